This design comes from an exercise in tuning for small area on the open sky130 flow, not from production work.
At most, simulation tests tie the RTL to the original design; equivalence was not proved.
The runs stand in the order in which they began. Some may have run side by side, so a run need not build on the results above it, and the first need not be the original design.
The series may have gaps, and a smaller design here may also do less where the tests do not look.
Function not checked in runs 5, 6, 11 to 16, 18 and 20: the RTL went through the layout flow alone.
In runs 11 to 30 the design's own scripts or RTL, not TritonCTS, make the clock network.
The clock input has no modelled driver; a real chip could not lean on it and would need a root buffer or a full tree.
Power figures rest on the tool's default switching activity, not on a simulated workload.

==> design.v <==
module uart_tx(
    input clk,
    input rst,
    input [7:0] data_in,
    input valid,
    output reg tx
);
    parameter CLK_FREQ = 12000000;
    parameter BAUD_RATE = 9600;
    parameter CLKS_PER_BIT = CLK_FREQ / BAUD_RATE;
    reg [3:0] bit_index;
    reg [13:0] clk_count;
    reg [9:0] tx_shift_reg;
    reg tx_active;
    reg [1:0] state;
    reg [7:0] digits[0:3];
    reg [1:0] digit_index;
    always @(posedge clk or posedge rst) begin
        if (rst) begin
            bit_index <= 0;
            clk_count <= 0;
            tx_shift_reg <= 10'b1111111111;
            tx <= 1;
            tx_active <= 0;
            state <= 0;
            digit_index <= 0;
        end else begin
            case (state)
                0: begin  
                    if (valid && !tx_active) begin
                        digits[0] <= (data_in / 100) + 8'd48;  
                        digits[1] <= ((data_in % 100) / 10) + 8'd48;  
                        digits[2] <= (data_in % 10) + 8'd48;  
                        digits[3] <= 8'd10;  
                        digit_index <= 0;
                        state <= 1;
                    end
                end
                1: begin  
                    if (!tx_active) begin
                        tx_shift_reg <= {1'b1, digits[digit_index], 1'b0};  
                        tx_active <= 1;
                        bit_index <= 0;
                        clk_count <= 0;
                        state <= 2;
                    end
                end
                2: begin  
                    if (tx_active) begin
                        if (clk_count == CLKS_PER_BIT - 1) begin
                            clk_count <= 0;
                            tx <= tx_shift_reg[bit_index];
                            bit_index <= bit_index + 1;
                            if (bit_index == 9) begin
                                tx_active <= 0;
                                tx <= 1;
                                if (digit_index == 3)
                                    state <= 0;
                                else begin
                                    digit_index <= digit_index + 1;
                                    state <= 1;
                                end
                            end
                        end else begin
                            clk_count <= clk_count + 1;
                        end
                    end
                end
            endcase
        end
    end
endmodule
module dht11_reader(
    input clk,
    input rst,
    input dht_data,
    output reg [7:0] temperature,
    output reg data_valid
);
    reg [16:0] counter;
    reg [5:0] bit_index;
    reg [39:0] data_bits;
    reg [3:0] state;
    parameter IDLE = 0, START = 1, WAIT_RESP = 2, READ_BITS = 3, DONE = 4;
    always @(posedge clk or posedge rst) begin
        if (rst) begin
            counter <= 0;
            bit_index <= 0;
            data_bits <= 0;
            state <= IDLE;
            temperature <= 0;
            data_valid <= 0;
        end else begin
            case (state)
                IDLE: begin
                    counter <= counter + 1;
                    if (counter == 100000) begin
                        counter <= 0;
                        state <= START;
                    end
                end
                START: begin
                    counter <= counter + 1;
                    if (counter < 18000) begin
                    end else begin
                        counter <= 0;
                        state <= WAIT_RESP;
                    end
                end
                WAIT_RESP: begin
                    state <= READ_BITS;
                    bit_index <= 0;
                    data_bits <= 0;
                end
                READ_BITS: begin
                    counter <= counter + 1;
                    if (counter == 500) begin
                        data_bits <= {data_bits[38:0], dht_data};
                        bit_index <= bit_index + 1;
                        counter <= 0;
                        if (bit_index == 39) begin
                            state <= DONE;
                        end
                    end
                end
                DONE: begin
                    temperature <= data_bits[31:24];
                    data_valid <= 1;
                    state <= IDLE;
                end
            endcase
        end
    end
endmodule
module top(
    input clk,
    input rst,
    input dht_data,
    output tx,
    output led_red,
    output led_green,
    output led_blue
);
    wire [7:0] temperature;
    wire data_valid;
    dht11_reader reader(
        .clk(clk),
        .rst(rst),
        .dht_data(dht_data),
        .temperature(temperature),
        .data_valid(data_valid)
    );
    uart_tx uart(
        .clk(clk),
        .rst(rst),
        .data_in(temperature),
        .valid(data_valid),
        .tx(tx)
    );
    assign led_red   = (temperature > 30);
    assign led_green = (temperature >= 20 && temperature <= 30);
    assign led_blue  = (temperature < 20);
endmodule
==> run.sh <==
#!/bin/bash
# synth_recipe.tcl (not shown) runs the flow's synth.tcl, then flattens the netlist and writes it again
# the make line also repeats each setting of config.mk as NAME=value (left out here)
make -C /OpenROAD-flow-scripts/flow DESIGN_CONFIG=/design/flow/config.mk WORK_HOME=/design/flow/orfs CLKGATE_MAP_FILE= SYNTH_SCRIPT=/design/flow/synth_recipe.tcl finish
==> config.mk <==
export PLATFORM = sky130hd
export DESIGN_NAME = top
export DESIGN_NICKNAME = top
export VERILOG_FILES = /design/flow/design.v
export SDC_FILE = /design/flow/constraint.sdc
export NUM_CORES = 4
export LEC_CHECK = 0
export CAP_MARGIN = 20
export CORE_MARGIN = 2
export CORE_UTILIZATION = 40
export SLEW_MARGIN = 20
==> constraint.sdc <==
create_clock -name core_clock -period 20.0 [get_ports {clk}]
set_input_delay 4.0000 -clock core_clock [delete_from_list [all_inputs] [get_ports {clk}]]
set_output_delay 4.0000 -clock core_clock [all_outputs]
set_load 0.01 [all_outputs]
==> metrics.md, run 1 <==
| Metric | Value |
|---|---|
| Area fraction in compound gates after synthesis | `0.2244` |
| Via count | `6065` |
| Nets | `882` |
| Die Footprint | `19930 um^2` |
| Remaining Overflow, GRT | `0` |
| Syn Inst Count | `866` |
| Final wirelength | `16.04 mm` |
| Max cap viols | `0` |
| Final Max Slew Viols | `0` |
| Sequential area share after synthesis | `0.4059` |
| Ys Warns | `3` |
| Worst Min Path Start | `reader.data_bits[21]` |
| Setup Buffers After CTS | `0` |
| Row Count | `50` |
| Core Footprint | `18580 um^2` |
| CTS tree | `done` |
| Final hold violation count | `0` |
| Max reg flops | `32` |
| Number of flops mapped to enable cells by yosys | `18` |
| Req. time, crit path | `16000 ps` |
| Syn nets | `893` |
| Reg with most FFs | `reader.data_bits` |
| FF-to-FF path depth | `18` |
| Synth Area in Adders | `0.04289` |
| Clock Pin Slew Worst Setup and Hold Paths | `60 ps` |
| Startpoint Class | `flop` |
| Min-delay worst type | `flop to flop` |
| Average wire per standard cell | `14.55 um` |
| Fraction of registers with async set/reset | `0.8475` |
| Layout cells sized above 1 | `0.1048` |
| Dpl ws | `13820 ps` |
| Post-cts hold buffer count | `0` |
| R2r setup slk | `14620 ps` |
| Post-DP HPWL | `10.99 mm` |
| H-tree depth | `4` |
| Total track usage | `0.1711` |
| Synth Cell Area | `7527 um^2` |
| Worst Path Max Fanout | `20` |
| Min Tclk post-route | `6629 ps` |
| Max Freq | `150.9 MHz` |
| Unrepaired setup endpoints after global routing | `false` |
| Initial antenna violation count | `0` |
| Top-count cell post-synth | `nand2_1` |
| Root Driver | `clkbuf_16` |
| Largest registers | `reader.data_bits: 32 flops, uart.digits: 18 flops, reader.counter: 17 flops` |
| RR Endpoint | `uart.digits[2][6]` |
| Status | `no timing/DRC/antenna violations` |
| Worst r2r src | `reader.temperature[6]` |
| Clk_skew | `10.06 ps` |
| Critical path class | `flop to primary output` |
| Io pins | `7` |
| Antenna Cells | `0` |
| Main combinational cell family by area after synthesis | `simple AND/OR/NAND/NOR gates` |
| Clock net sink count | `118` |
| Detailed Routing Iterations Pass 1 | `4` |
| Synth top area share | `0.2992` |
| CP Data Arrival Time | `2630 ps` |
| Drc violations | `0` |
| Worst setup EP type | `primary output` |
| Starting Density | `0.4051` |
| Initial drt markers | `386` |
| CTS Buffer Depth | `2` |
| XOR/XNOR share of the synthesized area | `0.04388` |
| Top cells by area, synth | `dfrtp_1 (30%), nand2_1 (7.4%), edfxtp_1 (7.2%), o21ai_0 (6.0%), ha_1 (4.0%)` |
| Slew HR | `0.3299` |
| Die height | `141.2 um` |
| CP endpoint | `led_blue` |
| Final setup fails | `0` |
| Fillers | `1789` |
| Post-synth top area cell | `dfrtp_1` |
| Synth Area per Inst | `8.692 um^2` |
| Multiplexer share of the synthesized area | `0.01745` |
| Hold depth | `2` |
| First-pass GRT wire length | `27.98 mm` |
| Vias in the first global route | `5561` |
| Via density | `5.504` |
| CP startpoint | `reader.temperature[3]` |
| Port bufs | `6` |
| Worst-Margin Slew | `1001 ps` |
| Area grow syn2layout | `10.94%` |
| Die width | `141.2 um` |
| Worst skew pair latency | `420 ps` |
| PostCTS Resize Cnt | `0` |
| Maximum number of pins on one net before global-route repair | `57` |
| Setup TNS | `0 ps` |
| Simple-Gate Fraction of Synth Area | `0.2246` |
| Top cells by count, synth | `nand2_1 (148), dfrtp_1 (90), o21ai_0 (90)` |
| RD Place Congestion | `0.8503` |
| Setup WS post-layout | `13370 ps` |
| Synthesis-stage register bit count | `118` |
| Post-DRT Antenna Nets | `0` |
| Number of distinct library cells after synthesis | `90` |
| Top FF cell, synth | `dfrtp_1` |
| Period Utilization, post-route | `0.3314` |
| CTS buffer count | `17` |
## cell usage in the layout, fill, tap and decap left out, types with 5 or more instances in the layout
cell type,count
a211oi_1,7
a21o_1,8
a21oi_1,38
a221oi_1,5
a22o_1,5
a22oi_1,6
a31oi_1,6
and2_1,10
and3_1,9
buf_4,6
clkbuf_16,17
clkdlybuf4s50_1,6
dfrtp_1,90
dfstp_2,10
edfxtp_1,18
ha_1,24
inv_1,33
mux2_2,5
nand2_1,148
nand2b_1,10
nand3_1,18
nand4_1,16
nor2_1,70
nor2b_1,7
nor3_1,15
o211ai_1,5
o21a_1,5
o21ai_0,90
o21ai_1,8
o22ai_1,10
or3_1,8
xnor2_1,17
xor2_1,17
## metrics by stage
stage,util,instance area [um^2],cells,hold WS [ps]
floorplan,-,7527,866,440.7
global placement,0.4178,7764,1070,459.0
detailed placement,0.4178,7764,1070,468.8
CTS,0.4494,8351,1102,477.8
global route,0.4494,8351,1102,488.1
finish,0.4494,8351,1102,474.1
## worst max-delay path: stages, from the launching register on
cell and delay, ps:
dfrtp_1 580, inv_1 280, nand2_1 130, a2111oi_0 560
clkdlybuf4s50_1 650
## logic make-up after synthesis
| family | Yosys count |
|---|---|
| and+or+nand+nor | 349 |
| AOI/OAI and AO/OA | 250 |
| DFF | 118 |
| buffers and inverters | 77 |
| xor gates and xnor gates | 36 |
| adders and majority gates | 26 |
| muxes | 10 |
## worst min path at each step
stage	end
floorplan	reader.data_valid
global placement	reader.data_bits[22]
detailed placement	reader.data_bits[24]
CTS	uart.tx_shift_reg[7]
global route	uart.tx_shift_reg[2]
finish	reader.data_bits[21]
## per-layer routing
| layer | track usage | routed length (um) | up-vias |
|---|---|---|---|
| li1 | - | - | 3098 |
| met5 | 0 | 0 | - |
| met3 | 0.03635 | 580 | 20 |
| met4 | 0.05474 | 222 | 0 |
| met2 | 0.2440 | 6981 | 122 |
| met1 | 0.2576 | 8253 | 2825 |
## layout make-up
class	instances	area, um^2	area share
multi-input cells	671	4177	0.5002
flip-flops and latches	118	3055	0.3659
clock buffers	22	454.2	0.05439
well taps	234	292.8	0.03506
inverters	35	133.9	0.01603
clock inverters	10	132.6	0.01588
repair buffers	12	105.1	0.01259
Power of run 1 is not shown: the default activity estimate is doubtful for this run.
==> run 2: changes to the inputs <==
==> design.v (replaced) <==
module top(
    input clk,
    input rst,
    input dht_data,
    output tx,
    output led_red,
    output led_green,
    output led_blue
);
    reg [8:0] q;
    reg [8:0] b;
    reg [9:0] temp;      
    reg [9:0] cap;       
    reg       valid;
    wire tick  = (q == 9'd500);
    wire sp    = (b == 9'd288);
    wire last  = (b == 9'd287);
    wire done  = sp & (q == 9'd232);
    wire shift = tick & (b[8:3] == 6'b100000);    
    wire clear = ~b[8] & b[7];                    
    wire [3:0] o  = cap[3:0];
    wire [3:0] t  = cap[7:4];
    wire [3:0] oa = (o >= 4'd5) ? o + 4'd3 : o;
    wire [3:0] ta = (t >= 4'd5) ? t + 4'd3 : t;
    wire [9:0] dd = {cap[8], ta, oa, dht_data};
    always @(posedge clk or posedge rst) begin
        if (rst) begin
            q <= 9'd233;
            b <= 9'd288;
            temp <= 10'd0;
            valid <= 1'b0;
        end else begin
            if (tick) begin
                q <= last ? 9'd232 : 9'd0;
                b <= sp ? 9'd13 : b + 9'd1;
            end else begin
                q <= q + 9'd1;
            end
            if (done) begin
                temp <= cap;
                valid <= 1'b1;
            end
        end
    end
    always @(posedge clk) begin
        if (done)
            cap <= temp;
        else if (shift)
            cap <= dd;
        else if (clear)
            cap <= 10'd0;
    end
    assign led_red   = (temp[9:8] != 2'd0) | (temp[7:4] > 4'd3) |
                       ((temp[7:4] == 4'd3) & (temp[3:0] != 4'd0));
    assign led_blue  = (temp[9:8] == 2'd0) & (temp[7:4] < 4'd2);
    assign led_green = ~led_red & ~led_blue;
    reg [10:0] p;
    reg [3:0]  s;
    reg [1:0]  c;
    reg        old;     
    wire pt  = (p == 11'd1251);
    wire s9  = (s == 4'd9);
    wire c3  = (c == 2'd3);
    wire eom = pt & s9 & c3;
    always @(posedge clk or posedge rst) begin
        if (rst) begin
            p <= 11'd0;
            s <= 4'd0;
            c <= 2'd0;
        end else if (valid) begin
            if (pt) begin
                p <= {9'd0, ~s9, s9 & ~c3};
                s <= s9 ? 4'd0 : s + 4'd1;
                if (s9)
                    c <= c + 2'd1;
            end else begin
                p <= p + 11'd1;
            end
        end
    end
    always @(posedge clk) begin
        if (~valid | eom)
            old <= 1'b0;
        else if (done)
            old <= 1'b1;
    end
    wire [9:0] v = old ? cap : temp;
    wire [1:0] k = s[1:0] - 2'd2;    
    reg dbit;
    always @(*) begin
        case (c)
            2'd0: dbit = ~k[1] & v[{3'b100, k[0]}];
            2'd1: dbit = v[{2'b01, k}];
            2'd2: dbit = v[{2'b00, k}];
            default: dbit = k[0];
        endcase
    end
    assign tx = (s == 4'd0) |
                ((s >= 4'd2) & (s <= 4'd5) & dbit) |
                ((s == 4'd6 | s == 4'd7) & ~c3);
endmodule
==> metrics.md, run 2 <==
| Metric | Value |
|---|---|
| Status | `no timing/DRC/antenna violations` |
| Top cells by count, synth | `dfrtp_1 (39), nor2_1 (22), inv_1 (18)` |
| Top cells by area, synth | `dfrtp_1 (31%), edfxtp_1 (9.5%), dfstp_2 (5.8%), ha_1 (4.7%), xnor2_1 (4.4%)` |
| Worst Path Max Fanout | `14` |
| Synthesis-stage register bit count | `57` |
| Initial antenna violation count | `0` |
| PostCTS Resize Cnt | `0` |
| Top-count cell post-synth | `dfrtp_1` |
| Vias in the first global route | `2089` |
| Number of flops mapped to enable cells by yosys | `10` |
| Root Driver | `clkbuf_8` |
| Min-delay worst type | `flop to flop` |
| Number of distinct library cells after synthesis | `55` |
| Req. time, crit path | `16000 ps` |
| Antenna Cells | `0` |
| Worst-Margin Slew | `947.3 ps` |
| Final setup fails | `0` |
| Port bufs | `6` |
| Non-Filler Instances | `409` |
| Post-cts hold buffer count | `0` |
| Maximum number of pins on one net before global-route repair | `47` |
| Starting Density | `0.4121` |
| CP Data Arrival Time | `2640 ps` |
| First-pass GRT wire length | `10.21 mm` |
| Io pins | `7` |
| CTS Buffer Depth | `2` |
| Synth top area share | `0.3081` |
| Reg with most FFs | `p` |
| Average wire per standard cell | `14.43 um` |
| Layout cells sized above 1 | `0.1531` |
| Core Footprint | `7687 um^2` |
| Synth Area per Inst | `10.74 um^2` |
| Most frequent cells in the layout | `dfrtp_1 (39), nor2_1 (22), inv_1 (17)` |
| Area of the multi-input gates | `1568 um^2` |
| Setup TNS | `0 ps` |
| Synth Cell Area | `3168 um^2` |
| Min Tclk post-route | `6640 ps` |
| CTS buffer count | `9` |
| Unrepaired setup endpoints after global routing | `false` |
| Sequential area share after synthesis | `0.4672` |
| Via density | `5.381` |
| Top FF cell, synth | `dfrtp_1` |
| Slew HR | `0.3661` |
| Initial drt markers | `143` |
| Setup Buffers After CTS | `0` |
| Nets | `317` |
| # placed instances | `393` |
| Max Freq | `150.6 MHz` |
| Largest registers | `p: 11 flops, cap: 10 flops, temp: 10 flops` |
| Remaining Overflow, GRT | `0` |
| Startpoint Class | `flop` |
| Post-synth top area cell | `dfrtp_1` |
| Row Count | `32` |
| Clk_skew | `4.443 ps` |
| Final Max Slew Viols | `0` |
| H-tree depth | `3` |
| RD Place Congestion | `0.7987` |
| Via count | `2201` |
| Syn Inst Count | `295` |
| Clock net sink count | `57` |
| Max cap viols | `0` |
| Drc violations | `0` |
| Final hold violation count | `0` |
| Area grow syn2layout | `9.676%` |
| Syn nets | `310` |
| Worst setup EP type | `primary output` |
| Fillers | `735` |
| Period Utilization, post-route | `0.3320` |
| Max reg flops | `11` |
| Critical path class | `flop to primary output` |
| Clock Pin Slew Worst Setup and Hold Paths | `60 ps` |
| Register area | `1480 um^2` |
| Post-DP HPWL | `3.961 mm` |
| Post-DRT Antenna Nets | `0` |
| Final wirelength | `5.900 mm` |
| Die width | `93.00 um` |
| Fin util | `0.4520` |
| Total track usage | `0.1497` |
| Die Footprint | `8648 um^2` |
| Detailed Routing Iterations Pass 1 | `4` |
| Die height | `93.00 um` |
| Most common cell after layout, fill and taps aside | `dfrtp_1` |
| Worst skew pair latency | `340 ps` |
| Fraction of registers with async set/reset | `0.8070` |
| CTS tree | `done` |
| Ys Warns | `1` |
[run 2: cell types whose count changed in the layout (fill, tap and decap cells not counted), moves of 12 or more]
| cell | previous run | this run |
|---|---|---|
| dfrtp_1 | 90 | 39 |
| ha_1 | 24 | 12 |
| clkbuf_16 | 17 | 0 |
| nand2_1 | 148 | 14 |
| inv_1 | 33 | 17 |
| nor2_1 | 70 | 22 |
| o21ai_0 | 90 | 11 |
| a21oi_1 | 38 | 9 |
[run 2: per-stage QoR]
step                setup slack (ps)  instance area, um^2  hold slack [ps]
detailed placement             13710                 3311            504.5
CTS                            13340                 3473            515.9
global placement               13760                 3311            485.0
finish                         13360                 3475            509.2
floorplan                      14460                 3168            460.2
global route                   13220                 3475            544.1
[run 2: routing by layer]
metal  up-vias  track usage  part of all wire
met5         -            0                 0
met4         0      0.04412             0.012
met3         8      0.05479             0.038
met2        36       0.2144              0.45
met1      1074       0.2124              0.50
li1       1083            -                 -
[run 2: path summary, 6_finish.rpt]
check | to | depth (start not counted) | start | slack (ps)
max | tx | 5 | s[0] | 13360
min | b[6] | 1 | b[6] | 510
max reg2reg | cap[3] | 5 | b[8] | 17130
min reg2reg | b[6] | 1 | b[6] | 510
max in group asynchronous | temp[2] | 2 | rst | 15410
min in group asynchronous | p[3] | 2 | rst | 4110
[run 2: cells by family (layout without fill, tap and decap cells)]
logic type | Yosys count | after routing | synth area share
AO/OA/AOI/OAI | 51 | 51 | 0.1153
XOR/XNOR | 24 | 24 | 0.06635
adder cells (fa/ha/maj) | 12 | 12 | 0.04739
buffers and inverters | 29 | 41 | 0.03791
flip-flops | 57 | 57 | 0.4672
multiplexers | 22 | 22 | 0.09005
AND/OR/NAND/NOR | 100 | 100 | 0.1758
[run 2: critical path, cell delays in order (launching register included)]
cell	delay [ps]
dfrtp_1	720
mux4_2	580
a2bb2oi_1	150
a22oi_1	220
o221ai_1	150
clkdlybuf4s50_1	500
[run 2: area by class of cell]
| cell class | count | area share |
|---|---|---|
| Clock buffer | 11 | 0.04069 |
| Sequential cell | 57 | 0.4260 |
| Tap cell | 102 | 0.03673 |
| Clock inverter | 5 | 0.006122 |
| Inverter | 18 | 0.01981 |
| Timing Repair Buffer | 7 | 0.01945 |
| Multi-Input combinational cell | 209 | 0.4512 |
Power of run 2 is not shown: the default activity estimate is doubtful for this run.
==> run 3: changes to the inputs <==
==> design.v (replaced) <==
module top(
    input clk,
    input rst,
    input dht_data,
    output tx,
    output led_red,
    output led_green,
    output led_blue
);
    reg [8:0] q;
    reg [8:0] b;
    reg [9:0] cap;       
    reg       red, blue;
    reg       valid;
    wire q_fb  = q[3] ^ q[8];
    wire tick  = (q == 9'b011110001);
    wire samp  = (q == 9'b001111000);
    wire last  = b[8] & (&b[4:0]);                
    wire done  = tick & last;                     
    wire shift = samp & (b[8:3] == 6'b100000);    
    wire clear = ~b[8] & b[7];                    
    wire [1:0] ch = cap[9:8];
    wire [3:0] ct = cap[7:4];
    wire [3:0] co = cap[3:0];
    wire [3:0] oa = (co >= 4'd5) ? co + 4'd3 : co;
    wire [3:0] ta = (ct >= 4'd5) ? ct + 4'd3 : ct;
    wire [8:0] q_nx;
    assign q_nx[0] = tick ? (last ? 1'b1 : 1'b0) : q_fb;
    assign q_nx[1] = q[0];
    assign q_nx[2] = q[1];
    assign q_nx[3] = q[2];
    assign q_nx[4] = tick ? (last ? 1'b0 : 1'b1) : q[3];
    assign q_nx[5] = q[4];
    assign q_nx[6] = q[5];
    assign q_nx[7] = tick ? (last ? 1'b1 : 1'b0) : q[6];
    assign q_nx[8] = q[7];
    always @(posedge clk or posedge rst) begin
        if (rst) begin
            q <= 9'b111100011;
            b <= 9'd12;
            red <= 1'b0;
            blue <= 1'b1;
            valid <= 1'b0;
        end else begin
            q <= q_nx;
            if (tick)
                b <= last ? 9'd12 : b + 9'd1;
            if (done) begin
                red <= (ch != 2'd0) | (ct > 4'd3) | ((ct == 4'd3) & (co != 4'd0));
                blue <= (ch == 2'd0) & (ct < 4'd2);
                valid <= 1'b1;
            end
        end
    end
    always @(posedge clk) begin
        if (shift)
            cap <= {cap[8], ta, oa, dht_data};
        else if (clear)
            cap <= 10'd0;
    end
    assign led_red   = red;
    assign led_blue  = blue;
    assign led_green = ~red & ~blue;
    reg [10:0] p;
    reg [3:0]  s;
    reg [1:0]  c;
    reg [9:0]  v;       
    reg        pend;    
    wire p_fb = p[8] ^ p[10];
    wire pt  = (p == 11'b10000001001);
    wire s9  = &s;
    wire c3  = &c;
    wire eom = pt & s9 & c3;
    wire [10:0] p_nx;
    assign p_nx[0] = p_fb;
    assign p_nx[1] = p[0];
    assign p_nx[2] = pt ? (s9 ? (c3 ? 1'b0 : 1'b1) : 1'b1) : p[1];
    assign p_nx[3] = pt ? (s9 ? (c3 ? 1'b0 : 1'b0) : 1'b1) : p[2];
    assign p_nx[4] = pt ? (s9 ? (c3 ? 1'b0 : 1'b0) : 1'b0) : p[3];
    assign p_nx[5] = p[4];
    assign p_nx[6] = p[5];
    assign p_nx[7] = p[6];
    assign p_nx[8] = p[7];
    assign p_nx[9] = pt ? (s9 ? (c3 ? 1'b1 : 1'b0) : 1'b0) : p[8];
    assign p_nx[10] = pt ? (s9 ? (c3 ? 1'b1 : 1'b1) : 1'b0) : p[9];
    always @(posedge clk or posedge rst) begin
        if (rst) begin
            p <= 11'b01111111010;
            s <= 4'd15;
            c <= 2'd0;
        end else begin
            p <= p_nx;
            if (pt) begin
                s <= s9 ? 4'd6 : s + 4'd1;
                if (s9)
                    c <= c + 2'd1;
            end
        end
    end
    always @(posedge clk) begin
        if (eom & (pend | done))
            v <= cap;
        pend <= ~eom & (pend | done);
    end
    wire [1:0] k = s[1:0];    
    reg dbit;
    always @(*) begin
        case (c)
            2'd0: dbit = ~k[1] & v[{3'b100, k[0]}];
            2'd1: dbit = v[{2'b01, k}];
            2'd2: dbit = v[{2'b00, k}];
            default: dbit = k[0];
        endcase
    end
    assign tx = ~valid | (s == 4'd6) |
                ((s[3:2] == 2'b10) & dbit) |
                ((s[3:1] == 3'b110) & ~c3);
endmodule
==> metrics.md, run 3 <==
| Metric | Value |
|---|---|
| Register area | `1598 um^2` |
| Clock net sink count | `59` |
| Critical path class | `flop to primary output` |
| First-pass GRT wire length | `7.976 mm` |
| H-tree depth | `3` |
| WL met2 | `2.059 mm` |
| Non-Filler Instances | `320` |
| PostCTS Resize Cnt | `0` |
| Post-DP HPWL | `3.045 mm` |
| Setup TNS | `0 ps` |
| Max reg flops | `11` |
| Clock Pin Slew Worst Setup and Hold Paths | `80 ps` |
| Number of distinct library cells after synthesis | `49` |
| Crit path max-delay family | `flip-flops` |
| Final setup fails | `0` |
| Post-synth top area cell | `edfxtp_1` |
| CTS Buffer Depth | `2` |
| Top cells by count, synth | `dfstp_2 (21), edfxtp_1 (20), nand2_1 (18)` |
| Syn Inst Count | `226` |
| Starting Density | `0.4175` |
| Maximum number of pins on one net before global-route repair | `39` |
| Final hold violation count | `0` |
| Min Tclk post-route | `6380 ps` |
| Final wirelength | `4.540 mm` |
| Critical Path Max Stage Delay | `630 ps` |
| Core Footprint | `6386 um^2` |
| Synth top area share | `0.2252` |
| Met1 Wirelength | `2.255 mm` |
| Layout cells sized above 1 | `0.2016` |
| Io pins | `7` |
| Met3 Wirelength | `114 um` |
| Detailed Routing Iterations Pass 1 | `4` |
| Synthesis-stage register bit count | `59` |
| Die height | `85.65 um` |
| Number of flops mapped to enable cells by yosys | `20` |
| Row Count | `29` |
| Total track usage | `0.1429` |
| Slowest cell on crit path | `dfstp_2` |
| Max Freq | `156.7 MHz` |
| Fraction of registers with async set/reset | `0.6441` |
| Final Hold Slack | `368.6 ps` |
| Req. time, crit path | `16000 ps` |
| Setup Buffers After CTS | `0` |
| Post-cts hold buffer count | `0` |
| Final Max Slew Viols | `0` |
| Syn nets | `241` |
| Largest registers | `p: 11 flops, cap: 10 flops, v: 10 flops` |
| Synth Area per Inst | `11.80 um^2` |
| Reg with most FFs | `p` |
| # placed instances | `304` |
| Period Utilization, post-route | `0.3190` |
| Area of the multi-input gates | `977.2 um^2` |
| Initial drt markers | `43` |
| Unrepaired setup endpoints after global routing | `false` |
| Via density | `5.181` |
| Most frequent cells in the layout | `dfstp_2 (21), edfxtp_1 (20), nand2_1 (18)` |
| Area grow syn2layout | `13.14%` |
| Sequential area share after synthesis | `0.5992` |
| RD Place Congestion | `0.7849` |
| CP Data Arrival Time | `2380 ps` |
| Top Layer Used | `met4` |
| Nets | `253` |
| Post-DRT Antenna Nets | `0` |
| Remaining Overflow, GRT | `0` |
| Worst setup EP type | `primary output` |
| Die width | `85.65 um` |
| Min-delay worst type | `flop to flop` |
| Max cap viols | `0` |
| Drc violations | `0` |
| Fillers | `567` |
| Dpl ws | `13960 ps` |
| Buf+Inv Stages, Crit Path | `1` |
| Via count | `1658` |
| Clk_skew | `10.07 ps` |
| Setup WS post-layout | `13620 ps` |
| Ys Warns | `1` |
| Worst Path Max Fanout | `8` |
| Antenna Cells | `0` |
| Port bufs | `6` |
| Worst skew pair latency | `340 ps` |
| Top cells by area, synth | `edfxtp_1 (23%), dfstp_2 (21%), dfrtp_1 (16%), ha_1 (5.6%), nand2_1 (2.5%)` |
| Slew HR | `0.3844` |
| Top-count cell post-synth | `dfstp_2` |
| CTS tree | `done` |
| CTS buffer count | `9` |
| Top FF cell, synth | `dfstp_2` |
| Most common cell after layout, fill and taps aside | `dfstp_2` |
| Synth Cell Area | `2666 um^2` |
| Worst-Margin Slew | `917.3 ps` |
| Die Footprint | `7335 um^2` |
| Initial antenna violation count | `0` |
| Status | `no timing/DRC/antenna violations` |
| Startpoint Class | `flop` |
| CP cell instances | `mux4_2 -> a2bb2oi_1 -> a31oi_1 -> o211ai_1 -> clkdlybuf4s50_1` |
| Root Driver | `clkbuf_8` |
| Average wire per standard cell | `14.19 um` |
| Vias in the first global route | `1705` |
-- run 3: final timing paths --
kind / endpoint / from / slack, ps / cells past startpoint
setup / recovery: tx / s[0] / 13620 / 5
hold / removal: p[6] / p[5] / 370 / 0
setup reg to reg: v[8] / q[5] / 17470 / 4
hold reg to reg: p[6] / p[5] / 370 / 0
max in group asynchronous: blue / rst / 15580 / 3
min in group asynchronous: p[10] / rst / 4060 / 3
-- run 3: cells by family after synthesis --
family,share of synthesized area
compound gates,0.08869
xor+xnor,0.02957
fa+ha+maj,0.05631
buf+inv,0.03425
flops,0.5993
mux,0.03707
simple gates,0.1549
-- run 3: routing by layer --
layer / track usage / up-vias
li1: - / 821
met4: 0.09235 / 0
met2: 0.2152 / 25
met3: 0.02599 / 9
met5: 0 / -
met1: 0.1896 / 803
-- run 3: metrics by stage --
step | area, um^2 | utilization
4_1_cts | 3017 | 0.4724
5_1_grt | 3017 | 0.4724
3_3_place_gp | 2799 | 0.4383
2_1_floorplan | 2666 | -
6_report | 3017 | 0.4724
3_5_place_dp | 2799 | 0.4383
-- run 3: layout make-up --
| class | instances | share of cell area |
|---|---|---|
| multi-input cells | 145 | 0.3239 |
| clock inverters | 6 | 0.02281 |
| well taps | 77 | 0.03194 |
| inverters | 16 | 0.01991 |
| clock buffers | 10 | 0.04936 |
| flip-flops and latches | 59 | 0.5297 |
| repair buffers | 7 | 0.02240 |
-- run 3: worst register-to-register path: stages (launching register included) --
cell and delay (ps):
dfstp_2 540, nand4b_1 170, or3_1 570, or2_1 400
a21oi_2 480
Power of run 3 is not shown: the default activity estimate is doubtful for this run.
==> run 4: changes to the inputs <==
--- a/config.mk
+++ b/config.mk
@@ -8,4 +8,7 @@
 export CAP_MARGIN = 20
 export CORE_MARGIN = 2
 export CORE_UTILIZATION = 40
+export CTS_BUF_LIST = sky130_fd_sc_hd__clkbuf_4
+export CTS_CLUSTER_DIAMETER = 100
+export CTS_CLUSTER_SIZE = 30
 export SLEW_MARGIN = 20
==> metrics.md, run 4 <==
| Metric | Value |
|---|---|
| Post-synth top area cell | `edfxtp_1` |
| Setup WS post-layout | `13560 ps` |
| First-pass GRT wire length | `8.010 mm` |
| Worst Path Max Fanout | `8` |
| Max cap viols | `0` |
| PostCTS Resize Cnt | `0` |
| Clock net sink count | `59` |
| Die height | `85.65 um` |
| Initial antenna violation count | `0` |
| Remaining Overflow, GRT | `0` |
| Slew HR | `0.3854` |
| Final setup fails | `0` |
| Min Tclk post-route | `6444 ps` |
| Startpoint Class | `flop` |
| Die width | `85.65 um` |
| Period Utilization, post-route | `0.3222` |
| Min-delay worst type | `flop to flop` |
| Post-cts hold buffer count | `0` |
| H-tree depth | `3` |
| CTS Buffer Depth | `2` |
| FF-to-FF path depth | `4` |
| Maximum number of pins on one net before global-route repair | `39` |
| RR Endpoint | `v[0]` |
| R2r setup slk | `17470 ps` |
| Clock Pin Slew Worst Setup and Hold Paths | `110 ps` |
| Status | `no timing/DRC/antenna violations` |
| Unrepaired setup endpoints after global routing | `false` |
| Area grow syn2layout | `11.22%` |
| Syn nets | `241` |
| Total track usage | `0.1422` |
| Final wirelength | `4.496 mm` |
| Nets | `253` |
| Worst r2r src | `q[5]` |
| Req. time, crit path | `16000 ps` |
| Via count | `1658` |
| Setup TNS | `0 ps` |
| Number of flops mapped to enable cells by yosys | `20` |
| Die Footprint | `7335 um^2` |
| Detailed Routing Iterations Pass 1 | `4` |
| Clk_skew | `11.96 ps` |
| Via density | `5.181` |
| CTS tree | `done` |
| Initial drt markers | `62` |
| Antenna Cells | `0` |
| Reg with most FFs | `p` |
| Top cells by count, synth | `dfstp_2 (21), edfxtp_1 (20), nand2_1 (18)` |
| Most frequent cells in the layout | `dfstp_2 (21), edfxtp_1 (20), nand2_1 (18)` |
| Dpl ws | `13960 ps` |
| Top cells by area, synth | `edfxtp_1 (23%), dfstp_2 (21%), dfrtp_1 (16%), ha_1 (5.6%), nand2_1 (2.5%)` |
| Synth top area share | `0.2252` |
| Synth Area per Inst | `11.80 um^2` |
| Setup Buffers After CTS | `0` |
| Fraction of registers with async set/reset | `0.6441` |
| Ys Warns | `1` |
| Worst setup EP type | `primary output` |
| RD Place Congestion | `0.7849` |
| Top FF cell, synth | `dfstp_2` |
| Syn Inst Count | `226` |
| Post-DRT Antenna Nets | `0` |
| Sequential area share after synthesis | `0.5992` |
| Fin util | `0.4643` |
| Drc violations | `0` |
| CTS buffer count | `9` |
| Hold Path Sink | `p[5]` |
| Worst Min Path Start | `p[4]` |
| Number of distinct library cells after synthesis | `49` |
| Row Count | `29` |
| Starting Density | `0.4175` |
| Most common cell after layout, fill and taps aside | `dfstp_2` |
| Top-count cell post-synth | `dfstp_2` |
| Io pins | `7` |
| Root Driver | `clkbuf_4` |
| Max Freq | `155.2 MHz` |
| Final Max Slew Viols | `0` |
| Vias in the first global route | `1722` |
| Hold depth | `0` |
| Final Hold Slack | `374.1 ps` |
| Synthesis-stage register bit count | `59` |
| Worst-Margin Slew | `915.8 ps` |
| Synth Cell Area | `2666 um^2` |
| Layout cells sized above 1 | `0.2016` |
| Port bufs | `6` |
| Critical path class | `flop to primary output` |
| Largest registers | `p: 11 flops, cap: 10 flops, v: 10 flops` |
| CP Data Arrival Time | `2440 ps` |
| Final hold violation count | `0` |
| Worst skew pair latency | `400 ps` |
| Core Footprint | `6386 um^2` |
| Post-DP HPWL | `3.045 mm` |
| Max reg flops | `11` |
| Average wire per standard cell | `14.05 um` |
run 4: how the worst max path moves through the flow:
stage	start	slack [ps]	end	depth (start not counted)
final	s[0]	13560	tx	5
after global routing	s[0]	13420	tx	5
after CTS	s[0]	13510	tx	5
after detailed placement	s[0]	13960	tx	5
after global placement	s[0]	13970	tx	5
after floorplan	s[0]	14400	tx	5
run 4: worst max-delay path, stage by stage (launching register included):
cell	delay, ps
dfstp_2	640
mux4_2	520
a2bb2oi_1	140
a31oi_1	170
o211ai_1	100
clkdlybuf4s50_1	480
run 4: routing by layer:
metal	up-vias	routed length, um	global-route usage
met2	22	2065	0.2166
met1	805	2214	0.1903
met3	10	111	0.02887
met5	-	0	0
li1	821	-	-
met4	0	105	0.07937
run 4: metrics by stage:
stage	area (um^2)	cells
finish	2965	320
global route	2965	320
CTS	2965	320
detailed placement	2799	304
global placement	2799	304
floorplan	2666	226
run 4: kinds of logic (layout without fill, tap and decap cells):
family,Yosys count,after routing,synth area share
and+or+nand+nor,78,78,0.1549
DFF,59,59,0.5993
AOI/OAI and AO/OA,38,38,0.08869
buffers and inverters,22,39,0.03425
adders and majority gates,12,12,0.05631
xor gates and xnor gates,9,9,0.02957
muxes,8,8,0.03707
run 4: area by class of cell:
class	instances	area, um^2
inverter	16	60.06
tap	77	96.34
clock inverter	7	98.84
multi-input combinational	145	977.2
timing repair buffer	7	67.56
clock buffer	9	67.56
sequential	59	1598
fill	574	3421
Power of run 4 is not shown: the default activity estimate is doubtful for this run.
==> run 5: changes to the inputs <==
--- a/design.v
+++ b/design.v
@@ -22,8 +22,18 @@
     wire [1:0] ch = cap[9:8];
     wire [3:0] ct = cap[7:4];
     wire [3:0] co = cap[3:0];
-    wire [3:0] oa = (co >= 4'd5) ? co + 4'd3 : co;
-    wire [3:0] ta = (ct >= 4'd5) ? ct + 4'd3 : ct;
+    function [3:0] adj(input [3:0] d);
+        reg a3;
+        begin
+            a3 = d[3] | (d[2] & (d[1] | d[0]));
+            adj = {a3,
+                   (d[3] & d[0]) | (d[2] & ~d[1] & ~d[0]),
+                   (d[1] & (~d[2] | d[0])) | (d[3] & ~d[0]),
+                   d[0] ^ a3};
+        end
+    endfunction
+    wire [3:0] oa = adj(co);
+    wire [3:0] ta = adj(ct);
     wire [8:0] q_nx;
     assign q_nx[0] = tick ? (last ? 1'b1 : 1'b0) : q_fb;
     assign q_nx[1] = q[0];
@@ -46,8 +56,8 @@
             if (tick)
                 b <= last ? 9'd12 : b + 9'd1;
             if (done) begin
-                red <= (ch != 2'd0) | (ct > 4'd3) | ((ct == 4'd3) & (co != 4'd0));
-                blue <= (ch == 2'd0) & (ct < 4'd2);
+                red <= (|ch) | ct[3] | ct[2] | (ct[1] & ct[0] & (|co));
+                blue <= ~((|ch) | ct[3] | ct[2] | ct[1]);
                 valid <= 1'b1;
             end
         end
--- a/config.mk
+++ b/config.mk
@@ -8,7 +8,7 @@
 export CAP_MARGIN = 20
 export CORE_MARGIN = 2
 export CORE_UTILIZATION = 40
-export CTS_BUF_LIST = sky130_fd_sc_hd__clkbuf_4
-export CTS_CLUSTER_DIAMETER = 100
-export CTS_CLUSTER_SIZE = 30
+export CTS_BUF_LIST = sky130_fd_sc_hd__clkbuf_16
+export CTS_CLUSTER_DIAMETER = 500
+export CTS_CLUSTER_SIZE = 60
 export SLEW_MARGIN = 20
==> metrics.md, run 5 <==
| Metric | Value |
|---|---|
| Status | `no timing/DRC/antenna violations` |
| Fraction of registers with async set/reset | `0.6441` |
| Met3 Wirelength | `158 um` |
| Clk_skew | `6.583 ps` |
| Setup TNS | `0 ps` |
| Post-DP HPWL | `2.868 mm` |
| Sequential area share after synthesis | `0.6184` |
| CTS Buffer Depth | `2` |
| First-pass GRT wire length | `7.659 mm` |
| CTS tree | `done` |
| Syn Inst Count | `208` |
| Worst skew pair latency | `330 ps` |
| Simple-Gate Fraction of Synth Area | `0.1443` |
| Top cells by count, synth | `dfstp_2 (21), edfxtp_1 (20), dfrtp_1 (17), o21ai_0 (17), inv_1 (12)` |
| Initial drt markers | `81` |
| Area fraction in compound gates after synthesis | `0.1404` |
| Unrepaired setup endpoints after global routing | `false` |
| Maximum number of pins on one net before global-route repair | `39` |
| Top cells by area, synth | `edfxtp_1 (23%), dfstp_2 (21%), dfrtp_1 (16%), ha_1 (3.4%), o21ai_0 (3.3%)` |
| Top-count cell post-synth | `dfstp_2` |
| Most frequent cells in the layout | `dfstp_2 (21), edfxtp_1 (20), o21ai_0 (17), dfrtp_1 (17), inv_1 (13)` |
| Startpoint Class | `flop` |
| Initial antenna violation count | `0` |
| Nets | `232` |
| XOR/XNOR share of the synthesized area | `0.01017` |
| Largest registers | `p: 11 flops, cap: 10 flops, v: 10 flops` |
| Total track usage | `0.1409` |
| Starting Density | `0.4092` |
| Io pins | `7` |
| Syn nets | `218` |
| Number of distinct library cells after synthesis | `50` |
| H-tree depth | `3` |
| Root Driver | `clkbuf_16` |
| Post-DRT Antenna Nets | `0` |
| Synth top area share | `0.2324` |
| Clock Pin Slew Worst Setup and Hold Paths | `50 ps` |
| Final wirelength | `4.491 mm` |
| Average wire per standard cell | `14.77 um` |
| Fillers | `580` |
| Max Freq | `153.2 MHz` |
| Worst Path Max Fanout | `8` |
| Dpl ws | `13800 ps` |
| Post-synth top area cell | `edfxtp_1` |
| Core Footprint | `6314 um^2` |
| Reg with most FFs | `p` |
| Main combinational cell family by area after synthesis | `simple AND/OR/NAND/NOR gates` |
| Min-delay worst type | `flop to flop` |
| Final Max Slew Viols | `0` |
| Area grow syn2layout | `16.66%` |
| Worst-Margin Slew | `497.9 ps` |
| Slew HR | `0.6670` |
| Setup Buffers After CTS | `0` |
| Final setup fails | `0` |
| Synth Area per Inst | `12.42 um^2` |
| Die width | `84.37 um` |
| Synthesis-stage register bit count | `59` |
| Top Layer Used | `met4` |
| Worst setup EP type | `primary output` |
| Met1 Wirelength | `2.241 mm` |
| Synth Area in Adders | `0.03390` |
| Max cap viols | `0` |
| CP Data Arrival Time | `2530 ps` |
| Layout cells sized above 1 | `0.1982` |
| Setup WS post-layout | `13470 ps` |
| Ys Warns | `1` |
| RD Place Congestion | `0.8158` |
| CTS buffer count | `9` |
| Detailed Routing Iterations Pass 1 | `4` |
| Via count | `1645` |
| Vias in the first global route | `1622` |
| Post-cts hold buffer count | `0` |
| Req. time, crit path | `16000 ps` |
| Die Footprint | `7118 um^2` |
| Critical path class | `flop to primary output` |
| Most common cell after layout, fill and taps aside | `dfstp_2` |
| Antenna Cells | `0` |
| Min Tclk post-route | `6527 ps` |
| Die height | `84.37 um` |
| Via density | `5.411` |
| Synth Cell Area | `2584 um^2` |
| WL met2 | `2.009 mm` |
| Clock net sink count | `59` |
| Period Utilization, post-route | `0.3263` |
| Remaining Overflow, GRT | `0` |
| Drc violations | `0` |
| Max reg flops | `11` |
| Port bufs | `6` |
| Final hold violation count | `0` |
| PostCTS Resize Cnt | `0` |
| Top FF cell, synth | `dfstp_2` |
| Row Count | `29` |
| Number of flops mapped to enable cells by yosys | `20` |
| Multiplexer share of the synthesized area | `0.02518` |
[run 5: cell types whose count changed in the layout (fill, tap and decap cells not counted), moves of 4 or more]
cell and change:
o21a_1 +5, o21ai_0 +7, clkbuf_4 -9, xnor2_1 -4, ha_1 -5, nand2_1 -10, clkbuf_16 +9, nor2_1 -5
[run 5: path summary, 6_finish.rpt]
| check | end | slack [ps] | depth (start not counted) | start |
|---|---|---|---|---|
| max in group asynchronous | blue | 15560 | 3 | rst |
| worst min-delay path | p[7] | 360 | 0 | p[6] |
| worst max-delay path | tx | 13470 | 5 | s[0] |
| worst min register to register | p[7] | 360 | 0 | p[6] |
| worst max register to register | v[1] | 17690 | 4 | q[6] |
| min in group asynchronous | b[5] | 4100 | 3 | rst |
[run 5: final cells by class]
class,count,area [um^2],area share
repair buffers,8,75.07,0.02491
well taps,77,96.34,0.03196
multi-input cells,132,914.6,0.3034
inverters,12,45.04,0.01494
clock buffers,9,225.2,0.07472
flip-flops and latches,59,1598,0.5301
clock inverters,7,60.06,0.01993
[run 5: cells by family after synthesis]
kind of cell	count (synthesis)
xor gates and xnor gates	3
muxes	5
DFF	59
and+or+nand+nor	63
adders and majority gates	7
buffers and inverters	17
AOI/OAI and AO/OA	54
[run 5: critical path, cell delays in order, from the launching register on]
cell	delay, ps
dfstp_2	630
mux4_2	520
nand2b_1	150
a311oi_1	300
o211ai_1	120
clkdlybuf4s50_1	480
[run 5: through the flow]
stage | cell area, um^2 | cells | hold WS (ps) | utilization
2_1_floorplan | 2584 | 208 | 347.2 | -
4_1_cts | 3014 | 304 | 364.1 | 0.4774
3_5_place_dp | 2729 | 288 | 360.2 | 0.4322
6_report | 3014 | 304 | 361.0 | 0.4774
5_1_grt | 3014 | 304 | 368.6 | 0.4774
3_3_place_gp | 2729 | 288 | 351.0 | 0.4322
[run 5: per-layer routing]
metal  GRT usage  vias up
met5           0        -
met4     0.06205        0
met3     0.06490        8
met2      0.2035       19
met1      0.1829      809
li1            -      809
Power of run 5 is not shown: the default activity estimate is doubtful for this run.
==> run 6: changes to the inputs <==
--- a/config.mk
+++ b/config.mk
@@ -8,7 +8,7 @@
 export CAP_MARGIN = 20
 export CORE_MARGIN = 2
 export CORE_UTILIZATION = 40
-export CTS_BUF_LIST = sky130_fd_sc_hd__clkbuf_16
+export CTS_BUF_LIST = sky130_fd_sc_hd__clkbuf_8
 export CTS_CLUSTER_DIAMETER = 500
 export CTS_CLUSTER_SIZE = 60
 export SLEW_MARGIN = 20
==> metrics.md, run 6 <==
| Metric | Value |
|---|---|
| Largest registers | `p: 11 flops, cap: 10 flops, v: 10 flops` |
| Fraction of registers with async set/reset | `0.6441` |
| Via count | `1635` |
| Row Count | `29` |
| Port bufs | `6` |
| Via density | `5.378` |
| Min Tclk post-route | `6537 ps` |
| Final setup fails | `0` |
| Total track usage | `0.1372` |
| Maximum number of pins on one net before global-route repair | `39` |
| Syn Inst Count | `208` |
| Sequential area share after synthesis | `0.6184` |
| Synthesis-stage register bit count | `59` |
| Final Hold Slack | `359.7 ps` |
| Top cells by count, synth | `dfstp_2 (21), edfxtp_1 (20), dfrtp_1 (17), o21ai_0 (17), inv_1 (12)` |
| Syn nets | `218` |
| Post-DRT Antenna Nets | `0` |
| Post-synth top area cell | `edfxtp_1` |
| Reg with most FFs | `p` |
| Max reg flops | `11` |
| Initial antenna violation count | `0` |
| Worst Path Max Fanout | `8` |
| Die height | `84.37 um` |
| Initial drt markers | `85` |
| Nets | `232` |
| Clock Pin Slew Worst Setup and Hold Paths | `70 ps` |
| Antenna Cells | `0` |
| Min-delay worst type | `flop to flop` |
| Worst setup EP type | `primary output` |
| Worst-Margin Slew | `492.3 ps` |
| Worst skew pair latency | `330 ps` |
| Req. time, crit path | `16000 ps` |
| Setup TNS | `0 ps` |
| CTS Buffer Depth | `2` |
| Starting Density | `0.4092` |
| Clk_skew | `11.24 ps` |
| Slew HR | `0.6708` |
| Fillers | `588` |
| Unrepaired setup endpoints after global routing | `false` |
| Synth top area share | `0.2324` |
| Die Footprint | `7118 um^2` |
| Layout cells sized above 1 | `0.2026` |
| H-tree depth | `3` |
| Top-count cell post-synth | `dfstp_2` |
| Final wirelength | `4.405 mm` |
| Setup Buffers After CTS | `0` |
| Post-cts hold buffer count | `0` |
| Critical path class | `flop to primary output` |
| Most common cell after layout, fill and taps aside | `dfstp_2` |
| RD Place Congestion | `0.8158` |
| CP Data Arrival Time | `2540 ps` |
| Most frequent cells in the layout | `dfstp_2 (21), edfxtp_1 (20), o21ai_0 (17), dfrtp_1 (17), inv_1 (13)` |
| Final hold violation count | `0` |
| Top cells by area, synth | `edfxtp_1 (23%), dfstp_2 (21%), dfrtp_1 (16%), ha_1 (3.4%), o21ai_0 (3.3%)` |
| Max Freq | `153.0 MHz` |
| Number of distinct library cells after synthesis | `50` |
| Post-DP HPWL | `2.868 mm` |
| PostCTS Resize Cnt | `0` |
| CTS tree | `done` |
| Top FF cell, synth | `dfstp_2` |
| Die width | `84.37 um` |
| Io pins | `7` |
| Number of flops mapped to enable cells by yosys | `20` |
| Synth Area per Inst | `12.42 um^2` |
| Max cap viols | `0` |
| Startpoint Class | `flop` |
| Detailed Routing Iterations Pass 1 | `5` |
| Period Utilization, post-route | `0.3269` |
| Core Footprint | `6314 um^2` |
| Status | `no timing/DRC/antenna violations` |
| Root Driver | `clkbuf_8` |
| Drc violations | `0` |
| CTS buffer count | `9` |
| Area grow syn2layout | `13.51%` |
| Remaining Overflow, GRT | `0` |
| Average wire per standard cell | `14.49 um` |
| First-pass GRT wire length | `7.583 mm` |
| Final Max Slew Viols | `0` |
| Clock net sink count | `59` |
| Synth Cell Area | `2584 um^2` |
| Ys Warns | `1` |
| Vias in the first global route | `1602` |
[run 6: cell counts after synthesis]
No cell type changed its count.
[run 6: layer usage]
metal | global-route usage | share of wire | wire length [um] | vias to the layer above
met1 | 0.1830 | 0.51 | 2246 | 796
li1 | - | - | - | 808
met5 | 0 | 0 | 0 | -
met3 | 0.05605 | 0.035 | 156 | 6
met2 | 0.2013 | 0.44 | 1947 | 25
met4 | 0.05339 | 0.012 | 55 | 0
[run 6: final timing paths]
path	startpoint	end	depth (start not counted)	slack, ps
max reg2reg	p[3]	v[1]	4	17740
max	s[0]	tx	5	13460
min	p[6]	p[7]	0	360
min in group asynchronous	rst	b[1]	3	4090
min reg2reg	p[6]	p[7]	0	360
max in group asynchronous	rst	p[6]	3	15560
[run 6: cell type report]
cell class / count / area, um^2 / share of cell area
Sequential cell: 59 / 1598 / 0.5448
Tap cell: 77 / 96.34 / 0.03285
Timing Repair Buffer: 8 / 75.07 / 0.02560
Multi-Input combinational cell: 132 / 914.6 / 0.3119
Clock buffer: 11 / 151.4 / 0.05162
Clock inverter: 5 / 52.55 / 0.01792
Inverter: 12 / 45.04 / 0.01536
[run 6: critical path, cell delays in order, from the launching register on]
cell and delay, ps:
dfstp_2 640, mux4_2 520, nand2b_1 150, a311oi_1 300, o211ai_1 120, clkdlybuf4s50_1 480
[run 6: cells by family (layout without fill, tap and decap cells)]
| logic type | count (synthesis) | in the layout | share of synthesized area |
|---|---|---|---|
| DFF | 59 | 59 | 0.6184 |
| AOI/OAI and AO/OA | 54 | 54 | 0.1404 |
| muxes | 5 | 5 | 0.02518 |
| adders and majority gates | 7 | 7 | 0.03390 |
| buffers and inverters | 17 | 36 | 0.02760 |
| xor gates and xnor gates | 3 | 3 | 0.01017 |
| and+or+nand+nor | 63 | 63 | 0.1443 |
[run 6: metrics by stage]
step,utilization,worst slack [ps],area [um^2],instances
2_1_floorplan,-,14160,2584,208
3_3_place_gp,0.4322,13830,2729,288
3_5_place_dp,0.4322,13800,2729,288
4_1_cts,0.4645,13440,2933,304
5_1_grt,0.4645,13330,2933,304
6_report,0.4645,13460,2933,304
Power of run 6 is not shown: the default activity estimate is doubtful for this run.
==> run 7: changes to the inputs <==
--- a/design.v
+++ b/design.v
@@ -75,7 +75,6 @@
     reg [3:0]  s;
     reg [1:0]  c;
     reg [9:0]  v;       
-    reg        pend;    
     wire p_fb = p[8] ^ p[10];
     wire pt  = (p == 11'b10000001001);
     wire s9  = &s;
@@ -107,10 +106,10 @@
             end
         end
     end
+    wire fresh = done | (~b[8] & ~b[7]);    
     always @(posedge clk) begin
-        if (eom & (pend | done))
+        if (eom & fresh)
             v <= cap;
-        pend <= ~eom & (pend | done);
     end
     wire [1:0] k = s[1:0];    
     reg dbit;
--- a/config.mk
+++ b/config.mk
@@ -8,7 +8,7 @@
 export CAP_MARGIN = 20
 export CORE_MARGIN = 2
 export CORE_UTILIZATION = 40
-export CTS_BUF_LIST = sky130_fd_sc_hd__clkbuf_8
-export CTS_CLUSTER_DIAMETER = 500
-export CTS_CLUSTER_SIZE = 60
+export CTS_BUF_LIST = sky130_fd_sc_hd__clkbuf_4
+export CTS_CLUSTER_DIAMETER = 100
+export CTS_CLUSTER_SIZE = 30
 export SLEW_MARGIN = 20
==> metrics.md, run 7 <==
| Metric | Value |
|---|---|
| Post-DRT Antenna Nets | `0` |
| Detailed Routing Iterations Pass 1 | `5` |
| Port bufs | `6` |
| Vias in the first global route | `1557` |
| Hold Path Sink | `q[6]` |
| Root Driver | `clkbuf_4` |
| Post-synth top area cell | `edfxtp_1` |
| Register area | `1578 um^2` |
| Via density | `5.294` |
| Clock Pin Slew Worst Setup and Hold Paths | `100 ps` |
| Layout cells sized above 1 | `0.2052` |
| R2r setup slk | `17330 ps` |
| Worst r2r src | `b[0]` |
| Setup Buffers After CTS | `0` |
| Buf+Inv Stages, Crit Path | `1` |
| Initial antenna violation count | `0` |
| Final Max Slew Viols | `0` |
| Area grow syn2layout | `11.15%` |
| Worst setup EP type | `primary output` |
| Slowest cell on crit path | `dfstp_2` |
| Final wirelength | `4.383 mm` |
| Area of the multi-input gates | `885.9 um^2` |
| Clk_skew | `5.711 ps` |
| Setup WS post-layout | `13550 ps` |
| Top cells by area, synth | `edfxtp_1 (24%), dfstp_2 (22%), dfrtp_1 (17%), ha_1 (3.4%), o21ai_0 (2.8%)` |
| Die width | `83.81 um` |
| Largest registers | `p: 11 flops, cap: 10 flops, v: 10 flops` |
| Reg with most FFs | `p` |
| Post-DP HPWL | `2.880 mm` |
| Crit path max-delay family | `flip-flops` |
| Clock net sink count | `58` |
| Slew HR | `0.3916` |
| Met1 Track Usage GR | `0.1992` |
| Req. time, crit path | `16000 ps` |
| Synthesis-stage register bit count | `58` |
| Total track usage | `0.1394` |
| RR Endpoint | `v[3]` |
| Worst skew pair latency | `410 ps` |
| Period Utilization, post-route | `0.3227` |
| Max reg flops | `11` |
| Crit. path cell count | `5` |
| Remaining Overflow, GRT | `0` |
| Maximum number of pins on one net before global-route repair | `39` |
| Synth top area share | `0.2358` |
| Die Footprint | `7023 um^2` |
| Top FF cell, synth | `dfstp_2` |
| Antenna Cells | `0` |
| Number of distinct library cells after synthesis | `49` |
| Synth Cell Area | `2547 um^2` |
| PostCTS Resize Cnt | `0` |
| FF-to-FF path depth | `6` |
| Syn nets | `220` |
| Most common cell after layout, fill and taps aside | `dfstp_2` |
| Hold depth | `0` |
| Row Count | `29` |
| Core Footprint | `6241 um^2` |
| Grt met3 use | `0.03561` |
| Top cells by count, synth | `dfstp_2 (21), edfxtp_1 (20), dfrtp_1 (17)` |
| CTS tree | `done` |
| Fraction of registers with async set/reset | `0.6552` |
| Initial drt markers | `64` |
| CP Data Arrival Time | `2450 ps` |
| Dpl ws | `13980 ps` |
| Die height | `83.81 um` |
| Max cap viols | `0` |
| Synth Area per Inst | `12.13 um^2` |
| Min Tclk post-route | `6455 ps` |
| First-pass GRT wire length | `7.562 mm` |
| Ys Warns | `1` |
| CTS Buffer Depth | `2` |
| Io pins | `7` |
| Final hold violation count | `0` |
| Unrepaired setup endpoints after global routing | `false` |
| Min-delay worst type | `flop to flop` |
| Grt met2 use | `0.1898` |
| Max Freq | `154.9 MHz` |
| Top-count cell post-synth | `dfstp_2` |
| CP cell instances | `mux4_2 -> a2bb2oi_1 -> a31oi_1 -> o211ai_1 -> clkdlybuf4s50_1` |
| Worst Path Max Fanout | `6` |
| Starting Density | `0.4082` |
| Drc violations | `0` |
| Startpoint Class | `flop` |
| Design area | `2831 um^2` |
| Critical Path Max Stage Delay | `630 ps` |
| Gr busiest metal | `met1` |
| CTS buffer count | `9` |
| Setup TNS | `0 ps` |
| Sequential area share after synthesis | `0.6194` |
| Number of flops mapped to enable cells by yosys | `20` |
| Syn Inst Count | `210` |
| Average wire per standard cell | `14.32 um` |
| Worst-Margin Slew | `912.6 ps` |
| Nets | `234` |
| Final Hold Slack | `372.5 ps` |
| RD Place Congestion | `0.7739` |
| Post-cts hold buffer count | `0` |
| Worst Min Path Start | `q[5]` |
| Fillers | `590` |
| Status | `no timing/DRC/antenna violations` |
| H-tree depth | `3` |
| Critical path class | `flop to primary output` |
| Via count | `1620` |
| Placement Cell Area | `2688 um^2` |
| Final setup fails | `0` |
| Most frequent cells in the layout | `dfstp_2 (21), edfxtp_1 (20), dfrtp_1 (17)` |
-- run 7: cell types whose count changed after synthesis, moves of 3 or more --
cell     delta
o21a_1      -3
o21ai_0     -3
nor2_1      +3
and3_1      +3
-- run 7: kinds of logic after synthesis --
logic type                 after synthesis  share of synthesized area
AOI/OAI and AO/OA                       46                     0.1154
buffers and inverters                   19                    0.03291
muxes                                    7                    0.03438
adders and majority gates                7                    0.03438
DFF                                     58                     0.6194
xor gates and xnor gates                 4                    0.01375
and+or+nand+nor                         69                     0.1498
-- run 7: how the worst max path moves through the flow --
stage,start,end,slack [ps]
4_1_cts,s[0],tx,13500
5_1_grt,s[0],tx,13440
3_5_place_dp,s[0],tx,13980
6_report,s[0],tx,13550
3_3_place_gp,s[0],tx,14010
2_1_floorplan,s[0],tx,14470
-- run 7: layout make-up --
class / instances / area share
Clock buffer: 9 / 0.02386
Tap cell: 77 / 0.03403
Clock inverter: 7 / 0.02696
Inverter: 14 / 0.01856
Multi-Input combinational cell: 133 / 0.3129
Timing Repair Buffer: 8 / 0.02651
Sequential cell: 58 / 0.5572
-- run 7: per-layer routing --
metal,part of all wire,wire length (um),vias to the layer above
met2,0.43,1905,23
met1,0.51,2225,782
li1,-,-,804
met4,0.024,107,0
met3,0.033,145,11
met5,0,0,-
-- run 7: stage by stage --
stage / std cells / util
2_1_floorplan: 210 / -
3_3_place_gp: 290 / 0.4306
3_5_place_dp: 290 / 0.4306
4_1_cts: 306 / 0.4537
5_1_grt: 306 / 0.4537
6_report: 306 / 0.4537
Power of run 7 is not shown: the default activity estimate is doubtful for this run.
==> run 8: changes to the inputs <==
==> flow/run.sh (new file) <==
#!/bin/bash
# Own layout flow: the standard flow (standard.sh) with two changes:
#  - synthesis maps with an area-oriented ABC script (flow/area.abc) instead
#    of ORFS's speed script; everything else in synthesis is the standard flow's;
#  - ports are buffered with the smallest buffer (buf_1).
# Each tool's output stays in orfs/logs/; make's output goes to flow.log.
set -euo pipefail
W=$(pwd)
sed 's|^  log_cmd abc {\*}\$abc_args$|  log_cmd abc -script '"$W"'/flow/area.abc {*}[lrange $abc_args 2 end]|' \
    "$FLOW_HOME/scripts/synth.tcl" > "$W/synth_area.tcl"
grep -q "flow/area.abc" "$W/synth_area.tcl"
sed 's|^source \$::env(SCRIPTS_DIR)/synth.tcl$|source '"$W"'/synth_area.tcl|' synth_recipe.tcl > "$W/synth_top.tcl"
grep -q "synth_area.tcl" "$W/synth_top.tcl"
sed -e 's|SYNTH_SCRIPT=[^ ]*|SYNTH_SCRIPT='"$W"'/synth_top.tcl "BUFFER_PORTS_ARGS=-buffer_cell sky130_fd_sc_hd__buf_1"|' \
    standard.sh > "$W/my_standard.sh"
grep -q "synth_top.tcl" "$W/my_standard.sh"
bash "$W/my_standard.sh" > "$W/flow.log" 2>&1
==> flow/area.abc (new file) <==
strash
ifraig
scorr
dc2
strash
&get -n
&dch -f
&nf -a
&put
==> standard.sh (new file) <==
#!/bin/bash
# synth_recipe.tcl (not shown) runs the flow's synth.tcl, then flattens the netlist and writes it again
# the make line also repeats each setting of config.mk as NAME=value (left out here)
make -C /OpenROAD-flow-scripts/flow DESIGN_CONFIG=/design/flow/config.mk WORK_HOME=/design/flow/orfs CLKGATE_MAP_FILE= SYNTH_SCRIPT=/design/flow/synth_recipe.tcl "${@:-finish}"
removed: run.sh
==> metrics.md, run 8 <==
| Metric | Value |
|---|---|
| Worst skew pair latency | `390 ps` |
| Drc violations | `0` |
| Die Footprint | `6783 um^2` |
| H-tree depth | `3` |
| CTS tree | `done` |
| Largest registers | `p: 11 flops, cap: 10 flops, v: 10 flops` |
| Req. time, crit path | `16000 ps` |
| Clock net sink count | `58` |
| Worst Path Max Fanout | `9` |
| Post-DRT Antenna Nets | `0` |
| Top-count cell post-synth | `dfstp_2` |
| Setup TNS | `0 ps` |
| Die height | `82.36 um` |
| Port bufs | `6` |
| Setup Buffers After CTS | `0` |
| Clock Pin Slew Worst Setup and Hold Paths | `100 ps` |
| Most frequent cells in the layout | `dfstp_2 (21), edfxtp_1 (20), nand2_1 (17), dfrtp_1 (17), clkinv_1 (16)` |
| Via density | `5.113` |
| Maximum number of pins on one net before global-route repair | `39` |
| Synth Cell Area | `2456 um^2` |
| Fraction of registers with async set/reset | `0.6552` |
| Final Hold Slack | `354.4 ps` |
| Via count | `1544` |
| Die width | `82.36 um` |
| Antenna Cells | `0` |
| Max reg flops | `11` |
| Synth Area per Inst | `12.10 um^2` |
| Average wire per standard cell | `13.57 um` |
| Clk_skew | `12.05 ps` |
| Post-synth top area cell | `edfxtp_1` |
| Reg with most FFs | `p` |
| Min Tclk post-route | `6357 ps` |
| Period Utilization, post-route | `0.3179` |
| Sequential area share after synthesis | `0.6424` |
| Max Freq | `157.3 MHz` |
| Syn Inst Count | `203` |
| First-pass GRT wire length | `6.962 mm` |
| Ys Warns | `1` |
| Final setup fails | `0` |
| Max cap viols | `0` |
| Simple-Gate Fraction of Synth Area | `0.1691` |
| Layout cells sized above 1 | `0.1674` |
| Number of flops mapped to enable cells by yosys | `20` |
| Area fraction in compound gates after synthesis | `0.09679` |
| Post-DP HPWL | `2.825 mm` |
| Core Footprint | `5921 um^2` |
| Top cells by count, synth | `dfstp_2 (21), edfxtp_1 (20), dfrtp_1 (17), nand2_1 (17), o21ai_0 (15)` |
| Starting Density | `0.4148` |
| Syn nets | `213` |
| Multiplexer share of the synthesized area | `0.01834` |
| Synth Area in Adders | `0.03566` |
| Nets | `232` |
| Area grow syn2layout | `9.577%` |
| Synth top area share | `0.2445` |
| Synthesis-stage register bit count | `58` |
| CP Data Arrival Time | `2360 ps` |
| Status | `no timing/DRC/antenna violations` |
| Initial drt markers | `66` |
| Most common cell after layout, fill and taps aside | `dfstp_2` |
| Root Driver | `clkbuf_4` |
| Final Max Slew Viols | `0` |
| Io pins | `7` |
| Post-cts hold buffer count | `0` |
| Top cells by area, synth | `edfxtp_1 (24%), dfstp_2 (22%), dfrtp_1 (17%), ha_1 (3.6%), o21ai_0 (3.1%)` |
| Detailed Routing Iterations Pass 1 | `4` |
| RD Place Congestion | `0.8228` |
| Unrepaired setup endpoints after global routing | `false` |
| Row Count | `28` |
| CTS buffer count | `9` |
| Remaining Overflow, GRT | `0` |
| Slew HR | `0.6799` |
| PostCTS Resize Cnt | `0` |
| Main combinational cell family by area after synthesis | `simple AND/OR/NAND/NOR gates` |
| Total track usage | `0.1427` |
| Number of distinct library cells after synthesis | `37` |
| Final wirelength | `4.097 mm` |
| Final hold violation count | `0` |
| Top FF cell, synth | `dfstp_2` |
| Placement Cell Area | `2587 um^2` |
| Design area | `2691 um^2` |
| Initial antenna violation count | `0` |
| CTS Buffer Depth | `2` |
| Worst-Margin Slew | `475.7 ps` |
| Min-delay worst type | `flop to flop` |
| Startpoint Class | `flop` |
| XOR/XNOR share of the synthesized area | `0.01783` |
| Worst setup EP type | `primary output` |
| Critical path class | `flop to primary output` |
| Vias in the first global route | `1455` |
[run 8: cell count changes in the layout (fill, tap and decap cells not counted), moves of 4 or more]
| cell | previous run | this run |
|---|---|---|
| or2_0 | 0 | 4 |
| nand2_1 | 9 | 17 |
| inv_1 | 14 | 0 |
| buf_1 | 0 | 6 |
| mux2_2 | 4 | 0 |
| a21oi_1 | 8 | 13 |
| clkinv_1 | 0 | 16 |
| a31oi_1 | 5 | 1 |
| clkdlybuf4s50_1 | 6 | 0 |
| nor2b_1 | 3 | 7 |
[run 8: worst max-delay path, cell delays in order, from the launching register on]
cell,delay (ps)
dfstp_2,640
mux4_2,510
o21ai_0,150
a21oi_1,50
o311ai_0,360
nand3_1,120
buf_1,140
[run 8: layout make-up]
class / count / area (um^2)
fillers: 555 / 3229
flip-flops and latches: 58 / 1578
multi-input cells: 132 / 829.5
well taps: 75 / 93.84
clock buffers: 11 / 82.58
inverters: 13 / 48.80
repair buffers: 8 / 37.54
clock inverters: 5 / 21.27
[run 8: final timing paths]
kind,to,slack (ps),startpoint,cells past startpoint
worst max-delay path,tx,13640,s[0],6
worst min-delay path,p[7],350,p[6],0
worst max register to register,v[0],17520,q[7],5
worst min register to register,p[7],350,p[6],0
max in group asynchronous,b[3],15960,rst,3
min in group asynchronous,p[2],3680,rst,3
[run 8: logic make-up (layout without fill, tap and decap cells)]
family	Yosys count	after routing
xor+xnor	5	5
simple gates	78	78
flops	58	58
mux	2	2
fa+ha+maj	7	7
compound gates	40	40
buf+inv	13	37
[run 8: per-layer routing]
layer | GRT usage | up-vias | part of all wire
li1 | - | 783 | -
met1 | 0.1752 | 740 | 0.50
met2 | 0.2169 | 15 | 0.45
met3 | 0.06522 | 6 | 0.031
met4 | 0.06000 | 0 | 0.017
met5 | 0 | - | 0
[run 8: through the flow]
step	util	setup WS (ps)	instances
6_report	0.4546	13640	302
5_1_grt	0.4546	13460	302
4_1_cts	0.4546	13610	302
3_5_place_dp	0.4370	14050	286
3_3_place_gp	0.4370	14060	286
2_1_floorplan	-	14250	203
Power of run 8 is not shown: the default activity estimate is doubtful for this run.
==> run 9: changes to the inputs <==
--- a/config.mk
+++ b/config.mk
@@ -7,8 +7,9 @@
 export LEC_CHECK = 0
 export CAP_MARGIN = 20
 export CORE_MARGIN = 2
-export CORE_UTILIZATION = 40
+export CORE_UTILIZATION = 80
 export CTS_BUF_LIST = sky130_fd_sc_hd__clkbuf_4
 export CTS_CLUSTER_DIAMETER = 100
 export CTS_CLUSTER_SIZE = 30
+export PLACE_DENSITY = 0.88
 export SLEW_MARGIN = 20
==> metrics.md, run 9 <==
| Metric | Value |
|---|---|
| Status | `no timing/DRC/antenna violations` |
| CP Data Arrival Time | `2310 ps` |
| Top FF cell, synth | `dfstp_2` |
| Final wirelength | `4.504 mm` |
| Vias in the first global route | `1559` |
| Post-DRT Antenna Nets | `0` |
| Post-cts hold buffer count | `0` |
| Post-synth top area cell | `edfxtp_1` |
| Area of the multi-input gates | `829.5 um^2` |
| Clock net sink count | `58` |
| Synthesis-stage register bit count | `58` |
| Setup TNS | `0 ps` |
| Most common cell after layout, fill and taps aside | `dfstp_2` |
| Top-count cell post-synth | `dfstp_2` |
| Row Count | `20` |
| Maximum number of pins on one net before global-route repair | `39` |
| Die width | `59.41 um` |
| Period Utilization, post-route | `0.3156` |
| Area grow syn2layout | `8.558%` |
| Dpl ws | `14090 ps` |
| Max reg flops | `11` |
| Register area | `1578 um^2` |
| Average wire per standard cell | `17.32 um` |
| PostCTS Resize Cnt | `0` |
| R2r setup slk | `17460 ps` |
| Worst r2r src | `q[7]` |
| Worst skew pair latency | `380 ps` |
| Syn Inst Count | `203` |
| FF-to-FF path depth | `5` |
| Unrepaired setup endpoints after global routing | `false` |
| Min-delay worst type | `flop to flop` |
| Root Driver | `clkbuf_4` |
| Layout cells sized above 1 | `0.1806` |
| Core Footprint | `2978 um^2` |
| RR Endpoint | `v[2]` |
| Min Tclk post-route | `6312 ps` |
| Clock Pin Slew Worst Setup and Hold Paths | `100 ps` |
| RD Place Congestion | `0.8317` |
| Detailed Routing Iterations Pass 1 | `5` |
| Via density | `6.258` |
| Startpoint Class | `flop` |
| Max cap viols | `0` |
| Req. time, crit path | `16000 ps` |
| Die height | `59.41 um` |
| Largest registers | `p: 11 flops, cap: 10 flops, v: 10 flops` |
| Initial drt markers | `191` |
| Number of distinct library cells after synthesis | `37` |
| Via count | `1627` |
| CTS tree | `done` |
| Starting Density | `0.8248` |
| Final setup fails | `0` |
| Post-DP HPWL | `3.035 mm` |
| Fillers | `138` |
| Port bufs | `6` |
| H-tree depth | `3` |
| Nets | `232` |
| Die Footprint | `3530 um^2` |
| Initial antenna violation count | `0` |
| Synth Area per Inst | `12.10 um^2` |
| Final hold violation count | `0` |
| Top cells by area, synth | `edfxtp_1 (24%), dfstp_2 (22%), dfrtp_1 (17%), ha_1 (3.6%), o21ai_0 (3.1%)` |
| Synth top area share | `0.2445` |
| Most frequent cells in the layout | `dfstp_2 (21), edfxtp_1 (20), nand2_1 (17), dfrtp_1 (17), o21ai_0 (15)` |
| CP startpoint | `s[0]` |
| Ys Warns | `1` |
| Syn nets | `213` |
| Fraction of registers with async set/reset | `0.6552` |
| Reg with most FFs | `p` |
| Io pins | `7` |
| Critical path class | `flop to primary output` |
| Total track usage | `0.3087` |
| Setup WS post-layout | `13690 ps` |
| Clk_skew | `20.64 ps` |
| Antenna Cells | `0` |
| Synth Cell Area | `2456 um^2` |
| Drc violations | `0` |
| Worst Path Max Fanout | `9` |
| Sequential area share after synthesis | `0.6424` |
| CTS Buffer Depth | `2` |
| Remaining Overflow, GRT | `0` |
| Max Freq | `158.4 MHz` |
| Top cells by count, synth | `dfstp_2 (21), edfxtp_1 (20), dfrtp_1 (17), nand2_1 (17), o21ai_0 (15)` |
| Slew HR | `0.6690` |
| Worst setup EP type | `primary output` |
| Final Max Slew Viols | `0` |
| CP endpoint | `tx` |
| CTS buffer count | `9` |
| Number of flops mapped to enable cells by yosys | `20` |
| First-pass GRT wire length | `7.562 mm` |
| Setup Buffers After CTS | `0` |
| Worst-Margin Slew | `491.9 ps` |
==> run 9: cell type report <==
cell class,instances,share of cell area
Timing Repair Buffer,8,0.01408
Tap cell,33,0.01549
Multi-Input combinational cell,132,0.3111
Sequential cell,58,0.5917
Clock inverter,6,0.02112
Inverter,13,0.01830
Clock buffer,10,0.02816
==> run 9: logic make-up after synthesis <==
logic type | synth area share
AO/OA/AOI/OAI | 0.09679
AND/OR/NAND/NOR | 0.1691
XOR/XNOR | 0.01783
adder cells (fa/ha/maj) | 0.03566
multiplexers | 0.01834
buffers and inverters | 0.01987
flip-flops | 0.6424
==> run 9: how the worst min path moves through the flow <==
stage / start / endpoint / slack [ps] / cells after the start
floorplan: p[0] / p[1] / 350 / 0
global placement: q[4] / q[5] / 350 / 0
detailed placement: q[5] / q[6] / 360 / 0
CTS: p[5] / p[6] / 370 / 0
global route: p[5] / p[6] / 380 / 0
finish: p[5] / p[6] / 370 / 0
==> run 9: stage by stage <==
step / hold WS, ps / cell area, um^2 / util / cells
4_1_cts: 372.3 / 2666 / 0.8954 / 260
2_1_floorplan: 346.6 / 2456 / - / 203
5_1_grt: 378.4 / 2666 / 0.8954 / 260
3_3_place_gp: 350.3 / 2535 / 0.8513 / 244
3_5_place_dp: 359.2 / 2535 / 0.8513 / 244
6_report: 372.5 / 2666 / 0.8954 / 260
==> run 9: worst max-delay path, stage by stage (launching register included) <==
cell	delay, ps
dfstp_2	650
mux4_2	510
o21ai_0	150
a21oi_1	60
o311ai_0	330
nand3_1	110
buf_1	140
==> run 9: metal layers <==
| metal | vias to the layer above | GRT usage | part of all wire |
|---|---|---|---|
| met2 | 56 | 0.4851 | 0.51 |
| met4 | 0 | 0.1364 | 0.025 |
| met1 | 785 | 0.3978 | 0.42 |
| met5 | - | 0 | 0 |
| met3 | 12 | 0.09607 | 0.042 |
| li1 | 774 | - | - |
Power of run 9 is not shown: the default activity estimate is doubtful for this run.
==> run 10: changes to the inputs <==
--- a/config.mk
+++ b/config.mk
@@ -7,9 +7,9 @@
 export LEC_CHECK = 0
 export CAP_MARGIN = 20
 export CORE_MARGIN = 2
-export CORE_UTILIZATION = 80
+export CORE_UTILIZATION = 65
 export CTS_BUF_LIST = sky130_fd_sc_hd__clkbuf_4
 export CTS_CLUSTER_DIAMETER = 100
 export CTS_CLUSTER_SIZE = 30
-export PLACE_DENSITY = 0.88
+export PLACE_DENSITY = 0.75
 export SLEW_MARGIN = 20
==> metrics.md, run 10 <==
| Metric | Value |
|---|---|
| Status | `no timing/DRC/antenna violations` |
| Crit path max-delay family | `flip-flops` |
| Worst skew pair latency | `380 ps` |
| Synth Cell Area | `2456 um^2` |
| Most frequent cells in the layout | `dfstp_2 (21), edfxtp_1 (20), nand2_1 (17), dfrtp_1 (17)` |
| Req. time, crit path | `16000 ps` |
| CP Data Arrival Time | `2390 ps` |
| Area of the multi-input gates | `829.5 um^2` |
| Row Count | `22` |
| Via density | `5.811` |
| Via count | `1598` |
| Final hold violation count | `0` |
| Top-count cell post-synth | `dfstp_2` |
| Setup Buffers After CTS | `0` |
| Fin util | `0.7393` |
| Synthesis-stage register bit count | `58` |
| RD Place Congestion | `0.7839` |
| Synth top area share | `0.2445` |
| Vias in the first global route | `1565` |
| Hold depth | `0` |
| Layout cells sized above 1 | `0.1718` |
| Post-synth top area cell | `edfxtp_1` |
| FF-to-FF path depth | `5` |
| Slew HR | `0.6876` |
| Clock net sink count | `58` |
| Worst Path Max Fanout | `9` |
| Post-DP HPWL | `2.888 mm` |
| Non-Filler Instances | `275` |
| Syn nets | `213` |
| Starting Density | `0.6760` |
| Number of distinct library cells after synthesis | `37` |
| Worst-Margin Slew | `467.2 ps` |
| Post-cts hold buffer count | `0` |
| Startpoint Class | `flop` |
| Die height | `65.47 um` |
| Top cells by count, synth | `dfstp_2 (21), edfxtp_1 (20), dfrtp_1 (17), nand2_1 (17), o21ai_0 (15)` |
| H-tree depth | `3` |
| Port bufs | `6` |
| Fraction of registers with async set/reset | `0.6552` |
| CTS buffer count | `9` |
| First-pass GRT wire length | `7.251 mm` |
| Final Max Slew Viols | `0` |
| CTS Buffer Depth | `2` |
| Register area | `1578 um^2` |
| Core Footprint | `3633 um^2` |
| Period Utilization, post-route | `0.3194` |
| Reg with most FFs | `p` |
| Setup TNS | `0 ps` |
| Grt met3 use | `0.06678` |
| RR Endpoint | `v[2]` |
| Unrepaired setup endpoints after global routing | `false` |
| Die Footprint | `4286 um^2` |
| Clk_skew | `10.83 ps` |
| Clock Pin Slew Worst Setup and Hold Paths | `80 ps` |
| Detailed Routing Iterations Pass 1 | `4` |
| Maximum number of pins on one net before global-route repair | `39` |
| Antenna Cells | `0` |
| Drc violations | `0` |
| CTS tree | `done` |
| Initial antenna violation count | `0` |
| Min Tclk post-route | `6388 ps` |
| R2r setup slk | `17560 ps` |
| Buf+Inv Stages, Crit Path | `1` |
| Root Driver | `clkbuf_4` |
| Design area | `2686 um^2` |
| Met1 Track Usage GR | `0.3068` |
| Die width | `65.47 um` |
| Slowest cell on crit path | `dfstp_2` |
| Worst setup EP type | `primary output` |
| # placed instances | `259` |
| Sequential area share after synthesis | `0.6424` |
| Synth Area per Inst | `12.10 um^2` |
| Top FF cell, synth | `dfstp_2` |
| CP cell instances | `mux4_2 -> o21ai_0 -> a21oi_1 -> o311ai_0 -> nand3_1 -> buf_1` |
| Ys Warns | `1` |
| Largest registers | `p: 11 flops, cap: 10 flops, v: 10 flops` |
| Nets | `232` |
| Final wirelength | `4.151 mm` |
| Worst r2r src | `q[7]` |
| Max cap viols | `0` |
| Top cells by area, synth | `edfxtp_1 (24%), dfstp_2 (22%), dfrtp_1 (17%), ha_1 (3.6%), o21ai_0 (3.1%)` |
| Max Freq | `156.5 MHz` |
| Grt met2 use | `0.3712` |
| Hold Path Sink | `p[7]` |
| Number of flops mapped to enable cells by yosys | `20` |
| Remaining Overflow, GRT | `0` |
| Most common cell after layout, fill and taps aside | `dfstp_2` |
| Io pins | `7` |
| Post-DRT Antenna Nets | `0` |
| Worst Min Path Start | `p[6]` |
| PostCTS Resize Cnt | `0` |
| Max reg flops | `11` |
| Final setup fails | `0` |
| Fillers | `261` |
| Average wire per standard cell | `15.09 um` |
| Critical path class | `flop to primary output` |
| Gr busiest metal | `met2` |
| Critical Path Max Stage Delay | `640 ps` |
| Syn Inst Count | `203` |
| Total track usage | `0.2338` |
| Area grow syn2layout | `9.374%` |
| Placement Cell Area | `2554 um^2` |
| Initial drt markers | `80` |
| Min-delay worst type | `flop to flop` |
-- run 10: changes by cell type in the layout (fill, tap and decap cells not counted) --
| cell | change |
|---|---|
| clkbuf_4 | +2 |
| clkinv_1 | +2 |
| clkinv_2 | -3 |
| inv_4 | -1 |
-- run 10: final cells by class --
cell class	instances	area share
timing repair buffer	8	0.01397
tap	48	0.02236
clock inverter	4	0.01584
clock buffer	12	0.03354
multi-input combinational	132	0.3088
inverter	13	0.01816
sequential	58	0.5873
-- run 10: layer usage --
metal / vias up / part of all wire
met3: 8 / 0.037
met1: 779 / 0.45
met2: 39 / 0.49
met4: 0 / 0.018
met5: - / 0
li1: 772 / -
-- run 10: logic make-up after synthesis --
kind of cell	after synthesis	synth area share
multiplexers	2	0.01834
AND/OR/NAND/NOR	78	0.1691
AO/OA/AOI/OAI	40	0.09679
XOR/XNOR	5	0.01783
adder cells (fa/ha/maj)	7	0.03566
buffers and inverters	13	0.01987
flip-flops	58	0.6424
-- run 10: worst max-delay path by stage --
stage	start	slack [ps]	endpoint	cells past startpoint
after floorplan	s[0]	14250	tx	5
after global placement	s[0]	14110	tx	6
after detailed placement	s[0]	14000	tx	6
after CTS	s[0]	13570	tx	6
after global routing	s[0]	13420	tx	6
final	s[0]	13610	tx	6
-- run 10: metrics by stage --
| stage | hold slack [ps] | setup WS [ps] |
|---|---|---|
| floorplan | 346.6 | 14250 |
| global placement | 352.2 | 14110 |
| detailed placement | 357.1 | 14000 |
| CTS | 372.6 | 13570 |
| global route | 380.4 | 13420 |
| finish | 374.0 | 13610 |
Power of run 10 is not shown: the default activity estimate is doubtful for this run.
==> run 11: changes to the inputs <==
--- a/design.v
+++ b/design.v
@@ -7,11 +7,12 @@
     output led_green,
     output led_blue
 );
-    reg [8:0] q;
+    reg [8:0] q_r;
+    wire [8:0] q = q_r;
     reg [8:0] b;
     reg [9:0] cap;       
     reg       red, blue;
-    reg       valid;
+    wire      valid = ~(red & blue);
     wire q_fb  = q[3] ^ q[8];
     wire tick  = (q == 9'b011110001);
     wire samp  = (q == 9'b001111000);
@@ -46,19 +47,17 @@
     assign q_nx[8] = q[7];
     always @(posedge clk or posedge rst) begin
         if (rst) begin
-            q <= 9'b111100011;
+            q_r <= 9'b111100011;
             b <= 9'd12;
-            red <= 1'b0;
+            red <= 1'b1;
             blue <= 1'b1;
-            valid <= 1'b0;
         end else begin
-            q <= q_nx;
+            q_r <= q_nx;
             if (tick)
                 b <= last ? 9'd12 : b + 9'd1;
             if (done) begin
                 red <= (|ch) | ct[3] | ct[2] | (ct[1] & ct[0] & (|co));
                 blue <= ~((|ch) | ct[3] | ct[2] | ct[1]);
-                valid <= 1'b1;
             end
         end
     end
@@ -68,11 +67,13 @@
         else if (clear)
             cap <= 10'd0;
     end
-    assign led_red   = red;
+    assign led_red   = red & ~blue;
     assign led_blue  = blue;
     assign led_green = ~red & ~blue;
-    reg [10:0] p;
-    reg [3:0]  s;
+    reg [10:0] p_r;
+    wire [10:0] p = p_r;
+    reg [3:0]  s_r;
+    wire [3:0] s = s_r;
     reg [1:0]  c;
     reg [9:0]  v;       
     wire p_fb = p[8] ^ p[10];
@@ -92,15 +93,16 @@
     assign p_nx[8] = p[7];
     assign p_nx[9] = pt ? (s9 ? (c3 ? 1'b1 : 1'b0) : 1'b0) : p[8];
     assign p_nx[10] = pt ? (s9 ? (c3 ? 1'b1 : 1'b1) : 1'b0) : p[9];
+    wire [3:0] s_nx = s9 ? 4'd6 : s + 4'd1;
     always @(posedge clk or posedge rst) begin
         if (rst) begin
-            p <= 11'b01111111010;
-            s <= 4'd15;
+            p_r <= 11'b01111111010;
+            s_r <= 4'd15;
             c <= 2'd0;
         end else begin
-            p <= p_nx;
+            p_r <= p_nx;
             if (pt) begin
-                s <= s9 ? 4'd6 : s + 4'd1;
+                s_r <= s_nx;
                 if (s9)
                     c <= c + 2'd1;
             end
==> flow/run.sh (replaced) <==
#!/bin/bash
# Own layout flow: the standard flow (standard.sh) with three changes:
#  - synthesis maps with an area-oriented ABC script (flow/area.abc) instead
#    of ORFS's speed script; everything else in synthesis is the standard flow's;
#  - ports are buffered with the smallest buffer (buf_1);
#  - CTS builds a one-level clock tree (flow/clock_tree.tcl) in place of
#    TritonCTS's H-tree; the rest of ORFS's cts.tcl (hold repair etc.) runs.
# Each tool's output stays in orfs/logs/; make's output goes to flow.log.
set -euo pipefail
W=$(pwd)
# ORFS scripts, with cts.tcl calling flow/clock_tree.tcl
rm -rf "$W/scripts"; cp -r "$FLOW_HOME/scripts" "$W/scripts"
sed -i 's|^log_cmd clock_tree_synthesis {\*}\$cts_args$|source '"$W"'/flow/clock_tree.tcl|' "$W/scripts/cts.tcl"
grep -q "flow/clock_tree.tcl" "$W/scripts/cts.tcl"
sed -i 's|^  log_cmd abc {\*}\$abc_args$|  log_cmd abc -script '"$W"'/flow/area.abc {*}[lrange $abc_args 2 end]|' "$W/scripts/synth.tcl"
grep -q "flow/area.abc" "$W/scripts/synth.tcl"
sed -e 's|SYNTH_SCRIPT=[^ ]*|SYNTH_SCRIPT='"$W"'/synth_recipe.tcl SCRIPTS_DIR='"$W"'/scripts CLOCK_BUF=sky130_fd_sc_hd__clkbuf_8 CLOCK_GROUPS=4 "BUFFER_PORTS_ARGS=-buffer_cell sky130_fd_sc_hd__buf_1"|' \
    standard.sh > "$W/my_standard.sh"
grep -q "SCRIPTS_DIR=" "$W/my_standard.sh"
bash "$W/my_standard.sh" > "$W/flow.log" 2>&1
==> flow/clock_tree.tcl (new file) <==
# Replaces clock_tree_synthesis in ORFS's cts.tcl: the clock sinks are split
# into CLOCK_GROUPS groups by position (each split halves the largest group
# across its wider side) and each group is driven by one CLOCK_BUF buffer at
# the group's centroid. The clock port drives only these buffers, so every
# register sees one buffer between the port and its clock pin.
proc my_clock_buffers { buf ng } {
  set block [ord::get_db_block]
  set net [$block findNet clk]
  set sinks {}
  foreach it [$net getITerms] {
    set inst [$it getInst]
    set loc [$inst getLocation]
    lappend sinks [list [lindex $loc 0] [lindex $loc 1] [$inst getName]/[[$it getMTerm] getName]]
  }
  set groups [list $sinks]
  while {[llength $groups] < $ng} {
    set gi 0; set best -1
    for {set i 0} {$i < [llength $groups]} {incr i} {
      if {[llength [lindex $groups $i]] > $best} { set best [llength [lindex $groups $i]]; set gi $i }
    }
    set g [lindex $groups $gi]
    set xs [lmap s $g {lindex $s 0}]; set ys [lmap s $g {lindex $s 1}]
    set wx [expr [tcl::mathfunc::max {*}$xs] - [tcl::mathfunc::min {*}$xs]]
    set wy [expr [tcl::mathfunc::max {*}$ys] - [tcl::mathfunc::min {*}$ys]]
    set k [expr {$wx >= $wy ? 0 : 1}]
    set g [lsort -integer -index $k $g]
    set h [expr [llength $g] / 2]
    set groups [lreplace $groups $gi $gi [lrange $g 0 [expr $h - 1]] [lrange $g $h end]]
  }
  set i 0
  foreach g $groups {
    set sx 0; set sy 0; set pins {}
    foreach s $g { set sx [expr $sx + [lindex $s 0]]; set sy [expr $sy + [lindex $s 1]]; lappend pins [get_pins [lindex $s 2]] }
    set x [expr $sx / [llength $g] / 1000.0]; set y [expr $sy / [llength $g] / 1000.0]
    insert_buffer -buffer_cell $buf -net clk -load_pins $pins -location [list $x $y] -buffer_name clkbuf_g$i -net_name clk_g$i
    puts "clock group $i: [llength $g] sinks, $buf at $x $y"
    incr i
  }
}
my_clock_buffers $::env(CLOCK_BUF) $::env(CLOCK_GROUPS)
set_propagated_clock [all_clocks]
==> config.mk (replaced) <==
export PLATFORM = sky130hd
export DESIGN_NAME = top
export DESIGN_NICKNAME = top
export VERILOG_FILES = /design/flow/design.v
export SDC_FILE = /design/flow/constraint.sdc
export NUM_CORES = 4
export LEC_CHECK = 0
export CAP_MARGIN = 20
export CORE_MARGIN = 2
export CORE_UTILIZATION = 40
export SLEW_MARGIN = 20
==> metrics.md, run 11 <==
| Metric | Value |
|---|---|
| Initial drt markers | `109` |
| Final wirelength | `4.015 mm` |
| Startpoint Class | `flop` |
| Via count | `1499` |
| Layout cells sized above 1 | `0.1495` |
| Final Max Slew Viols | `0` |
| Maximum number of pins on one net before global-route repair | `38` |
| Most common cell after layout, fill and taps aside | `dfstp_2` |
| Synth top area share | `0.2438` |
| Port bufs | `6` |
| Grt met2 use | `0.2129` |
| Req. time, crit path | `16000 ps` |
| Number of distinct library cells after synthesis | `39` |
| Worst-Margin Slew | `450.3 ps` |
| Worst Path Max Fanout | `8` |
| Io pins | `7` |
| Setup Buffers After CTS | `0` |
| PostCTS Resize Cnt | `0` |
| Unrepaired setup endpoints after global routing | `false` |
| Setup TNS | `0 ps` |
| Clock Pin Slew Worst Setup and Hold Paths | `90 ps` |
| Critical path class | `flop to primary output` |
| Die Footprint | `6803 um^2` |
| Clk_skew | `5.808 ps` |
| Antenna Cells | `0` |
| Starting Density | `0.4161` |
| Hold depth | `0` |
| Post-DRT Antenna Nets | `0` |
| Die height | `82.48 um` |
| Core Footprint | `5921 um^2` |
| Register area | `1554 um^2` |
| Vias in the first global route | `1466` |
| FF-to-FF path depth | `5` |
| Worst skew pair latency | `150 ps` |
| Hold Path Sink | `p_r[8]` |
| Top cells by area, synth | `edfxtp_1 (24%), dfstp_2 (23%), dfrtp_1 (15%), ha_1 (3.6%), a21oi_1 (2.8%)` |
| Largest registers | `p_r: 11 flops, cap: 10 flops, v: 10 flops` |
| Worst Min Path Start | `p_r[7]` |
| Nets | `226` |
| RD Place Congestion | `0.7474` |
| Min Tclk post-route | `6049 ps` |
| Post-cts hold buffer count | `0` |
| Remaining Overflow, GRT | `0` |
| Synth Area per Inst | `12.32 um^2` |
| CP Data Arrival Time | `2050 ps` |
| Slew HR | `0.6989` |
| Average wire per standard cell | `13.89 um` |
| Final hold violation count | `0` |
| Top-count cell post-synth | `dfstp_2` |
| RR Endpoint | `v[5]` |
| Most frequent cells in the layout | `dfstp_2 (22), edfxtp_1 (20), nor2_1 (16)` |
| Synth Cell Area | `2464 um^2` |
| Gr busiest metal | `met2` |
| Max Freq | `165.3 MHz` |
| Grt met3 use | `0.01196` |
| Top FF cell, synth | `dfstp_2` |
| Fraction of registers with async set/reset | `0.6491` |
| Worst r2r src | `q_r[6]` |
| Post-synth top area cell | `edfxtp_1` |
| Via density | `5.187` |
| Met1 Track Usage GR | `0.1872` |
| First-pass GRT wire length | `6.920 mm` |
| Top cells by count, synth | `dfstp_2 (22), edfxtp_1 (20), nor2_1 (16)` |
| Syn Inst Count | `200` |
| Area grow syn2layout | `8.177%` |
| Period Utilization, post-route | `0.3024` |
| R2r setup slk | `17410 ps` |
| Total track usage | `0.1274` |
| Max reg flops | `11` |
| Fillers | `551` |
| Min-delay worst type | `flop to flop` |
| Sequential area share after synthesis | `0.6308` |
| Final setup fails | `0` |
| Die width | `82.48 um` |
| Initial antenna violation count | `0` |
| Number of flops mapped to enable cells by yosys | `20` |
| Status | `no timing/DRC/antenna violations` |
| Synthesis-stage register bit count | `57` |
| Reg with most FFs | `p_r` |
| Ys Warns | `1` |
| CP startpoint | `s_r[0]` |
| Worst setup EP type | `primary output` |
| Max cap viols | `0` |
| Drc violations | `0` |
| Post-DP HPWL | `2.866 mm` |
| Area of the multi-input gates | `864.6 um^2` |
| Detailed Routing Iterations Pass 1 | `4` |
| Row Count | `28` |
| Syn nets | `210` |
-- run 11: cell count changes after synthesis, sizes merged, moves of 3 or more --
cell / change
nor2b: -3
mux2: +4
nand2: -6
o21ai: -4
-- run 11: worst max path at each step --
| stage | end | slack, ps | cells past startpoint |
|---|---|---|---|
| 5_1_grt | tx | 13750 | 6 |
| 4_1_cts | tx | 13920 | 6 |
| 3_3_place_gp | tx | 14120 | 6 |
| 3_5_place_dp | tx | 14100 | 6 |
| 2_1_floorplan | tx | 14230 | 5 |
| 6_report | tx | 13950 | 6 |
-- run 11: routing by layer --
| metal | wire length, um | part of all wire |
|---|---|---|
| met4 | 44 | 0.011 |
| met2 | 1864 | 0.46 |
| met1 | 1989 | 0.50 |
| met5 | 0 | 0 |
| met3 | 117 | 0.029 |
-- run 11: area by class of cell, without the clock buffers --
class	count	area share
flip-flops and latches	57	0.5831
multi-input cells	131	0.3244
inverters	12	0.01690
repair buffers	10	0.01972
well taps	75	0.03521
-- run 11: stage by stage --
stage	std cells	hold WS (ps)	instance area [um^2]	util	setup WS (ps)
2_1_floorplan	200	358.4	2464	-	14230
3_3_place_gp	285	364.2	2610	0.4408	14120
3_5_place_dp	285	366.4	2610	0.4408	14100
4_1_cts	289	380.5	2665	0.4501	13920
5_1_grt	289	386.4	2665	0.4501	13750
6_report	289	377.7	2665	0.4501	13950
-- run 11: logic make-up after synthesis --
| group | synth area share |
|---|---|
| adders and majority gates | 0.03555 |
| AOI/OAI and AO/OA | 0.09345 |
| xor gates and xnor gates | 0.01422 |
| DFF | 0.6308 |
| buffers and inverters | 0.01828 |
| and+or+nand+nor | 0.1712 |
| muxes | 0.03656 |
-- run 11: critical path, cell delays in order (launching register included) --
cell      delay (ps)
dfstp_2          620
mux4_2           500
o21ai_0          150
a21oi_1           50
o311ai_0         260
o311ai_0         170
buf_1            150
Power of run 11 is not shown: the default activity estimate is doubtful for this run.
==> run 12: changes to the inputs <==
--- a/config.mk
+++ b/config.mk
@@ -5,7 +5,7 @@
 export SDC_FILE = /design/flow/constraint.sdc
 export NUM_CORES = 4
 export LEC_CHECK = 0
-export CAP_MARGIN = 20
+export CAP_MARGIN = 0
 export CORE_MARGIN = 2
 export CORE_UTILIZATION = 40
-export SLEW_MARGIN = 20
+export SLEW_MARGIN = 0
==> metrics.md, run 12 <==
| Metric | Value |
|---|---|
| Status | `no timing/DRC/antenna violations` |
| Design area | `2665 um^2` |
| First-pass GRT wire length | `6.920 mm` |
| Number of flops mapped to enable cells by yosys | `20` |
| Antenna Cells | `0` |
| Core Footprint | `5921 um^2` |
| Starting Density | `0.4161` |
| Max reg flops | `11` |
| Initial antenna violation count | `0` |
| Worst Min Path Start | `p_r[7]` |
| Req. time, crit path | `16000 ps` |
| CP Data Arrival Time | `2050 ps` |
| Largest registers | `p_r: 11 flops, cap: 10 flops, v: 10 flops` |
| Area grow syn2layout | `8.177%` |
| Setup Buffers After CTS | `0` |
| Number of distinct library cells after synthesis | `39` |
| Max Freq | `165.3 MHz` |
| Worst Path Max Fanout | `8` |
| Via count | `1499` |
| Dpl ws | `14100 ps` |
| Critical path class | `flop to primary output` |
| Initial drt markers | `109` |
| Synth Cell Area | `2464 um^2` |
| Top FF cell, synth | `dfstp_2` |
| Worst-Margin Slew | `450.3 ps` |
| Syn nets | `210` |
| Fillers | `551` |
| Setup TNS | `0 ps` |
| Drc violations | `0` |
| Post-synth top area cell | `edfxtp_1` |
| Synth top area share | `0.2438` |
| Sequential area share after synthesis | `0.6308` |
| Ys Warns | `1` |
| Die Footprint | `6803 um^2` |
| Area fraction in compound gates after synthesis | `0.09345` |
| Unrepaired setup endpoints after global routing | `false` |
| Worst path most repeated cell | `o311ai_0` |
| Multiplexer share of the synthesized area | `0.03657` |
| Syn Inst Count | `200` |
| Remaining Overflow, GRT | `0` |
| Startpoint Class | `flop` |
| Final Hold Slack | `377.7 ps` |
| Slowest cell on crit path | `dfstp_2` |
| Final hold violation count | `0` |
| Min Tclk post-route | `6049 ps` |
| Clk_skew | `5.808 ps` |
| Clock Pin Slew Worst Setup and Hold Paths | `90 ps` |
| Period Utilization, post-route | `0.3024` |
| Top-count cell post-synth | `dfstp_2` |
| Reg with most FFs | `p_r` |
| Layout cells sized above 1 | `0.1495` |
| Average wire per standard cell | `13.89 um` |
| Io pins | `7` |
| Maximum number of pins on one net before global-route repair | `38` |
| Final wirelength | `4.015 mm` |
| XOR/XNOR share of the synthesized area | `0.01422` |
| Hold depth | `0` |
| Row Count | `28` |
| RD Place Congestion | `0.7474` |
| Critical Path Max Stage Delay | `620 ps` |
| Hold Path Sink | `p_r[8]` |
| Vias in the first global route | `1466` |
| R2r setup slk | `17410 ps` |
| Final setup fails | `0` |
| Detailed Routing Iterations Pass 1 | `4` |
| Setup WS post-layout | `13950 ps` |
| Worst r2r src | `q_r[6]` |
| PostCTS Resize Cnt | `0` |
| Post-DRT Antenna Nets | `0` |
| Post-DP HPWL | `2.866 mm` |
| Synth Area per Inst | `12.32 um^2` |
| RR Endpoint | `v[5]` |
| Port bufs | `6` |
| Fraction of registers with async set/reset | `0.6491` |
| Via density | `5.187` |
| Top cells by count, synth | `dfstp_2 (22), edfxtp_1 (20), nor2_1 (16)` |
| Post-cts hold buffer count | `0` |
| Synthesis-stage register bit count | `57` |
| Worst setup EP type | `primary output` |
| Min-delay worst type | `flop to flop` |
| Die height | `82.48 um` |
| Nets | `226` |
| Most frequent cells in the layout | `dfstp_2 (22), edfxtp_1 (20), nor2_1 (16)` |
| Final Max Slew Viols | `0` |
| Most common cell after layout, fill and taps aside | `dfstp_2` |
| Top cells by area, synth | `edfxtp_1 (24%), dfstp_2 (23%), dfrtp_1 (15%), ha_1 (3.6%), a21oi_1 (2.8%)` |
| Placement Cell Area | `2610 um^2` |
| CP cell instances | `mux4_2 -> o21ai_0 -> a21oi_1 -> o311ai_0 -> o311ai_0 -> buf_1` |
| FF-to-FF path depth | `5` |
| Max cap viols | `0` |
| Slew HR | `0.6989` |
| Synth Area in Adders | `0.03555` |
| Simple-Gate Fraction of Synth Area | `0.1712` |
| Worst skew pair latency | `150 ps` |
| Die width | `82.48 um` |
| Main combinational cell family by area after synthesis | `simple AND/OR/NAND/NOR gates` |
| Total track usage | `0.1274` |
[run 12: worst max-delay path: cells and delay by family, from the launching register on]
| family | cells | cell delay (ps) |
|---|---|---|
| compound gates | 4 | 630 |
| flops | 1 | 620 |
| buf+inv | 1 | 150 |
| mux | 1 | 500 |
[run 12: metal layers]
metal  global-route usage  wire [um]  vias up
met5                    0          0        -
met4              0.01333         44        0
met3              0.01196        117        4
met2               0.2129       1864       15
met1               0.1872       1989      710
li1                     -          -      770
[run 12: cell families (layout without fill, tap and decap cells)]
logic type	count (synthesis)	after routing
muxes	6	6
and+or+nand+nor	76	76
AOI/OAI and AO/OA	38	38
DFF	57	57
xor gates and xnor gates	4	4
buffers and inverters	12	26
adders and majority gates	7	7
[run 12: worst max-delay path by stage]
stage | startpoint | endpoint | slack, ps | cells after the start
2_1_floorplan | s_r[0] | tx | 14230 | 5
3_3_place_gp | s_r[0] | tx | 14120 | 6
5_1_grt | s_r[0] | tx | 13750 | 6
4_1_cts | s_r[0] | tx | 13920 | 6
3_5_place_dp | s_r[0] | tx | 14100 | 6
6_report | s_r[0] | tx | 13950 | 6
[run 12: stage by stage]
| step | utilization | instances |
|---|---|---|
| 6_report | 0.4501 | 289 |
| 5_1_grt | 0.4501 | 289 |
| 4_1_cts | 0.4501 | 289 |
| 3_5_place_dp | 0.4408 | 285 |
| 3_3_place_gp | 0.4408 | 285 |
| 2_1_floorplan | - | 200 |
[run 12: layout make-up, without the clock buffers]
class                   count  area, um^2  share of cell area
well taps                  75       93.84             0.03521
multi-input cells         131       864.6              0.3244
inverters                  12       45.04             0.01690
repair buffers             10       52.55             0.01972
flip-flops and latches     57        1554              0.5831
Power of run 12 is not shown: the default activity estimate is doubtful for this run.
==> run 13: changes to the inputs <==
--- a/config.mk
+++ b/config.mk
@@ -7,5 +7,6 @@
 export LEC_CHECK = 0
 export CAP_MARGIN = 0
 export CORE_MARGIN = 2
-export CORE_UTILIZATION = 40
+export CORE_UTILIZATION = 60
+export PLACE_DENSITY = 0.7
 export SLEW_MARGIN = 0
==> metrics.md, run 13 <==
| Metric | Value |
|---|---|
| Status | `no timing/DRC/antenna violations` |
| Io pins | `7` |
| Worst path most repeated cell | `o311ai_0` |
| Drc violations | `0` |
| Die width | `68.08 um` |
| Number of distinct library cells after synthesis | `39` |
| Syn Inst Count | `200` |
| Unrepaired setup endpoints after global routing | `false` |
| Synth Area per Inst | `12.32 um^2` |
| Final Hold Slack | `378.6 ps` |
| Worst Path Max Fanout | `8` |
| Nets | `226` |
| RR Endpoint | `v[6]` |
| FF-to-FF path depth | `5` |
| Largest registers | `p_r: 11 flops, cap: 10 flops, v: 10 flops` |
| Initial drt markers | `68` |
| Port bufs | `6` |
| Max cap viols | `0` |
| Dpl ws | `14050 ps` |
| Detailed Routing Iterations Pass 1 | `4` |
| Fillers | `310` |
| Most frequent cells in the layout | `dfstp_2 (22), edfxtp_1 (20), nor2_1 (16)` |
| Setup WS post-layout | `13910 ps` |
| Slew HR | `0.6968` |
| Clock Pin Slew Worst Setup and Hold Paths | `80 ps` |
| Worst-Margin Slew | `454.9 ps` |
| Req. time, crit path | `16000 ps` |
| Period Utilization, post-route | `0.3044` |
| Total track usage | `0.1796` |
| Startpoint Class | `flop` |
| Max Freq | `164.3 MHz` |
| Ys Warns | `1` |
| Synth Cell Area | `2464 um^2` |
| Post-DRT Antenna Nets | `0` |
| Worst setup EP type | `primary output` |
| Hold Path Sink | `p_r[6]` |
| Synth top area share | `0.2438` |
| Hold depth | `0` |
| Worst Min Path Start | `p_r[5]` |
| Top FF cell, synth | `dfstp_2` |
| Via count | `1531` |
| Post-synth top area cell | `edfxtp_1` |
| Die height | `68.08 um` |
| Post-cts hold buffer count | `0` |
| CP startpoint | `s_r[0]` |
| Number of flops mapped to enable cells by yosys | `20` |
| R2r setup slk | `17450 ps` |
| Critical Path Max Stage Delay | `620 ps` |
| Area grow syn2layout | `6.907%` |
| Worst skew pair latency | `140 ps` |
| Post-DP HPWL | `2.895 mm` |
| Final setup fails | `0` |
| Maximum number of pins on one net before global-route repair | `38` |
| Die Footprint | `4635 um^2` |
| Setup TNS | `0 ps` |
| Slowest cell on crit path | `dfstp_2` |
| Worst r2r src | `q_r[6]` |
| Design area | `2634 um^2` |
| Vias in the first global route | `1394` |
| Initial antenna violation count | `0` |
| Min Tclk post-route | `6088 ps` |
| Max reg flops | `11` |
| Final Max Slew Viols | `0` |
| Row Count | `23` |
| Layout cells sized above 1 | `0.1495` |
| First-pass GRT wire length | `6.506 mm` |
| Min-delay worst type | `flop to flop` |
| Syn nets | `210` |
| Remaining Overflow, GRT | `0` |
| Final wirelength | `3.884 mm` |
| Top cells by count, synth | `dfstp_2 (22), edfxtp_1 (20), nor2_1 (16)` |
| Final hold violation count | `0` |
| CP Data Arrival Time | `2090 ps` |
| Clk_skew | `4.244 ps` |
| Core Footprint | `3971 um^2` |
| Critical path class | `flop to primary output` |
| RD Place Congestion | `0.8357` |
| Antenna Cells | `0` |
| Setup Buffers After CTS | `0` |
| Fraction of registers with async set/reset | `0.6491` |
| Synthesis-stage register bit count | `57` |
| Placement Cell Area | `2579 um^2` |
| Top cells by area, synth | `edfxtp_1 (24%), dfstp_2 (23%), dfrtp_1 (15%), ha_1 (3.6%), a21oi_1 (2.8%)` |
| Average wire per standard cell | `14.71 um` |
| Sequential area share after synthesis | `0.6308` |
| Reg with most FFs | `p_r` |
| PostCTS Resize Cnt | `0` |
| Starting Density | `0.6204` |
| Most common cell after layout, fill and taps aside | `dfstp_2` |
| Top-count cell post-synth | `dfstp_2` |
| CP cell instances | `mux4_2 -> o21ai_0 -> a21oi_1 -> o311ai_0 -> o311ai_0 -> buf_1` |
| Via density | `5.799` |
run 13: cell counts after synthesis:
Identical to the previous run, type by type.
run 13: logic make-up (layout without fill, tap and decap cells):
family                   count (synthesis)  in the layout  synth area share
AO/OA/AOI/OAI                           38             38           0.09345
XOR/XNOR                                 4              4           0.01422
adder cells (fa/ha/maj)                  7              7           0.03555
buffers and inverters                   12             26           0.01828
flip-flops                              57             57            0.6308
multiplexers                             6              6           0.03656
AND/OR/NAND/NOR                         76             76            0.1712
run 13: layer usage:
metal / routed length (um) / global-route usage / part of all wire / vias to the layer above
li1: - / - / - / 762
met1: 1881 / 0.2632 / 0.48 / 750
met2: 1878 / 0.3083 / 0.48 / 17
met3: 102 / 0.008224 / 0.026 / 2
met4: 22 / 0.02500 / 0.0057 / 0
met5: 0 / 0 / 0 / -
run 13: layout make-up, without the clock buffers:
class                      instances  area, um^2  share of cell area
sequential                        57        1554              0.5900
multi-input combinational        131       864.6              0.3283
tap                               50       62.56             0.02375
timing repair buffer              10       52.55             0.01995
inverter                          12       45.04             0.01710
run 13: worst max path at each step:
stage               cells after the start  to  slack, ps
finish                                  6  tx      13910
detailed placement                      6  tx      14050
CTS                                     6  tx      13880
global placement                        6  tx      14120
global route                            6  tx      13760
floorplan                               5  tx      14230
run 13: worst max-delay path, delay by kind of cell (launching register included):
kind | cells | cell delay [ps]
flops | 1 | 620
mux | 1 | 510
buf+inv | 1 | 150
compound gates | 4 | 660
run 13: per-stage QoR:
stage | utilization | instances
floorplan | - | 200
detailed placement | 0.6493 | 260
global placement | 0.6493 | 260
finish | 0.6632 | 264
global route | 0.6632 | 264
CTS | 0.6632 | 264
Power of run 13 is not shown: the default activity estimate is doubtful for this run.
==> run 14: changes to the inputs <==
--- a/config.mk
+++ b/config.mk
@@ -7,6 +7,7 @@
 export LEC_CHECK = 0
 export CAP_MARGIN = 0
 export CORE_MARGIN = 2
-export CORE_UTILIZATION = 60
-export PLACE_DENSITY = 0.7
+export CORE_UTILIZATION = 40
+export GPL_ROUTABILITY_DRIVEN = 0
+export GPL_TIMING_DRIVEN = 0
 export SLEW_MARGIN = 0
==> metrics.md, run 14 <==
| Metric | Value |
|---|---|
| Via count | `1485` |
| CP endpoint | `tx` |
| Post-synth top area cell | `edfxtp_1` |
| Number of distinct library cells after synthesis | `39` |
| Max Freq | `164.0 MHz` |
| Worst path most repeated cell | `o311ai_0` |
| Top-count cell post-synth | `dfstp_2` |
| Largest registers | `p_r: 11 flops, cap: 10 flops, v: 10 flops` |
| Critical Path Max Stage Delay | `630 ps` |
| Post-DP HPWL | `2.812 mm` |
| Setup Buffers After CTS | `0` |
| Max reg flops | `11` |
| Die height | `82.48 um` |
| Post-DRT Antenna Nets | `0` |
| Number of flops mapped to enable cells by yosys | `20` |
| Sequential area share after synthesis | `0.6308` |
| Detailed Routing Iterations Pass 1 | `4` |
| Hold depth | `0` |
| Top cells by count, synth | `dfstp_2 (22), edfxtp_1 (20), nor2_1 (16)` |
| Row Count | `28` |
| Max cap viols | `0` |
| Synth top area share | `0.2438` |
| R2r setup slk | `17410 ps` |
| Worst-Margin Slew | `869.0 ps` |
| Port bufs | `6` |
| Remaining Overflow, GRT | `0` |
| Synth Cell Area | `2464 um^2` |
| Via density | `5.211` |
| Die width | `82.48 um` |
| Worst Path Max Fanout | `8` |
| Antenna Cells | `0` |
| First-pass GRT wire length | `6.934 mm` |
| Min Tclk post-route | `6096 ps` |
| FF-to-FF path depth | `5` |
| Req. time, crit path | `16000 ps` |
| Most frequent cells in the layout | `dfstp_2 (22), edfxtp_1 (20), nor2_1 (16)` |
| Top cells by area, synth | `edfxtp_1 (24%), dfstp_2 (23%), dfrtp_1 (15%), ha_1 (3.6%), a21oi_1 (2.8%)` |
| Total track usage | `0.1260` |
| Maximum number of pins on one net before global-route repair | `38` |
| Layout cells sized above 1 | `0.1429` |
| Final hold violation count | `0` |
| Crit. path cell count | `6` |
| Syn Inst Count | `200` |
| Initial drt markers | `87` |
| Drc violations | `0` |
| Slowest cell on crit path | `dfstp_2` |
| Final wirelength | `3.980 mm` |
| Critical path class | `flop to primary output` |
| Final Hold Slack | `369.5 ps` |
| Top FF cell, synth | `dfstp_2` |
| Syn nets | `210` |
| Setup TNS | `0 ps` |
| Average wire per standard cell | `13.96 um` |
| Min-delay worst type | `flop to flop` |
| Nets | `222` |
| CP cell instances | `mux4_2 -> o21ai_0 -> a21oi_1 -> o311ai_0 -> o311ai_0 -> buf_1` |
| Synth Area per Inst | `12.32 um^2` |
| PostCTS Resize Cnt | `0` |
| Startpoint Class | `flop` |
| Clk_skew | `5.866 ps` |
| CP Data Arrival Time | `2100 ps` |
| Synthesis-stage register bit count | `57` |
| Worst skew pair latency | `150 ps` |
| Unrepaired setup endpoints after global routing | `false` |
| Initial antenna violation count | `0` |
| Area grow syn2layout | `7.212%` |
| Core Footprint | `5921 um^2` |
| Buf+Inv Stages, Crit Path | `1` |
| Reg with most FFs | `p_r` |
| Status | `no timing/DRC/antenna violations` |
| Io pins | `7` |
| Worst setup EP type | `primary output` |
| Worst r2r src | `q_r[6]` |
| Ys Warns | `1` |
| Crit path max-delay family | `compound AO/OA/AOI/OAI gates` |
| CP startpoint | `s_r[0]` |
| Clock Pin Slew Worst Setup and Hold Paths | `90 ps` |
| Period Utilization, post-route | `0.3048` |
| Post-cts hold buffer count | `0` |
| Most common cell after layout, fill and taps aside | `dfstp_2` |
| Fraction of registers with async set/reset | `0.6491` |
| Starting Density | `0.4161` |
| Vias in the first global route | `1488` |
| Final Max Slew Viols | `0` |
| Slew HR | `0.4153` |
| RR Endpoint | `v[0]` |
| Die Footprint | `6803 um^2` |
| Final setup fails | `0` |
==> run 14: cell counts after synthesis <==
No cell type changed its count.
==> run 14: per-layer routing <==
| layer | up-vias | track usage | wire length (um) |
|---|---|---|---|
| li1 | 751 | - | - |
| met1 | 718 | 0.1875 | 2054 |
| met2 | 8 | 0.2105 | 1808 |
| met3 | 8 | 0.007609 | 62 |
| met4 | 0 | 0.01333 | 55 |
| met5 | - | 0 | 0 |
==> run 14: area by class of cell, without the clock buffers <==
class / count / area [um^2]
flip-flops and latches: 57 / 1554
repair buffers: 6 / 22.52
fillers: 563 / 3279
well taps: 75 / 93.84
inverters: 12 / 45.04
multi-input cells: 131 / 870.8
==> run 14: cell families after synthesis <==
kind of cell | Yosys count | synth area share
DFF | 57 | 0.6308
and+or+nand+nor | 76 | 0.1712
muxes | 6 | 0.03656
buffers and inverters | 12 | 0.01828
adders and majority gates | 7 | 0.03555
xor gates and xnor gates | 4 | 0.01422
AOI/OAI and AO/OA | 38 | 0.09345
==> run 14: worst min-delay path by stage <==
| stage | from | to |
|---|---|---|
| 2_1_floorplan | p_r[7] | p_r[8] |
| 3_3_place_gp | p_r[7] | p_r[8] |
| 3_5_place_dp | p_r[7] | p_r[8] |
| 4_1_cts | p_r[7] | p_r[8] |
| 5_1_grt | p_r[7] | p_r[8] |
| 6_report | p_r[7] | p_r[8] |
==> run 14: worst register-to-register path: cells and delay by family, from the launching register on <==
kind / cells / cell delay (ps)
simple gates: 4 / 1510
flops: 1 / 550
compound gates: 1 / 190
==> run 14: metrics by stage <==
stage	cells	utilization	setup WS (ps)	instance area [um^2]
after CTS	285	0.4451	13860	2635
after detailed placement	281	0.4358	14040	2580
final	285	0.4461	13900	2641
after global routing	285	0.4461	13770	2641
after global placement	281	0.4358	14060	2580
after floorplan	200	-	14230	2464
Power of run 14 is not shown: the default activity estimate is doubtful for this run.
==> run 15: changes to the inputs <==
==> config.mk (replaced) <==
export PLATFORM = sky130hd
export DESIGN_NAME = top
export DESIGN_NICKNAME = top
export VERILOG_FILES = /design/flow/design.v
export SDC_FILE = /design/flow/constraint.sdc
export NUM_CORES = 4
export LEC_CHECK = 0
export CAP_MARGIN = 20
export CORE_MARGIN = 2
export CORE_UTILIZATION = 40
export GPL_TIMING_DRIVEN = 0
export SLEW_MARGIN = 20
==> metrics.md, run 15 <==
| Metric | Value |
|---|---|
| Status | `no timing/DRC/antenna violations` |
| Via count | `1493` |
| Die Footprint | `6803 um^2` |
| Post-synth top area cell | `edfxtp_1` |
| Top FF cell, synth | `dfstp_2` |
| Synth top area share | `0.2438` |
| Syn nets | `210` |
| Setup TNS | `0 ps` |
| Remaining Overflow, GRT | `0` |
| RR Endpoint | `cap[3]` |
| Core Footprint | `5921 um^2` |
| Worst setup EP type | `primary output` |
| Most common cell after layout, fill and taps aside | `dfstp_2` |
| Detailed Routing Iterations Pass 1 | `4` |
| Number of flops mapped to enable cells by yosys | `20` |
| Top cells by count, synth | `dfstp_2 (22), edfxtp_1 (20), nor2_1 (16)` |
| Die width | `82.48 um` |
| Post-DRT Antenna Nets | `0` |
| Maximum number of pins on one net before global-route repair | `38` |
| Clk_skew | `7.708 ps` |
| Final Max Slew Viols | `0` |
| R2r setup slk | `17430 ps` |
| Clock Pin Slew Worst Setup and Hold Paths | `90 ps` |
| Largest registers | `p_r: 11 flops, cap: 10 flops, v: 10 flops` |
| Setup Buffers After CTS | `0` |
| Most frequent cells in the layout | `dfstp_2 (22), edfxtp_1 (20), nor2_1 (16)` |
| Ys Warns | `1` |
| PostCTS Resize Cnt | `0` |
| Area grow syn2layout | `7.262%` |
| Reg with most FFs | `p_r` |
| Worst Path Max Fanout | `8` |
| Max cap viols | `0` |
| Antenna Cells | `0` |
| Synthesis-stage register bit count | `57` |
| Starting Density | `0.4161` |
| Average wire per standard cell | `13.89 um` |
| Critical path class | `flop to primary output` |
| Top-count cell post-synth | `dfstp_2` |
| Synth Cell Area | `2464 um^2` |
| Hold Path Sink | `p_r[8]` |
| First-pass GRT wire length | `6.886 mm` |
| Slew HR | `0.4208` |
| Worst Min Path Start | `p_r[7]` |
| Max Freq | `164.4 MHz` |
| Min Tclk post-route | `6082 ps` |
| Total track usage | `0.1255` |
| Initial antenna violation count | `0` |
| Period Utilization, post-route | `0.3041` |
| Io pins | `7` |
| RD Place Congestion | `0.7127` |
| Vias in the first global route | `1506` |
| Min-delay worst type | `flop to flop` |
| Via density | `5.239` |
| Die height | `82.48 um` |
| Startpoint Class | `flop` |
| Req. time, crit path | `16000 ps` |
| Final hold violation count | `0` |
| Max reg flops | `11` |
| Top cells by area, synth | `edfxtp_1 (24%), dfstp_2 (23%), dfrtp_1 (15%), ha_1 (3.6%), a21oi_1 (2.8%)` |
| Nets | `222` |
| Worst r2r src | `q_r[6]` |
| Post-cts hold buffer count | `0` |
| Fraction of registers with async set/reset | `0.6491` |
| Sequential area share after synthesis | `0.6308` |
| Worst-Margin Slew | `863.1 ps` |
| Initial drt markers | `86` |
| Hold depth | `0` |
| Port bufs | `6` |
| Post-DP HPWL | `2.804 mm` |
| Syn Inst Count | `200` |
| Row Count | `28` |
| Number of distinct library cells after synthesis | `39` |
| Synth Area per Inst | `12.32 um^2` |
| Worst skew pair latency | `150 ps` |
| Unrepaired setup endpoints after global routing | `false` |
| Final wirelength | `3.958 mm` |
| CP Data Arrival Time | `2080 ps` |
| FF-to-FF path depth | `4` |
| Final setup fails | `0` |
| Layout cells sized above 1 | `0.1429` |
| Drc violations | `0` |
run 15: cell counts after synthesis:
No cell type changed its count.
run 15: worst max path at each step:
stage	from	end	slack (ps)	cells after the start
floorplan	s_r[0]	tx	14230	5
global placement	s_r[0]	tx	14060	6
detailed placement	s_r[0]	tx	14060	6
CTS	s_r[0]	tx	13880	6
global route	s_r[0]	tx	13790	6
finish	s_r[0]	tx	13920	6
run 15: layout make-up, without the clock buffers:
cell class              count  area (um^2)
fillers                   555         3278
inverters                  12        46.29
multi-input cells         131        870.8
flip-flops and latches     57         1554
well taps                  75        93.84
repair buffers              6        22.52
run 15: logic make-up after synthesis:
family	Yosys count	synth area share
adder cells (fa/ha/maj)	7	0.03555
AND/OR/NAND/NOR	76	0.1712
AO/OA/AOI/OAI	38	0.09345
multiplexers	6	0.03656
buffers and inverters	12	0.01828
flip-flops	57	0.6308
XOR/XNOR	4	0.01422
run 15: through the flow:
stage	hold slack (ps)	setup slack, ps	cell area (um^2)	util	instances
6_report	368.9	13920	2643	0.4463	285
5_1_grt	385.5	13790	2643	0.4463	285
4_1_cts	372.3	13880	2643	0.4463	285
3_5_place_dp	363.5	14060	2587	0.4370	281
3_3_place_gp	362.8	14060	2580	0.4358	281
2_1_floorplan	358.4	14230	2464	-	200
run 15: critical path, cell delays in order (launching register included):
cell and delay [ps]:
dfstp_2 640, mux4_2 500, o21ai_0 150, a21oi_1 60
o311ai_0 260, o311ai_0 170, buf_1 160
run 15: routing by layer:
metal | routed length (um) | up-vias | global-route usage
li1 | - | 753 | -
met1 | 2016 | 726 | 0.1854
met2 | 1807 | 8 | 0.2097
met3 | 69 | 6 | 0.007609
met4 | 65 | 0 | 0.01667
met5 | 0 | - | 0
Power of run 15 is not shown: the default activity estimate is doubtful for this run.
==> run 16: changes to the inputs <==
==> flow/area.abc (replaced) <==
strash
ifraig
scorr
dc2
strash
&get -n
&deepsyn -T 20
&dch -f
&nf -a
&put
==> metrics.md, run 16 <==
| Metric | Value |
|---|---|
| Ys Warns | `1` |
| Min Tclk post-route | `6246 ps` |
| Setup Buffers After CTS | `0` |
| Synth Cell Area | `2412 um^2` |
| Post-synth top area cell | `edfxtp_1` |
| Total track usage | `0.1218` |
| Final wirelength | `3.765 mm` |
| Final setup fails | `0` |
| Worst setup EP type | `primary output` |
| Die height | `81.66 um` |
| Worst skew pair latency | `150 ps` |
| Die Footprint | `6668 um^2` |
| RD Place Congestion | `0.7885` |
| Clk_skew | `3.543 ps` |
| Core Footprint | `5886 um^2` |
| Area grow syn2layout | `7.158%` |
| Drc violations | `0` |
| Post-DRT Antenna Nets | `0` |
| Starting Density | `0.4099` |
| Row Count | `28` |
| Detailed Routing Iterations Pass 1 | `5` |
| Synth top area share | `0.2490` |
| Io pins | `7` |
| Syn nets | `206` |
| Synth Area per Inst | `12.31 um^2` |
| Most frequent cells in the layout | `dfstp_2 (22), edfxtp_1 (20), nor2_1 (18)` |
| Unrepaired setup endpoints after global routing | `false` |
| Number of flops mapped to enable cells by yosys | `20` |
| PostCTS Resize Cnt | `0` |
| Clock Pin Slew Worst Setup and Hold Paths | `90 ps` |
| Sequential area share after synthesis | `0.6442` |
| Post-cts hold buffer count | `0` |
| Status | `no timing/DRC/antenna violations` |
| Setup TNS | `0 ps` |
| Startpoint Class | `flop` |
| Initial drt markers | `51` |
| Initial antenna violation count | `0` |
| Min-delay worst type | `flop to flop` |
| Remaining Overflow, GRT | `0` |
| Die width | `81.66 um` |
| Max cap viols | `0` |
| CP Data Arrival Time | `2250 ps` |
| Number of distinct library cells after synthesis | `40` |
| Final Max Slew Viols | `0` |
| Antenna Cells | `0` |
| Worst-Margin Slew | `910.9 ps` |
| Fraction of registers with async set/reset | `0.6491` |
| Critical path class | `flop to primary output` |
| Top cells by area, synth | `edfxtp_1 (25%), dfstp_2 (24%), dfrtp_1 (16%), ha_1 (3.6%), a21oi_1 (3.5%)` |
| Top FF cell, synth | `dfstp_2` |
| Vias in the first global route | `1450` |
| Synthesis-stage register bit count | `57` |
| Slew HR | `0.3887` |
| Post-DP HPWL | `2.621 mm` |
| Grt met3 use | `0.01319` |
| Layout cells sized above 1 | `0.1408` |
| First-pass GRT wire length | `6.589 mm` |
| Max reg flops | `11` |
| Syn Inst Count | `196` |
| Reg with most FFs | `p_r` |
| Met1 Track Usage GR | `0.1707` |
| Top-count cell post-synth | `dfstp_2` |
| Area of the multi-input gates | `805.8 um^2` |
| Average wire per standard cell | `13.40 um` |
| Via count | `1429` |
| Top cells by count, synth | `dfstp_2 (22), edfxtp_1 (20), nor2_1 (18)` |
| Worst Path Max Fanout | `9` |
| Req. time, crit path | `16000 ps` |
| Via density | `5.085` |
| Grt met2 use | `0.2131` |
| Gr busiest metal | `met2` |
| Period Utilization, post-route | `0.3123` |
| Largest registers | `p_r: 11 flops, cap: 10 flops, v: 10 flops` |
| Final hold violation count | `0` |
| Register area | `1554 um^2` |
| R2r setup slk | `16990 ps` |
| Max Freq | `160.1 MHz` |
| Maximum number of pins on one net before global-route repair | `38` |
| Nets | `218` |
| Port bufs | `6` |
| Fin util | `0.4392` |
| Fillers | `557` |
| Most common cell after layout, fill and taps aside | `dfstp_2` |
-- run 16: cell types whose count changed after synthesis, sizes merged, moves of 3 or more --
cell / delta
mux2: -3
nand3: -3
a21oi: +3
mux2i: +4
nor4: -4
-- run 16: critical path, stage by stage, from the launching register on --
cell	delay, ps
dfstp_2	660
mux4_2	530
mux2_1	290
a211o_1	290
o2111ai_1	100
nand3_1	90
buf_1	130
-- run 16: routing by layer --
layer | wire length [um] | share of wire
met5 | 0 | 0
met4 | 45 | 0.012
met3 | 110 | 0.029
met2 | 1736 | 0.46
met1 | 1873 | 0.50
-- run 16: final timing paths --
kind	start	to	cells after the start
max in group asynchronous	rst	b[7]	2
setup / recovery	s_r[0]	tx	6
hold reg to reg	q_r[5]	q_r[6]	0
hold / removal	q_r[5]	q_r[6]	0
setup reg to reg	p_r[3]	v[5]	5
min in group asynchronous	rst	p_r[2]	2
-- run 16: cell families after synthesis --
kind of cell | share of synthesized area
and+or+nand+nor | 0.1483
adders and majority gates | 0.03631
buffers and inverters | 0.02178
DFF | 0.6442
xor gates and xnor gates | 0.01453
AOI/OAI and AO/OA | 0.09492
muxes | 0.03994
-- run 16: layout make-up, without the clock buffers --
type / count / area share
tap: 75 / 0.03630
inverter: 14 / 0.02081
multi-input combinational: 125 / 0.3117
sequential: 57 / 0.6012
timing repair buffer: 6 / 0.008712
-- run 16: per-stage QoR --
step	area [um^2]	setup WS, ps	hold WS (ps)	cells
after floorplan	2412	14100	346.6	196
after global placement	2529	13910	355.8	277
after detailed placement	2530	13910	357.2	277
after CTS	2585	13720	371.0	281
after global routing	2585	13660	374.9	281
final	2585	13750	369.4	281
Power of run 16 is not shown: the default activity estimate is doubtful for this run.
==> run 17: changes to the inputs <==
--- a/design.v
+++ b/design.v
@@ -113,14 +113,25 @@
         if (eom & fresh)
             v <= cap;
     end
-    wire [1:0] k = s[1:0];    
     reg dbit;
     always @(*) begin
-        case (c)
-            2'd0: dbit = ~k[1] & v[{3'b100, k[0]}];
-            2'd1: dbit = v[{2'b01, k}];
-            2'd2: dbit = v[{2'b00, k}];
-            default: dbit = k[0];
+        case ({c, s[1:0]})
+            4'b0000: dbit = v[8];      
+            4'b0001: dbit = v[9];
+            4'b0010: dbit = 1'b0;
+            4'b0011: dbit = 1'b0;
+            4'b0100: dbit = v[4];      
+            4'b0101: dbit = v[5];
+            4'b0110: dbit = v[6];
+            4'b0111: dbit = v[7];
+            4'b1000: dbit = v[0];      
+            4'b1001: dbit = v[1];
+            4'b1010: dbit = v[2];
+            4'b1011: dbit = v[3];
+            4'b1100: dbit = 1'b0;      
+            4'b1101: dbit = 1'b1;
+            4'b1110: dbit = 1'b0;
+            default: dbit = 1'b1;
         endcase
     end
     assign tx = ~valid | (s == 4'd6) |
==> metrics.md, run 17 <==
| Metric | Value |
|---|---|
| Top-count cell post-synth | `dfstp_2` |
| Top FF cell, synth | `dfstp_2` |
| Max cap viols | `0` |
| Worst Path Max Fanout | `6` |
| Crit path max-delay family | `compound AO/OA/AOI/OAI gates` |
| Clock Pin Slew Worst Setup and Hold Paths | `80 ps` |
| Die width | `82.34 um` |
| Io pins | `7` |
| PostCTS Resize Cnt | `0` |
| Row Count | `28` |
| Port bufs | `6` |
| Critical path class | `flop to primary output` |
| Clk_skew | `11.20 ps` |
| Initial antenna violation count | `0` |
| Gr busiest metal | `met2` |
| Starting Density | `0.4146` |
| Via density | `5.190` |
| Detailed Routing Iterations Pass 1 | `4` |
| Most frequent cells in the layout | `dfstp_2 (22), edfxtp_1 (20), nand2_1 (17), a21oi_1 (17), nor2_1 (16)` |
| Area grow syn2layout | `7.034%` |
| Final Max Slew Viols | `0` |
| Req. time, crit path | `16000 ps` |
| Layout cells sized above 1 | `0.1256` |
| Initial drt markers | `95` |
| Post-synth top area cell | `edfxtp_1` |
| Synth top area share | `0.2446` |
| Grt met2 use | `0.2145` |
| Met1 Track Usage GR | `0.1815` |
| Worst setup EP type | `primary output` |
| Slowest cell on crit path | `dfstp_2` |
| Status | `no timing/DRC/antenna violations` |
| Via count | `1505` |
| CP cell instances | `clkinv_1 -> ha_1 -> a222oi_1 -> clkinv_1 -> a222oi_1 -> and3_1 -> o21ai_0 -> buf_1` |
| Unrepaired setup endpoints after global routing | `false` |
| Number of distinct library cells after synthesis | `39` |
| Core Footprint | `5921 um^2` |
| Most common cell after layout, fill and taps aside | `dfstp_2` |
| Syn Inst Count | `205` |
| Sequential area share after synthesis | `0.6330` |
| Final setup fails | `0` |
| Grt met3 use | `0.01304` |
| Startpoint Class | `flop` |
| Syn nets | `219` |
| Antenna Cells | `0` |
| Top cells by count, synth | `dfstp_2 (22), edfxtp_1 (20), a21oi_1 (17), nand2_1 (17), nor2_1 (16)` |
| Final hold violation count | `0` |
| Post-DP HPWL | `2.955 mm` |
| RD Place Congestion | `0.7781` |
| Synthesis-stage register bit count | `57` |
| Final wirelength | `4.113 mm` |
| Post-cts hold buffer count | `0` |
| Drc violations | `0` |
| Total track usage | `0.1268` |
| Setup TNS | `0 ps` |
| Setup Buffers After CTS | `0` |
| Top cells by area, synth | `edfxtp_1 (24%), dfstp_2 (24%), dfrtp_1 (15%), ha_1 (5.6%), a21oi_1 (3.5%)` |
| Synth Cell Area | `2455 um^2` |
| Worst skew pair latency | `150 ps` |
| Synth Area per Inst | `11.97 um^2` |
| Period Utilization, post-route | `0.3140` |
| Nets | `231` |
| Max Freq | `159.2 MHz` |
| Die height | `82.34 um` |
| Remaining Overflow, GRT | `0` |
| Slew HR | `0.3952` |
| Die Footprint | `6780 um^2` |
| Average wire per standard cell | `14.18 um` |
| Ys Warns | `1` |
| Worst-Margin Slew | `901.1 ps` |
| Critical Path Max Stage Delay | `590 ps` |
| Reg with most FFs | `p_r` |
| Max reg flops | `11` |
| CP Data Arrival Time | `2280 ps` |
| First-pass GRT wire length | `6.803 mm` |
| Number of flops mapped to enable cells by yosys | `20` |
| Min-delay worst type | `flop to flop` |
| Fraction of registers with async set/reset | `0.6491` |
| Vias in the first global route | `1423` |
| Buf+Inv Stages, Crit Path | `3` |
| Maximum number of pins on one net before global-route repair | `38` |
| Post-DRT Antenna Nets | `0` |
| Largest registers | `p_r: 11 flops, cap: 10 flops, v: 10 flops` |
| Min Tclk post-route | `6281 ps` |
-- run 17: cell type report, without the clock buffers --
| cell class | count | area (um^2) |
|---|---|---|
| tap | 75 | 93.84 |
| sequential | 57 | 1554 |
| fill | 547 | 3293 |
| multi-input combinational | 134 | 848.3 |
| timing repair buffer | 6 | 22.52 |
| inverter | 14 | 53.80 |
-- run 17: kinds of logic after synthesis --
group / after synthesis / share of synthesized area
buffers and inverters: 14 / 0.02141
xor gates and xnor gates: 3 / 0.01071
DFF: 57 / 0.6330
muxes: 2 / 0.008664
adders and majority gates: 11 / 0.05606
and+or+nand+nor: 76 / 0.1616
AOI/OAI and AO/OA: 42 / 0.1086
-- run 17: worst reg2reg max path, stage by stage (launching register included) --
cell	delay, ps
dfstp_2	530
nor4b_1	240
and3_1	400
and4_1	320
o2111a_1	490
-- run 17: through the flow --
| step | util | hold WS (ps) | area, um^2 | setup slack [ps] | instances |
|---|---|---|---|---|---|
| after floorplan | - | 346.6 | 2455 | 14100 | 205 |
| after global placement | 0.4343 | 354.4 | 2571 | 13900 | 286 |
| after detailed placement | 0.4345 | 356.5 | 2572 | 13910 | 286 |
| after CTS | 0.4438 | 367.8 | 2628 | 13710 | 290 |
| after global routing | 0.4438 | 376.0 | 2628 | 13570 | 290 |
| final | 0.4438 | 367.7 | 2628 | 13720 | 290 |
-- run 17: metal layers --
layer / vias up / wire length [um]
met2: 9 / 1896
met1: 734 / 2092
met5: - / 0
met4: 0 / 37
li1: 760 / -
met3: 2 / 86
-- run 17: final timing paths --
kind / from / end / slack (ps) / cells after the start
min: p_r[7] / p_r[8] / 370 / 0
max reg2reg: p_r[3] / v[6] / 17680 / 4
min in group asynchronous: rst / c[1] / 3880 / 2
max: s_r[0] / tx / 13720 / 8
min reg2reg: p_r[7] / p_r[8] / 370 / 0
max in group asynchronous: rst / q_r[6] / 15730 / 2
Power of run 17 is not shown: the default activity estimate is doubtful for this run.
==> run 18: changes to the inputs <==
--- a/design.v
+++ b/design.v
@@ -113,25 +113,14 @@
         if (eom & fresh)
             v <= cap;
     end
+    wire [1:0] k = s[1:0];    
     reg dbit;
     always @(*) begin
-        case ({c, s[1:0]})
-            4'b0000: dbit = v[8];      
-            4'b0001: dbit = v[9];
-            4'b0010: dbit = 1'b0;
-            4'b0011: dbit = 1'b0;
-            4'b0100: dbit = v[4];      
-            4'b0101: dbit = v[5];
-            4'b0110: dbit = v[6];
-            4'b0111: dbit = v[7];
-            4'b1000: dbit = v[0];      
-            4'b1001: dbit = v[1];
-            4'b1010: dbit = v[2];
-            4'b1011: dbit = v[3];
-            4'b1100: dbit = 1'b0;      
-            4'b1101: dbit = 1'b1;
-            4'b1110: dbit = 1'b0;
-            default: dbit = 1'b1;
+        case (c)
+            2'd0: dbit = ~k[1] & v[{3'b100, k[0]}];
+            2'd1: dbit = v[{2'b01, k}];
+            2'd2: dbit = v[{2'b00, k}];
+            default: dbit = k[0];
         endcase
     end
     assign tx = ~valid | (s == 4'd6) |
==> flow/run.sh (replaced) <==
#!/bin/bash
# Own layout flow: the standard flow (standard.sh) with three changes:
#  - synthesis maps with an area-oriented ABC script (flow/area.abc) instead
#    of ORFS's speed script, and leaves adders to ABC (no ADDER_MAP_FILE)
#    instead of mapping them to half/full adder cells first; everything else
#    in synthesis is the standard flow's;
#  - ports are buffered with the smallest buffer (buf_1);
#  - CTS builds a one-level clock tree (flow/clock_tree.tcl) in place of
#    TritonCTS's H-tree; the rest of ORFS's cts.tcl (hold repair etc.) runs.
# Each tool's output stays in orfs/logs/; make's output goes to flow.log.
set -euo pipefail
W=$(pwd)
# ORFS scripts, with cts.tcl calling flow/clock_tree.tcl
rm -rf "$W/scripts"; cp -r "$FLOW_HOME/scripts" "$W/scripts"
sed -i 's|^log_cmd clock_tree_synthesis {\*}\$cts_args$|source '"$W"'/flow/clock_tree.tcl|' "$W/scripts/cts.tcl"
grep -q "flow/clock_tree.tcl" "$W/scripts/cts.tcl"
sed -i 's|^  log_cmd abc {\*}\$abc_args$|  log_cmd abc -script '"$W"'/flow/area.abc {*}[lrange $abc_args 2 end]|' "$W/scripts/synth.tcl"
grep -q "flow/area.abc" "$W/scripts/synth.tcl"
sed -e 's|SYNTH_SCRIPT=[^ ]*|SYNTH_SCRIPT='"$W"'/synth_recipe.tcl SCRIPTS_DIR='"$W"'/scripts CLOCK_BUF=sky130_fd_sc_hd__clkbuf_8 CLOCK_GROUPS=4 ADDER_MAP_FILE= "BUFFER_PORTS_ARGS=-buffer_cell sky130_fd_sc_hd__buf_1"|' \
    standard.sh > "$W/my_standard.sh"
grep -q "SCRIPTS_DIR=" "$W/my_standard.sh"
bash "$W/my_standard.sh" > "$W/flow.log" 2>&1
==> flow/area.abc (replaced) <==
strash
ifraig
scorr
dc2
strash
&get -n
&deepsyn -T 10
&dch -f
&nf -a
&put
==> metrics.md, run 18 <==
| Metric | Value |
|---|---|
| Main combinational cell family by area after synthesis | `simple AND/OR/NAND/NOR gates` |
| Detailed Routing Iterations Pass 1 | `4` |
| Max cap viols | `0` |
| Worst-Margin Slew | `617.2 ps` |
| Via density | `5.109` |
| Post-synth top area cell | `edfxtp_1` |
| Sequential area share after synthesis | `0.6805` |
| Number of flops mapped to enable cells by yosys | `20` |
| Post-cts hold buffer count | `0` |
| Syn Inst Count | `184` |
| Synth Area per Inst | `12.41 um^2` |
| Top FF cell, synth | `dfstp_2` |
| Post-DRT Antenna Nets | `0` |
| Post-DP HPWL | `2.453 mm` |
| Worst IR drop on VDD | `0.00004874 V` |
| FF-to-FF path depth | `6` |
| Setup Buffers After CTS | `0` |
| Via count | `1359` |
| Fraction of registers with async set/reset | `0.6491` |
| Die height | `79.56 um` |
| Final wirelength | `3.556 mm` |
| Area grow syn2layout | `7.397%` |
| Maximum number of pins on one net before global-route repair | `38` |
| Worst skew pair latency | `150 ps` |
| Row Count | `27` |
| Final hold violation count | `0` |
| Setup TNS | `0 ps` |
| Final Hold Slack | `369.7 ps` |
| Most frequent cells in the layout | `nor2_1 (25), dfstp_2 (22), edfxtp_1 (20)` |
| Die width | `79.56 um` |
| Period Utilization, post-route | `0.3047` |
| Synth Area in Adders | `0` |
| Layout cells sized above 1 | `0.1443` |
| Clk_skew | `7.423 ps` |
| Top cells by area, synth | `edfxtp_1 (26%), dfstp_2 (25%), dfrtp_1 (16%), nor2_1 (4.1%), a21oi_1 (3.1%)` |
| Critical path class | `flop to primary output` |
| Top cells by count, synth | `nor2_1 (25), dfstp_2 (22), edfxtp_1 (20)` |
| Io pins | `7` |
| Drc violations | `0` |
| Synthesis-stage register bit count | `57` |
| CP Data Arrival Time | `2090 ps` |
| Most common cell after layout, fill and taps aside | `nor2_1` |
| Total track usage | `0.1178` |
| Initial drt markers | `26` |
| Min Tclk post-route | `6094 ps` |
| Hold depth | `0` |
| PostCTS Resize Cnt | `0` |
| Final setup fails | `0` |
| Port bufs | `6` |
| Unrepaired setup endpoints after global routing | `false` |
| Synth Cell Area | `2283 um^2` |
| Max Freq | `164.1 MHz` |
| Pleak | `0.0009165 uW` |
| Average wire per standard cell | `13.37 um` |
| Max reg flops | `11` |
| Vias in the first global route | `1288` |
| Remaining Overflow, GRT | `0` |
| Number of distinct library cells after synthesis | `39` |
| RD Place Congestion | `0.7073` |
| Clock Pin Slew Worst Setup and Hold Paths | `90 ps` |
| Ys Warns | `1` |
| Startpoint Class | `flop` |
| Initial antenna violation count | `0` |
| Top-count cell post-synth | `nor2_1` |
| Starting Density | `0.4147` |
| Slew HR | `0.5881` |
| Worst setup EP type | `primary output` |
| Multiplexer share of the synthesized area | `0.01425` |
| Worst Path Max Fanout | `9` |
| XOR/XNOR share of the synthesized area | `0.02685` |
| Largest registers | `p_r: 11 flops, cap: 10 flops, v: 10 flops` |
| Status | `no timing/DRC/antenna violations` |
| First-pass GRT wire length | `6.216 mm` |
| Antenna Cells | `0` |
| Req. time, crit path | `16000 ps` |
| Final Max Slew Viols | `0` |
| Simple-Gate Fraction of Synth Area | `0.1693` |
| Reg with most FFs | `p_r` |
| Nets | `199` |
| Core Footprint | `5507 um^2` |
| P per Cell Area | `68.45 nW/um^2` |
| Min-delay worst type | `flop to flop` |
| Area fraction in compound gates after synthesis | `0.09260` |
| Synth top area share | `0.2630` |
| Die Footprint | `6329 um^2` |
| Syn nets | `187` |
## run 18: cell types whose count changed in the layout (fill, tap and decap cells not counted), moves of 3 or more
cell and change:
a21oi_1 -3, a222oi_1 -3, a22o_1 -3, and2_0 +3, clkinv_1 -4, ha_1 -11, nand2_1 -8, nor2_1 +9
nor3_1 -7, xnor2_1 +3
## run 18: per-layer routing
layer	global-route usage	routed length [um]
met5	0	0
met3	0.007919	73
met4	0.01897	71
met1	0.1790	1811
met2	0.1891	1600
## run 18: logic make-up (layout without fill, tap and decap cells)
group	after synthesis	after routing
AO/OA/AOI/OAI	35	35
XOR/XNOR	7	7
buffers and inverters	10	20
flip-flops	57	57
multiplexers	2	2
AND/OR/NAND/NOR	73	73
## run 18: per-stage QoR
stage / util / area (um^2) / cells / total power [uW] / worst slack [ps]
final: 0.4454 / 2452 / 266 / 167.9 / 13910
after global routing: 0.4454 / 2452 / 266 / 175.0 / 13750
after CTS: 0.4454 / 2452 / 266 / 169.4 / 13890
after detailed placement: 0.4354 / 2397 / 262 / 124.3 / 14060
after global placement: 0.4351 / 2396 / 262 / 124.2 / 14060
after floorplan: - / 2283 / 184 / 123.7 / 14250
## run 18: layout make-up, without the clock buffers
class,instances,area (um^2)
fillers,491,3054
repair buffers,6,22.52
flip-flops and latches,57,1554
inverters,10,38.79
multi-input cells,117,691.9
well taps,72,90.09
## run 18: final timing paths
check	from	slack (ps)	endpoint
max	s_r[0]	13910	tx
min	q_r[5]	370	q_r[6]
max reg2reg	q_r[5]	17320	v[1]
min reg2reg	q_r[5]	370	q_r[6]
max in group asynchronous	rst	15740	red
min in group asynchronous	rst	3880	q_r[2]
## run 18: worst max-delay path, cell delays in order, from the launching register on
cell and delay, ps:
dfstp_2 620, mux4_2 500, nor2b_1 140, o21ai_0 130, o21ai_0 110, a221o_1 320, buf_1 130
## run 18: where the power goes
part	internal (uW)	switching (uW)	leakage, uW	total [uW]
clock	18.4	27.5	0.0000288	46.0
combinational	0.130	1.46	0.000321	1.59
sequential	120	0	0.000567	120
total	139	29.0	0.000917	168
==> run 19: changes to the inputs <==
--- a/design.v
+++ b/design.v
@@ -113,14 +113,25 @@
         if (eom & fresh)
             v <= cap;
     end
-    wire [1:0] k = s[1:0];    
     reg dbit;
     always @(*) begin
-        case (c)
-            2'd0: dbit = ~k[1] & v[{3'b100, k[0]}];
-            2'd1: dbit = v[{2'b01, k}];
-            2'd2: dbit = v[{2'b00, k}];
-            default: dbit = k[0];
+        case ({c, s[1:0]})
+            4'b0000: dbit = v[8];      
+            4'b0001: dbit = v[9];
+            4'b0010: dbit = 1'b0;
+            4'b0011: dbit = 1'b0;
+            4'b0100: dbit = v[4];      
+            4'b0101: dbit = v[5];
+            4'b0110: dbit = v[6];
+            4'b0111: dbit = v[7];
+            4'b1000: dbit = v[0];      
+            4'b1001: dbit = v[1];
+            4'b1010: dbit = v[2];
+            4'b1011: dbit = v[3];
+            4'b1100: dbit = 1'b0;      
+            4'b1101: dbit = 1'b1;
+            4'b1110: dbit = 1'b0;
+            default: dbit = 1'b1;
         endcase
     end
     assign tx = ~valid | (s == 4'd6) |
==> metrics.md, run 19 <==
| Metric | Value |
|---|---|
| Status | `no timing/DRC/antenna violations` |
| Area of the multi-input gates | `680.7 um^2` |
| Critical Path Max Stage Delay | `670 ps` |
| Register area | `1554 um^2` |
| Number of distinct library cells after synthesis | `36` |
| Post-synth top area cell | `edfxtp_1` |
| Min Tclk post-route | `5866 ps` |
| Remaining Overflow, GRT | `0` |
| Post-DP HPWL | `2.422 mm` |
| Startpoint Class | `flop` |
| XOR/XNOR share of the synthesized area | `0.02309` |
| Nets | `204` |
| Clock Pin Slew Worst Setup and Hold Paths | `90 ps` |
| Total track usage | `0.1174` |
| Synthesis-stage register bit count | `57` |
| Die width | `79.43 um` |
| Slew HR | `0.4029` |
| Post-DRT Antenna Nets | `0` |
| Synth Area per Inst | `12.04 um^2` |
| Multiplexer share of the synthesized area | `0.01319` |
| Worst IR drop on VDD | `0.00003432 V` |
| Min-delay worst type | `flop to flop` |
| Die height | `79.43 um` |
| Initial antenna violation count | `0` |
| Simple-Gate Fraction of Synth Area | `0.1688` |
| Non-Filler Instances | `271` |
| Max reg flops | `11` |
| Initial drt markers | `57` |
| Core Footprint | `5507 um^2` |
| Ys Warns | `1` |
| Final hold violation count | `0` |
| First-pass GRT wire length | `6.244 mm` |
| Most frequent cells in the layout | `nor2_1 (22), dfstp_2 (22), edfxtp_1 (20)` |
| Antenna Cells | `0` |
| RD Place Congestion | `0.8001` |
| Maximum number of pins on one net before global-route repair | `38` |
| Row Count | `27` |
| Io pins | `7` |
| Die Footprint | `6309 um^2` |
| Drc violations | `0` |
| Max Freq | `170.5 MHz` |
| Via density | `5.015` |
| Max cap viols | `0` |
| Area fraction in compound gates after synthesis | `0.09401` |
| Unrepaired setup endpoints after global routing | `false` |
| Syn Inst Count | `189` |
| Period Utilization, post-route | `0.2933` |
| Psw | `29.19 uW` |
| Final Max Slew Viols | `0` |
| Slowest cell on crit path | `dfstp_2` |
| Worst skew pair latency | `150 ps` |
| Detailed Routing Iterations Pass 1 | `4` |
| Top cells by count, synth | `dfstp_2 (22), nor2_1 (22), edfxtp_1 (20)` |
| Internal power | `138.9 uW` |
| Average wire per standard cell | `12.92 um` |
| PostCTS Resize Cnt | `0` |
| Req. time, crit path | `16000 ps` |
| Main combinational cell family by area after synthesis | `simple AND/OR/NAND/NOR gates` |
| Critical path class | `flop to primary output` |
| Logic pwr share | `0.009` |
| R2r setup slk | `16940 ps` |
| Layout cells sized above 1 | `0.1357` |
| Crit path max-delay family | `flip-flops` |
| Synth top area share | `0.2639` |
| Largest registers | `p_r: 11 flops, cap: 10 flops, v: 10 flops` |
| Top cells by area, synth | `edfxtp_1 (26%), dfstp_2 (25%), dfrtp_1 (16%), nor2_1 (3.6%), a21oi_1 (2.6%)` |
| Port bufs | `6` |
| Setup Buffers After CTS | `0` |
| Post-cts hold buffer count | `0` |
| # placed instances | `267` |
| Fraction of registers with async set/reset | `0.6491` |
| Via count | `1359` |
| Final wirelength | `3.501 mm` |
| Vias in the first global route | `1356` |
| Synth Cell Area | `2276 um^2` |
| Worst setup EP type | `primary output` |
| Buf+Inv Stages, Crit Path | `1` |
| Starting Density | `0.4133` |
| Pleak | `0.0009175 uW` |
| Syn nets | `192` |
| CP Data Arrival Time | `1870 ps` |
| Setup TNS | `0 ps` |
| Final setup fails | `0` |
| Clock share of power | `0.275` |
| Sw Share | `0.1737` |
| Top FF cell, synth | `dfstp_2` |
| CP cell instances | `mux2i_1 -> a22oi_1 -> a211oi_1 -> o22ai_1 -> a22oi_1 -> o31ai_1 -> buf_1` |
| Synth Area in Adders | `0` |
| Area grow syn2layout | `7.421%` |
| Sequential area share after synthesis | `0.6828` |
| Worst-Margin Slew | `895.6 ps` |
| Sequential share of power | `0.716` |
| Number of flops mapped to enable cells by yosys | `20` |
| Clk_skew | `5.199 ps` |
| P per Cell Area | `68.74 nW/um^2` |
| Worst Path Max Fanout | `12` |
| Fillers | `529` |
| Reg with most FFs | `p_r` |
| Worst path most repeated cell | `a22oi_1` |
## run 19: layout make-up, without the clock buffers
cell class / instances / share of cell area
inverter: 11 / 0.01740
timing repair buffer: 6 / 0.009212
sequential: 57 / 0.6356
multi-input combinational: 121 / 0.2784
tap: 72 / 0.03685
## run 19: per-stage QoR
step / total power, uW / area, um^2 / setup slack, ps / hold WS [ps] / util
floorplan: 123.7 / 2276 / 14530 / 346.6 / -
global placement: 124.2 / 2389 / 14290 / 349.1 / 0.4338
detailed placement: 124.3 / 2390 / 14270 / 355.7 / 0.4340
CTS: 170.0 / 2445 / 14080 / 370.0 / 0.4440
global route: 175.3 / 2445 / 13960 / 379.3 / 0.4440
finish: 168.1 / 2445 / 14130 / 370.6 / 0.4440
## run 19: final timing paths
check	startpoint	to	depth (start not counted)
min in group asynchronous	rst	c[0]	2
max	s_r[0]	tx	7
min reg2reg	q_r[5]	q_r[6]	0
max in group asynchronous	rst	q_r[6]	2
max reg2reg	q_r[5]	v[0]	5
min	q_r[5]	q_r[6]	0
## run 19: metal layers
metal	wire length, um	GRT usage	up-vias
met1	1765	0.1739	647
li1	-	-	696
met4	48	0.01379	0
met5	0	0	-
met3	77	0.01018	4
met2	1609	0.1950	12
## run 19: logic make-up after synthesis
kind of cell,after synthesis
and+or+nand+nor,76
DFF,57
AOI/OAI and AO/OA,36
buffers and inverters,11
xor gates and xnor gates,6
muxes,3
## run 19: power groups by stage
stage               combinational (uW)  clock [uW]  sequential [uW]
floorplan                         1.11           0              123
global placement                  1.67           0              123
detailed placement                1.70           0              123
CTS                               1.72        48.0              120
global route                      1.96        53.0              120
finish                            1.59        46.2              120
## run 19: worst register-to-register path, stage by stage (launching register included)
cell and delay [ps]:
dfstp_2 540, nand4b_1 150, nor4_1 480, and4_1 350, nand3_1 350, a21oi_1 820
==> run 20: changes to the inputs <==
--- a/design.v
+++ b/design.v
@@ -18,23 +18,18 @@
     wire samp  = (q == 9'b001111000);
     wire last  = b[8] & (&b[4:0]);                
     wire done  = tick & last;                     
-    wire shift = samp & (b[8:3] == 6'b100000);    
-    wire clear = ~b[8] & b[7];                    
+    wire conv  = b[8];
+    wire step  = samp & (conv ? ~(b[5] | b[4] | b[3]) : b[7]);
     wire [1:0] ch = cap[9:8];
     wire [3:0] ct = cap[7:4];
     wire [3:0] co = cap[3:0];
-    function [3:0] adj(input [3:0] d);
-        reg a3;
+    function [3:0] adj(input [3:0] d, input en);
         begin
-            a3 = d[3] | (d[2] & (d[1] | d[0]));
-            adj = {a3,
-                   (d[3] & d[0]) | (d[2] & ~d[1] & ~d[0]),
-                   (d[1] & (~d[2] | d[0])) | (d[3] & ~d[0]),
-                   d[0] ^ a3};
+            adj = (en & (d >= 4'd5)) ? d + 4'd3 : d;
         end
     endfunction
-    wire [3:0] oa = adj(co);
-    wire [3:0] ta = adj(ct);
+    wire [3:0] oa = adj(co, conv);
+    wire [3:0] ta = adj(ct, conv);
     wire [8:0] q_nx;
     assign q_nx[0] = tick ? (last ? 1'b1 : 1'b0) : q_fb;
     assign q_nx[1] = q[0];
@@ -62,10 +57,8 @@
         end
     end
     always @(posedge clk) begin
-        if (shift)
-            cap <= {cap[8], ta, oa, dht_data};
-        else if (clear)
-            cap <= 10'd0;
+        if (step)
+            cap <= {cap[8], ta, oa, dht_data & conv};
     end
     assign led_red   = red & ~blue;
     assign led_blue  = blue;
==> metrics.md, run 20 <==
| Metric | Value |
|---|---|
| Ys Warns | `1` |
| Top FF cell, synth | `dfstp_2` |
| CP Data Arrival Time | `2100 ps` |
| Startpoint Class | `flop` |
| Post-DP HPWL | `2.665 mm` |
| Core Footprint | `5473 um^2` |
| Post-cts hold buffer count | `0` |
| Die height | `79.20 um` |
| Maximum number of pins on one net before global-route repair | `38` |
| Row Count | `27` |
| Critical path class | `flop to primary output` |
| Syn Inst Count | `168` |
| R2r setup slk | `16530 ps` |
| Via count | `1319` |
| Antenna Cells | `0` |
| Top cells by count, synth | `dfstp_2 (22), edfxtp_1 (20), nor2_1 (17)` |
| Synthesis-stage register bit count | `57` |
| Fraction of registers with async set/reset | `0.6491` |
| Detailed Routing Iterations Pass 1 | `4` |
| Slowest cell on crit path | `dfstp_2` |
| RD Place Congestion | `0.7788` |
| Hold depth | `0` |
| CP endpoint | `tx` |
| Number of flops mapped to enable cells by yosys | `20` |
| Port bufs | `6` |
| Clock Pin Slew Worst Setup and Hold Paths | `80 ps` |
| CP cell instances | `mux4_2 -> nor2b_1 -> o21ai_0 -> o22ai_1 -> a221o_1 -> buf_1` |
| Final setup fails | `0` |
| Worst-Margin Slew | `870.6 ps` |
| PostCTS Resize Cnt | `0` |
| Top cells by area, synth | `edfxtp_1 (27%), dfstp_2 (26%), dfrtp_1 (17%), nor2_1 (2.8%), a21o_1 (1.7%)` |
| Reg with most FFs | `p_r` |
| Syn nets | `171` |
| Initial antenna violation count | `0` |
| Max Freq | `163.9 MHz` |
| Unrepaired setup endpoints after global routing | `false` |
| Max cap viols | `0` |
| Period Utilization, post-route | `0.3051` |
| Area grow syn2layout | `8.075%` |
| Clk_skew | `8.209 ps` |
| Min-delay worst type | `flop to flop` |
| Sequential area share after synthesis | `0.6869` |
| Area of the multi-input gates | `699.4 um^2` |
| Synth Cell Area | `2262 um^2` |
| Synth Area per Inst | `13.47 um^2` |
| Setup TNS | `0 ps` |
| Average wire per standard cell | `14.39 um` |
| Most common cell after layout, fill and taps aside | `dfstp_2` |
| Post-synth top area cell | `edfxtp_1` |
| Vias in the first global route | `1355` |
| Register area | `1554 um^2` |
| Io pins | `7` |
| Max reg flops | `11` |
| Remaining Overflow, GRT | `0` |
| Drc violations | `0` |
| Nets | `184` |
| Most frequent cells in the layout | `dfstp_2 (22), edfxtp_1 (20), nor2_1 (17)` |
| Final wirelength | `3.611 mm` |
| Die width | `79.20 um` |
| Top-count cell post-synth | `dfstp_2` |
| Worst r2r src | `q_r[5]` |
| Starting Density | `0.4134` |
| Slew HR | `0.4196` |
| Min Tclk post-route | `6102 ps` |
| Worst Path Max Fanout | `9` |
| Setup Buffers After CTS | `0` |
| Critical Path Max Stage Delay | `640 ps` |
| CP startpoint | `s_r[0]` |
| Fillers | `514` |
| First-pass GRT wire length | `6.361 mm` |
| RR Endpoint | `v[3]` |
| FF-to-FF path depth | `6` |
| Final Max Slew Viols | `0` |
| Total track usage | `0.1227` |
| Synth top area share | `0.2655` |
| Largest registers | `p_r: 11 flops, cap: 10 flops, v: 10 flops` |
| Status | `no timing/DRC/antenna violations` |
| Worst skew pair latency | `150 ps` |
| Via density | `5.255` |
| Die Footprint | `6273 um^2` |
| Number of distinct library cells after synthesis | `43` |
| Req. time, crit path | `16000 ps` |
| Worst setup EP type | `primary output` |
| Initial drt markers | `106` |
| Final hold violation count | `0` |
| Post-DRT Antenna Nets | `0` |
| Layout cells sized above 1 | `0.1676` |
## run 20: how the worst min path moves through the flow
stage | startpoint | slack, ps | endpoint
2_1_floorplan | p_r[0] | 350 | p_r[1]
3_3_place_gp | q_r[5] | 360 | q_r[6]
3_5_place_dp | q_r[2] | 350 | q_r[3]
4_1_cts | p_r[5] | 370 | p_r[6]
5_1_grt | p_r[5] | 370 | p_r[6]
6_report | p_r[5] | 370 | p_r[6]
## run 20: kinds of logic after synthesis
group | count (synthesis) | share of synthesized area
compound gates | 34 | 0.1095
xor+xnor | 8 | 0.03097
buf+inv | 4 | 0.006635
flops | 57 | 0.6869
mux | 2 | 0.01438
simple gates | 63 | 0.1515
## run 20: worst max-delay path: cells and delay by family, from the launching register on
kind	cells	cell delay (ps)
AO/OA/AOI/OAI	3	530
buffers and inverters	1	120
flip-flops	1	640
multiplexers	1	510
AND/OR/NAND/NOR	1	150
## run 20: area by class of cell, without the clock buffers
type,count,area share
inverters,4,0.006653
multi-input cells,107,0.2861
flip-flops and latches,57,0.6356
well taps,72,0.03685
repair buffers,7,0.01228
## run 20: per-layer routing
layer,routed length (um),vias to the layer above,GRT usage
met1,1688,654,0.1724
met3,121,2,0.01250
li1,-,648,-
met5,0,-,0
met2,1791,15,0.2161
met4,10,0,0.008621
## run 20: through the flow
step                hold WS (ps)  utilization  setup WS [ps]  area (um^2)  std cells
floorplan                  346.6            -          14260         2262        168
detailed placement         353.2       0.4367          14060         2390        247
finish                     368.5       0.4467          13900         2445        251
CTS                        370.2       0.4467          13890         2445        251
global route               374.8       0.4467          13830         2445        251
global placement           356.6       0.4339          14090         2375        246
Power of run 20 is not shown: the default activity estimate is doubtful for this run.
==> run 21: changes to the inputs <==
--- a/design.v
+++ b/design.v
@@ -8,7 +8,7 @@
     output led_blue
 );
     reg [8:0] q_r;
-    wire [8:0] q = q_r;
+    wire [8:0] q = ~q_r;
     reg [8:0] b;
     reg [9:0] cap;       
     reg       red, blue;
@@ -42,12 +42,12 @@
     assign q_nx[8] = q[7];
     always @(posedge clk or posedge rst) begin
         if (rst) begin
-            q_r <= 9'b111100011;
+            q_r <= 9'b000011100;
             b <= 9'd12;
             red <= 1'b1;
             blue <= 1'b1;
         end else begin
-            q_r <= q_nx;
+            q_r <= ~q_nx;
             if (tick)
                 b <= last ? 9'd12 : b + 9'd1;
             if (done) begin
@@ -64,38 +64,38 @@
     assign led_blue  = blue;
     assign led_green = ~red & ~blue;
     reg [10:0] p_r;
-    wire [10:0] p = p_r;
+    wire [10:0] p = ~p_r;
     reg [3:0]  s_r;
-    wire [3:0] s = s_r;
+    wire [3:0] s = ~s_r;
     reg [1:0]  c;
     reg [9:0]  v;       
     wire p_fb = p[8] ^ p[10];
-    wire pt  = (p == 11'b10000001001);
+    wire pt  = (p == 11'b00010011000);
     wire s9  = &s;
     wire c3  = &c;
     wire eom = pt & s9 & c3;
     wire [10:0] p_nx;
     assign p_nx[0] = p_fb;
     assign p_nx[1] = p[0];
-    assign p_nx[2] = pt ? (s9 ? (c3 ? 1'b0 : 1'b1) : 1'b1) : p[1];
-    assign p_nx[3] = pt ? (s9 ? (c3 ? 1'b0 : 1'b0) : 1'b1) : p[2];
-    assign p_nx[4] = pt ? (s9 ? (c3 ? 1'b0 : 1'b0) : 1'b0) : p[3];
+    assign p_nx[2] = pt ? (s9 ? (c3 ? 1'b1 : 1'b0) : 1'b0) : p[1];
+    assign p_nx[3] = pt ? (s9 ? (c3 ? 1'b1 : 1'b1) : 1'b0) : p[2];
+    assign p_nx[4] = p[3];
     assign p_nx[5] = p[4];
-    assign p_nx[6] = p[5];
-    assign p_nx[7] = p[6];
-    assign p_nx[8] = p[7];
-    assign p_nx[9] = pt ? (s9 ? (c3 ? 1'b1 : 1'b0) : 1'b0) : p[8];
-    assign p_nx[10] = pt ? (s9 ? (c3 ? 1'b1 : 1'b1) : 1'b0) : p[9];
+    assign p_nx[6] = pt ? (s9 ? (c3 ? 1'b0 : 1'b1) : 1'b1) : p[5];
+    assign p_nx[7] = pt ? (s9 ? (c3 ? 1'b0 : 1'b0) : 1'b1) : p[6];
+    assign p_nx[8] = pt ? (s9 ? (c3 ? 1'b0 : 1'b0) : 1'b0) : p[7];
+    assign p_nx[9] = p[8];
+    assign p_nx[10] = p[9];
     wire [3:0] s_nx = s9 ? 4'd6 : s + 4'd1;
     always @(posedge clk or posedge rst) begin
         if (rst) begin
-            p_r <= 11'b01111111010;
-            s_r <= 4'd15;
+            p_r <= 11'b00001010111;
+            s_r <= 4'd0;
             c <= 2'd0;
         end else begin
-            p_r <= p_nx;
+            p_r <= ~p_nx;
             if (pt) begin
-                s_r <= s_nx;
+                s_r <= ~s_nx;
                 if (s9)
                     c <= c + 2'd1;
             end
==> metrics.md, run 21 <==
| Metric | Value |
|---|---|
| Top cells by area, synth | `dfrtp_1 (28%), edfxtp_1 (27%), dfstp_2 (14%), nor2_1 (2.0%), xnor2_1 (2.0%)` |
| Row Count | `27` |
| Vias in the first global route | `1394` |
| Initial antenna violation count | `0` |
| Fillers | `521` |
| Sequential area share after synthesis | `0.6871` |
| Worst Path Max Fanout | `10` |
| Setup TNS | `0 ps` |
| Average wire per standard cell | `14.23 um` |
| Core Footprint | `5473 um^2` |
| Min Tclk post-route | `5699 ps` |
| Min-delay worst type | `flop to flop` |
| Top cells by count, synth | `dfrtp_1 (25), edfxtp_1 (20), dfstp_2 (12), nor2_1 (12), nand2_1 (10)` |
| Post-DRT Antenna Nets | `0` |
| First-pass GRT wire length | `6.423 mm` |
| Main combinational cell family by area after synthesis | `simple AND/OR/NAND/NOR gates` |
| Synth Cell Area | `2243 um^2` |
| PostCTS Resize Cnt | `0` |
| Hold Path Sink | `p_r[1]` |
| Die Footprint | `6224 um^2` |
| Period Utilization, post-route | `0.2849` |
| Clock Pin Slew Worst Setup and Hold Paths | `80 ps` |
| Final Max Slew Viols | `0` |
| Worst-Margin Slew | `882.2 ps` |
| CP cell instances | `nor3b_1 -> a221oi_1 -> o21ai_0 -> o2bb2ai_1 -> a32oi_1 -> o21ai_0 -> buf_1` |
| Final wirelength | `3.644 mm` |
| Synth Area per Inst | `12.97 um^2` |
| Top FF cell, synth | `dfrtp_1` |
| Synthesis-stage register bit count | `57` |
| Synth top area share | `0.2789` |
| CP Data Arrival Time | `1700 ps` |
| Clk_skew | `9.474 ps` |
| Drc violations | `0` |
| Setup Buffers After CTS | `0` |
| Slowest cell on crit path | `dfrtp_1` |
| Reg with most FFs | `p_r` |
| Worst path most repeated cell | `o21ai_0` |
| Area fraction in compound gates after synthesis | `0.1071` |
| FF-to-FF path depth | `6` |
| Worst skew pair latency | `150 ps` |
| Via count | `1332` |
| Startpoint Class | `flop` |
| XOR/XNOR share of the synthesized area | `0.03904` |
| Status | `no timing/DRC/antenna violations` |
| Worst r2r src | `q_r[5]` |
| Syn Inst Count | `173` |
| Io pins | `7` |
| Total track usage | `0.1243` |
| Remaining Overflow, GRT | `0` |
| Top-count cell post-synth | `dfrtp_1` |
| Detailed Routing Iterations Pass 1 | `4` |
| Multiplexer share of the synthesized area | `0.01004` |
| Max reg flops | `11` |
| Critical path class | `flop to primary output` |
| Unrepaired setup endpoints after global routing | `false` |
| Worst setup EP type | `primary output` |
| Most common cell after layout, fill and taps aside | `dfrtp_1` |
| Layout cells sized above 1 | `0.1033` |
| Ys Warns | `1` |
| RD Place Congestion | `0.7090` |
| Max cap viols | `0` |
| Max Freq | `175.5 MHz` |
| Area grow syn2layout | `8.143%` |
| Initial drt markers | `126` |
| Nets | `189` |
| Fraction of registers with async set/reset | `0.6491` |
| R2r setup slk | `16250 ps` |
| Antenna Cells | `0` |
| Worst Min Path Start | `p_r[0]` |
| Die width | `78.89 um` |
| Final setup fails | `0` |
| Hold depth | `0` |
| Simple-Gate Fraction of Synth Area | `0.1417` |
| Number of distinct library cells after synthesis | `39` |
| RR Endpoint | `v[4]` |
| Post-synth top area cell | `dfrtp_1` |
| Final hold violation count | `0` |
| Slew HR | `0.4119` |
| Maximum number of pins on one net before global-route repair | `38` |
| Synth Area in Adders | `0` |
| Req. time, crit path | `16000 ps` |
| Largest registers | `p_r: 11 flops, cap: 10 flops, v: 10 flops` |
| Port bufs | `6` |
| Post-DP HPWL | `2.632 mm` |
| Dpl ws | `14470 ps` |
| Most frequent cells in the layout | `dfrtp_1 (25), edfxtp_1 (20), nor2_1 (12), dfstp_2 (12), nand2_1 (10)` |
| Critical Path Max Stage Delay | `500 ps` |
| Setup WS post-layout | `14300 ps` |
| Via density | `5.203` |
| Syn nets | `176` |
| Number of flops mapped to enable cells by yosys | `20` |
| Starting Density | `0.4099` |
| Die height | `78.89 um` |
| Post-cts hold buffer count | `0` |
-- run 21: cell count changes in the layout (fill, tap and decap cells not counted), moves of 3 or more --
| cell | change |
|---|---|
| dfrtp_1 | +10 |
| dfstp_2 | -10 |
| clkinv_1 | +5 |
| nor2_1 | -5 |
| o21ai_0 | +5 |
| a21o_1 | -3 |
| a21oi_1 | +3 |
-- run 21: area by class of cell, without the clock buffers --
| cell class | count | area, um^2 | area share |
|---|---|---|---|
| Timing Repair Buffer | 7 | 30.03 | 0.01238 |
| Tap cell | 72 | 90.09 | 0.03713 |
| Multi-Input combinational cell | 107 | 674.4 | 0.2780 |
| Sequential cell | 57 | 1541 | 0.6354 |
| Inverter | 9 | 35.03 | 0.01444 |
-- run 21: worst max path at each step --
stage               start  to  slack, ps
CTS                  c[0]  tx      14290
global route         c[0]  tx      14140
floorplan            c[0]  tx      14680
global placement     c[0]  tx      14560
finish               c[0]  tx      14300
detailed placement   c[0]  tx      14470
-- run 21: metrics by stage --
stage | hold slack, ps | cells | util | instance area, um^2
floorplan | 346.4 | 173 | - | 2243
global placement | 354.8 | 251 | 0.4305 | 2356
detailed placement | 357.7 | 252 | 0.4332 | 2371
CTS | 370.1 | 256 | 0.4433 | 2426
global route | 379.7 | 256 | 0.4433 | 2426
finish | 367.3 | 256 | 0.4433 | 2426
-- run 21: critical path: cells and delay by family (launching register included) --
kind / cells / cell delay (ps)
AOI/OAI and AO/OA: 5 / 650
DFF: 1 / 500
and+or+nand+nor: 1 / 240
buffers and inverters: 1 / 160
-- run 21: per-layer routing --
metal / wire length, um / up-vias / share of wire / global-route usage
met4: 74 / 0 / 0.020 / 0.02241
met5: 0 / - / 0 / 0
met1: 1682 / 656 / 0.46 / 0.1695
met3: 99 / 8 / 0.027 / 0.007955
met2: 1786 / 15 / 0.49 / 0.2231
li1: - / 653 / - / -
-- run 21: cell families after synthesis --
kind of cell    count (synthesis)
compound gates                 36
buf+inv                         9
mux                             2
simple gates                   59
flops                          57
xor+xnor                       10
Power of run 21 is not shown: the default activity estimate is doubtful for this run.
==> run 22: changes to the inputs <==
--- a/flow/run.sh
+++ b/flow/run.sh
@@ -16,7 +16,7 @@
 grep -q "flow/clock_tree.tcl" "$W/scripts/cts.tcl"
 sed -i 's|^  log_cmd abc {\*}\$abc_args$|  log_cmd abc -script '"$W"'/flow/area.abc {*}[lrange $abc_args 2 end]|' "$W/scripts/synth.tcl"
 grep -q "flow/area.abc" "$W/scripts/synth.tcl"
-sed -e 's|SYNTH_SCRIPT=[^ ]*|SYNTH_SCRIPT='"$W"'/synth_recipe.tcl SCRIPTS_DIR='"$W"'/scripts CLOCK_BUF=sky130_fd_sc_hd__clkbuf_8 CLOCK_GROUPS=4 ADDER_MAP_FILE= "BUFFER_PORTS_ARGS=-buffer_cell sky130_fd_sc_hd__buf_1"|' \
+sed -e 's|SYNTH_SCRIPT=[^ ]*|SYNTH_SCRIPT='"$W"'/synth_recipe.tcl SCRIPTS_DIR='"$W"'/scripts CLOCK_BUF=sky130_fd_sc_hd__buf_12 CLOCK_GROUPS=2 ADDER_MAP_FILE= "BUFFER_PORTS_ARGS=-buffer_cell sky130_fd_sc_hd__buf_1"|' \
     standard.sh > "$W/my_standard.sh"
 grep -q "SCRIPTS_DIR=" "$W/my_standard.sh"
 bash "$W/my_standard.sh" > "$W/flow.log" 2>&1
==> metrics.md, run 22 <==
| Metric | Value |
|---|---|
| Status | `no timing/DRC/antenna violations` |
| Drc violations | `0` |
| Startpoint Class | `flop` |
| Average wire per standard cell | `14.28 um` |
| Post-synth top area cell | `dfrtp_1` |
| Final setup fails | `0` |
| Port bufs | `6` |
| Most frequent cells in the layout | `dfrtp_1 (25), edfxtp_1 (20), nor2_1 (12), dfstp_2 (12), nand2_1 (10)` |
| Worst-Margin Slew | `885.5 ps` |
| Syn Inst Count | `173` |
| Max reg flops | `11` |
| Req. time, crit path | `16000 ps` |
| Starting Density | `0.4099` |
| Setup TNS | `0 ps` |
| Placement Cell Area | `2371 um^2` |
| Remaining Overflow, GRT | `0` |
| CP Data Arrival Time | `1710 ps` |
| Via count | `1323` |
| PostCTS Resize Cnt | `0` |
| Slew HR | `0.4097` |
| Die height | `78.89 um` |
| Worst path most repeated cell | `o21ai_0` |
| Syn nets | `176` |
| Total track usage | `0.1235` |
| Synth Area per Inst | `12.97 um^2` |
| Final hold violation count | `0` |
| Final wirelength | `3.627 mm` |
| Number of flops mapped to enable cells by yosys | `20` |
| Die width | `78.89 um` |
| Initial antenna violation count | `0` |
| Core Footprint | `5473 um^2` |
| Via density | `5.209` |
| Io pins | `7` |
| Fraction of registers with async set/reset | `0.6491` |
| Fillers | `521` |
| Critical path class | `flop to primary output` |
| Number of distinct library cells after synthesis | `39` |
| RD Place Congestion | `0.7090` |
| Min Tclk post-route | `5712 ps` |
| Register area | `1541 um^2` |
| Nets | `187` |
| Min-delay worst type | `flop to flop` |
| Setup Buffers After CTS | `0` |
| Reg with most FFs | `p_r` |
| Synth Cell Area | `2243 um^2` |
| Worst skew pair latency | `140 ps` |
| Most common cell after layout, fill and taps aside | `dfrtp_1` |
| Final Max Slew Viols | `0` |
| Synth top area share | `0.2789` |
| Row Count | `27` |
| Post-cts hold buffer count | `0` |
| Post-DP HPWL | `2.632 mm` |
| Initial drt markers | `65` |
| Synthesis-stage register bit count | `57` |
| Ys Warns | `1` |
| Clock Pin Slew Worst Setup and Hold Paths | `100 ps` |
| Unrepaired setup endpoints after global routing | `false` |
| Max Freq | `175.1 MHz` |
| Layout cells sized above 1 | `0.09341` |
| Design area | `2411 um^2` |
| Maximum number of pins on one net before global-route repair | `38` |
| Post-DRT Antenna Nets | `0` |
| Largest registers | `p_r: 11 flops, cap: 10 flops, v: 10 flops` |
| Critical Path Max Stage Delay | `510 ps` |
| CP cell instances | `nor3b_1 -> a221oi_1 -> o21ai_0 -> o2bb2ai_1 -> a32oi_1 -> o21ai_0 -> buf_1` |
| Area of the multi-input gates | `674.4 um^2` |
| Dpl ws | `14470 ps` |
| Slowest cell on crit path | `dfrtp_1` |
| Antenna Cells | `0` |
| Buf+Inv Stages, Crit Path | `1` |
| Sequential area share after synthesis | `0.6871` |
| Setup WS post-layout | `14290 ps` |
| Crit path max-delay family | `compound AO/OA/AOI/OAI gates` |
| Worst setup EP type | `primary output` |
| R2r setup slk | `16220 ps` |
| Area grow syn2layout | `7.473%` |
| Detailed Routing Iterations Pass 1 | `4` |
| Final Hold Slack | `370.3 ps` |
| Worst Path Max Fanout | `10` |
| Top FF cell, synth | `dfrtp_1` |
| Clk_skew | `7.405 ps` |
| Period Utilization, post-route | `0.2856` |
| Max cap viols | `0` |
| First-pass GRT wire length | `6.375 mm` |
| Die Footprint | `6224 um^2` |
| Top cells by area, synth | `dfrtp_1 (28%), edfxtp_1 (27%), dfstp_2 (14%), nor2_1 (2.0%), xnor2_1 (2.0%)` |
| Top cells by count, synth | `dfrtp_1 (25), edfxtp_1 (20), dfstp_2 (12), nor2_1 (12), nand2_1 (10)` |
| Top-count cell post-synth | `dfrtp_1` |
| Vias in the first global route | `1391` |
==> run 22: path summary, 6_finish.rpt <==
check                               to  startpoint  depth (start not counted)
worst max register to register    v[7]      q_r[5]                          6
worst min register to register  p_r[1]      p_r[0]                          0
max in group asynchronous       p_r[4]         rst                          2
worst min-delay path            p_r[1]      p_r[0]                          0
worst max-delay path                tx        c[0]                          7
min in group asynchronous         b[1]         rst                          2
==> run 22: worst register-to-register path, delay by kind of cell (launching register included) <==
kind	cells	cell delay, ps
flip-flops	1	390
AND/OR/NAND/NOR	5	2270
AO/OA/AOI/OAI	1	770
==> run 22: through the flow <==
stage / std cells / utilization
final: 254 / 0.4406
after global routing: 254 / 0.4406
after CTS: 254 / 0.4406
after detailed placement: 252 / 0.4332
after global placement: 251 / 0.4305
after floorplan: 173 / -
==> run 22: per-layer routing <==
metal / GRT usage / vias up / wire length, um
met5: 0 / - / 0
met4: 0.01897 / 0 / 56
met3: 0.007955 / 5 / 93
met2: 0.2248 / 15 / 1768
met1: 0.1672 / 655 / 1709
li1: - / 648 / -
==> run 22: logic make-up after synthesis <==
group | Yosys count | synth area share
AND/OR/NAND/NOR | 59 | 0.1417
flip-flops | 57 | 0.6871
AO/OA/AOI/OAI | 36 | 0.1071
XOR/XNOR | 10 | 0.03904
buffers and inverters | 9 | 0.01506
multiplexers | 2 | 0.01004
==> run 22: final cells by class, without the clock buffers <==
class                   instances  share of cell area
flip-flops and latches         57              0.6393
multi-input cells             107              0.2797
well taps                      72             0.03736
inverters                       9             0.01453
repair buffers                  7             0.01245
Power of run 22 is not shown: the default activity estimate is doubtful for this run.
==> run 23: changes to the inputs <==
--- a/flow/run.sh
+++ b/flow/run.sh
@@ -5,7 +5,8 @@
 #    instead of mapping them to half/full adder cells first; everything else
 #    in synthesis is the standard flow's;
 #  - ports are buffered with the smallest buffer (buf_1);
-#  - CTS builds a one-level clock tree (flow/clock_tree.tcl) in place of
+#  - CTS builds a one-level clock tree (flow/clock_tree.tcl: two buf_12,
+#    each driving the registers of one half of the core) in place of
 #    TritonCTS's H-tree; the rest of ORFS's cts.tcl (hold repair etc.) runs.
 # Each tool's output stays in orfs/logs/; make's output goes to flow.log.
 set -euo pipefail
==> metrics.md, run 23 <==
| Metric | Value |
|---|---|
| Met1 Track Usage GR | `0.1672` |
| Layout cells sized above 1 | `0.09341` |
| Row Count | `27` |
| Top cells by area, synth | `dfrtp_1 (28%), edfxtp_1 (27%), dfstp_2 (14%), nor2_1 (2.0%), xnor2_1 (2.0%)` |
| Syn nets | `176` |
| Via count | `1323` |
| Sequential area share after synthesis | `0.6871` |
| Ys Warns | `1` |
| Core Footprint | `5473 um^2` |
| Placement Cell Area | `2371 um^2` |
| Average wire per standard cell | `14.28 um` |
| Area grow syn2layout | `7.473%` |
| Period Utilization, post-route | `0.2856` |
| Drc violations | `0` |
| Grt met2 use | `0.2248` |
| Initial drt markers | `65` |
| Port bufs | `6` |
| Final setup fails | `0` |
| Fraction of registers with async set/reset | `0.6491` |
| Min Tclk post-route | `5712 ps` |
| Main combinational cell family by area after synthesis | `simple AND/OR/NAND/NOR gates` |
| Post-cts hold buffer count | `0` |
| Number of flops mapped to enable cells by yosys | `20` |
| Most frequent cells in the layout | `dfrtp_1 (25), edfxtp_1 (20), nor2_1 (12), dfstp_2 (12), nand2_1 (10)` |
| Die height | `78.89 um` |
| Simple-Gate Fraction of Synth Area | `0.1417` |
| Synth top area share | `0.2789` |
| Non-Filler Instances | `254` |
| Top FF cell, synth | `dfrtp_1` |
| Fillers | `521` |
| Vias in the first global route | `1391` |
| Synth Cell Area | `2243 um^2` |
| Synth Area per Inst | `12.97 um^2` |
| Worst-Margin Slew | `885.5 ps` |
| Largest registers | `p_r: 11 flops, cap: 10 flops, v: 10 flops` |
| Io pins | `7` |
| Gr busiest metal | `met2` |
| Nets | `187` |
| Detailed Routing Iterations Pass 1 | `4` |
| Clock Pin Slew Worst Setup and Hold Paths | `100 ps` |
| Worst skew pair latency | `140 ps` |
| Syn Inst Count | `173` |
| Unrepaired setup endpoints after global routing | `false` |
| Worst setup EP type | `primary output` |
| Antenna Cells | `0` |
| Post-synth top area cell | `dfrtp_1` |
| Max cap viols | `0` |
| Post-DRT Antenna Nets | `0` |
| Setup TNS | `0 ps` |
| Design area | `2411 um^2` |
| Post-DP HPWL | `2.632 mm` |
| Reg with most FFs | `p_r` |
| CP Data Arrival Time | `1710 ps` |
| Req. time, crit path | `16000 ps` |
| PostCTS Resize Cnt | `0` |
| Total track usage | `0.1235` |
| Min-delay worst type | `flop to flop` |
| Synth Area in Adders | `0` |
| Slew HR | `0.4097` |
| Die width | `78.89 um` |
| Status | `no timing/DRC/antenna violations` |
| Top cells by count, synth | `dfrtp_1 (25), edfxtp_1 (20), dfstp_2 (12), nor2_1 (12), nand2_1 (10)` |
| Register area | `1541 um^2` |
| Clk_skew | `7.405 ps` |
| Setup Buffers After CTS | `0` |
| Max reg flops | `11` |
| Startpoint Class | `flop` |
| Maximum number of pins on one net before global-route repair | `38` |
| Max Freq | `175.1 MHz` |
| Via density | `5.209` |
| Final hold violation count | `0` |
| Die Footprint | `6224 um^2` |
| RD Place Congestion | `0.7090` |
| Top-count cell post-synth | `dfrtp_1` |
| Final Hold Slack | `370.3 ps` |
| Remaining Overflow, GRT | `0` |
| First-pass GRT wire length | `6.375 mm` |
| Area of the multi-input gates | `674.4 um^2` |
| Grt met3 use | `0.007955` |
| Final wirelength | `3.627 mm` |
| Critical path class | `flop to primary output` |
| Multiplexer share of the synthesized area | `0.01004` |
| Initial antenna violation count | `0` |
| XOR/XNOR share of the synthesized area | `0.03904` |
| Most common cell after layout, fill and taps aside | `dfrtp_1` |
| Synthesis-stage register bit count | `57` |
| Starting Density | `0.4099` |
| Number of distinct library cells after synthesis | `39` |
| # placed instances | `252` |
| Final Max Slew Viols | `0` |
| Area fraction in compound gates after synthesis | `0.1071` |
| Worst Path Max Fanout | `10` |
[run 23: cell families after synthesis]
| family | count (synthesis) |
|---|---|
| XOR/XNOR | 10 |
| AND/OR/NAND/NOR | 59 |
| multiplexers | 2 |
| AO/OA/AOI/OAI | 36 |
| flip-flops | 57 |
| buffers and inverters | 9 |
[run 23: final cells by class, without the clock buffers]
cell class                 instances  share of cell area
sequential                        57              0.6393
multi-input combinational        107              0.2797
tap                               72             0.03736
inverter                           9             0.01453
timing repair buffer               7             0.01245
[run 23: critical path, stage by stage (launching register included)]
cell       delay [ps]
dfrtp_1           510
nor3b_1           240
a221oi_1           70
o21ai_0           190
o2bb2ai_1         150
a32oi_1            90
o21ai_0           170
buf_1             170
[run 23: per-stage QoR]
step | util | worst slack [ps]
after global placement | 0.4305 | 14560
after global routing | 0.4406 | 14130
final | 0.4406 | 14290
after floorplan | - | 14680
after CTS | 0.4406 | 14290
after detailed placement | 0.4332 | 14470
[run 23: routing by layer]
metal,share of wire,up-vias
met5,0,-
met4,0.015,0
met3,0.026,5
met2,0.49,15
met1,0.47,655
li1,-,648
[run 23: final timing paths]
check                           cells after the start  slack (ps)  endpoint    from
min in group asynchronous                           2        3880      b[1]     rst
worst max-delay path                                7       14290        tx    c[0]
worst max register to register                      6       16220      v[7]  q_r[5]
worst min-delay path                                0         370    p_r[1]  p_r[0]
worst min register to register                      0         370    p_r[1]  p_r[0]
max in group asynchronous                           2       15730    p_r[4]     rst
Power of run 23 is not shown: the default activity estimate is doubtful for this run.
==> run 24: changes to the inputs <==
==> flow/area.abc (replaced) <==
strash
ifraig
scorr
dc2
strash
&get -n
&deepsyn -T 10
&put
strash
dch -f
amap
topo
==> metrics.md, run 24 <==
| Metric | Value |
|---|---|
| Post-cts hold buffer count | `0` |
| Max cap viols | `0` |
| Total track usage | `0.1238` |
| PostCTS Resize Cnt | `0` |
| Worst skew pair latency | `140 ps` |
| CP Data Arrival Time | `1720 ps` |
| Detailed Routing Iterations Pass 1 | `4` |
| Clk_skew | `5.285 ps` |
| Initial antenna violation count | `0` |
| Average wire per standard cell | `12.67 um` |
| Top cells by count, synth | `nor2_1 (34), clkinv_1 (26), dfrtp_1 (25)` |
| Io pins | `7` |
| Final wirelength | `3.497 mm` |
| Synth Area per Inst | `11.38 um^2` |
| Synthesis-stage register bit count | `57` |
| Top cells by area, synth | `dfrtp_1 (28%), edfxtp_1 (27%), dfstp_2 (14%), nor2_1 (5.8%), clkinv_1 (4.4%)` |
| RD Place Congestion | `0.8956` |
| Die width | `78.47 um` |
| Nets | `209` |
| Min Tclk post-route | `5717 ps` |
| Synth Cell Area | `2218 um^2` |
| R2r setup slk | `16310 ps` |
| First-pass GRT wire length | `6.375 mm` |
| Top FF cell, synth | `dfrtp_1` |
| CP endpoint | `tx` |
| Number of flops mapped to enable cells by yosys | `20` |
| Slew HR | `0.4003` |
| Max Freq | `174.9 MHz` |
| Startpoint Class | `flop` |
| Die Footprint | `6158 um^2` |
| Reg with most FFs | `p_r` |
| Final hold violation count | `0` |
| Number of distinct library cells after synthesis | `30` |
| Area grow syn2layout | `7.558%` |
| Drc violations | `0` |
| Syn Inst Count | `195` |
| Final Max Slew Viols | `0` |
| Most common cell after layout, fill and taps aside | `nor2_1` |
| Via count | `1370` |
| Vias in the first global route | `1381` |
| Min-delay worst type | `flop to flop` |
| Initial drt markers | `58` |
| Port bufs | `6` |
| Layout cells sized above 1 | `0.08333` |
| Synth top area share | `0.2820` |
| Worst-Margin Slew | `899.5 ps` |
| Row Count | `27` |
| Worst Path Max Fanout | `6` |
| Remaining Overflow, GRT | `0` |
| Setup Buffers After CTS | `0` |
| Most frequent cells in the layout | `nor2_1 (34), clkinv_1 (25), dfrtp_1 (25)` |
| Worst r2r src | `q_r[5]` |
| Status | `no timing/DRC/antenna violations` |
| Starting Density | `0.4079` |
| Post-synth top area cell | `dfrtp_1` |
| Unrepaired setup endpoints after global routing | `false` |
| Critical path class | `flop to primary output` |
| Maximum number of pins on one net before global-route repair | `38` |
| Req. time, crit path | `16000 ps` |
| Top-count cell post-synth | `nor2_1` |
| Clock Pin Slew Worst Setup and Hold Paths | `110 ps` |
| Via density | `4.964` |
| Post-DP HPWL | `2.551 mm` |
| Sequential area share after synthesis | `0.6949` |
| Period Utilization, post-route | `0.2859` |
| Max reg flops | `11` |
| Final setup fails | `0` |
| FF-to-FF path depth | `12` |
| Setup TNS | `0 ps` |
| Largest registers | `p_r: 11 flops, cap: 10 flops, v: 10 flops` |
| RR Endpoint | `v[0]` |
| CP startpoint | `c[0]` |
| Antenna Cells | `0` |
| Syn nets | `198` |
| Worst setup EP type | `primary output` |
| Post-DRT Antenna Nets | `0` |
| Core Footprint | `5439 um^2` |
| Fraction of registers with async set/reset | `0.6491` |
| Ys Warns | `1` |
| Die height | `78.47 um` |
==> run 24: cell families (layout without fill, tap and decap cells) <==
family | Yosys count | after routing | synth area share
compound gates | 41 | 41 | 0.1156
simple gates | 71 | 71 | 0.1455
buf+inv | 26 | 35 | 0.04399
flops | 57 | 57 | 0.6949
==> run 24: worst min-delay path by stage <==
stage / start / end / slack, ps / cells after the start
finish: p_r[0] / p_r[1] / 370 / 0
detailed placement: p_r[0] / p_r[1] / 360 / 0
CTS: p_r[0] / p_r[1] / 370 / 0
floorplan: p_r[3] / p_r[4] / 350 / 0
global route: q_r[2] / q_r[3] / 380 / 0
global placement: q_r[1] / q_r[2] / 360 / 0
==> run 24: layout make-up, without the clock buffers <==
class                           count  area [um^2]
Timing Repair Buffer                7        30.03
Fill cell                         513         3053
Tap cell                           72        90.09
Sequential cell                    57         1541
Multi-Input combinational cell    112        585.6
Inverter                           26        98.84
==> run 24: per-stage QoR <==
| stage | worst slack, ps | utilization | area (um^2) | instances | hold slack [ps] |
|---|---|---|---|---|---|
| after floorplan | 14600 | - | 2218 | 195 | 347.3 |
| after global placement | 14440 | 0.4286 | 2331 | 273 | 357.1 |
| after detailed placement | 14480 | 0.4313 | 2346 | 274 | 355.8 |
| after CTS | 14280 | 0.4387 | 2386 | 276 | 374.9 |
| after global routing | 14100 | 0.4387 | 2386 | 276 | 380.9 |
| final | 14280 | 0.4387 | 2386 | 276 | 372.9 |
==> run 24: worst max-delay path, stage by stage (launching register included) <==
cell	delay [ps]
dfrtp_1	460
clkinv_1	120
o221a_1	190
a31oi_1	40
o32a_1	290
o32a_1	150
o21ai_0	160
buf_1	180
==> run 24: layer usage <==
| layer | routed length (um) | vias to the layer above | global-route usage |
|---|---|---|---|
| met5 | 0 | - | 0 |
| met4 | 38 | 0 | 0.01228 |
| met3 | 66 | 2 | 0.008046 |
| met2 | 1706 | 7 | 0.2284 |
| met1 | 1685 | 654 | 0.1664 |
| li1 | - | 707 | - |
Power of run 24 is not shown: the default activity estimate is doubtful for this run.
==> run 25: changes to the inputs <==
==> flow/area.abc (replaced) <==
strash
ifraig
scorr
dc2
strash
&get -n
&deepsyn -T 10
&dch -f
&nf -a -R 1000
&put
==> metrics.md, run 25 <==
| Metric | Value |
|---|---|
| Worst setup EP type | `primary output` |
| Total power | `165.4 uW` |
| Max reg flops | `11` |
| Final setup fails | `0` |
| Final wirelength | `3.547 mm` |
| First-pass GRT wire length | `6.078 mm` |
| Layout cells sized above 1 | `0.09239` |
| Max Freq | `176.9 MHz` |
| Starting Density | `0.4095` |
| Startpoint Class | `flop` |
| Dpl ws | `14520 ps` |
| Post-cts hold buffer count | `0` |
| FF-to-FF path depth | `8` |
| Post-synth top area cell | `dfrtp_1` |
| Area grow syn2layout | `7.359%` |
| Post-DP HPWL | `2.530 mm` |
| Synth Area per Inst | `12.65 um^2` |
| Synth Cell Area | `2227 um^2` |
| Period Utilization, post-route | `0.2826` |
| PostCTS Resize Cnt | `0` |
| Ys Warns | `1` |
| Placement Cell Area | `2351 um^2` |
| Initial antenna violation count | `0` |
| Post-DRT Antenna Nets | `0` |
| Status | `no timing/DRC/antenna violations` |
| Syn Inst Count | `176` |
| R2r setup slk | `16250 ps` |
| Via count | `1294` |
| Synth top area share | `0.2809` |
| Via density | `5.055` |
| Remaining Overflow, GRT | `0` |
| Pleak | `0.0008572 uW` |
| CP endpoint | `tx` |
| Core Footprint | `5439 um^2` |
| Vias in the first global route | `1321` |
| Setup Buffers After CTS | `0` |
| Non-Filler Instances | `256` |
| Worst r2r src | `q_r[5]` |
| Drc violations | `0` |
| Req. time, crit path | `16000 ps` |
| Port bufs | `6` |
| Row Count | `27` |
| Die height | `78.62 um` |
| Maximum number of pins on one net before global-route repair | `38` |
| Setup TNS | `0 ps` |
| Min-delay worst type | `flop to flop` |
| Final Max Slew Viols | `0` |
| Top cells by count, synth | `dfrtp_1 (25), edfxtp_1 (20), nand2_1 (15)` |
| Worst skew pair latency | `140 ps` |
| # placed instances | `254` |
| Sequential area share after synthesis | `0.6921` |
| Number of flops mapped to enable cells by yosys | `20` |
| Total track usage | `0.1187` |
| Most frequent cells in the layout | `dfrtp_1 (25), edfxtp_1 (20), nand2_1 (15)` |
| P per Cell Area | `69.18 nW/um^2` |
| Worst IR drop on VDD | `0.00003493 V` |
| Unrepaired setup endpoints after global routing | `false` |
| Antenna Cells | `0` |
| Clk_skew | `9.687 ps` |
| Clock Pin Slew Worst Setup and Hold Paths | `100 ps` |
| RR Endpoint | `v[0]` |
| Initial drt markers | `89` |
| Top cells by area, synth | `dfrtp_1 (28%), edfxtp_1 (27%), dfstp_2 (14%), nand2_1 (2.5%), o21ai_0 (2.5%)` |
| Final hold violation count | `0` |
| Syn nets | `179` |
| Die Footprint | `6180 um^2` |
| Most common cell after layout, fill and taps aside | `dfrtp_1` |
| Top-count cell post-synth | `dfrtp_1` |
| Top FF cell, synth | `dfrtp_1` |
| RD Place Congestion | `0.7283` |
| Setup WS post-layout | `14350 ps` |
| Fraction of registers with async set/reset | `0.6491` |
| CP Data Arrival Time | `1650 ps` |
| Slew HR | `0.4778` |
| Worst-Margin Slew | `779.1 ps` |
| Min Tclk post-route | `5653 ps` |
| CP startpoint | `c[0]` |
| Max cap viols | `0` |
| Reg with most FFs | `p_r` |
| Average wire per standard cell | `13.86 um` |
| Io pins | `7` |
| Synthesis-stage register bit count | `57` |
| Nets | `189` |
| Largest registers | `p_r: 11 flops, cap: 10 flops, v: 10 flops` |
| Design area | `2391 um^2` |
| Worst Path Max Fanout | `10` |
| Number of distinct library cells after synthesis | `34` |
| Critical path class | `flop to primary output` |
| Detailed Routing Iterations Pass 1 | `4` |
| Die width | `78.62 um` |
[run 25: cell count changes in the layout (fill, tap and decap cells not counted), sizes merged, moves of 3 or more]
cell and change:
nand2b +8, nor4 -5, clkinv -20, nor3b +3, nand3 +4, xor2 +4, nor2 -22, nor3 +3
xnor2 +6, a21oi -5, nand2 +4
[run 25: worst max-delay path, cell delays in order, from the launching register on]
cell	delay (ps)
dfrtp_1	500
nor3b_1	230
a221oi_1	70
o21ai_0	170
nand2_1	70
o21ai_0	80
a32oi_1	70
o21ai_0	150
buf_1	190
[run 25: cell type report, without the clock buffers]
| class | instances | area [um^2] |
|---|---|---|
| Timing Repair Buffer | 6 | 22.52 |
| Sequential cell | 57 | 1541 |
| Fill cell | 489 | 3048 |
| Inverter | 6 | 23.77 |
| Tap cell | 72 | 90.09 |
| Multi-Input combinational cell | 113 | 673.1 |
[run 25: through the flow]
stage          utilization  hold slack (ps)
3_3_place_gp        0.4302            355.7
2_1_floorplan            -            351.3
4_1_cts             0.4396            379.1
6_report            0.4396            376.0
3_5_place_dp        0.4323            363.3
5_1_grt             0.4396            383.8
[run 25: how the worst min path moves through the flow]
stage / startpoint / to / depth (start not counted) / slack (ps)
2_1_floorplan: p_r[0] / p_r[1] / 0 / 350
3_3_place_gp: p_r[0] / p_r[1] / 0 / 360
3_5_place_dp: q_r[2] / q_r[3] / 0 / 360
4_1_cts: p_r[0] / p_r[1] / 0 / 380
5_1_grt: p_r[0] / p_r[1] / 0 / 380
6_report: p_r[0] / p_r[1] / 0 / 380
[run 25: logic make-up (layout without fill, tap and decap cells)]
group / count (synthesis) / count (layout) / synth area share
compound gates: 34 / 34 / 0.09607
xor+xnor: 10 / 10 / 0.03932
buf+inv: 6 / 14 / 0.01011
flops: 57 / 57 / 0.6921
mux: 1 / 1 / 0.005056
simple gates: 68 / 68 / 0.1573
[run 25: power by group]
group / total [uW] / switching, uW / internal, uW
Clock: 43.7 / 27.3 / 16.3
Combinational: 1.55 / 1.43 / 0.114
Sequential: 120 / 0 / 120
[run 25: per-layer routing]
layer / global-route usage / share of wire / vias to the layer above / wire length [um]
met5: 0 / 0 / - / 0
met4: 0.01053 / 0.011 / 0 / 39
met3: 0.005747 / 0.016 / 4 / 58
met2: 0.2077 / 0.48 / 11 / 1719
met1: 0.1711 / 0.49 / 637 / 1729
li1: - / - / 642 / -
==> run 26: changes to the inputs <==
==> flow/area.abc (replaced) <==
strash
ifraig
scorr
dc2
strash
&get -n
&deepsyn -T 10
&put
strash
dch -f
amap
topo
--- a/config.mk
+++ b/config.mk
@@ -7,6 +7,7 @@
 export LEC_CHECK = 0
 export CAP_MARGIN = 20
 export CORE_MARGIN = 2
-export CORE_UTILIZATION = 40
+export CORE_UTILIZATION = 55
 export GPL_TIMING_DRIVEN = 0
+export PLACE_DENSITY = 0.7
 export SLEW_MARGIN = 20
==> metrics.md, run 26 <==
| Metric | Value |
|---|---|
| Worst-Margin Slew | `892.5 ps` |
| Worst skew pair latency | `140 ps` |
| Setup Buffers After CTS | `0` |
| Placement Cell Area | `2318 um^2` |
| Req. time, crit path | `16000 ps` |
| Initial drt markers | `87` |
| Fillers | `311` |
| Synth top area share | `0.2820` |
| Synth Area per Inst | `11.38 um^2` |
| Final wirelength | `3.513 mm` |
| Ys Warns | `1` |
| Clock Pin Slew Worst Setup and Hold Paths | `110 ps` |
| Remaining Overflow, GRT | `0` |
| Initial antenna violation count | `0` |
| Critical path class | `flop to primary output` |
| Top FF cell, synth | `dfrtp_1` |
| Startpoint Class | `flop` |
| Synthesis-stage register bit count | `57` |
| Top cells by area, synth | `dfrtp_1 (28%), edfxtp_1 (27%), dfstp_2 (14%), nor2_1 (5.8%), clkinv_1 (4.4%)` |
| Most common cell after layout, fill and taps aside | `nor2_1` |
| Design area | `2359 um^2` |
| Die width | `67.51 um` |
| Final Max Slew Viols | `0` |
| PostCTS Resize Cnt | `0` |
| Worst setup EP type | `primary output` |
| Maximum number of pins on one net before global-route repair | `38` |
| Max Freq | `176.1 MHz` |
| Post-cts hold buffer count | `0` |
| Drc violations | `0` |
| Area grow syn2layout | `6.317%` |
| Total track usage | `0.1704` |
| Syn nets | `198` |
| Fraction of registers with async set/reset | `0.6491` |
| First-pass GRT wire length | `6.154 mm` |
| RD Place Congestion | `0.7912` |
| Post-DP HPWL | `2.615 mm` |
| Via count | `1407` |
| Nets | `209` |
| Post-DRT Antenna Nets | `0` |
| Die height | `67.51 um` |
| Sequential area share after synthesis | `0.6949` |
| Min-delay worst type | `flop to flop` |
| Post-synth top area cell | `dfrtp_1` |
| Status | `no timing/DRC/antenna violations` |
| Vias in the first global route | `1353` |
| Period Utilization, post-route | `0.2840` |
| Layout cells sized above 1 | `0.08333` |
| Via density | `5.539` |
| Number of distinct library cells after synthesis | `30` |
| Worst Path Max Fanout | `6` |
| Slew HR | `0.4050` |
| Port bufs | `6` |
| Top cells by count, synth | `nor2_1 (34), clkinv_1 (26), dfrtp_1 (25)` |
| Antenna Cells | `0` |
| Top-count cell post-synth | `nor2_1` |
| Largest registers | `p_r: 11 flops, cap: 10 flops, v: 10 flops` |
| CP Data Arrival Time | `1680 ps` |
| Die Footprint | `4558 um^2` |
| Synth Cell Area | `2218 um^2` |
| Average wire per standard cell | `13.83 um` |
| Unrepaired setup endpoints after global routing | `false` |
| Syn Inst Count | `195` |
| Most frequent cells in the layout | `nor2_1 (34), clkinv_1 (25), dfrtp_1 (25)` |
| Reg with most FFs | `p_r` |
| Max cap viols | `0` |
| Number of flops mapped to enable cells by yosys | `20` |
| Final setup fails | `0` |
| Clk_skew | `10.60 ps` |
| Max reg flops | `11` |
| Setup TNS | `0 ps` |
| Fin util | `0.5982` |
| Row Count | `23` |
| Io pins | `7` |
| Detailed Routing Iterations Pass 1 | `4` |
| Min Tclk post-route | `5680 ps` |
| Core Footprint | `3943 um^2` |
| Starting Density | `0.5627` |
| Final hold violation count | `0` |
==> run 26: cell count changes after synthesis, moves of 4 or more <==
| cell | before | now |
|---|---|---|
| a21oi_1 | 7 | 12 |
| nand2_1 | 15 | 11 |
| nand2b_1 | 8 | 0 |
| clkinv_1 | 6 | 26 |
| xnor2_1 | 6 | 0 |
| nand3_1 | 8 | 4 |
| nor4_1 | 1 | 6 |
| nor2_1 | 12 | 34 |
| xor2_1 | 4 | 0 |
==> run 26: cell type report, without the clock buffers <==
class / instances / area, um^2 / share of cell area
tap: 50 / 62.56 / 0.02653
sequential: 57 / 1541 / 0.6536
timing repair buffer: 7 / 30.03 / 0.01273
multi-input combinational: 112 / 585.6 / 0.2483
inverter: 26 / 98.84 / 0.04191
==> run 26: metal layers <==
metal | up-vias | global-route usage | wire length (um)
met5 | - | 0 | 0
met4 | 0 | 0.01531 | 38
met3 | 3 | 0.006667 | 80
met2 | 20 | 0.2904 | 1720
met1 | 688 | 0.2539 | 1673
li1 | 696 | - | -
==> run 26: final timing paths <==
| kind | slack (ps) | depth (start not counted) | end | startpoint |
|---|---|---|---|---|
| hold reg to reg | 380 | 0 | q_r[3] | q_r[2] |
| setup reg to reg | 16190 | 12 | v[3] | q_r[5] |
| setup / recovery | 14320 | 7 | tx | c[0] |
| hold / removal | 380 | 0 | q_r[3] | q_r[2] |
| max in group asynchronous | 15730 | 2 | q_r[3] | rst |
| min in group asynchronous | 3890 | 2 | b[5] | rst |
==> run 26: critical path, stage by stage, from the launching register on <==
cell,delay (ps)
dfrtp_1,450
clkinv_1,110
o221a_1,190
a31oi_1,40
o32a_1,290
o32a_1,150
o21ai_0,140
buf_1,170
==> run 26: per-stage QoR <==
stage	hold WS (ps)	setup slack [ps]	instances
2_1_floorplan	347.3	14600	195
3_3_place_gp	357.9	14510	251
3_5_place_dp	363.9	14500	252
4_1_cts	379.3	14310	254
5_1_grt	384.6	14190	254
6_report	376.6	14320	254
==> run 26: logic make-up (layout without fill, tap and decap cells) <==
logic type | count (synthesis) | count (layout) | synth area share
AND/OR/NAND/NOR | 71 | 71 | 0.1455
buffers and inverters | 26 | 35 | 0.04399
AO/OA/AOI/OAI | 41 | 41 | 0.1156
flip-flops | 57 | 57 | 0.6949
Power of run 26 is not shown: the default activity estimate is doubtful for this run.
==> run 27: changes to the inputs <==
--- a/config.mk
+++ b/config.mk
@@ -7,7 +7,7 @@
 export LEC_CHECK = 0
 export CAP_MARGIN = 20
 export CORE_MARGIN = 2
-export CORE_UTILIZATION = 55
+export CORE_UTILIZATION = 70
 export GPL_TIMING_DRIVEN = 0
-export PLACE_DENSITY = 0.7
+export PLACE_DENSITY = 0.85
 export SLEW_MARGIN = 20
==> metrics.md, run 27 <==
| Metric | Value |
|---|---|
| Ys Warns | `1` |
| Fraction of registers with async set/reset | `0.6491` |
| CP startpoint | `c[0]` |
| PostCTS Resize Cnt | `0` |
| Slowest cell on crit path | `dfrtp_1` |
| Die width | `60.30 um` |
| Most common cell after layout, fill and taps aside | `nor2_1` |
| Initial antenna violation count | `0` |
| CP Data Arrival Time | `1700 ps` |
| Worst Path Max Fanout | `6` |
| Initial drt markers | `172` |
| Req. time, crit path | `16000 ps` |
| Top-count cell post-synth | `nor2_1` |
| Syn nets | `198` |
| Antenna Cells | `0` |
| Number of distinct library cells after synthesis | `30` |
| Min-delay worst type | `flop to flop` |
| Port bufs | `6` |
| Clk_skew | `6.837 ps` |
| Critical Path Max Stage Delay | `460 ps` |
| Worst r2r src | `q_r[5]` |
| Core Footprint | `3028 um^2` |
| Top cells by area, synth | `dfrtp_1 (28%), edfxtp_1 (27%), dfstp_2 (14%), nor2_1 (5.8%), clkinv_1 (4.4%)` |
| Critical path class | `flop to primary output` |
| Total track usage | `0.2233` |
| Starting Density | `0.7326` |
| Area grow syn2layout | `5.978%` |
| Slew HR | `0.4184` |
| Crit. path cell count | `7` |
| Clock Pin Slew Worst Setup and Hold Paths | `100 ps` |
| Max reg flops | `11` |
| Setup Buffers After CTS | `0` |
| Max Freq | `175.4 MHz` |
| Synth Cell Area | `2218 um^2` |
| Largest registers | `p_r: 11 flops, cap: 10 flops, v: 10 flops` |
| Period Utilization, post-route | `0.2851` |
| Nets | `209` |
| First-pass GRT wire length | `6.210 mm` |
| FF-to-FF path depth | `12` |
| Post-cts hold buffer count | `0` |
| Worst-Margin Slew | `872.4 ps` |
| Reg with most FFs | `p_r` |
| Worst path most repeated cell | `o32a_1` |
| Top FF cell, synth | `dfrtp_1` |
| Synth Area per Inst | `11.38 um^2` |
| Via count | `1491` |
| Die Footprint | `3635 um^2` |
| Final setup fails | `0` |
| Top cells by count, synth | `nor2_1 (34), clkinv_1 (26), dfrtp_1 (25)` |
| Vias in the first global route | `1419` |
| Maximum number of pins on one net before global-route repair | `38` |
| Post-DRT Antenna Nets | `0` |
| Unrepaired setup endpoints after global routing | `false` |
| Crit path max-delay family | `compound AO/OA/AOI/OAI gates` |
| Synthesis-stage register bit count | `57` |
| Final hold violation count | `0` |
| Sequential area share after synthesis | `0.6949` |
| Startpoint Class | `flop` |
| Most frequent cells in the layout | `nor2_1 (34), clkinv_1 (25), dfrtp_1 (25)` |
| Worst Min Path Start | `q_r[2]` |
| Final wirelength | `3.786 mm` |
| Max cap viols | `0` |
| Hold depth | `0` |
| Buf+Inv Stages, Crit Path | `2` |
| Worst skew pair latency | `140 ps` |
| Row Count | `20` |
| Final Max Slew Viols | `0` |
| Detailed Routing Iterations Pass 1 | `4` |
| CP cell instances | `clkinv_1 -> o221a_1 -> a31oi_1 -> o32a_1 -> o32a_1 -> o21ai_0 -> buf_1` |
| Setup TNS | `0 ps` |
| Syn Inst Count | `195` |
| Die height | `60.30 um` |
| Layout cells sized above 1 | `0.08333` |
| Min Tclk post-route | `5702 ps` |
| Status | `no timing/DRC/antenna violations` |
| Remaining Overflow, GRT | `0` |
| Via density | `6.012` |
| Average wire per standard cell | `15.27 um` |
| Synth top area share | `0.2820` |
| RD Place Congestion | `0.9307` |
| Worst setup EP type | `primary output` |
| Number of flops mapped to enable cells by yosys | `20` |
| Post-DP HPWL | `2.754 mm` |
| Drc violations | `0` |
| Io pins | `7` |
| Post-synth top area cell | `dfrtp_1` |
[run 27: worst reg2reg max path, delay by kind of cell (launching register included)]
family / cells / cell delay [ps]
buf+inv: 3 / 480
compound gates: 1 / 730
flops: 1 / 390
simple gates: 8 / 1860
[run 27: path summary, 6_finish.rpt]
path	slack, ps	endpoint
worst max-delay path	14300	tx
worst min-delay path	370	q_r[3]
worst max register to register	16170	v[3]
worst min register to register	370	q_r[3]
max in group asynchronous	15720	q_r[4]
min in group asynchronous	3890	b[5]
[run 27: layout make-up, without the clock buffers]
class,instances,area (um^2)
flip-flops and latches,57,1541
repair buffers,7,30.03
inverters,26,98.84
fillers,197,676.9
well taps,44,55.05
multi-input cells,112,585.6
[run 27: stage by stage]
stage	cells	hold WS, ps	utilization	instance area (um^2)	setup WS (ps)
after global placement	245	358.5	0.7583	2296	14510
after global routing	248	384.5	0.7764	2351	14210
after CTS	248	374.9	0.7764	2351	14310
after detailed placement	246	359.7	0.7632	2311	14490
after floorplan	195	347.3	-	2218	14600
final	248	373.5	0.7764	2351	14300
[run 27: metal layers]
| layer | share of wire | up-vias | wire length [um] | track usage |
|---|---|---|---|---|
| met1 | 0.43 | 722 | 1621 | 0.3090 |
| met3 | 0.048 | 7 | 182 | 0.01082 |
| li1 | - | 697 | - | - |
| met2 | 0.51 | 65 | 1927 | 0.4022 |
| met4 | 0.015 | 0 | 55 | 0.03175 |
| met5 | 0 | - | 0 | 0 |
[run 27: cells by family (layout without fill, tap and decap cells)]
family,after synthesis,after routing,share of synthesized area
buf+inv,26,35,0.04399
compound gates,41,41,0.1156
flops,57,57,0.6949
simple gates,71,71,0.1455
Power of run 27 is not shown: the default activity estimate is doubtful for this run.
==> run 28: changes to the inputs <==
--- a/design.v
+++ b/design.v
@@ -70,26 +70,26 @@
     reg [1:0]  c;
     reg [9:0]  v;       
     wire p_fb = p[8] ^ p[10];
-    wire pt  = (p == 11'b00010011000);
+    wire pt  = (p == 11'b10000001001);
     wire s9  = &s;
     wire c3  = &c;
     wire eom = pt & s9 & c3;
     wire [10:0] p_nx;
     assign p_nx[0] = p_fb;
     assign p_nx[1] = p[0];
-    assign p_nx[2] = pt ? (s9 ? (c3 ? 1'b1 : 1'b0) : 1'b0) : p[1];
-    assign p_nx[3] = pt ? (s9 ? (c3 ? 1'b1 : 1'b1) : 1'b0) : p[2];
-    assign p_nx[4] = p[3];
+    assign p_nx[2] = pt ? (s9 ? (c3 ? 1'b0 : 1'b1) : 1'b1) : p[1];
+    assign p_nx[3] = pt ? (s9 ? (c3 ? 1'b0 : 1'b0) : 1'b1) : p[2];
+    assign p_nx[4] = pt ? (s9 ? (c3 ? 1'b0 : 1'b0) : 1'b0) : p[3];
     assign p_nx[5] = p[4];
-    assign p_nx[6] = pt ? (s9 ? (c3 ? 1'b0 : 1'b1) : 1'b1) : p[5];
-    assign p_nx[7] = pt ? (s9 ? (c3 ? 1'b0 : 1'b0) : 1'b1) : p[6];
-    assign p_nx[8] = pt ? (s9 ? (c3 ? 1'b0 : 1'b0) : 1'b0) : p[7];
-    assign p_nx[9] = p[8];
-    assign p_nx[10] = p[9];
+    assign p_nx[6] = p[5];
+    assign p_nx[7] = p[6];
+    assign p_nx[8] = p[7];
+    assign p_nx[9] = pt ? (s9 ? (c3 ? 1'b1 : 1'b0) : 1'b0) : p[8];
+    assign p_nx[10] = pt ? (s9 ? (c3 ? 1'b1 : 1'b1) : 1'b0) : p[9];
     wire [3:0] s_nx = s9 ? 4'd6 : s + 4'd1;
     always @(posedge clk or posedge rst) begin
         if (rst) begin
-            p_r <= 11'b00001010111;
+            p_r <= 11'b10000000101;
             s_r <= 4'd0;
             c <= 2'd0;
         end else begin
--- a/config.mk
+++ b/config.mk
@@ -7,7 +7,6 @@
 export LEC_CHECK = 0
 export CAP_MARGIN = 20
 export CORE_MARGIN = 2
-export CORE_UTILIZATION = 70
+export CORE_UTILIZATION = 40
 export GPL_TIMING_DRIVEN = 0
-export PLACE_DENSITY = 0.85
 export SLEW_MARGIN = 20
==> metrics.md, run 28 <==
| Metric | Value |
|---|---|
| Status | `no timing/DRC/antenna violations` |
| Total track usage | `0.1148` |
| Startpoint Class | `flop` |
| Most frequent cells in the layout | `nor2_1 (34), dfrtp_1 (27), clkinv_1 (26)` |
| Number of flops mapped to enable cells by yosys | `20` |
| Syn Inst Count | `196` |
| Top-count cell post-synth | `nor2_1` |
| Synth top area share | `0.3073` |
| XOR/XNOR share of the synthesized area | `0` |
| Ys Warns | `1` |
| Number of distinct library cells after synthesis | `25` |
| Multiplexer share of the synthesized area | `0` |
| Post-synth top area cell | `dfrtp_1` |
| Fraction of registers with async set/reset | `0.6491` |
| Starting Density | `0.4224` |
| Max reg flops | `11` |
| Slew HR | `0.3772` |
| Sequential area share after synthesis | `0.7001` |
| Largest registers | `p_r: 11 flops, cap: 10 flops, v: 10 flops` |
| Final Max Slew Viols | `0` |
| Area grow syn2layout | `7.399%` |
| CP Data Arrival Time | `1820 ps` |
| R2r setup slk | `16190 ps` |
| Via count | `1341` |
| Worst r2r src | `q_r[5]` |
| Io pins | `7` |
| Synth Area per Inst | `11.22 um^2` |
| Hold Path Sink | `q_r[3]` |
| Top Layer Used | `met4` |
| Die Footprint | `6105 um^2` |
| Top cells by count, synth | `nor2_1 (34), clkinv_1 (27), dfrtp_1 (27)` |
| Top FF cell, synth | `dfrtp_1` |
| Clk_skew | `8.694 ps` |
| Port bufs | `6` |
| Die height | `78.14 um` |
| Unrepaired setup endpoints after global routing | `false` |
| Worst skew pair latency | `140 ps` |
| Max cap viols | `0` |
| Min Tclk post-route | `5822 ps` |
| First-pass GRT wire length | `5.954 mm` |
| CP cell instances | `clkinv_1 -> o22ai_1 -> a221oi_1 -> or4_1 -> nand3_1 -> o221ai_1 -> buf_1` |
| Synthesis-stage register bit count | `57` |
| Core Footprint | `5205 um^2` |
| Synth Cell Area | `2198 um^2` |
| Main combinational cell family by area after synthesis | `simple AND/OR/NAND/NOR gates` |
| Syn nets | `199` |
| Worst-Margin Slew | `934.2 ps` |
| Initial drt markers | `73` |
| Clock Pin Slew Worst Setup and Hold Paths | `110 ps` |
| Remaining Overflow, GRT | `0` |
| Worst Min Path Start | `q_r[2]` |
| Final wirelength | `3.266 mm` |
| Critical Path Max Stage Delay | `430 ps` |
| Fillers | `483` |
| Setup Buffers After CTS | `0` |
| Post-DP HPWL | `2.420 mm` |
| Period Utilization, post-route | `0.2911` |
| Average wire per standard cell | `11.88 um` |
| Row Count | `26` |
| RD Place Congestion | `0.7694` |
| Synth Area in Adders | `0` |
| Setup TNS | `0 ps` |
| Worst setup EP type | `primary output` |
| Worst Path Max Fanout | `6` |
| WL met2 | `1.487 mm` |
| Nets | `210` |
| Min-delay worst type | `flop to flop` |
| Layout cells sized above 1 | `0.07317` |
| Max Freq | `171.8 MHz` |
| Die width | `78.14 um` |
| Reg with most FFs | `p_r` |
| Drc violations | `0` |
| Vias in the first global route | `1288` |
| Antenna Cells | `0` |
| Post-cts hold buffer count | `0` |
| Met3 Wirelength | `62 um` |
| Simple-Gate Fraction of Synth Area | `0.1468` |
| Slowest cell on crit path | `dfrtp_1` |
| PostCTS Resize Cnt | `0` |
| Final setup fails | `0` |
| Area fraction in compound gates after synthesis | `0.1070` |
| Met1 Wirelength | `1.684 mm` |
| Initial antenna violation count | `0` |
| Final hold violation count | `0` |
| Critical path class | `flop to primary output` |
| Via density | `4.876` |
| Top cells by area, synth | `dfrtp_1 (31%), edfxtp_1 (27%), dfstp_2 (12%), nor2_1 (5.8%), clkinv_1 (4.6%)` |
| Post-DRT Antenna Nets | `0` |
| FF-to-FF path depth | `12` |
| Most common cell after layout, fill and taps aside | `nor2_1` |
| Hold depth | `0` |
| Req. time, crit path | `16000 ps` |
| Maximum number of pins on one net before global-route repair | `38` |
| RR Endpoint | `v[4]` |
| Detailed Routing Iterations Pass 1 | `4` |
-- run 28: cell families after synthesis --
kind of cell | count (synthesis)
AND/OR/NAND/NOR | 72
flip-flops | 57
AO/OA/AOI/OAI | 40
buffers and inverters | 27
-- run 28: stage by stage --
stage	setup slack, ps	hold WS (ps)	area, um^2	utilization	instances
2_1_floorplan	14610	353.3	2198	-	196
3_3_place_gp	14380	357.2	2308	0.4435	272
3_5_place_dp	14370	363.5	2321	0.4459	273
4_1_cts	14180	374.6	2361	0.4536	275
5_1_grt	14040	382.8	2361	0.4536	275
6_report	14180	365.1	2361	0.4536	275
-- run 28: area by class of cell, without the clock buffers --
class,count,area [um^2],share of cell area
sequential,57,1539,0.6518
multi-input combinational,112,564.3,0.2390
inverter,27,102.6,0.04346
tap,70,87.58,0.03710
timing repair buffer,7,27.53,0.01166
-- run 28: worst max path at each step --
stage               startpoint  endpoint  cells after the start
floorplan                 c[0]        tx                      6
global placement          c[0]        tx                      7
detailed placement        c[0]        tx                      7
CTS                       c[0]        tx                      7
global route              c[0]        tx                      7
finish                    c[0]        tx                      7
-- run 28: layer usage --
layer,up-vias,GRT usage
li1,704,-
met1,629,0.1744
met2,6,0.1888
met3,2,0.008046
met4,0,0.01228
met5,-,0
-- run 28: worst max-delay path: cells and delay by family (launching register included) --
family,cells,cell delay [ps]
AND/OR/NAND/NOR,2,480
flip-flops,1,430
AO/OA/AOI/OAI,3,430
buffers and inverters,2,340
Power of run 28 is not shown: the default activity estimate is doubtful for this run.
==> run 29: changes to the inputs <==
==> flow/area.abc (replaced) <==
strash
ifraig
scorr
dc2
strash
&get -n
&deepsyn -T 10
&dch
&nf -a
&put
==> metrics.md, run 29 <==
| Metric | Value |
|---|---|
| Fin util | `0.4433` |
| Final Max Slew Viols | `0` |
| Initial drt markers | `52` |
| Die Footprint | `6247 um^2` |
| Critical path class | `flop to primary output` |
| Remaining Overflow, GRT | `0` |
| Post-cts hold buffer count | `0` |
| CP Data Arrival Time | `1620 ps` |
| Top cells by count, synth | `dfrtp_1 (27), edfxtp_1 (20), nand2_1 (15)` |
| Worst r2r src | `q_r[3]` |
| Initial antenna violation count | `0` |
| Synth Area per Inst | `12.94 um^2` |
| Period Utilization, post-route | `0.2810` |
| Row Count | `27` |
| Fraction of registers with async set/reset | `0.6491` |
| Top-count cell post-synth | `dfrtp_1` |
| Drc violations | `0` |
| Status | `no timing/DRC/antenna violations` |
| Syn Inst Count | `174` |
| Max cap viols | `0` |
| Number of flops mapped to enable cells by yosys | `20` |
| Detailed Routing Iterations Pass 1 | `6` |
| R2r setup slk | `16660 ps` |
| Number of distinct library cells after synthesis | `43` |
| Min Tclk post-route | `5621 ps` |
| PostCTS Resize Cnt | `0` |
| Final hold violation count | `0` |
| Via density | `5.392` |
| Top FF cell, synth | `dfrtp_1` |
| Via count | `1375` |
| Antenna Cells | `0` |
| Clk_skew | `6.610 ps` |
| Final setup fails | `0` |
| Port bufs | `6` |
| Nets | `188` |
| Clock Pin Slew Worst Setup and Hold Paths | `110 ps` |
| Worst Path Max Fanout | `11` |
| Synth Cell Area | `2252 um^2` |
| RD Place Congestion | `0.8002` |
| Maximum number of pins on one net before global-route repair | `38` |
| RR Endpoint | `v[7]` |
| Layout cells sized above 1 | `0.08743` |
| Req. time, crit path | `16000 ps` |
| Unrepaired setup endpoints after global routing | `false` |
| Core Footprint | `5473 um^2` |
| Setup TNS | `0 ps` |
| Reg with most FFs | `p_r` |
| Die height | `79.04 um` |
| Most common cell after layout, fill and taps aside | `dfrtp_1` |
| Most frequent cells in the layout | `dfrtp_1 (27), edfxtp_1 (20), nand2_1 (15)` |
| Worst Min Path Start | `q_r[2]` |
| Post-DP HPWL | `2.726 mm` |
| Setup WS post-layout | `14380 ps` |
| Top cells by area, synth | `dfrtp_1 (30%), edfxtp_1 (27%), dfstp_2 (12%), xor2_1 (2.7%), nand2_1 (2.5%)` |
| Max Freq | `177.9 MHz` |
| Largest registers | `p_r: 11 flops, cap: 10 flops, v: 10 flops` |
| Dpl ws | `14590 ps` |
| Setup Buffers After CTS | `0` |
| Area grow syn2layout | `7.722%` |
| FF-to-FF path depth | `5` |
| Synth top area share | `0.3000` |
| Vias in the first global route | `1342` |
| Synthesis-stage register bit count | `57` |
| Starting Density | `0.4115` |
| Total track usage | `0.1222` |
| Fillers | `523` |
| Syn nets | `177` |
| Io pins | `7` |
| Startpoint Class | `flop` |
| Hold Path Sink | `q_r[3]` |
| First-pass GRT wire length | `6.382 mm` |
| Ys Warns | `1` |
| Die width | `79.04 um` |
| Slew HR | `0.4196` |
| CP startpoint | `c[0]` |
| Design area | `2426 um^2` |
| Placement Cell Area | `2380 um^2` |
| Post-DRT Antenna Nets | `0` |
| Max reg flops | `11` |
| Post-synth top area cell | `dfrtp_1` |
| Sequential area share after synthesis | `0.6833` |
| Worst setup EP type | `primary output` |
| Worst-Margin Slew | `870.6 ps` |
| Worst skew pair latency | `140 ps` |
| Hold depth | `0` |
| Final wirelength | `3.748 mm` |
| Min-delay worst type | `flop to flop` |
| Average wire per standard cell | `14.70 um` |
[run 29: cell types whose count changed after synthesis, sizes merged, moves of 4 or more]
cell and change:
o21ai -4, xnor2 +5, xor2 +7, nand2b +4
a21oi -7, o22ai -4, clkinv -21, nor2 -23
[run 29: area by class of cell, without the clock buffers]
cell class              instances  area (um^2)  area share
flip-flops and latches         57         1539      0.6343
multi-input cells             111        703.2      0.2898
well taps                      72        90.09     0.03713
repair buffers                  7        30.03     0.01238
inverters                       6        23.77    0.009799
[run 29: how the worst max path moves through the flow]
stage | to | slack (ps) | cells after the start
6_report | tx | 14380 | 5
4_1_cts | tx | 14410 | 5
3_3_place_gp | tx | 14650 | 5
5_1_grt | tx | 14280 | 5
2_1_floorplan | tx | 14740 | 4
3_5_place_dp | tx | 14590 | 5
[run 29: kinds of logic (layout without fill, tap and decap cells)]
logic type | count (synthesis) | after routing | share of synthesized area
multiplexers | 1 | 1 | 0.005000
XOR/XNOR | 12 | 12 | 0.04667
buffers and inverters | 6 | 15 | 0.009999
AND/OR/NAND/NOR | 63 | 63 | 0.1494
AO/OA/AOI/OAI | 35 | 35 | 0.1056
flip-flops | 57 | 57 | 0.6833
[run 29: worst max-delay path, cell delays in order (launching register included)]
cell and delay, ps:
dfrtp_1 510, and2_0 230, o21ai_0 200, a32oi_1 130, o31ai_1 230, buf_1 170
[run 29: layer usage]
metal / global-route usage / share of wire / vias up
li1: - / - / 654
met1: 0.1712 / 0.46 / 680
met2: 0.2102 / 0.48 / 30
met3: 0.01023 / 0.033 / 11
met4: 0.02414 / 0.025 / 0
met5: 0 / 0 / -
[run 29: stage by stage]
| stage | hold WS (ps) | std cells |
|---|---|---|
| 2_1_floorplan | 345.4 | 174 |
| 3_3_place_gp | 356.0 | 252 |
| 3_5_place_dp | 353.0 | 253 |
| 4_1_cts | 380.7 | 255 |
| 5_1_grt | 386.9 | 255 |
| 6_report | 379.4 | 255 |
Power of run 29 is not shown: the default activity estimate is doubtful for this run.
==> run 30: changes to the inputs <==
==> flow/area.abc (replaced) <==
strash
ifraig
scorr
dc2
strash
&get -n
&deepsyn -T 10
&dch -f
&nf -a -R 1000
&put
==> metrics.md, run 30 <==
| Metric | Value |
|---|---|
| Setup Buffers After CTS | `0` |
| Clock Pin Slew Worst Setup and Hold Paths | `110 ps` |
| Fillers | `492` |
| Final wirelength | `3.424 mm` |
| PostCTS Resize Cnt | `0` |
| Most common cell after layout, fill and taps aside | `dfrtp_1` |
| Worst setup EP type | `primary output` |
| Register area | `1539 um^2` |
| Port bufs | `6` |
| Synth top area share | `0.3077` |
| Die width | `78.09 um` |
| Nets | `181` |
| Slowest cell on crit path | `dfrtp_1` |
| FF-to-FF path depth | `8` |
| Area grow syn2layout | `7.123%` |
| Synth Cell Area | `2196 um^2` |
| Post-cts hold buffer count | `0` |
| Die height | `78.09 um` |
| CP cell instances | `mux4_2 -> o21ai_0 -> a311o_1 -> nand2_1 -> buf_1` |
| Startpoint Class | `flop` |
| RD Place Congestion | `0.7469` |
| Detailed Routing Iterations Pass 1 | `4` |
| Starting Density | `0.4219` |
| Worst Min Path Start | `q_r[2]` |
| Crit path max-delay family | `flip-flops` |
| R2r setup slk | `16280 ps` |
| Slew HR | `0.4817` |
| Reg with most FFs | `p_r` |
| Die Footprint | `6098 um^2` |
| Critical Path Max Stage Delay | `540 ps` |
| Post-DP HPWL | `2.516 mm` |
| Synthesis-stage register bit count | `57` |
| Most frequent cells in the layout | `dfrtp_1 (27), edfxtp_1 (20), nor2_1 (15), nand2_1 (15), dfstp_2 (10)` |
| Initial antenna violation count | `0` |
| P per Cell Area | `70.37 nW/um^2` |
| Area of the multi-input gates | `643.1 um^2` |
| Worst r2r src | `q_r[5]` |
| Setup TNS | `0 ps` |
| Core Footprint | `5205 um^2` |
| Hold Path Sink | `q_r[3]` |
| Post-DRT Antenna Nets | `0` |
| Final hold violation count | `0` |
| Total track usage | `0.1129` |
| Remaining Overflow, GRT | `0` |
| Number of flops mapped to enable cells by yosys | `20` |
| Worst-Margin Slew | `771.5 ps` |
| Max reg flops | `11` |
| Number of distinct library cells after synthesis | `34` |
| Vias in the first global route | `1258` |
| RR Endpoint | `v[3]` |
| Syn Inst Count | `168` |
| Worst IR drop on VDD | `0.00004143 V` |
| Layout cells sized above 1 | `0.08523` |
| Average wire per standard cell | `13.92 um` |
| Total power | `165.5 uW` |
| Row Count | `26` |
| CP Data Arrival Time | `1750 ps` |
| Io pins | `7` |
| Req. time, crit path | `16000 ps` |
| Final Max Slew Viols | `0` |
| Status | `no timing/DRC/antenna violations` |
| Hold depth | `0` |
| Unrepaired setup endpoints after global routing | `false` |
| First-pass GRT wire length | `5.823 mm` |
| Antenna Cells | `0` |
| Initial drt markers | `85` |
| Buf+Inv Stages, Crit Path | `1` |
| Syn nets | `171` |
| Maximum number of pins on one net before global-route repair | `38` |
| Min Tclk post-route | `5748 ps` |
| Top cells by count, synth | `dfrtp_1 (27), edfxtp_1 (20), nand2_1 (15), nor2_1 (15), dfstp_2 (10)` |
| Top cells by area, synth | `dfrtp_1 (31%), edfxtp_1 (27%), dfstp_2 (12%), nand2_1 (2.6%), nor2_1 (2.6%)` |
| Post-synth top area cell | `dfrtp_1` |
| Top-count cell post-synth | `dfrtp_1` |
| Critical path class | `flop to primary output` |
| Worst Path Max Fanout | `9` |
| Via count | `1265` |
| Ys Warns | `1` |
| Drc violations | `0` |
| Max Freq | `174.0 MHz` |
| Max cap viols | `0` |
| Top FF cell, synth | `dfrtp_1` |
| Worst skew pair latency | `140 ps` |
| Sequential area share after synthesis | `0.7009` |
| Clk_skew | `11.05 ps` |
| Fraction of registers with async set/reset | `0.6491` |
| Synth Area per Inst | `13.07 um^2` |
| Pleak | `0.0008647 uW` |
| Final setup fails | `0` |
| Largest registers | `p_r: 11 flops, cap: 10 flops, v: 10 flops` |
| Period Utilization, post-route | `0.2874` |
| Via density | `5.142` |
| Min-delay worst type | `flop to flop` |
==> run 30: changes by cell type after synthesis, moves of 2 or more <==
cell,before,now
a21o_1,1,3
nor4_1,5,1
or2_0,3,1
a31oi_1,3,1
nor2_1,11,15
xor2_1,7,5
nor4b_1,0,2
nor3_1,2,6
==> run 30: layout make-up, without the clock buffers <==
cell class,count,area share
inverter,5,0.008511
multi-input combinational,106,0.2734
sequential,57,0.6543
tap,70,0.03723
timing repair buffer,6,0.009574
==> run 30: kinds of logic after synthesis <==
kind of cell / after synthesis / share of synthesized area
AO/OA/AOI/OAI: 30 / 0.08718
XOR/XNOR: 11 / 0.04387
buffers and inverters: 5 / 0.008548
flip-flops: 57 / 0.7009
multiplexers: 2 / 0.01538
AND/OR/NAND/NOR: 63 / 0.1442
==> run 30: worst max path at each step <==
stage	depth (start not counted)	slack, ps	endpoint	start
after floorplan	4	14650	tx	s_r[0]
after global placement	5	14440	tx	s_r[0]
after detailed placement	5	14430	tx	s_r[0]
after CTS	5	14250	tx	s_r[0]
after global routing	5	14140	tx	s_r[0]
final	5	14250	tx	s_r[0]
==> run 30: per-stage QoR <==
step	utilization	std cells	instance area, um^2	setup slack [ps]	hold slack (ps)
after floorplan	-	168	2196	14650	353.3
after global placement	0.4430	244	2306	14440	358.3
after detailed placement	0.4442	244	2312	14430	363.4
after CTS	0.4519	246	2352	14250	376.9
after global routing	0.4519	246	2352	14140	385.3
final	0.4519	246	2352	14250	376.0
==> run 30: per-layer routing <==
metal	GRT usage	vias up	part of all wire	routed length [um]
met5	0	-	0	0
met4	0.01404	0	0.015	50
met3	0.006897	4	0.015	53
met2	0.2000	7	0.49	1685
met1	0.1591	636	0.48	1635
li1	-	618	-	-
==> run 30: power by group <==
group          total [uW]  switching, uW  internal (uW)
combinational        1.48           1.37          0.115
sequential            120              0            120
clock                43.9           27.5           16.3

port drivers added, routing unchanged:
The flow's constraints put no driver on any port. The routed layouts listed below were extracted and timed again, unchanged, in two steps. Step 1, drivers: a clkbuf_16 drives clk and a buf_2 each remaining input, both assumed. Step 2 times the ports against the registers' clock, not the clock port: input delays grow and output delays shrink by t, the midpoint of the rising clock arrivals with the driver on. Three values: ideal, step 1, step 2; two values: the first two.
run | t, ns | setup slack, ns | clock arrival spread, ns | worst data-port slew with drivers (ns)
run 1 | 0.457 | 13.371 / 13.330 / 13.787 | 0.011 / 0.011 | 0.03
run 2 | 0.364 | 13.360 / 13.330 / 13.694 | 0.005 / 0.004 | 0.03
run 3 | 0.362 | 13.620 / 13.593 / 13.955 | 0.010 / 0.010 | 0.03
run 4 | 0.420 | 13.556 / 13.531 / 13.951 | 0.013 / 0.013 | 0.03
run 5 | 0.357 | 13.473 / 13.439 / 13.796 | 0.007 / 0.007 | 0.03
run 6 | 0.352 | 13.463 / 13.433 / 13.786 | 0.011 / 0.011 | 0.03
run 7 | 0.434 | 13.545 / 13.519 / 13.953 | 0.005 / 0.006 | 0.03
run 8 | 0.406 | 13.643 / 13.619 / 14.025 | 0.014 / 0.014 | 0.03
run 9 | 0.398 | 13.688 / 13.662 / 14.060 | 0.021 / 0.021 | 0.03
run 10 | 0.404 | 13.612 / 13.587 / 13.991 | 0.012 / 0.012 | 0.03
run 11 | 0.202 | 13.951 / 13.894 / 14.096 | 0.006 / 0.006 | 0.03
run 12 | 0.202 | 13.951 / 13.894 / 14.096 | 0.006 / 0.006 | 0.03
run 13 | 0.193 | 13.912 / 13.861 / 14.054 | 0.005 / 0.004 | 0.03
run 14 | 0.198 | 13.904 / 13.850 / 14.048 | 0.005 / 0.006 | 0.03
run 15 | 0.201 | 13.918 / 13.864 / 14.065 | 0.008 / 0.008 | 0.03
run 16 | 0.202 | 13.754 / 13.698 / 13.900 | 0.005 / 0.005 | 0.03
run 17 | 0.205 | 13.719 / 13.663 / 13.867 | 0.011 / 0.011 | 0.03
run 18 | 0.200 | 13.907 / 13.852 / 14.052 | 0.008 / 0.008 | 0.03
run 19 | 0.200 | 14.134 / 14.079 / 14.279 | 0.006 / 0.005 | 0.03
run 20 | 0.195 | 13.897 / 13.847 / 14.042 | 0.008 / 0.008 | 0.03
run 21 | 0.197 | 14.301 / 14.249 / 14.446 | 0.009 / 0.009 | 0.03
run 22 | 0.185 | 14.288 / 14.241 / 14.426 | 0.008 / 0.008 | 0.03
run 23 | 0.185 | 14.288 / 14.241 / 14.426 | 0.008 / 0.008 | 0.03
run 24 | 0.186 | 14.283 / 14.234 / 14.421 | 0.005 / 0.005 | 0.03
run 25 | 0.184 | 14.347 / 14.299 / 14.483 | 0.010 / 0.010 | 0.03
run 26 | 0.185 | 14.320 / 14.272 / 14.457 | 0.011 / 0.011 | 0.03
run 27 | 0.180 | 14.298 / 14.250 / 14.430 | 0.009 / 0.010 | 0.03
run 28 | 0.184 | 14.178 / 14.128 / 14.312 | 0.009 / 0.008 | 0.03
run 29 | 0.185 | 14.379 / 14.329 / 14.515 | 0.006 / 0.007 | 0.03
run 30 | 0.186 | 14.252 / 14.201 / 14.387 | 0.011 / 0.012 | 0.03
After both steps every run listed still meets setup and hold.
